Background: an optimization exercise with open tools, aiming at small area. Do not read the settings as production practice.
Only simulation tests tie the RTL to the original design; equivalence was not proved.
Runs are listed by start time; runs that overlapped did not see each other's results, and the first one shown may already differ from the original design.
Some runs may be left out. An edit can pass the tests and still lose a function that they never use.
Power is estimated from default activity; no workload was simulated.

$ cat constraint.sdc
create_clock -name core_clock -period 10.0 [get_ports {clk}]
set_input_delay 2.0000 -clock core_clock [delete_from_list [all_inputs] [get_ports {clk}]]
set_output_delay 2.0000 -clock core_clock [all_outputs]
set_load 0.01 [all_outputs]
$ cat run.sh
#!/bin/bash
# synth_recipe.tcl (not shown) runs the flow's synth.tcl, then flattens the netlist and writes it again
# the make line also repeats each setting of config.mk as NAME=value (left out here)
make -C /OpenROAD-flow-scripts/flow DESIGN_CONFIG=/design/flow/config.mk WORK_HOME=/design/flow/orfs CLKGATE_MAP_FILE= SYNTH_SCRIPT=/design/flow/synth_recipe.tcl finish
$ cat config.mk
export PLATFORM = sky130hd
export DESIGN_NAME = MacArray
export DESIGN_NICKNAME = MacArray
export VERILOG_FILES = /design/flow/design.v
export SDC_FILE = /design/flow/constraint.sdc
export NUM_CORES = 4
export LEC_CHECK = 0
export CAP_MARGIN = 20
export CORE_MARGIN = 2
export CORE_UTILIZATION = 40
export SLEW_MARGIN = 20
$ cat design.v
`timescale 1 ns / 1 ps
module mac #(
  parameter IFMAP_BITWIDTH   = 16,
  parameter W_BITWIDTH   = 8,
  parameter OFMAP_BITWIDTH   = 32
)
(
  input  logic                                             clk,
  input  logic                                             rstn,
  input  logic                                             I_en,
  output logic                                             I_ready,
  input  logic [IFMAP_BITWIDTH-1:0]                        I_in,
  output logic [IFMAP_BITWIDTH-1:0]                        I_out,
  input  logic                                             W_en,
  output logic                                             W_ready,
  input  logic [W_BITWIDTH-1:0]                            W_in,
  output logic [W_BITWIDTH-1:0]                            W_out,
  input  logic [OFMAP_BITWIDTH-1:0]                        P_in,
  output logic [OFMAP_BITWIDTH-1:0]                        P_out
);
  always_ff @( posedge clk) begin
    if (!rstn) begin
      I_out       <= 0;
      I_ready     <= 0;
      W_out       <= 0;
      W_ready     <= 0;
      P_out       <= 0;
    end else begin
      if (W_en) begin
        W_out     <= W_in;
        W_ready   <= 1;
      end else begin
        W_ready   <= 0;
      end
      if (I_en) begin
        I_out     <= I_in;
        I_ready   <= 1;
        P_out     <= P_in + {{24{W_out[W_BITWIDTH-1]}}, W_out[W_BITWIDTH-1:0]} * {{16{I_in[IFMAP_BITWIDTH-1]}}, I_in[IFMAP_BITWIDTH-1:0]};
      end else begin
        I_ready   <= 0;
      end
    end
  end
endmodule
`timescale 1 ns / 1 ps
module MacArray
#(
    parameter MAC_ROW                                                   = 4,
    parameter MAC_COL                                                   = 4,
    parameter IFMAP_BITWIDTH                                            = 16,
    parameter W_BITWIDTH                                                = 8,
    parameter OFMAP_BITWIDTH                                            = 32
)
(
    input  logic                                                        clk,
    input  logic                                                        rstn,
    input  logic                                                        w_prefetch_in,
    input  logic                                                        w_enable_in,
    input  logic [MAC_COL-1:0][W_BITWIDTH-1:0]                          w_data_in,
    input  logic                                                        ifmap_start_in,
    input  logic [MAC_ROW-1:0]                                          ifmap_enable_in,
    input  logic [MAC_ROW-1:0][IFMAP_BITWIDTH-1:0]                      ifmap_data_in,
    output logic [MAC_COL-1:0]                                          ofmap_valid_out,
    output logic [MAC_COL-1:0][OFMAP_BITWIDTH-1:0]                      ofmap_data_out
);
    logic [MAC_COL-1:0][MAC_ROW-1:0]                                    mac_I_en;
    logic [MAC_COL-1:0][MAC_ROW-1:0]                                    mac_I_ready;
    logic [MAC_COL-1:0][MAC_ROW-1:0][IFMAP_BITWIDTH-1:0]                mac_I_in;
    logic [MAC_COL-1:0][MAC_ROW-1:0][IFMAP_BITWIDTH-1:0]                mac_I_out;
    logic [MAC_COL-1:0][MAC_ROW-1:0]                                    mac_W_en;
    logic [MAC_COL-1:0][MAC_ROW-1:0]                                    mac_W_ready;
    logic [MAC_COL-1:0][MAC_ROW-1:0][W_BITWIDTH-1:0]                    mac_W_in;
    logic [MAC_COL-1:0][MAC_ROW-1:0][W_BITWIDTH-1:0]                    mac_W_out;
    logic [MAC_COL-1:0][MAC_ROW-1:0][OFMAP_BITWIDTH-1:0]                mac_P_in;
    logic [MAC_COL-1:0][MAC_ROW-1:0][OFMAP_BITWIDTH-1:0]                mac_P_out;
    logic                                                               bias;  
    assign bias = 1'b0;
    genvar i, j;
    generate
        for (i = 0; i< MAC_COL; i = i+1) begin
            for (j=0; j< MAC_ROW; j = j+1) begin
                mac #(.IFMAP_BITWIDTH(IFMAP_BITWIDTH), .W_BITWIDTH(W_BITWIDTH), .OFMAP_BITWIDTH(OFMAP_BITWIDTH))
                mac_i_j ( .clk(clk), .rstn(rstn), .I_en(mac_I_en[i][j]),
                    .I_ready(mac_I_ready[i][j]), .I_in(mac_I_in[i][j]), .I_out(mac_I_out[i][j]),
                    .W_en(mac_W_en[i][j]), .W_ready(mac_W_ready[i][j]), .W_in(mac_W_in[i][j]),
                    .W_out(mac_W_out[i][j]), .P_in(mac_P_in[i][j]), .P_out(mac_P_out[i][j]));
            end
        end
    endgenerate
    integer r, c;
    always_comb begin
        for (r = 0; r < MAC_ROW; r = r+1) begin
            for (c = 0; c < MAC_COL; c = c+1) begin
                if (c == 0) begin
                    mac_I_en[c][r] = ifmap_enable_in[r];
                    mac_I_in[c][r] = ifmap_data_in[r];
                end else begin
                    mac_I_en[c][r] = mac_I_ready[c-1][r];
                    mac_I_in[c][r] = mac_I_out[c-1][r];
                end
                if (r == 0) begin
                    mac_W_en[c][r] = w_enable_in;
                    mac_W_in[c][r] = w_data_in[c];
                    mac_P_in[c][r] = bias;
                end else begin
                    mac_W_en[c][r] = w_enable_in & mac_W_ready[c][r-1];
                    mac_W_in[c][r] = mac_W_out[c][r-1];
                    mac_P_in[c][r] = mac_P_out[c][r-1];
                end
            end
        end
        for (c = 0; c < MAC_COL; c = c+1) begin
            ofmap_valid_out[c] = mac_I_ready[c][MAC_ROW-1];
            ofmap_data_out[c] = mac_P_out[c][MAC_ROW-1];
        end
    end
endmodule
==> results of run 1 <==
where the power goes:
group          internal (mW)  total (mW)  switching, mW  leakage (nW)
Sequential              3.36        3.56          0.204          6.62
Combinational          0.578        1.42          0.841          53.1
Clock                   2.59        4.27           1.68          1.88
synth_stat cells (10+ instances only):
cell / count
mux2i_1: 529
nand4_1: 32
o21ai_1: 13
and3_1: 54
dfxtp_1: 816
o21bai_1: 84
o31ai_1: 28
xor2_1: 133
a41o_1: 10
nand2b_1: 155
nor2b_1: 83
nand2_1: 891
a31oi_1: 57
o41ai_1: 15
and2_1: 1394
a21oi_1: 569
or3_1: 50
a211o_1: 10
xnor2_1: 488
o2111ai_1: 10
fa_1: 1660
nor2_1: 1144
a2111oi_0: 12
a21boi_0: 31
or2_2: 23
and4_1: 12
o21ai_0: 299
o211ai_1: 33
o21a_1: 79
nand4b_1: 10
o22ai_1: 10
a211oi_1: 89
clkbuf_1: 395
nor3_1: 118
inv_1: 2251
ha_1: 1080
buf_1: 58
a21o_1: 199
nand3_1: 128
nand3b_1: 31
o311ai_0: 11
metrics by stage:
stage	power [mW]	instances	instance area (µm²)
2_1_floorplan	4.528	13250	115500
3_3_place_gp	5.032	16890	121500
3_5_place_dp	5.045	16890	121500
4_1_cts	9.380	17090	125300
5_1_grt	9.688	17090	125400
6_report	9.250	17100	125400
kinds of logic after synthesis:
logic type / count (synthesis) / synth area share (%)
AO/OA/AOI/OAI: 1667 / 9.207
XOR/XNOR: 625 / 4.791
flip-flops: 816 / 14.14
buffers and inverters: 2712 / 8.829
adder cells (fa/ha/maj): 2740 / 40.47
multiplexers: 530 / 4.595
AND/OR/NAND/NOR: 4156 / 17.96
cell type report:
type                            instances  area, µm²  share of cell area, %
Multi-Input combinational cell       9718      88970                  70.97
Sequential cell                       816      16350                  13.04
Inverter                             2253       8464                  6.752
Tap cell                             3781       4731                  3.774
Clock buffer                          141       3083                  2.459
Timing Repair Buffer                  319       2957                  2.358
Clock inverter                         57      784.5                 0.6258
Antenna cell                           10      25.02                0.01996
path summary, 6_finish.rpt:
check                                                                         start                                                    to  slack, ps  depth (start not counted)
worst max-delay path                                              ifmap_data_in[35]  genblk1[0].genblk1[2].mac_i_j.P_out[31]$_SDFFE_PN0P_        900                         31
worst min-delay path            genblk1[2].genblk1[1].mac_i_j.W_out[2]$_SDFFE_PN0P_   genblk1[2].genblk1[1].mac_i_j.W_out[2]$_SDFFE_PN0P_        450                          2
worst max register to register  genblk1[3].genblk1[3].mac_i_j.W_out[3]$_SDFFE_PN0P_  genblk1[3].genblk1[3].mac_i_j.P_out[31]$_SDFFE_PN0P_       1790                         26
worst min register to register  genblk1[2].genblk1[1].mac_i_j.W_out[2]$_SDFFE_PN0P_   genblk1[2].genblk1[1].mac_i_j.W_out[2]$_SDFFE_PN0P_        450                          2
placed cells by master (no fill, tap or decap), types with 50 or more instances in the layout:
cell type and instances:
dfxtp_1 805, a31oi_1 57, nor3_1 118, and3_1 54
nor2_1 1144, clkbuf_16 113, nand2_1 891, ha_1 1080
nand2b_1 155, mux2i_1 529, o21bai_1 84, o21a_1 79
a21oi_1 569, fa_1 1660, and2_1 1393, a211oi_1 89
inv_1 2250, or3_1 50, clkdlybuf4s50_1 228, nor2b_1 83
xor2_1 133, buf_4 85, nand3_1 128, a21o_1 199
xnor2_1 487, o21ai_0 299
routing by layer:
metal | track usage (%) | vias up | part of all wire, %
li1 | - | 41800 | -
met1 | 28.78 | 42290 | 49
met2 | 31.19 | 1305 | 44
met3 | 2.700 | 298 | 4.8
met4 | 4.010 | 32 | 1.8
met5 | 0 | - | 0.073
flip-flops by register name (all words and copies together), names as in the netlist:
| register | flops |
|---|---|
| genblk1.genblk1.mac_i_j.W_out | 128 |
| genblk1.genblk1.mac_i_j.P_out | 480 |
| genblk1.genblk1.mac_i_j.W_ready | 3 |
| genblk1.genblk1.mac_i_j.I_ready | 13 |
| genblk1.genblk1.mac_i_j.I_out | 192 |
worst min-delay path: stages, from the launching register on:
cell,delay (ps)
dfxtp_1,310
nand2_1,50
a21oi_1,50
==> results by group, run 1 <==
Run status
  – Status: timing/DRC/antenna clean

Detailed routing
  – DR pass1 iterations: 5
  – Remaining DRCs: 0
  – Routed length per placed instance: 16.85 µm
  – Final WL: 288100 µm
  – Vias/cell: 5.014
  – Detailed Route Iter0 Violations: 4748
  – Final ANT Viol Nets: 0
  – Routed vias: 85720

Placed design
  – Dpl hpwl: 232800 µm
  – RePlAce Congestion: 0.8643
  – PortBufs: 234
  – Place WS: 203.2 ps

Synthesis
  – Synth Area per Inst: 8.719 µm²
  – Synth Cell Area: 115500 µm²
  – Async S/R FF share, synth: 0%
  – Mapped Cells: 13250
  – Sequential area share after synthesis: 14.14%
  – Ys Warns: 2
  – Area contributors post-synth: fa_1 (29%), dfxtp_1 (14%), ha_1 (12%), and2_1 (7.6%), inv_1 (7.3%)
  – Yosys cell types: 89
  – Top_reg_cell synth: dfxtp_1
  – #FFs+latches synth: 816
  – Post-synth EDFFs: 0
  – Synth top area share: 28.77%
  – Largest area contributor in the netlist: fa_1

Clock network
  – Clock transition at the registers of the reported paths: 60 ps
  – Clk latency of the worst-skew pair: 880 ps
  – Post-CTS setup buffer count: 0
  – TritonCTS clock tree: done
  – Sinks on Clock Net: 816
  – Clk Tree Root Cell: clkbuf_16
  – TritonCTS Buffers: 110
  – H-tree depth: 3
  – Clk buf depth: 4
  – Post-cts hold buffer count: 0
  – Cts repair resizes: 0

Worst setup path
  – Crit. End Element: flip-flop
  – Worst path required time: 10690 ps
  – Worst Setup Start Kind: input pin
  – WS Path Type: input pin to flip-flop
  – CP bufs+invs: 5
  – Max stage delay on crit path: 810 ps
  – Worst-path maximum fanout: 9
  – Crit-path leading delay family: compound AO/OA/AOI/OAI gates
  – Worst EP arrival: 9790 ps
  – CP max stage cell: clkdlybuf4s50_1

Global routing
  – GR Util All Layers: 19.78%
  – First-pass GRT wire length: 469400 µm
  – Initial antenna violation count: 30
  – Largest net degree at the start of global routing: 84
  – Vias in the first global route: 85600
  – Gr ovfl total: 0

Floorplan
  – DIE AREA: 293000 µm²
  – # IOs: 237
  – Rows: 197
  – Die height: 541.3 µm
  – Die width: 541.3 µm
  – Initial core utilization: 40.15%
  – Core area: 287700 µm²

Timing
  – Final setup viols: 0
  – Least-Margin Pin Slew: 1160 ps
  – Min setup slack post-route: 895.1 ps
  – Skew final: 83.25 ps
  – Relative slew margins: 22.09%
  – WHS: 454.2 ps
  – Hold Vio Cnt, Final: 0
  – Tmin final: 9105 ps
  – Final Max Slew Viols: 0
  – Tcrit/Tclk final: 91.05%
  – RSZ-0062 raised after global routing: false
  – Fmax achieved: 0.1098 GHz
  – Total negative slack: 0 ps

Layout
  – Final Util: 43.58%
  – Fill count: 28530
  – Layout cells sized above 1: 2.586%
  – Area Growth Syn to Fin: 8.547%
  – Final-stage net count: 16060

Pwr
  – Maximum vdd drop: 0.1689 mV
  – PwrDens: 73.78 nW/µm²
  – LEAKAGE: 61.58 nW

Hold path
  – Min-delay worst type: flip-flop to flip-flop

Job
  – Max-cap viol count: 0
## Run 2: large edit since run 1, in outline
design.v: 117 -> 3654 lines; modules unchanged: 0
  MacArray: edited, 72 -> 423 lines, not shown
  macc_c0_r0: new, 317 lines
  macc_c0_r1: new, 430 lines, shown in part
  macc_c0_r2: new, 403 lines, not shown
  macc_c0_r3: new, 403 lines, not shown
  fin_c0: new, 66 lines
  macc_cn_r0: new, 362 lines, not shown
  macc_cn_r1: new, 394 lines, not shown
  macc_cn_r2: new, 394 lines, not shown
  macc_cn_r3: new, 394 lines, not shown
  fin_cn: new, 46 lines
  fa: new, 4 lines
  ha: new, 4 lines
  fa1: new, 4 lines
  bsel: new, 3 lines
  bsel0: new, 3 lines
  bseln: new, 3 lines
  removed: mac
  code outside the modules changed too, not shown
==> module macc_c0_r0 as of run 2 <==
module macc_c0_r0 (
    input  logic [7:0]  w,
    input  logic [15:0] x,
    output logic [1:0] dout,
    output logic [25:0] sum
);
    wire s1;
    wire c1;
    wire s2;
    wire c2;
    wire s3;
    wire c3;
    wire s4;
    wire c4;
    wire s5;
    wire c5;
    wire s6;
    wire c6;
    wire s7;
    wire c7;
    wire s8;
    wire c8;
    wire s9;
    wire c9;
    wire s10;
    wire c10;
    wire s11;
    wire c11;
    wire s12;
    wire c12;
    wire s13;
    wire c13;
    wire s14;
    wire c14;
    wire s15;
    wire c15;
    wire s16;
    wire c16;
    wire s17;
    wire c17;
    wire s18;
    wire c18;
    wire s19;
    wire c19;
    wire s20;
    wire c20;
    wire s21;
    wire c21;
    wire s22;
    wire c22;
    wire s23;
    wire c23;
    wire s24;
    wire c24;
    wire s25;
    wire c25;
    wire s26;
    wire c26;
    wire s27;
    wire c27;
    wire s28;
    wire c28;
    wire s29;
    wire c29;
    wire s30;
    wire c30;
    wire s31;
    wire c31;
    wire s32;
    wire c32;
    wire s33;
    wire c33;
    wire s34;
    wire c34;
    wire s35;
    wire c35;
    wire s36;
    wire c36;
    wire s37;
    wire c37;
    wire s38;
    wire c38;
    wire s39;
    wire c39;
    wire s40;
    wire c40;
    wire s41;
    wire c41;
    wire s42;
    wire c42;
    wire s43;
    wire c43;
    wire s44;
    wire c44;
    wire s45;
    wire c45;
    wire s46;
    wire c46;
    wire s47;
    wire c47;
    wire s48;
    wire c48;
    wire s49;
    wire c49;
    wire s50;
    wire c50;
    wire s51;
    wire c51;
    wire s52;
    wire c52;
    wire one0 = w[0] ^ 1'b0;
    wire two0 = (w[1] & ~w[0] & ~1'b0) | (~w[1] & w[0] & 1'b0);
    wire neg0 = w[1];
    wire nz0  = one0 | two0;
    wire pp0_0;
    bsel0 upp0_0 (.one(one0), .neg(neg0), .xa(x[0]), .pp(pp0_0));
    wire pp0_1;
    bsel upp0_1 (.one(one0), .two(two0), .neg(neg0), .xa(x[1]), .xb(x[0]), .pp(pp0_1));
    wire pp0_2;
    bsel upp0_2 (.one(one0), .two(two0), .neg(neg0), .xa(x[2]), .xb(x[1]), .pp(pp0_2));
    wire pp0_3;
    bsel upp0_3 (.one(one0), .two(two0), .neg(neg0), .xa(x[3]), .xb(x[2]), .pp(pp0_3));
    wire pp0_4;
    bsel upp0_4 (.one(one0), .two(two0), .neg(neg0), .xa(x[4]), .xb(x[3]), .pp(pp0_4));
    wire pp0_5;
    bsel upp0_5 (.one(one0), .two(two0), .neg(neg0), .xa(x[5]), .xb(x[4]), .pp(pp0_5));
    wire pp0_6;
    bsel upp0_6 (.one(one0), .two(two0), .neg(neg0), .xa(x[6]), .xb(x[5]), .pp(pp0_6));
    wire pp0_7;
    bsel upp0_7 (.one(one0), .two(two0), .neg(neg0), .xa(x[7]), .xb(x[6]), .pp(pp0_7));
    wire pp0_8;
    bsel upp0_8 (.one(one0), .two(two0), .neg(neg0), .xa(x[8]), .xb(x[7]), .pp(pp0_8));
    wire pp0_9;
    bsel upp0_9 (.one(one0), .two(two0), .neg(neg0), .xa(x[9]), .xb(x[8]), .pp(pp0_9));
    wire pp0_10;
    bsel upp0_10 (.one(one0), .two(two0), .neg(neg0), .xa(x[10]), .xb(x[9]), .pp(pp0_10));
    wire pp0_11;
    bsel upp0_11 (.one(one0), .two(two0), .neg(neg0), .xa(x[11]), .xb(x[10]), .pp(pp0_11));
    wire pp0_12;
    bsel upp0_12 (.one(one0), .two(two0), .neg(neg0), .xa(x[12]), .xb(x[11]), .pp(pp0_12));
    wire pp0_13;
    bsel upp0_13 (.one(one0), .two(two0), .neg(neg0), .xa(x[13]), .xb(x[12]), .pp(pp0_13));
    wire pp0_14;
    bsel upp0_14 (.one(one0), .two(two0), .neg(neg0), .xa(x[14]), .xb(x[13]), .pp(pp0_14));
    wire pp0_15;
    bsel upp0_15 (.one(one0), .two(two0), .neg(neg0), .xa(x[15]), .xb(x[14]), .pp(pp0_15));
    wire pp0_16;
    bseln upp0_16 (.nz(nz0), .neg(neg0), .xs(x[15]), .ppn(pp0_16));
    wire one1 = w[2] ^ w[1];
    wire two1 = (w[3] & ~w[2] & ~w[1]) | (~w[3] & w[2] & w[1]);
    wire neg1 = w[3];
    wire nz1  = one1 | two1;
    wire pp1_0;
    bsel0 upp1_0 (.one(one1), .neg(neg1), .xa(x[0]), .pp(pp1_0));
    wire pp1_1;
    bsel upp1_1 (.one(one1), .two(two1), .neg(neg1), .xa(x[1]), .xb(x[0]), .pp(pp1_1));
    wire pp1_2;
    bsel upp1_2 (.one(one1), .two(two1), .neg(neg1), .xa(x[2]), .xb(x[1]), .pp(pp1_2));
    wire pp1_3;
    bsel upp1_3 (.one(one1), .two(two1), .neg(neg1), .xa(x[3]), .xb(x[2]), .pp(pp1_3));
    wire pp1_4;
    bsel upp1_4 (.one(one1), .two(two1), .neg(neg1), .xa(x[4]), .xb(x[3]), .pp(pp1_4));
    wire pp1_5;
    bsel upp1_5 (.one(one1), .two(two1), .neg(neg1), .xa(x[5]), .xb(x[4]), .pp(pp1_5));
    wire pp1_6;
    bsel upp1_6 (.one(one1), .two(two1), .neg(neg1), .xa(x[6]), .xb(x[5]), .pp(pp1_6));
    wire pp1_7;
    bsel upp1_7 (.one(one1), .two(two1), .neg(neg1), .xa(x[7]), .xb(x[6]), .pp(pp1_7));
    wire pp1_8;
    bsel upp1_8 (.one(one1), .two(two1), .neg(neg1), .xa(x[8]), .xb(x[7]), .pp(pp1_8));
    wire pp1_9;
    bsel upp1_9 (.one(one1), .two(two1), .neg(neg1), .xa(x[9]), .xb(x[8]), .pp(pp1_9));
    wire pp1_10;
    bsel upp1_10 (.one(one1), .two(two1), .neg(neg1), .xa(x[10]), .xb(x[9]), .pp(pp1_10));
    wire pp1_11;
    bsel upp1_11 (.one(one1), .two(two1), .neg(neg1), .xa(x[11]), .xb(x[10]), .pp(pp1_11));
    wire pp1_12;
    bsel upp1_12 (.one(one1), .two(two1), .neg(neg1), .xa(x[12]), .xb(x[11]), .pp(pp1_12));
    wire pp1_13;
    bsel upp1_13 (.one(one1), .two(two1), .neg(neg1), .xa(x[13]), .xb(x[12]), .pp(pp1_13));
    wire pp1_14;
    bsel upp1_14 (.one(one1), .two(two1), .neg(neg1), .xa(x[14]), .xb(x[13]), .pp(pp1_14));
    wire pp1_15;
    bsel upp1_15 (.one(one1), .two(two1), .neg(neg1), .xa(x[15]), .xb(x[14]), .pp(pp1_15));
    wire pp1_16;
    bseln upp1_16 (.nz(nz1), .neg(neg1), .xs(x[15]), .ppn(pp1_16));
    wire one2 = w[4] ^ w[3];
    wire two2 = (w[5] & ~w[4] & ~w[3]) | (~w[5] & w[4] & w[3]);
    wire neg2 = w[5];
    wire nz2  = one2 | two2;
    wire pp2_0;
    bsel0 upp2_0 (.one(one2), .neg(neg2), .xa(x[0]), .pp(pp2_0));
    wire pp2_1;
    bsel upp2_1 (.one(one2), .two(two2), .neg(neg2), .xa(x[1]), .xb(x[0]), .pp(pp2_1));
    wire pp2_2;
    bsel upp2_2 (.one(one2), .two(two2), .neg(neg2), .xa(x[2]), .xb(x[1]), .pp(pp2_2));
    wire pp2_3;
    bsel upp2_3 (.one(one2), .two(two2), .neg(neg2), .xa(x[3]), .xb(x[2]), .pp(pp2_3));
    wire pp2_4;
    bsel upp2_4 (.one(one2), .two(two2), .neg(neg2), .xa(x[4]), .xb(x[3]), .pp(pp2_4));
    wire pp2_5;
    bsel upp2_5 (.one(one2), .two(two2), .neg(neg2), .xa(x[5]), .xb(x[4]), .pp(pp2_5));
    wire pp2_6;
    bsel upp2_6 (.one(one2), .two(two2), .neg(neg2), .xa(x[6]), .xb(x[5]), .pp(pp2_6));
    wire pp2_7;
    bsel upp2_7 (.one(one2), .two(two2), .neg(neg2), .xa(x[7]), .xb(x[6]), .pp(pp2_7));
    wire pp2_8;
    bsel upp2_8 (.one(one2), .two(two2), .neg(neg2), .xa(x[8]), .xb(x[7]), .pp(pp2_8));
    wire pp2_9;
    bsel upp2_9 (.one(one2), .two(two2), .neg(neg2), .xa(x[9]), .xb(x[8]), .pp(pp2_9));
    wire pp2_10;
    bsel upp2_10 (.one(one2), .two(two2), .neg(neg2), .xa(x[10]), .xb(x[9]), .pp(pp2_10));
    wire pp2_11;
    bsel upp2_11 (.one(one2), .two(two2), .neg(neg2), .xa(x[11]), .xb(x[10]), .pp(pp2_11));
    wire pp2_12;
    bsel upp2_12 (.one(one2), .two(two2), .neg(neg2), .xa(x[12]), .xb(x[11]), .pp(pp2_12));
    wire pp2_13;
    bsel upp2_13 (.one(one2), .two(two2), .neg(neg2), .xa(x[13]), .xb(x[12]), .pp(pp2_13));
    wire pp2_14;
    bsel upp2_14 (.one(one2), .two(two2), .neg(neg2), .xa(x[14]), .xb(x[13]), .pp(pp2_14));
    wire pp2_15;
    bsel upp2_15 (.one(one2), .two(two2), .neg(neg2), .xa(x[15]), .xb(x[14]), .pp(pp2_15));
    wire pp2_16;
    bseln upp2_16 (.nz(nz2), .neg(neg2), .xs(x[15]), .ppn(pp2_16));
    wire one3 = w[6] ^ w[5];
    wire two3 = (w[7] & ~w[6] & ~w[5]) | (~w[7] & w[6] & w[5]);
    wire neg3 = w[7];
    wire nz3  = one3 | two3;
    wire pp3_0;
    bsel0 upp3_0 (.one(one3), .neg(neg3), .xa(x[0]), .pp(pp3_0));
    wire pp3_1;
    bsel upp3_1 (.one(one3), .two(two3), .neg(neg3), .xa(x[1]), .xb(x[0]), .pp(pp3_1));
    wire pp3_2;
    bsel upp3_2 (.one(one3), .two(two3), .neg(neg3), .xa(x[2]), .xb(x[1]), .pp(pp3_2));
    wire pp3_3;
    bsel upp3_3 (.one(one3), .two(two3), .neg(neg3), .xa(x[3]), .xb(x[2]), .pp(pp3_3));
    wire pp3_4;
    bsel upp3_4 (.one(one3), .two(two3), .neg(neg3), .xa(x[4]), .xb(x[3]), .pp(pp3_4));
    wire pp3_5;
    bsel upp3_5 (.one(one3), .two(two3), .neg(neg3), .xa(x[5]), .xb(x[4]), .pp(pp3_5));
    wire pp3_6;
    bsel upp3_6 (.one(one3), .two(two3), .neg(neg3), .xa(x[6]), .xb(x[5]), .pp(pp3_6));
    wire pp3_7;
    bsel upp3_7 (.one(one3), .two(two3), .neg(neg3), .xa(x[7]), .xb(x[6]), .pp(pp3_7));
    wire pp3_8;
    bsel upp3_8 (.one(one3), .two(two3), .neg(neg3), .xa(x[8]), .xb(x[7]), .pp(pp3_8));
    wire pp3_9;
    bsel upp3_9 (.one(one3), .two(two3), .neg(neg3), .xa(x[9]), .xb(x[8]), .pp(pp3_9));
    wire pp3_10;
    bsel upp3_10 (.one(one3), .two(two3), .neg(neg3), .xa(x[10]), .xb(x[9]), .pp(pp3_10));
    wire pp3_11;
    bsel upp3_11 (.one(one3), .two(two3), .neg(neg3), .xa(x[11]), .xb(x[10]), .pp(pp3_11));
    wire pp3_12;
    bsel upp3_12 (.one(one3), .two(two3), .neg(neg3), .xa(x[12]), .xb(x[11]), .pp(pp3_12));
    wire pp3_13;
    bsel upp3_13 (.one(one3), .two(two3), .neg(neg3), .xa(x[13]), .xb(x[12]), .pp(pp3_13));
    wire pp3_14;
    bsel upp3_14 (.one(one3), .two(two3), .neg(neg3), .xa(x[14]), .xb(x[13]), .pp(pp3_14));
    wire pp3_15;
    bsel upp3_15 (.one(one3), .two(two3), .neg(neg3), .xa(x[15]), .xb(x[14]), .pp(pp3_15));
    wire pp3_16;
    bseln upp3_16 (.nz(nz3), .neg(neg3), .xs(x[15]), .ppn(pp3_16));
    ha us1 (.a(neg0), .b(pp0_0), .s(s1), .co(c1));
    fa us2 (.a(neg1), .b(pp0_2), .ci(pp1_0), .s(s2), .co(c2));
    fa us3 (.a(pp0_3), .b(pp1_1), .ci(c2), .s(s3), .co(c3));
    fa us4 (.a(neg2), .b(pp0_4), .ci(pp1_2), .s(s4), .co(c4));
    fa us5 (.a(pp2_0), .b(s4), .ci(c3), .s(s5), .co(c5));
    fa us6 (.a(pp0_5), .b(pp1_3), .ci(pp2_1), .s(s6), .co(c6));
    fa us7 (.a(c4), .b(s6), .ci(c5), .s(s7), .co(c7));
    fa us8 (.a(neg3), .b(pp0_6), .ci(pp1_4), .s(s8), .co(c8));
    fa us9 (.a(pp2_2), .b(pp3_0), .ci(c6), .s(s9), .co(c9));
    fa us10 (.a(s8), .b(s9), .ci(c7), .s(s10), .co(c10));
    fa us11 (.a(pp0_7), .b(pp1_5), .ci(pp2_3), .s(s11), .co(c11));
    fa us12 (.a(pp3_1), .b(c8), .ci(s11), .s(s12), .co(c12));
    fa us13 (.a(c9), .b(s12), .ci(c10), .s(s13), .co(c13));
    fa us14 (.a(pp0_8), .b(pp1_6), .ci(pp2_4), .s(s14), .co(c14));
    fa us15 (.a(pp3_2), .b(c11), .ci(s14), .s(s15), .co(c15));
    fa us16 (.a(c12), .b(s15), .ci(c13), .s(s16), .co(c16));
    fa us17 (.a(pp0_9), .b(pp1_7), .ci(pp2_5), .s(s17), .co(c17));
    fa us18 (.a(pp3_3), .b(c14), .ci(s17), .s(s18), .co(c18));
    fa us19 (.a(c15), .b(s18), .ci(c16), .s(s19), .co(c19));
    fa us20 (.a(pp0_10), .b(pp1_8), .ci(pp2_6), .s(s20), .co(c20));
    fa us21 (.a(pp3_4), .b(c17), .ci(s20), .s(s21), .co(c21));
    fa us22 (.a(c18), .b(s21), .ci(c19), .s(s22), .co(c22));
    fa us23 (.a(pp0_11), .b(pp1_9), .ci(pp2_7), .s(s23), .co(c23));
    fa us24 (.a(pp3_5), .b(c20), .ci(s23), .s(s24), .co(c24));
    fa us25 (.a(c21), .b(s24), .ci(c22), .s(s25), .co(c25));
    fa us26 (.a(pp0_12), .b(pp1_10), .ci(pp2_8), .s(s26), .co(c26));
    fa us27 (.a(pp3_6), .b(c23), .ci(s26), .s(s27), .co(c27));
    ha us28 (.a(c24), .b(s27), .s(s28), .co(c28));
    fa us29 (.a(pp0_13), .b(pp1_11), .ci(pp2_9), .s(s29), .co(c29));
    fa us30 (.a(pp3_7), .b(c26), .ci(s29), .s(s30), .co(c30));
    fa us31 (.a(c27), .b(s30), .ci(c28), .s(s31), .co(c31));
    fa us32 (.a(pp0_14), .b(pp1_12), .ci(pp2_10), .s(s32), .co(c32));
    fa us33 (.a(pp3_8), .b(c29), .ci(s32), .s(s33), .co(c33));
    fa us34 (.a(c30), .b(s33), .ci(c31), .s(s34), .co(c34));
    fa us35 (.a(pp0_15), .b(pp1_13), .ci(pp2_11), .s(s35), .co(c35));
    fa us36 (.a(pp3_9), .b(c32), .ci(s35), .s(s36), .co(c36));
    fa us37 (.a(c33), .b(s36), .ci(c34), .s(s37), .co(c37));
    fa us38 (.a(pp0_16), .b(pp1_14), .ci(pp2_12), .s(s38), .co(c38));
    fa us39 (.a(pp3_10), .b(c35), .ci(s38), .s(s39), .co(c39));
    fa us40 (.a(c36), .b(s39), .ci(c37), .s(s40), .co(c40));
    fa us41 (.a(pp1_15), .b(pp2_13), .ci(pp3_11), .s(s41), .co(c41));
    fa us42 (.a(c38), .b(s41), .ci(c39), .s(s42), .co(c42));
    ha us43 (.a(s42), .b(c40), .s(s43), .co(c43));
    fa us44 (.a(pp1_16), .b(pp2_14), .ci(pp3_12), .s(s44), .co(c44));
    fa us45 (.a(c41), .b(s44), .ci(c42), .s(s45), .co(c45));
    ha us46 (.a(s45), .b(c43), .s(s46), .co(c46));
    fa us47 (.a(pp2_15), .b(pp3_13), .ci(c44), .s(s47), .co(c47));
    fa us48 (.a(s47), .b(c45), .ci(c46), .s(s48), .co(c48));
    fa us49 (.a(pp2_16), .b(pp3_14), .ci(c47), .s(s49), .co(c49));
    ha us50 (.a(s49), .b(c48), .s(s50), .co(c50));
    fa us51 (.a(pp3_15), .b(c49), .ci(c50), .s(s51), .co(c51));
    ha us52 (.a(pp3_16), .b(c51), .s(s52), .co(c52));
    assign sum = {1'b0, 1'b0, c52, s52, s51, s50, s48, s46, s43, s40, s37, s34, s31, s28, s25, s22, s19, s16, s13, s10, s7, s5, s3, s2, pp0_1, s1};
    assign dout = {c25, c1};
endmodule
==> module macc_c0_r1 as of run 2, first 124 of 430 lines <==
module macc_c0_r1 (
    input  logic [7:0]  w,
    input  logic [15:0] x,
    input  logic [25:0] pin,
    input  logic [1:0] din,
    output logic [1:0] dout,
    output logic [25:0] sum
);
    wire s1;
    wire c1;
    wire s2;
    wire c2;
    wire s3;
    wire c3;
    wire s4;
    wire c4;
    wire s5;
    wire c5;
    wire s6;
    wire c6;
    wire s7;
    wire c7;
    wire s8;
    wire c8;
    wire s9;
    wire c9;
    wire s10;
    wire c10;
    wire s11;
    wire c11;
    wire s12;
    wire c12;
    wire s13;
    wire c13;
    wire s14;
    wire c14;
    wire s15;
    wire c15;
    wire s16;
    wire c16;
    wire s17;
    wire c17;
    wire s18;
    wire c18;
    wire s19;
    wire c19;
    wire s20;
    wire c20;
    wire s21;
    wire c21;
    wire s22;
    wire c22;
    wire s23;
    wire c23;
    wire s24;
    wire c24;
    wire s25;
    wire c25;
    wire s26;
    wire c26;
    wire s27;
    wire c27;
    wire s28;
    wire c28;
    wire s29;
    wire c29;
    wire s30;
    wire c30;
    wire s31;
    wire c31;
    wire s32;
    wire c32;
    wire s33;
    wire c33;
    wire s34;
    wire c34;
    wire s35;
    wire c35;
    wire s36;
    wire c36;
    wire s37;
    wire c37;
    wire s38;
    wire c38;
    wire s39;
    wire c39;
    wire s40;
    wire c40;
    wire s41;
    wire c41;
    wire s42;
    wire c42;
    wire s43;
    wire c43;
    wire s44;
    wire c44;
    wire s45;
    wire c45;
    wire s46;
    wire c46;
    wire s47;
    wire c47;
    wire s48;
    wire c48;
    wire s49;
    wire c49;
    wire s50;
    wire c50;
    wire s51;
    wire c51;
    wire s52;
    wire c52;
    wire s53;
    wire c53;
    wire s54;
    wire c54;
    wire s55;
    wire c55;
    wire s56;
    wire c56;
    wire s57;
    wire c57;
    wire s58;
    wire c58;
==> module fin_c0 as of run 2 <==
module fin_c0 (
    input  logic [25:0] s,
    input  logic [1:0] d,
    output logic [25:0] y
);
    wire s1;
    wire c1;
    wire s2;
    wire c2;
    wire s3;
    wire c3;
    wire s4;
    wire c4;
    wire s5;
    wire c5;
    wire s6;
    wire c6;
    wire s7;
    wire c7;
    wire s8;
    wire c8;
    wire s9;
    wire c9;
    wire s10;
    wire c10;
    wire s11;
    wire c11;
    wire s12;
    wire c12;
    wire s13;
    wire c13;
    wire s14;
    wire c14;
    wire s15;
    wire c15;
    wire s16;
    wire c16;
    wire s17;
    wire c17;
    wire s18;
    wire c18;
    wire s19;
    wire c19;
    ha us1 (.a(s[9]), .b(d[0]), .s(s1), .co(c1));
    ha us2 (.a(s[10]), .b(c1), .s(s2), .co(c2));
    ha us3 (.a(s[11]), .b(c2), .s(s3), .co(c3));
    ha us4 (.a(s[12]), .b(c3), .s(s4), .co(c4));
    ha us5 (.a(s[13]), .b(c4), .s(s5), .co(c5));
    ha us6 (.a(s[14]), .b(c5), .s(s6), .co(c6));
    ha us7 (.a(s[15]), .b(c6), .s(s7), .co(c7));
    ha us8 (.a(s[16]), .b(c7), .s(s8), .co(c8));
    ha us9 (.a(s[17]), .b(c8), .s(s9), .co(c9));
    fa us10 (.a(s[18]), .b(d[1]), .ci(c9), .s(s10), .co(c10));
    assign s11 = ~s10;
    assign c11 = s10;
    fa us12 (.a(s[19]), .b(c10), .ci(c11), .s(s12), .co(c12));
    assign s13 = ~s12;
    assign c13 = s12;
    fa us14 (.a(s[20]), .b(c12), .ci(c13), .s(s14), .co(c14));
    fa1 us15 (.a(s[21]), .b(c14), .s(s15), .co(c15));
    ha us16 (.a(s[22]), .b(c15), .s(s16), .co(c16));
    fa1 us17 (.a(s[23]), .b(c16), .s(s17), .co(c17));
    ha us18 (.a(s[24]), .b(c17), .s(s18), .co(c18));
    assign s19 = s[25] ~^ c18;
    assign y = {s19, s18, s17, s16, s15, s14, s13, s11, s9, s8, s7, s6, s5, s4, s3, s2, s1, s[8], s[7], s[6], s[5], s[4], s[3], s[2], s[1], s[0]};
endmodule
==> module fin_cn as of run 2 <==
module fin_cn (
    input  logic [25:0] s,
    input  logic [0:0] d,
    output logic [25:0] y
);
    wire s1;
    wire c1;
    wire s2;
    wire c2;
    wire s3;
    wire c3;
    wire s4;
    wire c4;
    wire s5;
    wire c5;
    wire s6;
    wire c6;
    wire s7;
    wire c7;
    wire s8;
    wire c8;
    wire s9;
    wire c9;
    wire s10;
    wire c10;
    wire s11;
    wire c11;
    wire s12;
    wire c12;
    wire s13;
    wire c13;
    ha us1 (.a(s[13]), .b(d[0]), .s(s1), .co(c1));
    ha us2 (.a(s[14]), .b(c1), .s(s2), .co(c2));
    ha us3 (.a(s[15]), .b(c2), .s(s3), .co(c3));
    ha us4 (.a(s[16]), .b(c3), .s(s4), .co(c4));
    ha us5 (.a(s[17]), .b(c4), .s(s5), .co(c5));
    fa1 us6 (.a(s[18]), .b(c5), .s(s6), .co(c6));
    fa1 us7 (.a(s[19]), .b(c6), .s(s7), .co(c7));
    ha us8 (.a(s[20]), .b(c7), .s(s8), .co(c8));
    fa1 us9 (.a(s[21]), .b(c8), .s(s9), .co(c9));
    ha us10 (.a(s[22]), .b(c9), .s(s10), .co(c10));
    fa1 us11 (.a(s[23]), .b(c10), .s(s11), .co(c11));
    ha us12 (.a(s[24]), .b(c11), .s(s12), .co(c12));
    assign s13 = s[25] ~^ c12;
    assign y = {s13, s12, s11, s10, s9, s8, s7, s6, s5, s4, s3, s2, s1, s[12], s[11], s[10], s[9], s[8], s[7], s[6], s[5], s[4], s[3], s[2], s[1], s[0]};
endmodule
==> module fa as of run 2 <==
module fa (input logic a, input logic b, input logic ci, output logic s, output logic co);
    assign s  = a ^ b ^ ci;
    assign co = (a & b) | (a & ci) | (b & ci);
endmodule
==> module ha as of run 2 <==
module ha (input logic a, input logic b, output logic s, output logic co);
    assign s  = a ^ b;
    assign co = a & b;
endmodule
==> module fa1 as of run 2 <==
module fa1 (input logic a, input logic b, output logic s, output logic co);
    assign s  = ~(a ^ b);
    assign co = a | b;
endmodule
==> module bsel as of run 2 <==
module bsel (input logic one, input logic two, input logic neg, input logic xa, input logic xb, output logic pp);
    assign pp = ((one & xa) | (two & xb)) ^ neg;
endmodule
==> module bsel0 as of run 2 <==
module bsel0 (input logic one, input logic neg, input logic xa, output logic pp);
    assign pp = (one & xa) ^ neg;
endmodule
==> module bseln as of run 2 <==
module bseln (input logic nz, input logic neg, input logic xs, output logic ppn);
    assign ppn = ~((nz & xs) ^ neg);
endmodule
--- a/config.mk
+++ b/config.mk
@@ -5,7 +5,9 @@
 export SDC_FILE = /design/flow/constraint.sdc
 export NUM_CORES = 4
 export LEC_CHECK = 0
+export ABC_CLOCK_PERIOD_IN_PS = 10000
 export CAP_MARGIN = 20
 export CORE_MARGIN = 2
 export CORE_UTILIZATION = 40
 export SLEW_MARGIN = 20
+export SYNTH_HIERARCHICAL = 1
==> results by group, run 2 <==
Run status
  – Status: timing/DRC/antenna clean

Synthesis
  – Synth Area per Inst: 11.88 µm²
  – Async S/R FF share, synth: 0%
  – Sequential area share after synthesis: 19.90%
  – Synth Cell Area: 77560 µm²
  – #FFs+latches synth: 771
  – Area contributors post-synth: fa_1 (27%), dfxtp_1 (20%), a22oi_2 (15%), xnor2_1 (12%), mux2i_1 (6.9%)
  – Mapped Cells: 6530
  – Post-synth EDFFs: 0
  – Top_reg_cell synth: dfxtp_1
  – Synth cell count leaders: fa_1 (1042), xnor2_1 (1028), a22oi_2 (960)
  – Yosys cell types: 30
  – Largest area contributor in the netlist: fa_1
  – Synth top area share: 26.89%
  – Cell with the most instances after synthesis: fa_1
  – Ys Warns: 7

Clock network
  – Sinks on Clock Net: 771
  – Post-cts hold buffer count: 0
  – Clock transition at the registers of the reported paths: 60 ps
  – Clk buf depth: 3
  – TritonCTS clock tree: done
  – H-tree depth: 3
  – Cts repair resizes: 0
  – Post-CTS setup buffer count: 0
  – Clk latency of the worst-skew pair: 730 ps
  – Clk Tree Root Cell: clkbuf_16
  – TritonCTS Buffers: 92

Worst setup path
  – Critical-path cell list: buf_4 > xor2_1 > buf_4 > nand2_1 > xnor2_1 > fa_1 > fa_1 > fa_1 > fa_1 > fa_1 > fa_1 > fa_1 > fa_1 > fa_1 > fa_1 > fa_1 > fa_1 > fa_1 > fa_1 > fa_1 > ha_1 > fa_1 > mux2i_1 > nor2b_1
  – Max stage delay on crit path: 480 ps
  – Worst EP arrival: 9120 ps
  – WS Path Type: flip-flop to flip-flop
  – Worst path required time: 10640 ps
  – Crit. End Element: flip-flop
  – Worst Setup Start Kind: flip-flop
  – Crit-path leading delay family: adder cells
  – Most frequent CP cell: fa_1
  – CP max stage cell: fa_1
  – CP bufs+invs: 2
  – Worst-path maximum fanout: 23

Detailed routing
  – Remaining DRCs: 0
  – Routed length per placed instance: 20.75 µm
  – Detailed Route Iter0 Violations: 2676
  – Vias/cell: 5.218
  – Routed vias: 46630
  – Final WL: 185400 µm
  – Final ANT Viol Nets: 0
  – DR pass1 iterations: 5

Global routing
  – Initial antenna violation count: 0
  – First-pass GRT wire length: 293000 µm
  – Vias in the first global route: 49540
  – Gr ovfl total: 0
  – Largest net degree at the start of global routing: 254
  – GR Util All Layers: 18.67%

Layout
  – Area Growth Syn to Fin: 6.488%
  – Design Area, Final: 82600 µm²
  – Layout cells sized above 1: 20.91%
  – Final-stage net count: 7673
  – Commonest non-fill, non-tap cells in the layout: fa_1 (1042), xnor2_1 (1028), a22oi_2 (960), dfxtp_1 (767), mux2i_1 (531)
  – Commonest non-fill, non-tap cell in the layout: fa_1

Floorplan
  – Rows: 161
  – Die height: 444.4 µm
  – # IOs: 237
  – Core area: 192600 µm²
  – Initial core utilization: 40.28%
  – Die width: 444.4 µm
  – DIE AREA: 197500 µm²

Placed design
  – Dpl hpwl: 142000 µm
  – RePlAce Congestion: 0.8381
  – PortBufs: 234
  – Post-DP Area: 79320 µm²

Timing
  – Final Max Slew Viols: 0
  – Total negative slack: 0 ps
  – Relative slew margins: 27.91%
  – Fmax achieved: 0.1179 GHz
  – Final setup viols: 0
  – Skew final: 24.25 ps
  – Least-Margin Pin Slew: 1074 ps
  – Hold Vio Cnt, Final: 0
  – RSZ-0062 raised after global routing: false
  – Tcrit/Tclk final: 84.79%
  – Tmin final: 8479 ps

Job
  – Max-cap viol count: 0

Pwr
  – Maximum vdd drop: 0.2008 mV
  – PwrDens: 132.6 nW/µm²
  – LEAKAGE: 30.68 nW

Hold path
  – Min-delay worst type: flip-flop to flip-flop
==> run 2: changes by cell type in the layout (fill, tap and decap cells not counted), moves of 320 or more <==
cell,before,now
ha_1,1080,193
nor2_1,1144,48
and2_1,1393,14
nor2b_1,83,403
a22oi_2,0,960
a21oi_1,569,0
fa_1,1660,1042
nand2_1,891,304
xnor2_1,487,1028
inv_1,2250,58
==> run 2: kinds of logic (layout without fill, tap and decap cells) <==
group           count (synthesis)  after routing  share of synthesized area [%]
compound gates               1040           1040                          16.00
xor+xnor                     1152           1152                          13.01
fa+ha+maj                    1235           1235                          30.01
buf+inv                       783            658                          7.156
flops                         771            771                          19.90
mux                           531            531                          6.853
other cells                     4             10                        0.01935
simple gates                 1014           1014                          7.056
==> run 2: layout make-up <==
type	count	area, µm²
Timing Repair Buffer	430	3821
Fill cell	18040	110000
Tap cell	2526	3161
Antenna cell	2	5.005
Clock buffer	121	2592
Sequential cell	771	15440
Clock inverter	49	651.9
Multi-Input combinational cell	4980	56710
Inverter	58	217.7
==> run 2: per-stage QoR <==
stage                     power (mW)  utilization, %  hold slack, ps  cells  worst slack, ps
after global routing           11.70           42.89           503.0   8935             1121
after CTS                      11.21           42.87           469.4   8935             1547
after detailed placement       7.539           41.19           457.2   8765             1260
final                          10.96           42.89           459.8   8937             1521
after floorplan                7.306               -           441.2   6534            802.7
after global placement         7.478           41.19           448.2   8765             1274
==> run 2: layer usage <==
metal  up-vias  track usage [%]  wire (µm)
met1     24170            25.04      82120
met3       163            2.023       5598
met4         0            3.914       3529
met5         -                0          0
met2       762            32.42      94160
li1      21540                -          -
==> run 2: worst paths after layout <==
kind / start / slack [ps] / cells after the start / to
max: w_c2r0[1]$_SDFFE_PN0P_ / 1520 / 24 / p_c2r0[17]$_SDFFE_PN0P_
min: w_c3r3[7]$_SDFFE_PN0P_ / 460 / 2 / w_c3r3[7]$_SDFFE_PN0P_
max reg2reg: w_c2r0[1]$_SDFFE_PN0P_ / 1520 / 24 / p_c2r0[17]$_SDFFE_PN0P_
min reg2reg: w_c3r3[7]$_SDFFE_PN0P_ / 460 / 2 / w_c3r3[7]$_SDFFE_PN0P_
==> run 2: where the power goes <==
group	internal (mW)	switching (mW)	total, mW
sequential	3.30	0.393	3.70
combinational	1.79	1.86	3.65
clock	2.13	1.48	3.61
==> run 2: per-module statistics from Yosys (local to each module, per instance), excerpt <==
module,area (µm²),cells inside,copies in the design
bseln,12.51,2,64
macc_c0_r3,381.6,54,1
macc_cn_r0,361.6,52,3
fa1,27.53,5,14
fa,20.02,1,1042
MacArray,25340,2115,1
bsel,21.27,2,960
macc_cn_r3,366.6,52,3
macc_c0_r2,366.6,52,1
fin_cn,203.9,27,3
fin_c0,211.5,29,1
ha,12.51,1,179
macc_c0_r1,386.6,54,1
bsel0,12.51,2,64
==> run 2: worst reg2reg max path: cells and delay by family (launching register included) <==
family,cells,cell delay [ps]
flip-flops,1,380
multiplexers,1,60
XOR/XNOR,2,340
AND/OR/NAND/NOR,2,250
buffers and inverters,2,640
adder cells (fa/ha/maj),17,6750
==> inputs of run 3 (changes only) <==
==> flow/run.sh (new file) <==
#!/bin/bash
# Standard layout; keep a copy of the helper scripts for reference.
set -e
ls -la > ls.txt
bash standard.sh > standard.log 2>&1
==> standard.sh (new file) <==
#!/bin/bash
# synth_recipe.tcl (not shown) runs the flow's synth.tcl, then flattens the netlist and writes it again
# the make line also repeats each setting of config.mk as NAME=value (left out here)
make -C /OpenROAD-flow-scripts/flow DESIGN_CONFIG=/design/flow/config.mk WORK_HOME=/design/flow/orfs CLKGATE_MAP_FILE= SYNTH_SCRIPT=/design/flow/synth_recipe.tcl "${@:-finish}"
--- a/config.mk
+++ b/config.mk
@@ -8,6 +8,7 @@
 export ABC_CLOCK_PERIOD_IN_PS = 10000
 export CAP_MARGIN = 20
 export CORE_MARGIN = 2
-export CORE_UTILIZATION = 40
+export CORE_UTILIZATION = 65
+export PLACE_DENSITY = 0.75
 export SLEW_MARGIN = 20
 export SYNTH_HIERARCHICAL = 1
removed: run.sh
==> results by group, run 3 <==
Worst setup path
  – Max stage delay on crit path: 710 ps
  – Critical-path cell list: nor2b_1 > a22oi_2 > xnor2_1 > fa_1 > fa_1 > fa_1 > fa_1 > fa_1 > fa_1 > fa_1 > fa_1 > fa_1 > fa_1 > fa_1 > fa_1 > fa_1 > fa_1 > fa_1 > ha_1 > fa_1 > mux2i_1 > nor2b_1
  – Worst EP arrival: 9100 ps
  – Worst Setup Start Kind: flip-flop
  – Crit. End Element: flip-flop
  – Worst-path maximum fanout: 13
  – WS Path Type: flip-flop to flip-flop
  – CP max stage cell: dfxtp_1
  – Worst path required time: 10560 ps
  – Most frequent CP cell: fa_1

Floorplan
  – DIE AREA: 122100 µm²
  – Rows: 126
  – Die height: 349.4 µm
  – Die width: 349.4 µm
  – Core area: 118200 µm²
  – Initial core utilization: 65.60%
  – # IOs: 237

Clock network
  – Clk buf depth: 3
  – TritonCTS Buffers: 89
  – Clk Tree Root Cell: clkbuf_16
  – TritonCTS clock tree: done
  – H-tree depth: 3
  – Cts repair resizes: 0
  – Post-CTS setup buffer count: 0
  – Clock transition at the registers of the reported paths: 60 ps
  – Clk latency of the worst-skew pair: 680 ps
  – Post-cts hold buffer count: 0
  – Sinks on Clock Net: 771

Timing
  – Final Max Slew Viols: 0
  – RSZ-0062 raised after global routing: false
  – Least-Margin Pin Slew: 1120 ps
  – Skew final: 23.45 ps
  – Total negative slack: 0 ps
  – Fmax achieved: 0.1172 GHz
  – Hold Vio Cnt, Final: 0
  – Tcrit/Tclk final: 85.33%
  – Relative slew margins: 24.87%
  – Final setup viols: 0
  – Tmin final: 8533 ps

Pwr
  – Switching pwr: 3.704 mW
  – Power Internal: 7.222 mW
  – Comb pwr share: 34.1%
  – Sequential power share: 33.8%
  – Maximum vdd drop: 0.2769 mV
  – LEAKAGE: 30.64 nW
  – PwrDens: 134.5 nW/µm²
  – Clock Power Share: 32.1%
  – Switching part of the total: 33.90%

Synthesis
  – Ys Warns: 7
  – Synth cell count leaders: fa_1 (1042), xnor2_1 (1028), a22oi_2 (960)
  – #FFs+latches synth: 771
  – Post-synth EDFFs: 0
  – Cell with the most instances after synthesis: fa_1
  – Sequential area share after synthesis: 19.90%
  – Top_reg_cell synth: dfxtp_1
  – Area contributors post-synth: fa_1 (27%), dfxtp_1 (20%), a22oi_2 (15%), xnor2_1 (12%), mux2i_1 (6.9%)
  – Yosys cell types: 30
  – Largest area contributor in the netlist: fa_1
  – Synth Cell Area: 77560 µm²
  – Async S/R FF share, synth: 0%
  – Synth top area share: 26.89%
  – Mapped Cells: 6530
  – Synth Area per Inst: 11.88 µm²

Detailed routing
  – Final WL: 171900 µm
  – Routed vias: 47410
  – Remaining DRCs: 0
  – Length of routed wiring on met1: 71060 µm
  – DR pass1 iterations: 5
  – Detailed Route Iter0 Violations: 3047
  – DR WL met3: 6389 µm
  – Routed length per placed instance: 21.64 µm
  – Top sig layer: met4
  – Final ANT Viol Nets: 0
  – Met2 routed WL: 87700 µm
  – Vias/cell: 5.967

Layout
  – Commonest non-fill, non-tap cell in the layout: fa_1
  – ANT cells: 0
  – Fill count: 8828
  – Layout cells sized above 1: 20.83%
  – Final-stage net count: 7675
  – Commonest non-fill, non-tap cells in the layout: fa_1 (1042), xnor2_1 (1028), a22oi_2 (960), dfxtp_1 (767), mux2i_1 (531)
  – Final Util: 68.71%
  – Area Growth Syn to Fin: 4.741%

Global routing
  – Vias in the first global route: 50090
  – Largest net degree at the start of global routing: 193
  – Gr ovfl total: 0
  – First-pass GRT wire length: 279300 µm
  – Initial antenna violation count: 0
  – GR Util All Layers: 28.72%

Run status
  – Status: timing/DRC/antenna clean

Job
  – Max-cap viol count: 0

Placed design
  – RePlAce Congestion: 0.8842
  – Dpl hpwl: 129300 µm
  – PortBufs: 234

Hold path
  – Min-delay worst type: flip-flop to flip-flop
## run 3: cell counts after synthesis
Identical to the previous run, type by type.
## run 3: area by class of cell
cell class	count	area (µm²)	share of cell area, %
Multi-Input combinational cell	4980	56670	69.76
Sequential cell	771	15440	19.00
Timing Repair Buffer	435	3846	4.734
Clock buffer	120	2546	3.134
Tap cell	1536	1922	2.366
Clock inverter	45	596.8	0.7346
Inverter	58	217.7	0.2680
## run 3: final timing paths
| kind | depth (start not counted) | start | end | slack, ps |
|---|---|---|---|---|
| max reg2reg | 22 | w_c3r0[1]$_SDFFE_PN0P_ | p_c3r0[17]$_SDFFE_PN0P_ | 1470 |
| min | 2 | p_c1r3[18]$_SDFFE_PN1P_ | p_c1r3[18]$_SDFFE_PN1P_ | 480 |
| min reg2reg | 2 | p_c1r3[18]$_SDFFE_PN1P_ | p_c1r3[18]$_SDFFE_PN1P_ | 480 |
| max | 22 | w_c3r0[1]$_SDFFE_PN0P_ | p_c3r0[17]$_SDFFE_PN0P_ | 1470 |
## run 3: logic make-up after synthesis
kind of cell / count (synthesis) / synth area share, %
flops: 771 / 19.90
compound gates: 1040 / 16.00
other cells: 4 / 0.01935
mux: 531 / 6.853
fa+ha+maj: 1235 / 30.01
xor+xnor: 1152 / 13.01
simple gates: 1014 / 7.056
buf+inv: 783 / 7.156
## run 3: power groups by stage
stage	clock [mW]	sequential (mW)	combinational (mW)
global route	3.70	3.73	4.17
detailed placement	0	3.76	3.78
global placement	0	3.75	3.69
finish	3.51	3.69	3.73
floorplan	0	3.65	3.66
CTS	3.58	3.69	3.81
## run 3: metrics by stage
step	cells	worst slack, ps	power, mW	instance area, µm²	hold slack (ps)
after global placement	7780	1500	7.445	78070	455.4
after floorplan	6534	802.7	7.306	77580	441.2
after CTS	7945	1430	11.08	81230	483.8
final	7945	1467	10.93	81240	478.0
after global routing	7945	1136	11.59	81240	499.9
after detailed placement	7780	1373	7.542	78080	467.4
## run 3: Yosys stat by module, one instance, submodules excluded, a selection
module	area, µm²	copies in the design	cells inside
bsel	21.27	960	2
fa1	27.53	14	5
fin_c0	211.5	1	29
MacArray	25340	1	2115
macc_cn_r3	366.6	3	52
ha	12.51	179	1
macc_c0_r2	366.6	1	52
bsel0	12.51	64	2
macc_c0_r3	381.6	1	54
bseln	12.51	64	2
macc_cn_r0	361.6	3	52
macc_cn_r2	366.6	3	52
macc_c0_r0	376.6	1	54
fa	20.02	1042	1
## run 3: worst max-delay path, delay by kind of cell (launching register included)
kind / cells / cell delay, ps
DFF: 1 / 710
xor gates and xnor gates: 1 / 170
AOI/OAI and AO/OA: 1 / 120
and+or+nand+nor: 2 / 640
muxes: 1 / 140
adders and majority gates: 17 / 6630
## run 3: layer usage
layer  up-vias  GRT usage (%)
li1      21560              -
met1     24400          38.00
met2      1149          49.26
met3       304          2.573
met4         0          10.58
met5         -              0
==> inputs of run 4 (changes only) <==
==> flow/run.sh (replaced) <==
#!/bin/bash
# Layout flow: the standard synthesis, then an area-oriented re-mapping of the
# combinational logic (every cell except the registers, full adders, half
# adders and tie cells is turned back into logic and mapped again by ABC for
# area), then the standard flow from floorplan to finish.
# Each tool's output goes to a log file of its own in this folder.
set -euo pipefail
R=orfs/results/${FLOW_PLATFORM:-sky130hd}/MacArray/base
LIB=${FLOW_HOME}/platforms/sky130hd/lib/sky130_fd_sc_hd__tt_025C_1v80.lib
YOSYS=$(command -v yosys || echo /OpenROAD-flow-scripts/tools/install/yosys/bin/yosys)

bash standard.sh synth > 1_synth_standard.log 2>&1
cp $R/1_2_yosys.v 1_2_yosys_standard.v

DONT_USE=""
for c in $(sed -n 's/^export DONT_USE_CELLS += //p; /^ *sky130_fd_sc_hd__/p' ${FLOW_HOME}/platforms/sky130hd/config.mk | tr -d '\\'); do
  DONT_USE="$DONT_USE -dont_use $c"
done
cat > remap.abc <<EOF
strash
dch
map -a
topo
EOF
cat > remap.ys <<EOF
read_liberty -ignore_miss_func $LIB
read_verilog 1_2_yosys_standard.v
hierarchy -top MacArray
setattr -mod -set keep_hierarchy 1 sky130_fd_sc_hd__fa_1 sky130_fd_sc_hd__ha_1 sky130_fd_sc_hd__dfxtp_1 sky130_fd_sc_hd__conb_1
flatten
opt_clean
abc -liberty $LIB -script remap.abc $DONT_USE
opt_clean -purge
tee -o remap_stat.txt stat -liberty $LIB
select MacArray
write_verilog -noattr -noexpr -nohex -nodec -selected 1_2_yosys_remapped.v
EOF
$YOSYS -s remap.ys > 1_remap_yosys.log 2>&1
cp 1_2_yosys_remapped.v $R/1_2_yosys.v
touch $R/1_2_yosys.v

bash standard.sh finish > 2_layout_standard.log 2>&1
--- a/config.mk
+++ b/config.mk
@@ -8,7 +8,7 @@
 export ABC_CLOCK_PERIOD_IN_PS = 10000
 export CAP_MARGIN = 20
 export CORE_MARGIN = 2
-export CORE_UTILIZATION = 65
-export PLACE_DENSITY = 0.75
+export CORE_UTILIZATION = 60
+export PLACE_DENSITY = 0.7
 export SLEW_MARGIN = 20
 export SYNTH_HIERARCHICAL = 1
==> results by group, run 4 <==
Run status
  – Status: timing/DRC/antenna clean

Placed design
  – PortBufs: 234
  – Dpl hpwl: 137600 µm
  – RePlAce Congestion: 0.9508
  – Place WS: 1358 ps

Timing
  – Skew final: 42.62 ps
  – Final setup viols: 0
  – Hold Vio Cnt, Final: 0
  – Tcrit/Tclk final: 87.40%
  – Fmax achieved: 0.1144 GHz
  – Min setup slack post-route: 1260 ps
  – Tmin final: 8740 ps
  – Final Max Slew Viols: 0
  – Least-Margin Pin Slew: 1071 ps
  – RSZ-0062 raised after global routing: false
  – Total negative slack: 0 ps
  – Relative slew margins: 28.53%

Job
  – Max-cap viol count: 0

Worst setup path
  – CP bufs+invs: 1
  – Critical-path cell list: clkinv_1 > nand2_1 > nand2_1 > nor2_1 > xor2_1 > fa_1 > fa_1 > fa_1 > fa_1 > fa_1 > fa_1 > fa_1 > fa_1 > fa_1 > fa_1 > fa_1 > fa_1 > fa_1 > fa_1 > fa_1 > ha_1 > fa_1 > nor2_1 > nor2_1
  – FF-to-FF setup slack: 1260 ps
  – Worst R2R End: p_c2r0[17]$_SDFFE_PN0P_
  – CP Launch Point: w_c2r0[1]$_SDFFE_PN0P_
  – Crit path depth: 24
  – R2r startpoint: w_c2r0[1]$_SDFFE_PN0P_
  – CP max stage cell: dfxtp_1
  – Worst EP arrival: 9280 ps
  – Crit. End Element: flip-flop
  – Worst path required time: 10550 ps
  – Max stage delay on crit path: 660 ps
  – Worst-path maximum fanout: 16
  – WS Path Type: flip-flop to flip-flop
  – Worst R2R Path Depth: 24
  – Most frequent CP cell: fa_1
  – Worst Setup Start Kind: flip-flop
  – Crit-path leading delay family: adder cells
  – CP endpoint: p_c2r0[17]$_SDFFE_PN0P_

Detailed routing
  – Final ANT Viol Nets: 0
  – Vias/cell: 6.114
  – Final WL: 181400 µm
  – Routed length per placed instance: 21.36 µm
  – Routed vias: 51930
  – Detailed Route Iter0 Violations: 4777
  – DR pass1 iterations: 6
  – Remaining DRCs: 0

Clock network
  – Post-cts hold buffer count: 0
  – TritonCTS clock tree: done
  – TritonCTS Buffers: 87
  – Clock transition at the registers of the reported paths: 60 ps
  – Post-CTS setup buffer count: 0
  – Clk latency of the worst-skew pair: 680 ps
  – H-tree depth: 3
  – Clk Tree Root Cell: clkbuf_16
  – Cts repair resizes: 0
  – Clk buf depth: 3
  – Sinks on Clock Net: 771

Floorplan
  – # IOs: 237
  – Rows: 120
  – Initial core utilization: 60.32%
  – Die height: 331.6 µm
  – DIE AREA: 110000 µm²
  – Core area: 106800 µm²
  – Die width: 331.6 µm

Synthesis
  – Ys Warns: 7
  – Mapped Cells: 6596
  – Synth Area per Inst: 9.762 µm²
  – Synth Cell Area: 64390 µm²

Layout
  – Fill count: 8683
  – Commonest non-fill, non-tap cells in the layout: fa_1 (1042), o22ai_1 (990), xor2_1 (890), nor2_1 (851), dfxtp_1 (771)
  – Commonest non-fill, non-tap cell in the layout: fa_1
  – Area Growth Syn to Fin: 12.39%
  – Final-stage net count: 8357
  – Layout cells sized above 1: 4.374%

Global routing
  – First-pass GRT wire length: 289900 µm
  – Largest net degree at the start of global routing: 206
  – GR Util All Layers: 33.18%
  – Initial antenna violation count: 6
  – Gr ovfl total: 0
  – Vias in the first global route: 52550

Pwr
  – Overall power: 11.86 mW
  – LEAKAGE: 35.13 nW
  – Maximum vdd drop: 0.1758 mV
  – PwrDens: 163.9 nW/µm²

Hold path
  – Min-delay worst type: flip-flop to flip-flop
  – Hold Startpoint: x_c1r0[13]$_DFF_P_
==> run 4: cell types whose count changed in the layout (fill, tap and decap cells not counted), moves of 58 or more <==
cell and change:
nor2_1 +803, nand3_1 +119, a21oi_1 +298, inv_1 -58, xnor2_1 -1008, clkinv_1 +405
xor2_1 +775, buf_4 -104, a22oi_2 -960, nor2b_1 -403, o21ai_0 +452, nand2_1 +161
o22ai_1 +990, mux2i_1 -531
==> run 4: worst min path at each step <==
stage,end,slack [ps],depth (start not counted)
6_report,x_c2r0[13]$_DFF_P_,350,0
5_1_grt,x_c2r0[13]$_DFF_P_,350,0
4_1_cts,x_c2r0[13]$_DFF_P_,350,0
3_5_place_dp,x_c1r3[3]$_DFF_P_,340,0
3_3_place_gp,x_c1r3[2]$_DFF_P_,350,0
2_1_floorplan,x_c1r0[10]$_DFF_P_,340,0
==> run 4: report_power, final <==
group | internal, mW | switching (mW)
logic | 2.15 | 2.69
clock network | 2.02 | 1.39
registers | 3.33 | 0.277
total | 7.51 | 4.35
==> run 4: layout make-up <==
cell class                      instances  area [µm²]  area share [%]
Sequential cell                       771       15430           21.33
Antenna cell                            3       7.507         0.01037
Tap cell                             1403        1755           2.426
Multi-Input combinational cell       5415       47420           65.53
Inverter                              407        1528           2.111
Clock inverter                         39       476.7          0.6587
Timing Repair Buffer                  335        3166           4.374
Clock buffer                          121        2579           3.563
==> run 4: stage by stage <==
stage	util [%]	area, µm²	instances	hold slack (ps)
finish	67.79	72370	8494	351.5
global route	67.78	72360	8492	353.5
CTS	67.77	72340	8490	348.8
detailed placement	64.91	69290	8330	344.3
global placement	64.85	69230	8328	345.8
floorplan	-	64390	6596	338.0
==> run 4: layer usage <==
| layer | vias to the layer above | track usage (%) | part of all wire (%) |
|---|---|---|---|
| met2 | 2126 | 56.77 | 49 |
| met4 | 4 | 13.50 | 4.5 |
| met5 | - | 0 | 0.016 |
| li1 | 23670 | - | - |
| met3 | 422 | 4.543 | 6.6 |
| met1 | 25710 | 42.58 | 40 |
==> inputs of run 5 (changes only) <==
--- a/config.mk
+++ b/config.mk
@@ -9,6 +9,8 @@
 export CAP_MARGIN = 20
 export CORE_MARGIN = 2
 export CORE_UTILIZATION = 60
+export CTS_BUF_LIST = sky130_fd_sc_hd__clkbuf_4
+export CTS_CLUSTER_SIZE = 20
 export PLACE_DENSITY = 0.7
 export SLEW_MARGIN = 20
 export SYNTH_HIERARCHICAL = 1
==> results by group, run 5 <==
Floorplan
  – # IOs: 237
  – Rows: 120
  – Die height: 331.6 µm
  – Core area: 106800 µm²
  – Die width: 331.6 µm
  – Initial core utilization: 60.32%
  – DIE AREA: 110000 µm²

Pwr
  – Switching pwr: 4.341 mW
  – PwrDens: 156.4 nW/µm²
  – Maximum vdd drop: 0.1589 mV
  – LEAKAGE: 35.16 nW
  – Switching part of the total: 38.60%
  – Clock Power Share: 25.0%
  – Overall power: 11.25 mW
  – Comb pwr share: 43.0%
  – Sequential power share: 32.1%
  – Power Internal: 6.905 mW

Clock network
  – TritonCTS Buffers: 205
  – Clock transition at the registers of the reported paths: 80 ps
  – TritonCTS clock tree: done
  – Post-CTS setup buffer count: 0
  – Sinks on Clock Net: 771
  – H-tree depth: 4
  – Post-cts hold buffer count: 0
  – Cts repair resizes: 0
  – Clk Tree Root Cell: clkbuf_4
  – Clk latency of the worst-skew pair: 1130 ps
  – Clk buf depth: 3

Synthesis
  – Mapped Cells: 6596
  – Synth Cell Area: 64390 µm²
  – Ys Warns: 7
  – Synth Area per Inst: 9.762 µm²

Worst setup path
  – Worst path required time: 10980 ps
  – R2r startpoint: w_c2r0[1]$_SDFFE_PN0P_
  – Worst R2R End: p_c2r0[17]$_SDFFE_PN0P_
  – Worst EP arrival: 9730 ps
  – WS Path Type: flip-flop to flip-flop
  – Crit path depth: 24
  – Worst R2R Path Depth: 24
  – Worst-path maximum fanout: 16
  – Critical-path cell list: clkinv_1 > nand2_1 > nand2_1 > nor2_1 > xor2_1 > fa_1 > fa_1 > fa_1 > fa_1 > fa_1 > fa_1 > fa_1 > fa_1 > fa_1 > fa_1 > fa_1 > fa_1 > fa_1 > fa_1 > fa_1 > ha_1 > fa_1 > nor2_1 > nor2_1
  – Most frequent CP cell: fa_1
  – Crit-path leading delay family: adder cells
  – FF-to-FF setup slack: 1260 ps
  – CP bufs+invs: 1
  – Max stage delay on crit path: 660 ps
  – Worst Setup Start Kind: flip-flop
  – Crit. End Element: flip-flop
  – CP max stage cell: dfxtp_1

Hold path
  – Min-delay worst type: flip-flop to flip-flop
  – Hold-critical path depth: 0
  – Hold Path End: x_c2r2[13]$_DFF_P_
  – Hold Startpoint: x_c1r2[13]$_DFF_P_

Global routing
  – Gr ovfl total: 0
  – First-pass GRT wire length: 290300 µm
  – GR Util All Layers: 33.30%
  – Largest net degree at the start of global routing: 206
  – Vias in the first global route: 53620
  – Initial antenna violation count: 7

Timing
  – Skew final: 99.24 ps
  – Final Max Slew Viols: 0
  – Final setup viols: 0
  – Tcrit/Tclk final: 87.45%
  – Hold Vio Cnt, Final: 0
  – Tmin final: 8745 ps
  – Total negative slack: 0 ps
  – Least-Margin Pin Slew: 1165 ps
  – Fmax achieved: 0.1144 GHz
  – Relative slew margins: 22.25%
  – RSZ-0062 raised after global routing: false

Layout
  – Area Growth Syn to Fin: 11.65%
  – Commonest non-fill, non-tap cells in the layout: fa_1 (1042), o22ai_1 (990), xor2_1 (890), nor2_1 (851), dfxtp_1 (771)
  – Final cell count without fillers: 8702
  – Commonest non-fill, non-tap cell in the layout: fa_1
  – Final-stage net count: 8474
  – Layout cells sized above 1: 6.501%

Detailed routing
  – DR pass1 iterations: 7
  – Remaining DRCs: 0
  – Final ANT Viol Nets: 0
  – Detailed Route Iter0 Violations: 4881
  – Routed vias: 52650
  – Final WL: 181600 µm
  – Routed length per placed instance: 20.87 µm
  – Vias/cell: 6.050

Placed design
  – RePlAce Congestion: 0.9508
  – Dpl hpwl: 137600 µm
  – PortBufs: 234
  – Post-Place Cells: 8330

Run status
  – Status: timing/DRC/antenna clean

Job
  – Max-cap viol count: 0
## run 5: through the flow
| step | area [µm²] | utilization, % | setup slack, ps | hold slack, ps |
|---|---|---|---|---|
| finish | 71890 | 67.34 | 1255 | 328.0 |
| global route | 71890 | 67.34 | 899.8 | 346.1 |
| CTS | 71870 | 67.32 | 1327 | 326.2 |
| detailed placement | 69290 | 64.91 | 1358 | 344.3 |
| global placement | 69230 | 64.85 | 1397 | 345.8 |
| floorplan | 64390 | - | 1615 | 338.0 |
## run 5: power groups by stage
stage | clock network, mW | logic, mW | registers, mW
after floorplan | 0 | 3.18 | 3.60
after global placement | 0 | 4.77 | 3.68
after detailed placement | 0 | 4.85 | 3.68
after CTS | 2.88 | 4.89 | 3.61
after global routing | 3.04 | 5.49 | 3.63
final | 2.81 | 4.83 | 3.61
## run 5: layer usage
metal	vias up	wire length (µm)	track usage, %
met5	-	29	0
li1	24030	-	-
met2	2286	89990	56.77
met4	4	7873	14.60
met1	25870	71220	42.08
met3	461	12540	5.191
## run 5: worst max path at each step
stage	slack, ps	to	startpoint
after floorplan	1610	p_c3r0[17]$_SDFFE_PN0P_	w_c3r0[1]$_SDFFE_PN0P_
after global placement	1400	p_c2r0[17]$_SDFFE_PN0P_	w_c2r0[1]$_SDFFE_PN0P_
after detailed placement	1360	p_c2r0[17]$_SDFFE_PN0P_	w_c2r0[1]$_SDFFE_PN0P_
after CTS	1330	ofmap_data_out[29]	p_c0r3[9]$_SDFFE_PN0P_
after global routing	900	p_c2r0[17]$_SDFFE_PN0P_	w_c2r0[1]$_SDFFE_PN0P_
final	1260	p_c2r0[17]$_SDFFE_PN0P_	w_c2r0[1]$_SDFFE_PN0P_
## run 5: area by class of cell
type                       count  area, µm²
fill                        8860      34860
multi-input combinational   5415      47420
timing repair buffer         334       3151
inverter                     407       1528
tap                         1403       1755
clock buffer                 286       2147
sequential                   771      15430
clock inverter                78      434.2
antenna                        8      20.02
## run 5: worst register-to-register path, delay by kind of cell (launching register included)
| kind | cells | cell delay, ps |
|---|---|---|
| adder cells (fa/ha/maj) | 17 | 6600 |
| AND/OR/NAND/NOR | 5 | 960 |
| flip-flops | 1 | 660 |
| buffers and inverters | 1 | 310 |
| XOR/XNOR | 1 | 100 |
==> inputs of run 6 (changes only) <==
--- a/flow/run.sh
+++ b/flow/run.sh
@@ -39,4 +39,9 @@
 cp 1_2_yosys_remapped.v $R/1_2_yosys.v
 touch $R/1_2_yosys.v
 
-bash standard.sh finish > 2_layout_standard.log 2>&1
+# Clock tree: mid-size clock buffers in larger sink clusters, no dummy loads.
+# Ports: buffered as in the standard flow, with the smallest buffer.
+bash standard.sh finish \
+  "CTS_ARGS=-sink_clustering_enable -repair_clock_nets -buf_list sky130_fd_sc_hd__clkbuf_8 -dont_use_dummy_load -sink_clustering_size 15 -sink_clustering_max_diameter 80" \
+  "BUFFER_PORTS_ARGS=-buffer_cell sky130_fd_sc_hd__buf_1" \
+  > 2_layout_standard.log 2>&1
--- a/config.mk
+++ b/config.mk
@@ -9,8 +9,6 @@
 export CAP_MARGIN = 20
 export CORE_MARGIN = 2
 export CORE_UTILIZATION = 60
-export CTS_BUF_LIST = sky130_fd_sc_hd__clkbuf_4
-export CTS_CLUSTER_SIZE = 20
 export PLACE_DENSITY = 0.7
 export SLEW_MARGIN = 20
 export SYNTH_HIERARCHICAL = 1
==> results by group, run 6 <==
Timing
  – Final setup viols: 0
  – Fmax achieved: 0.1172 GHz
  – Skew final: 85.91 ps
  – Final Max Slew Viols: 0
  – Least-Margin Pin Slew: 1103 ps
  – Relative slew margins: 26.38%
  – Tmin final: 8533 ps
  – Total negative slack: 0 ps
  – RSZ-0062 raised after global routing: false
  – Tcrit/Tclk final: 85.33%
  – Hold Vio Cnt, Final: 0

Worst setup path
  – Critical-path cell list: clkinv_1 > nand2_1 > nand2_1 > nor2_1 > xor2_1 > fa_1 > fa_1 > fa_1 > fa_1 > fa_1 > fa_1 > fa_1 > fa_1 > fa_1 > fa_1 > fa_1 > fa_1 > fa_1 > fa_1 > fa_1 > ha_1 > fa_1 > nor2_1 > nor2_1
  – Worst R2R End: p_c1r0[17]$_SDFFE_PN0P_
  – Worst EP arrival: 9140 ps
  – Crit path depth: 24
  – Worst path required time: 10610 ps
  – R2r startpoint: w_c1r0[1]$_SDFFE_PN0P_
  – Worst Setup Start Kind: flip-flop
  – Worst R2R Path Depth: 24
  – Crit. End Element: flip-flop
  – Max stage delay on crit path: 610 ps
  – Worst-path maximum fanout: 16
  – Most frequent CP cell: fa_1
  – Crit-path leading delay family: adder cells
  – CP bufs+invs: 1
  – FF-to-FF setup slack: 1470 ps
  – CP max stage cell: dfxtp_1
  – CP Launch Point: w_c1r0[1]$_SDFFE_PN0P_
  – CP endpoint: p_c1r0[17]$_SDFFE_PN0P_
  – WS Path Type: flip-flop to flip-flop

Global routing
  – GR Util All Layers: 32.59%
  – Initial antenna violation count: 9
  – GR Util met1: 42.45%
  – Met3 Use GR: 4.426%
  – Gr ovfl total: 0
  – Largest net degree at the start of global routing: 192
  – Met2 usage in global routing: 55.23%
  – First-pass GRT wire length: 285000 µm
  – Layer carrying the most global-route usage: met2
  – Vias in the first global route: 51740

Hold path
  – Hold Startpoint: x_c1r2[3]$_DFF_P_
  – Min-delay worst type: flip-flop to flip-flop

Floorplan
  – Initial core utilization: 60.32%
  – Die height: 331.6 µm
  – # IOs: 237
  – Core area: 106800 µm²
  – DIE AREA: 110000 µm²
  – Rows: 120
  – Die width: 331.6 µm

Clock network
  – Post-CTS setup buffer count: 0
  – Clock transition at the registers of the reported paths: 90 ps
  – TritonCTS Buffers: 68
  – Sinks on Clock Net: 771
  – Cts repair resizes: 0
  – H-tree depth: 3
  – Clk buf depth: 3
  – Clk Tree Root Cell: clkbuf_8
  – TritonCTS clock tree: done
  – Post-cts hold buffer count: 0
  – Clk latency of the worst-skew pair: 730 ps

Detailed routing
  – Remaining DRCs: 0
  – Vias/cell: 6.133
  – Final ANT Viol Nets: 0
  – Final WL: 178200 µm
  – Routed length per placed instance: 21.22 µm
  – Routed vias: 51510
  – DR pass1 iterations: 5
  – Detailed Route Iter0 Violations: 4845

Synthesis
  – Synth Cell Area: 64390 µm²
  – Ys Warns: 7
  – Synth Area per Inst: 9.762 µm²
  – Mapped Cells: 6596

Pwr
  – Maximum vdd drop: 0.1836 mV
  – Overall power: 10.01 mW
  – LEAKAGE: 33.50 nW
  – PwrDens: 145.7 nW/µm²

Layout
  – Fill count: 9233
  – Commonest non-fill, non-tap cell in the layout: fa_1
  – Final-stage net count: 8334
  – Area Growth Syn to Fin: 6.768%
  – Commonest non-fill, non-tap cells in the layout: fa_1 (1042), o22ai_1 (990), xor2_1 (890), nor2_1 (851), dfxtp_1 (771)
  – Layout cells sized above 1: 3.232%

Run status
  – Status: timing/DRC/antenna clean

Placed design
  – Dpl hpwl: 136500 µm
  – PortBufs: 234
  – RePlAce Congestion: 0.9591

Job
  – Max-cap viol count: 0
-- run 6: worst min-delay path by stage --
stage | end | slack, ps | cells after the start
final | x_c2r2[3]$_DFF_P_ | 360 | 0
after global routing | x_c1r0[9]$_DFF_P_ | 350 | 0
after CTS | x_c1r0[9]$_DFF_P_ | 350 | 0
after global placement | x_c2r0[11]$_DFF_P_ | 350 | 0
after floorplan | x_c1r0[10]$_DFF_P_ | 340 | 0
after detailed placement | x_c2r2[3]$_DFF_P_ | 350 | 0
-- run 6: report_power, final --
| group | switching, mW | total, mW | leakage, nW | internal, mW |
|---|---|---|---|---|
| logic | 2.70 | 4.74 | 26.6 | 2.04 |
| registers | 0.279 | 3.61 | 6.37 | 3.33 |
| clock network | 1.06 | 1.67 | 0.489 | 0.609 |
| total | 4.04 | 10.0 | 33.5 | 5.98 |
-- run 6: through the flow --
step                area [µm²]  setup slack, ps  hold WS (ps)  instances  util (%)
global placement         67750             1675         345.1       8325     63.46
finish                   68750             1467         359.4       8398     64.40
CTS                      68740             1512         354.9       8395     64.39
detailed placement       67810             1527         345.1       8327     63.52
floorplan                64390             1615         338.0       6596         -
global route             68740             1042         350.5       8396     64.40
-- run 6: cell type report --
type / count / area, µm² / area share [%]
multi-input cells: 5415 / 47420 / 68.98
flip-flops and latches: 771 / 15430 / 22.45
well taps: 1403 / 1755 / 2.553
repair buffers: 331 / 1664 / 2.421
inverters: 407 / 1528 / 2.222
clock buffers: 68 / 935.9 / 1.361
diodes: 3 / 7.507 / 0.01092
-- run 6: routing by layer --
metal  share of wire (%)  up-vias
met5               0.033        -
met4                 4.2       10
met3                 6.9      400
met2                  49     2100
met1                  40    25480
li1                    -    23510
==> inputs of run 7 (changes only) <==
--- a/design.v
+++ b/design.v
@@ -43,12 +43,12 @@
     logic ir_c0r2;
     logic [25:0] p_c0r2, sum_c0r2;
     logic [15:0] x_c0r2;
-    logic [0:0] d_c0r2, dsum_c0r2;
+    logic [1:0] d_c0r2, dsum_c0r2;
     logic [7:0] w_c0r3;
     logic ir_c0r3;
     logic [25:0] p_c0r3, sum_c0r3;
     logic [15:0] x_c0r3;
-    logic [1:0] d_c0r3, dsum_c0r3;
+    logic [0:0] d_c0r3, dsum_c0r3;
     macc_c0_r0 u_c0r0 (.w(w_c0r0), .x(ifmap_data_in[0]), .dout(dsum_c0r0), .sum(sum_c0r0));
     always_ff @(posedge clk) begin
         if (!rstn)       w_c0r0 <= 8'd0;
@@ -118,7 +118,7 @@
     always_ff @(posedge clk) x_c0r3 <= ifmap_data_in[3];
     always_ff @(posedge clk) begin
         if (!rstn) begin
-            p_c0r3 <= 26'h1540000;
+            p_c0r3 <= 26'h0000000;
             d_c0r3 <= '0;
         end else if (ifmap_enable_in[3]) begin
             p_c0r3 <= sum_c0r3;
@@ -133,17 +133,17 @@
     logic ir_c1r0;
     logic [25:0] p_c1r0, sum_c1r0;
     logic [15:0] x_c1r0;
-    logic [0:0] d_c1r0, dsum_c1r0;
+    logic [1:0] d_c1r0, dsum_c1r0;
     logic [7:0] w_c1r1;
     logic ir_c1r1;
     logic [25:0] p_c1r1, sum_c1r1;
     logic [15:0] x_c1r1;
-    logic [0:0] d_c1r1, dsum_c1r1;
+    logic [1:0] d_c1r1, dsum_c1r1;
     logic [7:0] w_c1r2;
     logic ir_c1r2;
     logic [25:0] p_c1r2, sum_c1r2;
     logic [15:0] x_c1r2;
-    logic [0:0] d_c1r2, dsum_c1r2;
+    logic [1:0] d_c1r2, dsum_c1r2;
     logic [7:0] w_c1r3;
     logic ir_c1r3;
     logic [25:0] p_c1r3, sum_c1r3;
@@ -218,7 +218,7 @@
     always_ff @(posedge clk) x_c1r3 <= x_c0r3;
     always_ff @(posedge clk) begin
         if (!rstn) begin
-            p_c1r3 <= 26'h1540000;
+            p_c1r3 <= 26'h0000000;
             d_c1r3 <= '0;
         end else if (ir_c0r3) begin
             p_c1r3 <= sum_c1r3;
@@ -233,17 +233,17 @@
     logic ir_c2r0;
     logic [25:0] p_c2r0, sum_c2r0;
     logic [15:0] x_c2r0;
-    logic [0:0] d_c2r0, dsum_c2r0;
+    logic [1:0] d_c2r0, dsum_c2r0;
     logic [7:0] w_c2r1;
     logic ir_c2r1;
     logic [25:0] p_c2r1, sum_c2r1;
     logic [15:0] x_c2r1;
-    logic [0:0] d_c2r1, dsum_c2r1;
+    logic [1:0] d_c2r1, dsum_c2r1;
     logic [7:0] w_c2r2;
     logic ir_c2r2;
     logic [25:0] p_c2r2, sum_c2r2;
     logic [15:0] x_c2r2;
-    logic [0:0] d_c2r2, dsum_c2r2;
+    logic [1:0] d_c2r2, dsum_c2r2;
     logic [7:0] w_c2r3;
     logic ir_c2r3;
     logic [25:0] p_c2r3, sum_c2r3;
@@ -318,7 +318,7 @@
     always_ff @(posedge clk) x_c2r3 <= x_c1r3;
     always_ff @(posedge clk) begin
         if (!rstn) begin
-            p_c2r3 <= 26'h1540000;
+            p_c2r3 <= 26'h0000000;
             d_c2r3 <= '0;
         end else if (ir_c1r3) begin
             p_c2r3 <= sum_c2r3;
@@ -332,15 +332,15 @@
     logic [7:0] w_c3r0;
     logic ir_c3r0;
     logic [25:0] p_c3r0, sum_c3r0;
-    logic [0:0] d_c3r0, dsum_c3r0;
+    logic [1:0] d_c3r0, dsum_c3r0;
     logic [7:0] w_c3r1;
     logic ir_c3r1;
     logic [25:0] p_c3r1, sum_c3r1;
-    logic [0:0] d_c3r1, dsum_c3r1;
+    logic [1:0] d_c3r1, dsum_c3r1;
     logic [7:0] w_c3r2;
     logic ir_c3r2;
     logic [25:0] p_c3r2, sum_c3r2;
-    logic [0:0] d_c3r2, dsum_c3r2;
+    logic [1:0] d_c3r2, dsum_c3r2;
     logic [7:0] w_c3r3;
     logic ir_c3r3;
     logic [25:0] p_c3r3, sum_c3r3;
@@ -410,7 +410,7 @@
     end
     always_ff @(posedge clk) begin
         if (!rstn) begin
-            p_c3r3 <= 26'h1540000;
+            p_c3r3 <= 26'h0000000;
             d_c3r3 <= '0;
         end else if (ir_c2r3) begin
             p_c3r3 <= sum_c3r3;
@@ -528,10 +528,6 @@
     wire c49;
     wire s50;
     wire c50;
-    wire s51;
-    wire c51;
-    wire s52;
-    wire c52;
     wire one0 = w[0] ^ 1'b0;
     wire two0 = (w[1] & ~w[0] & ~1'b0) | (~w[1] & w[0] & 1'b0);
     wire neg0 = w[1];
@@ -711,7 +707,7 @@
     fa us25 (.a(c21), .b(s24), .ci(c22), .s(s25), .co(c25));
     fa us26 (.a(pp0_12), .b(pp1_10), .ci(pp2_8), .s(s26), .co(c26));
     fa us27 (.a(pp3_6), .b(c23), .ci(s26), .s(s27), .co(c27));
-    ha us28 (.a(c24), .b(s27), .s(s28), .co(c28));
+    fa us28 (.a(c24), .b(s27), .ci(c25), .s(s28), .co(c28));
     fa us29 (.a(pp0_13), .b(pp1_11), .ci(pp2_9), .s(s29), .co(c29));
     fa us30 (.a(pp3_7), .b(c26), .ci(s29), .s(s30), .co(c30));
     fa us31 (.a(c27), .b(s30), .ci(c28), .s(s31), .co(c31));
@@ -726,18 +722,16 @@
     fa us40 (.a(c36), .b(s39), .ci(c37), .s(s40), .co(c40));
     fa us41 (.a(pp1_15), .b(pp2_13), .ci(pp3_11), .s(s41), .co(c41));
     fa us42 (.a(c38), .b(s41), .ci(c39), .s(s42), .co(c42));
-    ha us43 (.a(s42), .b(c40), .s(s43), .co(c43));
-    fa us44 (.a(pp1_16), .b(pp2_14), .ci(pp3_12), .s(s44), .co(c44));
-    fa us45 (.a(c41), .b(s44), .ci(c42), .s(s45), .co(c45));
-    ha us46 (.a(s45), .b(c43), .s(s46), .co(c46));
-    fa us47 (.a(pp2_15), .b(pp3_13), .ci(c44), .s(s47), .co(c47));
-    fa us48 (.a(s47), .b(c45), .ci(c46), .s(s48), .co(c48));
-    fa us49 (.a(pp2_16), .b(pp3_14), .ci(c47), .s(s49), .co(c49));
-    ha us50 (.a(s49), .b(c48), .s(s50), .co(c50));
-    fa us51 (.a(pp3_15), .b(c49), .ci(c50), .s(s51), .co(c51));
-    ha us52 (.a(pp3_16), .b(c51), .s(s52), .co(c52));
-    assign sum = {1'b0, 1'b0, c52, s52, s51, s50, s48, s46, s43, s40, s37, s34, s31, s28, s25, s22, s19, s16, s13, s10, s7, s5, s3, s2, pp0_1, s1};
-    assign dout = {c25, c1};
+    fa us43 (.a(pp1_16), .b(pp2_14), .ci(pp3_12), .s(s43), .co(c43));
+    fa us44 (.a(c41), .b(s43), .ci(c42), .s(s44), .co(c44));
+    fa us45 (.a(pp2_15), .b(pp3_13), .ci(c43), .s(s45), .co(c45));
+    ha us46 (.a(s45), .b(c44), .s(s46), .co(c46));
+    fa us47 (.a(pp2_16), .b(pp3_14), .ci(c45), .s(s47), .co(c47));
+    ha us48 (.a(s47), .b(c46), .s(s48), .co(c48));
+    fa us49 (.a(pp3_15), .b(c47), .ci(c48), .s(s49), .co(c49));
+    ha us50 (.a(pp3_16), .b(c49), .s(s50), .co(c50));
+    assign sum = {1'b0, 1'b0, c50, s50, s49, s48, s46, s44, s42, s40, s37, s34, s31, s28, s25, s22, s19, s16, s13, s10, s7, s5, s3, s2, pp0_1, s1};
+    assign dout = {c40, c1};
 endmodule
 module macc_c0_r1 (
     input  logic [7:0]  w,
@@ -901,30 +895,6 @@
     wire c76;
     wire s77;
     wire c77;
-    wire s78;
-    wire c78;
-    wire s79;
-    wire c79;
-    wire s80;
-    wire c80;
-    wire s81;
-    wire c81;
-    wire s82;
-    wire c82;
-    wire s83;
-    wire c83;
-    wire s84;
-    wire c84;
-    wire s85;
-    wire c85;
-    wire s86;
-    wire c86;
-    wire s87;
-    wire c87;
-    wire s88;
-    wire c88;
-    wire s89;
-    wire c89;
     wire one0 = w[0] ^ 1'b0;
     wire two0 = (w[1] & ~w[0] & ~1'b0) | (~w[1] & w[0] & 1'b0);
     wire neg0 = w[1];
@@ -1079,102 +1049,90 @@
     bseln upp3_16 (.nz(nz3), .neg(neg3), .xs(x[15]), .ppn(pp3_16));
     fa us1 (.a(pin[0]), .b(neg0), .ci(pp0_0), .s(s1), .co(c1));
     fa us2 (.a(pin[1]), .b(din[0]), .ci(pp0_1), .s(s2), .co(c2));
-    ha us3 (.a(c1), .b(s2), .s(s3), .co(c3));
-    fa us4 (.a(pin[2]), .b(neg1), .ci(pp0_2), .s(s4), .co(c4));
-    fa us5 (.a(pp1_0), .b(c2), .ci(s4), .s(s5), .co(c5));
-    ha us6 (.a(c3), .b(s5), .s(s6), .co(c6));
-    fa us7 (.a(pin[3]), .b(pp0_3), .ci(pp1_1), .s(s7), .co(c7));
-    fa us8 (.a(c4), .b(s7), .ci(c5), .s(s8), .co(c8));
-    ha us9 (.a(c6), .b(s8), .s(s9), .co(c9));
-    fa us10 (.a(pin[4]), .b(neg2), .ci(pp0_4), .s(s10), .co(c10));
-    fa us11 (.a(pp1_2), .b(pp2_0), .ci(s10), .s(s11), .co(c11));
-    fa us12 (.a(c7), .b(s11), .ci(c8), .s(s12), .co(c12));
-    ha us13 (.a(c9), .b(s12), .s(s13), .co(c13));
-    fa us14 (.a(pin[5]), .b(pp0_5), .ci(pp1_3), .s(s14), .co(c14));
-    fa us15 (.a(pp2_1), .b(c10), .ci(s14), .s(s15), .co(c15));
+    fa us3 (.a(pin[2]), .b(neg1), .ci(pp0_2), .s(s3), .co(c3));
+    fa us4 (.a(pp1_0), .b(c2), .ci(s3), .s(s4), .co(c4));
+    fa us5 (.a(pin[3]), .b(pp0_3), .ci(pp1_1), .s(s5), .co(c5));
+    fa us6 (.a(c3), .b(s5), .ci(c4), .s(s6), .co(c6));
+    fa us7 (.a(pin[4]), .b(neg2), .ci(pp0_4), .s(s7), .co(c7));
+    fa us8 (.a(pp1_2), .b(pp2_0), .ci(c5), .s(s8), .co(c8));
+    fa us9 (.a(s7), .b(s8), .ci(c6), .s(s9), .co(c9));
+    fa us10 (.a(pin[5]), .b(pp0_5), .ci(pp1_3), .s(s10), .co(c10));
+    fa us11 (.a(pp2_1), .b(c7), .ci(s10), .s(s11), .co(c11));
+    fa us12 (.a(c8), .b(s11), .ci(c9), .s(s12), .co(c12));
+    fa us13 (.a(pin[6]), .b(neg3), .ci(pp0_6), .s(s13), .co(c13));
+    fa us14 (.a(pp1_4), .b(pp2_2), .ci(pp3_0), .s(s14), .co(c14));
+    fa us15 (.a(c10), .b(s13), .ci(s14), .s(s15), .co(c15));
     fa us16 (.a(c11), .b(s15), .ci(c12), .s(s16), .co(c16));
-    ha us17 (.a(c13), .b(s16), .s(s17), .co(c17));
-    fa us18 (.a(pin[6]), .b(neg3), .ci(pp0_6), .s(s18), .co(c18));
-    fa us19 (.a(pp1_4), .b(pp2_2), .ci(pp3_0), .s(s19), .co(c19));
-    fa us20 (.a(s18), .b(c14), .ci(s19), .s(s20), .co(c20));
-    fa us21 (.a(c15), .b(s20), .ci(c16), .s(s21), .co(c21));
-    ha us22 (.a(c17), .b(s21), .s(s22), .co(c22));
-    fa us23 (.a(pin[7]), .b(pp0_7), .ci(pp1_5), .s(s23), .co(c23));
-    fa us24 (.a(pp2_3), .b(pp3_1), .ci(c18), .s(s24), .co(c24));
-    fa us25 (.a(c19), .b(s23), .ci(s24), .s(s25), .co(c25));
-    fa us26 (.a(c20), .b(s25), .ci(c21), .s(s26), .co(c26));
-    ha us27 (.a(c22), .b(s26), .s(s27), .co(c27));
-    fa us28 (.a(pin[8]), .b(pp0_8), .ci(pp1_6), .s(s28), .co(c28));
-    fa us29 (.a(pp2_4), .b(pp3_2), .ci(c23), .s(s29), .co(c29));
-    fa us30 (.a(s28), .b(c24), .ci(s29), .s(s30), .co(c30));
-    fa us31 (.a(c25), .b(s30), .ci(c26), .s(s31), .co(c31));
-    ha us32 (.a(c27), .b(s31), .s(s32), .co(c32));
-    fa us33 (.a(pin[9]), .b(pp0_9), .ci(pp1_7), .s(s33), .co(c33));
-    fa us34 (.a(pp2_5), .b(pp3_3), .ci(c28), .s(s34), .co(c34));
-    fa us35 (.a(s33), .b(c29), .ci(s34), .s(s35), .co(c35));
-    fa us36 (.a(c30), .b(s35), .ci(c31), .s(s36), .co(c36));
-    ha us37 (.a(c32), .b(s36), .s(s37), .co(c37));
-    fa us38 (.a(pin[10]), .b(pp0_10), .ci(pp1_8), .s(s38), .co(c38));
-    fa us39 (.a(pp2_6), .b(pp3_4), .ci(c33), .s(s39), .co(c39));
-    fa us40 (.a(s38), .b(c34), .ci(s39), .s(s40), .co(c40));
-    fa us41 (.a(c35), .b(s40), .ci(c36), .s(s41), .co(c41));
-    ha us42 (.a(c37), .b(s41), .s(s42), .co(c42));
-    fa us43 (.a(pin[11]), .b(pp0_11), .ci(pp1_9), .s(s43), .co(c43));
-    fa us44 (.a(pp2_7), .b(pp3_5), .ci(c38), .s(s44), .co(c44));
-    fa us45 (.a(s43), .b(c39), .ci(s44), .s(s45), .co(c45));
-    fa us46 (.a(c40), .b(s45), .ci(c41), .s(s46), .co(c46));
-    ha us47 (.a(c42), .b(s46), .s(s47), .co(c47));
-    fa us48 (.a(pin[12]), .b(din[1]), .ci(pp0_12), .s(s48), .co(c48));
-    fa us49 (.a(pp1_10), .b(pp2_8), .ci(pp3_6), .s(s49), .co(c49));
-    fa us50 (.a(s48), .b(c43), .ci(s49), .s(s50), .co(c50));
-    fa us51 (.a(c44), .b(s50), .ci(c45), .s(s51), .co(c51));
-    fa us52 (.a(s51), .b(c46), .ci(c47), .s(s52), .co(c52));
-    fa us53 (.a(pin[13]), .b(pp0_13), .ci(pp1_11), .s(s53), .co(c53));
-    fa us54 (.a(pp2_9), .b(pp3_7), .ci(c48), .s(s54), .co(c54));
-    fa us55 (.a(c49), .b(s53), .ci(s54), .s(s55), .co(c55));
-    fa us56 (.a(c50), .b(s55), .ci(c51), .s(s56), .co(c56));
-    fa us57 (.a(pin[14]), .b(pp0_14), .ci(pp1_12), .s(s57), .co(c57));
-    fa us58 (.a(pp2_10), .b(pp3_8), .ci(c53), .s(s58), .co(c58));
+    fa us17 (.a(pin[7]), .b(pp0_7), .ci(pp1_5), .s(s17), .co(c17));
+    fa us18 (.a(pp2_3), .b(pp3_1), .ci(c13), .s(s18), .co(c18));
+    fa us19 (.a(c14), .b(s17), .ci(s18), .s(s19), .co(c19));
+    fa us20 (.a(c15), .b(s19), .ci(c16), .s(s20), .co(c20));
+    fa us21 (.a(pin[8]), .b(pp0_8), .ci(pp1_6), .s(s21), .co(c21));
+    fa us22 (.a(pp2_4), .b(pp3_2), .ci(c17), .s(s22), .co(c22));
+    fa us23 (.a(s21), .b(c18), .ci(s22), .s(s23), .co(c23));
+    fa us24 (.a(c19), .b(s23), .ci(c20), .s(s24), .co(c24));
+    fa us25 (.a(pin[9]), .b(pp0_9), .ci(pp1_7), .s(s25), .co(c25));
+    fa us26 (.a(pp2_5), .b(pp3_3), .ci(c21), .s(s26), .co(c26));
+    fa us27 (.a(s25), .b(c22), .ci(s26), .s(s27), .co(c27));
+    fa us28 (.a(c23), .b(s27), .ci(c24), .s(s28), .co(c28));
+    fa us29 (.a(pin[10]), .b(pp0_10), .ci(pp1_8), .s(s29), .co(c29));
+    fa us30 (.a(pp2_6), .b(pp3_4), .ci(c25), .s(s30), .co(c30));
+    fa us31 (.a(s29), .b(c26), .ci(s30), .s(s31), .co(c31));
+    fa us32 (.a(c27), .b(s31), .ci(c28), .s(s32), .co(c32));
+    fa us33 (.a(pin[11]), .b(pp0_11), .ci(pp1_9), .s(s33), .co(c33));
+    fa us34 (.a(pp2_7), .b(pp3_5), .ci(c29), .s(s34), .co(c34));
+    fa us35 (.a(s33), .b(c30), .ci(s34), .s(s35), .co(c35));
+    ha us36 (.a(c31), .b(s35), .s(s36), .co(c36));
+    fa us37 (.a(pin[12]), .b(pp0_12), .ci(pp1_10), .s(s37), .co(c37));
+    fa us38 (.a(pp2_8), .b(pp3_6), .ci(c33), .s(s38), .co(c38));
+    fa us39 (.a(s37), .b(c34), .ci(s38), .s(s39), .co(c39));
+    fa us40 (.a(c35), .b(s39), .ci(c36), .s(s40), .co(c40));
+    fa us41 (.a(pin[13]), .b(pp0_13), .ci(pp1_11), .s(s41), .co(c41));
+    fa us42 (.a(pp2_9), .b(pp3_7), .ci(c37), .s(s42), .co(c42));
+    fa us43 (.a(s41), .b(c38), .ci(s42), .s(s43), .co(c43));
+    fa us44 (.a(c39), .b(s43), .ci(c40), .s(s44), .co(c44));
+    fa us45 (.a(pin[14]), .b(pp0_14), .ci(pp1_12), .s(s45), .co(c45));
+    fa us46 (.a(pp2_10), .b(pp3_8), .ci(c41), .s(s46), .co(c46));
+    fa us47 (.a(s45), .b(c42), .ci(s46), .s(s47), .co(c47));
+    fa us48 (.a(c43), .b(s47), .ci(c44), .s(s48), .co(c48));
+    fa us49 (.a(pin[15]), .b(pp0_15), .ci(pp1_13), .s(s49), .co(c49));
+    fa us50 (.a(pp2_11), .b(pp3_9), .ci(c45), .s(s50), .co(c50));
+    fa us51 (.a(s49), .b(c46), .ci(s50), .s(s51), .co(c51));
+    fa us52 (.a(c47), .b(s51), .ci(c48), .s(s52), .co(c52));
+    fa us53 (.a(pin[16]), .b(pp0_16), .ci(pp1_14), .s(s53), .co(c53));
+    fa us54 (.a(pp2_12), .b(pp3_10), .ci(c49), .s(s54), .co(c54));
+    fa us55 (.a(s53), .b(c50), .ci(s54), .s(s55), .co(c55));
+    fa us56 (.a(c51), .b(s55), .ci(c52), .s(s56), .co(c56));
+    fa us57 (.a(pin[17]), .b(din[1]), .ci(pp1_15), .s(s57), .co(c57));
+    fa us58 (.a(pp2_13), .b(pp3_11), .ci(c53), .s(s58), .co(c58));
     fa us59 (.a(s57), .b(c54), .ci(s58), .s(s59), .co(c59));
-    ha us60 (.a(c55), .b(s59), .s(s60), .co(c60));
-    fa us61 (.a(pin[15]), .b(pp0_15), .ci(pp1_13), .s(s61), .co(c61));
-    fa us62 (.a(pp2_11), .b(pp3_9), .ci(c57), .s(s62), .co(c62));
-    fa us63 (.a(s61), .b(c58), .ci(s62), .s(s63), .co(c63));
-    fa us64 (.a(c59), .b(s63), .ci(c60), .s(s64), .co(c64));
-    fa us65 (.a(pin[16]), .b(pp0_16), .ci(pp1_14), .s(s65), .co(c65));
-    fa us66 (.a(pp2_12), .b(pp3_10), .ci(c61), .s(s66), .co(c66));
-    fa us67 (.a(s65), .b(c62), .ci(s66), .s(s67), .co(c67));
-    fa us68 (.a(c63), .b(s67), .ci(c64), .s(s68), .co(c68));
-    fa us69 (.a(pin[17]), .b(pp1_15), .ci(pp2_13), .s(s69), .co(c69));
-    fa us70 (.a(pp3_11), .b(c65), .ci(s69), .s(s70), .co(c70));
-    fa us71 (.a(c66), .b(s70), .ci(c67), .s(s71), .co(c71));
-    ha us72 (.a(s71), .b(c68), .s(s72), .co(c72));
-    fa us73 (.a(pin[18]), .b(pp1_16), .ci(pp2_14), .s(s73), .co(c73));
-    fa us74 (.a(pp3_12), .b(c69), .ci(s73), .s(s74), .co(c74));
-    fa us75 (.a(c70), .b(s74), .ci(c71), .s(s75), .co(c75));
-    ha us76 (.a(s75), .b(c72), .s(s76), .co(c76));
-    fa us77 (.a(pin[19]), .b(pp2_15), .ci(pp3_13), .s(s77), .co(c77));
-    fa us78 (.a(c73), .b(s77), .ci(c74), .s(s78), .co(c78));
-    fa us79 (.a(s78), .b(c75), .ci(c76), .s(s79), .co(c79));
-    fa us80 (.a(pin[20]), .b(pp2_16), .ci(pp3_14), .s(s80), .co(c80));
-    fa us81 (.a(c77), .b(s80), .ci(c78), .s(s81), .co(c81));
-    ha us82 (.a(s81), .b(c79), .s(s82), .co(c82));
-    fa us83 (.a(pin[21]), .b(pp3_15), .ci(c80), .s(s83), .co(c83));
-    fa us84 (.a(s83), .b(c81), .ci(c82), .s(s84), .co(c84));
-    fa us85 (.a(pin[22]), .b(pp3_16), .ci(c83), .s(s85), .co(c85));
-    ha us86 (.a(s85), .b(c84), .s(s86), .co(c86));
-    fa us87 (.a(pin[23]), .b(c85), .ci(c86), .s(s87), .co(c87));
-    ha us88 (.a(pin[24]), .b(c87), .s(s88), .co(c88));
-    assign s89 = pin[25] ^ c88;
-    assign sum = {s89, s88, s87, s86, s84, s82, s79, s76, s72, s68, s64, s60, s56, s52, s47, s42, s37, s32, s27, s22, s17, s13, s9, s6, s3, s1};
-    assign dout = {c56, c52};
+    fa us60 (.a(c55), .b(s59), .ci(c56), .s(s60), .co(c60));
+    fa us61 (.a(pin[18]), .b(pp1_16), .ci(pp2_14), .s(s61), .co(c61));
+    fa us62 (.a(pp3_12), .b(c57), .ci(s61), .s(s62), .co(c62));
+    fa us63 (.a(c58), .b(s62), .ci(c59), .s(s63), .co(c63));
+    ha us64 (.a(s63), .b(c60), .s(s64), .co(c64));
+    fa us65 (.a(pin[19]), .b(pp2_15), .ci(pp3_13), .s(s65), .co(c65));
+    fa us66 (.a(c61), .b(s65), .ci(c62), .s(s66), .co(c66));
+    fa us67 (.a(s66), .b(c63), .ci(c64), .s(s67), .co(c67));
+    fa us68 (.a(pin[20]), .b(pp2_16), .ci(pp3_14), .s(s68), .co(c68));
+    fa us69 (.a(c65), .b(s68), .ci(c66), .s(s69), .co(c69));
+    ha us70 (.a(s69), .b(c67), .s(s70), .co(c70));
+    fa us71 (.a(pin[21]), .b(pp3_15), .ci(c68), .s(s71), .co(c71));
+    fa us72 (.a(s71), .b(c69), .ci(c70), .s(s72), .co(c72));
+    fa us73 (.a(pin[22]), .b(pp3_16), .ci(c71), .s(s73), .co(c73));
+    ha us74 (.a(s73), .b(c72), .s(s74), .co(c74));
+    fa us75 (.a(pin[23]), .b(c73), .ci(c74), .s(s75), .co(c75));
+    ha us76 (.a(pin[24]), .b(c75), .s(s76), .co(c76));
+    assign s77 = pin[25] ^ c76;
+    assign sum = {s77, s76, s75, s74, s72, s70, s67, s64, s60, s56, s52, s48, s44, s40, s36, s32, s28, s24, s20, s16, s12, s9, s6, s4, s2, s1};
+    assign dout = {c32, c1};
 endmodule
 module macc_c0_r2 (
     input  logic [7:0]  w,
     input  logic [15:0] x,
     input  logic [25:0] pin,
     input  logic [1:0] din,
-    output logic [0:0] dout,
+    output logic [1:0] dout,
     output logic [25:0] sum
 );
     wire s1;
@@ -1331,12 +1289,6 @@
     wire c76;
     wire s77;
     wire c77;
-    wire s78;
-    wire c78;
-    wire s79;
-    wire c79;
-    wire s80;
-    wire c80;
     wire one0 = w[0] ^ 1'b0;
     wire two0 = (w[1] & ~w[0] & ~1'b0) | (~w[1] & w[0] & 1'b0);
     wire neg0 = w[1];
@@ -1490,20 +1442,20 @@
     wire pp3_16;
     bseln upp3_16 (.nz(nz3), .neg(neg3), .xs(x[15]), .ppn(pp3_16));
     fa us1 (.a(pin[0]), .b(neg0), .ci(pp0_0), .s(s1), .co(c1));
-    fa us2 (.a(pin[1]), .b(pp0_1), .ci(c1), .s(s2), .co(c2));
+    fa us2 (.a(pin[1]), .b(din[0]), .ci(pp0_1), .s(s2), .co(c2));
     fa us3 (.a(pin[2]), .b(neg1), .ci(pp0_2), .s(s3), .co(c3));
-    fa us4 (.a(pp1_0), .b(s3), .ci(c2), .s(s4), .co(c4));
+    fa us4 (.a(pp1_0), .b(c2), .ci(s3), .s(s4), .co(c4));
     fa us5 (.a(pin[3]), .b(pp0_3), .ci(pp1_1), .s(s5), .co(c5));
     fa us6 (.a(c3), .b(s5), .ci(c4), .s(s6), .co(c6));
     fa us7 (.a(pin[4]), .b(neg2), .ci(pp0_4), .s(s7), .co(c7));
-    fa us8 (.a(pp1_2), .b(pp2_0), .ci(s7), .s(s8), .co(c8));
-    fa us9 (.a(c5), .b(s8), .ci(c6), .s(s9), .co(c9));
+    fa us8 (.a(pp1_2), .b(pp2_0), .ci(c5), .s(s8), .co(c8));
+    fa us9 (.a(s7), .b(s8), .ci(c6), .s(s9), .co(c9));
     fa us10 (.a(pin[5]), .b(pp0_5), .ci(pp1_3), .s(s10), .co(c10));
     fa us11 (.a(pp2_1), .b(c7), .ci(s10), .s(s11), .co(c11));
     fa us12 (.a(c8), .b(s11), .ci(c9), .s(s12), .co(c12));
     fa us13 (.a(pin[6]), .b(neg3), .ci(pp0_6), .s(s13), .co(c13));
     fa us14 (.a(pp1_4), .b(pp2_2), .ci(pp3_0), .s(s14), .co(c14));
-    fa us15 (.a(s13), .b(c10), .ci(s14), .s(s15), .co(c15));
+    fa us15 (.a(c10), .b(s13), .ci(s14), .s(s15), .co(c15));
     fa us16 (.a(c11), .b(s15), .ci(c12), .s(s16), .co(c16));
     fa us17 (.a(pin[7]), .b(pp0_7), .ci(pp1_5), .s(s17), .co(c17));
     fa us18 (.a(pp2_3), .b(pp3_1), .ci(c13), .s(s18), .co(c18));
@@ -1521,63 +1473,60 @@
     fa us30 (.a(pp2_6), .b(pp3_4), .ci(c25), .s(s30), .co(c30));
     fa us31 (.a(s29), .b(c26), .ci(s30), .s(s31), .co(c31));
     fa us32 (.a(c27), .b(s31), .ci(c28), .s(s32), .co(c32));
-    fa us33 (.a(pin[11]), .b(pp0_11), .ci(pp1_9), .s(s33), .co(c33));
-    fa us34 (.a(pp2_7), .b(pp3_5), .ci(c29), .s(s34), .co(c34));
-    fa us35 (.a(s33), .b(c30), .ci(s34), .s(s35), .co(c35));
-    fa us36 (.a(c31), .b(s35), .ci(c32), .s(s36), .co(c36));
+    fa us33 (.a(pin[11]), .b(din[1]), .ci(pp0_11), .s(s33), .co(c33));
+    fa us34 (.a(pp1_9), .b(pp2_7), .ci(pp3_5), .s(s34), .co(c34));
+    fa us35 (.a(c29), .b(s33), .ci(s34), .s(s35), .co(c35));
+    fa us36 (.a(c30), .b(s35), .ci(c31), .s(s36), .co(c36));
     fa us37 (.a(pin[12]), .b(pp0_12), .ci(pp1_10), .s(s37), .co(c37));
     fa us38 (.a(pp2_8), .b(pp3_6), .ci(c33), .s(s38), .co(c38));
-    fa us39 (.a(s37), .b(c34), .ci(s38), .s(s39), .co(c39));
+    fa us39 (.a(c34), .b(s37), .ci(s38), .s(s39), .co(c39));
     fa us40 (.a(c35), .b(s39), .ci(c36), .s(s40), .co(c40));
-    fa us41 (.a(pin[13]), .b(din[0]), .ci(pp0_13), .s(s41), .co(c41));
-    fa us42 (.a(pp1_11), .b(pp2_9), .ci(pp3_7), .s(s42), .co(c42));
-    fa us43 (.a(s41), .b(c37), .ci(s42), .s(s43), .co(c43));
-    fa us44 (.a(c38), .b(s43), .ci(c39), .s(s44), .co(c44));
-    fa us45 (.a(pin[14]), .b(din[1]), .ci(pp0_14), .s(s45), .co(c45));
-    fa us46 (.a(pp1_12), .b(pp2_10), .ci(pp3_8), .s(s46), .co(c46));
-    fa us47 (.a(c41), .b(s45), .ci(c42), .s(s47), .co(c47));
-    fa us48 (.a(s46), .b(s47), .ci(c43), .s(s48), .co(c48));
-    ha us49 (.a(s48), .b(c44), .s(s49), .co(c49));
-    fa us50 (.a(pin[15]), .b(pp0_15), .ci(pp1_13), .s(s50), .co(c50));
-    fa us51 (.a(pp2_11), .b(pp3_9), .ci(c45), .s(s51), .co(c51));
-    fa us52 (.a(c46), .b(s50), .ci(s51), .s(s52), .co(c52));
-    fa us53 (.a(c47), .b(s52), .ci(c48), .s(s53), .co(c53));
-    ha us54 (.a(s53), .b(c49), .s(s54), .co(c54));
-    fa us55 (.a(pin[16]), .b(pp0_16), .ci(pp1_14), .s(s55), .co(c55));
-    fa us56 (.a(pp2_12), .b(pp3_10), .ci(c50), .s(s56), .co(c56));
-    fa us57 (.a(s55), .b(c51), .ci(s56), .s(s57), .co(c57));
-    fa us58 (.a(c52), .b(s57), .ci(c53), .s(s58), .co(c58));
-    ha us59 (.a(c54), .b(s58), .s(s59), .co(c59));
-    fa us60 (.a(pin[17]), .b(pp1_15), .ci(pp2_13), .s(s60), .co(c60));
-    fa us61 (.a(pp3_11), .b(c55), .ci(s60), .s(s61), .co(c61));
-    fa us62 (.a(c56), .b(s61), .ci(c57), .s(s62), .co(c62));
-    fa us63 (.a(s62), .b(c58), .ci(c59), .s(s63), .co(c63));
-    fa us64 (.a(pin[18]), .b(pp1_16), .ci(pp2_14), .s(s64), .co(c64));
-    fa us65 (.a(pp3_12), .b(c60), .ci(s64), .s(s65), .co(c65));
+    fa us41 (.a(pin[13]), .b(pp0_13), .ci(pp1_11), .s(s41), .co(c41));
+    fa us42 (.a(pp2_9), .b(pp3_7), .ci(c37), .s(s42), .co(c42));
+    fa us43 (.a(s41), .b(c38), .ci(s42), .s(s43), .co(c43));
+    fa us44 (.a(c39), .b(s43), .ci(c40), .s(s44), .co(c44));
+    fa us45 (.a(pin[14]), .b(pp0_14), .ci(pp1_12), .s(s45), .co(c45));
+    fa us46 (.a(pp2_10), .b(pp3_8), .ci(c41), .s(s46), .co(c46));
+    fa us47 (.a(s45), .b(c42), .ci(s46), .s(s47), .co(c47));
+    fa us48 (.a(c43), .b(s47), .ci(c44), .s(s48), .co(c48));
+    fa us49 (.a(pin[15]), .b(pp0_15), .ci(pp1_13), .s(s49), .co(c49));
+    fa us50 (.a(pp2_11), .b(pp3_9), .ci(c45), .s(s50), .co(c50));
+    fa us51 (.a(s49), .b(c46), .ci(s50), .s(s51), .co(c51));
+    fa us52 (.a(c47), .b(s51), .ci(c48), .s(s52), .co(c52));
+    fa us53 (.a(pin[16]), .b(pp0_16), .ci(pp1_14), .s(s53), .co(c53));
+    fa us54 (.a(pp2_12), .b(pp3_10), .ci(c49), .s(s54), .co(c54));
+    fa us55 (.a(s53), .b(c50), .ci(s54), .s(s55), .co(c55));
+    fa us56 (.a(c51), .b(s55), .ci(c52), .s(s56), .co(c56));
+    fa us57 (.a(pin[17]), .b(pp1_15), .ci(pp2_13), .s(s57), .co(c57));
+    fa us58 (.a(pp3_11), .b(c53), .ci(s57), .s(s58), .co(c58));
+    fa us59 (.a(c54), .b(s58), .ci(c55), .s(s59), .co(c59));
+    ha us60 (.a(s59), .b(c56), .s(s60), .co(c60));
+    fa us61 (.a(pin[18]), .b(pp1_16), .ci(pp2_14), .s(s61), .co(c61));
+    fa us62 (.a(pp3_12), .b(c57), .ci(s61), .s(s62), .co(c62));
+    fa us63 (.a(c58), .b(s62), .ci(c59), .s(s63), .co(c63));
+    ha us64 (.a(s63), .b(c60), .s(s64), .co(c64));
+    fa us65 (.a(pin[19]), .b(pp2_15), .ci(pp3_13), .s(s65), .co(c65));
     fa us66 (.a(c61), .b(s65), .ci(c62), .s(s66), .co(c66));
-    ha us67 (.a(s66), .b(c63), .s(s67), .co(c67));
-    fa us68 (.a(pin[19]), .b(pp2_15), .ci(pp3_13), .s(s68), .co(c68));
-    fa us69 (.a(c64), .b(s68), .ci(c65), .s(s69), .co(c69));
-    fa us70 (.a(s69), .b(c66), .ci(c67), .s(s70), .co(c70));
-    fa us71 (.a(pin[20]), .b(pp2_16), .ci(pp3_14), .s(s71), .co(c71));
-    fa us72 (.a(c68), .b(s71), .ci(c69), .s(s72), .co(c72));
-    ha us73 (.a(s72), .b(c70), .s(s73), .co(c73));
-    fa us74 (.a(pin[21]), .b(pp3_15), .ci(c71), .s(s74), .co(c74));
-    fa us75 (.a(s74), .b(c72), .ci(c73), .s(s75), .co(c75));
-    fa us76 (.a(pin[22]), .b(pp3_16), .ci(c74), .s(s76), .co(c76));
-    ha us77 (.a(s76), .b(c75), .s(s77), .co(c77));
-    fa us78 (.a(pin[23]), .b(c76), .ci(c77), .s(s78), .co(c78));
-    ha us79 (.a(pin[24]), .b(c78), .s(s79), .co(c79));
-    assign s80 = pin[25] ^ c79;
-    assign sum = {s80, s79, s78, s77, s75, s73, s70, s67, s63, s59, s54, s49, s44, s40, s36, s32, s28, s24, s20, s16, s12, s9, s6, s4, s2, s1};
-    assign dout = {c40};
+    fa us67 (.a(s66), .b(c63), .ci(c64), .s(s67), .co(c67));
+    fa us68 (.a(pin[20]), .b(pp2_16), .ci(pp3_14), .s(s68), .co(c68));
+    fa us69 (.a(c65), .b(s68), .ci(c66), .s(s69), .co(c69));
+    ha us70 (.a(s69), .b(c67), .s(s70), .co(c70));
+    fa us71 (.a(pin[21]), .b(pp3_15), .ci(c68), .s(s71), .co(c71));
+    fa us72 (.a(s71), .b(c69), .ci(c70), .s(s72), .co(c72));
+    fa us73 (.a(pin[22]), .b(pp3_16), .ci(c71), .s(s73), .co(c73));
+    ha us74 (.a(s73), .b(c72), .s(s74), .co(c74));
+    fa us75 (.a(pin[23]), .b(c73), .ci(c74), .s(s75), .co(c75));
+    ha us76 (.a(pin[24]), .b(c75), .s(s76), .co(c76));
+    assign s77 = pin[25] ^ c76;
+    assign sum = {s77, s76, s75, s74, s72, s70, s67, s64, s60, s56, s52, s48, s44, s40, s36, s32, s28, s24, s20, s16, s12, s9, s6, s4, s2, s1};
+    assign dout = {c32, c1};
 endmodule
 module macc_c0_r3 (
     input  logic [7:0]  w,
     input  logic [15:0] x,
     input  logic [25:0] pin,
-    input  logic [0:0] din,
-    output logic [1:0] dout,
+    input  logic [1:0] din,
+    output logic [0:0] dout,
     output logic [25:0] sum
 );
     wire s1;
@@ -1740,6 +1689,38 @@
     wire c79;
     wire s80;
     wire c80;
+    wire s81;
+    wire c81;
+    wire s82;
+    wire c82;
+    wire s83;
+    wire c83;
+    wire s84;
+    wire c84;
+    wire s85;
+    wire c85;
+    wire s86;
+    wire c86;
+    wire s87;
+    wire c87;
+    wire s88;
+    wire c88;
+    wire s89;
+    wire c89;
+    wire s90;
+    wire c90;
+    wire s91;
+    wire c91;
+    wire s92;
+    wire c92;
+    wire s93;
+    wire c93;
+    wire s94;
+    wire c94;
+    wire s95;
+    wire c95;
+    wire s96;
+    wire c96;
     wire one0 = w[0] ^ 1'b0;
     wire two0 = (w[1] & ~w[0] & ~1'b0) | (~w[1] & w[0] & 1'b0);
     wire neg0 = w[1];
@@ -1893,91 +1874,111 @@
     wire pp3_16;
     bseln upp3_16 (.nz(nz3), .neg(neg3), .xs(x[15]), .ppn(pp3_16));
     fa us1 (.a(pin[0]), .b(neg0), .ci(pp0_0), .s(s1), .co(c1));
-    fa us2 (.a(pin[1]), .b(pp0_1), .ci(c1), .s(s2), .co(c2));
-    fa us3 (.a(pin[2]), .b(neg1), .ci(pp0_2), .s(s3), .co(c3));
-    fa us4 (.a(pp1_0), .b(s3), .ci(c2), .s(s4), .co(c4));
-    fa us5 (.a(pin[3]), .b(pp0_3), .ci(pp1_1), .s(s5), .co(c5));
-    fa us6 (.a(c3), .b(s5), .ci(c4), .s(s6), .co(c6));
-    fa us7 (.a(pin[4]), .b(neg2), .ci(pp0_4), .s(s7), .co(c7));
-    fa us8 (.a(pp1_2), .b(pp2_0), .ci(s7), .s(s8), .co(c8));
-    fa us9 (.a(c5), .b(s8), .ci(c6), .s(s9), .co(c9));
-    fa us10 (.a(pin[5]), .b(pp0_5), .ci(pp1_3), .s(s10), .co(c10));
-    fa us11 (.a(pp2_1), .b(c7), .ci(s10), .s(s11), .co(c11));
-    fa us12 (.a(c8), .b(s11), .ci(c9), .s(s12), .co(c12));
-    fa us13 (.a(pin[6]), .b(neg3), .ci(pp0_6), .s(s13), .co(c13));
-    fa us14 (.a(pp1_4), .b(pp2_2), .ci(pp3_0), .s(s14), .co(c14));
-    fa us15 (.a(s13), .b(c10), .ci(s14), .s(s15), .co(c15));
+    fa us2 (.a(pin[1]), .b(din[0]), .ci(pp0_1), .s(s2), .co(c2));
+    ha us3 (.a(c1), .b(s2), .s(s3), .co(c3));
+    fa us4 (.a(pin[2]), .b(neg1), .ci(pp0_2), .s(s4), .co(c4));
+    fa us5 (.a(pp1_0), .b(c2), .ci(s4), .s(s5), .co(c5));
+    ha us6 (.a(c3), .b(s5), .s(s6), .co(c6));
+    fa us7 (.a(pin[3]), .b(pp0_3), .ci(pp1_1), .s(s7), .co(c7));
+    fa us8 (.a(c4), .b(s7), .ci(c5), .s(s8), .co(c8));
+    ha us9 (.a(c6), .b(s8), .s(s9), .co(c9));
+    fa us10 (.a(pin[4]), .b(neg2), .ci(pp0_4), .s(s10), .co(c10));
+    fa us11 (.a(pp1_2), .b(pp2_0), .ci(c7), .s(s11), .co(c11));
+    fa us12 (.a(s10), .b(s11), .ci(c8), .s(s12), .co(c12));
+    ha us13 (.a(c9), .b(s12), .s(s13), .co(c13));
+    fa us14 (.a(pin[5]), .b(pp0_5), .ci(pp1_3), .s(s14), .co(c14));
+    fa us15 (.a(pp2_1), .b(c10), .ci(s14), .s(s15), .co(c15));
     fa us16 (.a(c11), .b(s15), .ci(c12), .s(s16), .co(c16));
-    fa us17 (.a(pin[7]), .b(pp0_7), .ci(pp1_5), .s(s17), .co(c17));
-    fa us18 (.a(pp2_3), .b(pp3_1), .ci(c13), .s(s18), .co(c18));
-    fa us19 (.a(c14), .b(s17), .ci(s18), .s(s19), .co(c19));
-    fa us20 (.a(c15), .b(s19), .ci(c16), .s(s20), .co(c20));
-    fa us21 (.a(pin[8]), .b(pp0_8), .ci(pp1_6), .s(s21), .co(c21));
-    fa us22 (.a(pp2_4), .b(pp3_2), .ci(c17), .s(s22), .co(c22));
-    fa us23 (.a(s21), .b(c18), .ci(s22), .s(s23), .co(c23));
-    fa us24 (.a(c19), .b(s23), .ci(c20), .s(s24), .co(c24));
-    fa us25 (.a(pin[9]), .b(pp0_9), .ci(pp1_7), .s(s25), .co(c25));
-    fa us26 (.a(pp2_5), .b(pp3_3), .ci(c21), .s(s26), .co(c26));
-    fa us27 (.a(s25), .b(c22), .ci(s26), .s(s27), .co(c27));
-    ha us28 (.a(c23), .b(s27), .s(s28), .co(c28));
-    fa us29 (.a(pin[10]), .b(pp0_10), .ci(pp1_8), .s(s29), .co(c29));
-    fa us30 (.a(pp2_6), .b(pp3_4), .ci(c25), .s(s30), .co(c30));
-    fa us31 (.a(s29), .b(c26), .ci(s30), .s(s31), .co(c31));
-    fa us32 (.a(c27), .b(s31), .ci(c28), .s(s32), .co(c32));
-    fa us33 (.a(pin[11]), .b(pp0_11), .ci(pp1_9), .s(s33), .co(c33));
-    fa us34 (.a(pp2_7), .b(pp3_5), .ci(c29), .s(s34), .co(c34));
-    fa us35 (.a(s33), .b(c30), .ci(s34), .s(s35), .co(c35));
-    fa us36 (.a(c31), .b(s35), .ci(c32), .s(s36), .co(c36));
-    fa us37 (.a(pin[12]), .b(pp0_12), .ci(pp1_10), .s(s37), .co(c37));
-    fa us38 (.a(pp2_8), .b(pp3_6), .ci(c33), .s(s38), .co(c38));
-    fa us39 (.a(s37), .b(c34), .ci(s38), .s(s39), .co(c39));
-    fa us40 (.a(c35), .b(s39), .ci(c36), .s(s40), .co(c40));
-    fa us41 (.a(pin[13]), .b(din[0]), .ci(pp0_13), .s(s41), .co(c41));
-    fa us42 (.a(pp1_11), .b(pp2_9), .ci(pp3_7), .s(s42), .co(c42));
-    fa us43 (.a(s41), .b(c37), .ci(s42), .s(s43), .co(c43));
-    fa us44 (.a(c38), .b(s43), .ci(c39), .s(s44), .co(c44));
-    ha us45 (.a(s44), .b(c40), .s(s45), .co(c45));
-    fa us46 (.a(pin[14]), .b(pp0_14), .ci(pp1_12), .s(s46), .co(c46));
-    fa us47 (.a(pp2_10), .b(pp3_8), .ci(c41), .s(s47), .co(c47));
-    fa us48 (.a(c42), .b(s46), .ci(s47), .s(s48), .co(c48));
-    fa us49 (.a(c43), .b(s48), .ci(c44), .s(s49), .co(c49));
-    ha us50 (.a(s49), .b(c45), .s(s50), .co(c50));
-    fa us51 (.a(pin[15]), .b(pp0_15), .ci(pp1_13), .s(s51), .co(c51));
-    fa us52 (.a(pp2_11), .b(pp3_9), .ci(c46), .s(s52), .co(c52));
-    fa us53 (.a(s51), .b(c47), .ci(s52), .s(s53), .co(c53));
-    fa us54 (.a(c48), .b(s53), .ci(c49), .s(s54), .co(c54));
-    ha us55 (.a(s54), .b(c50), .s(s55), .co(c55));
-    fa us56 (.a(pin[16]), .b(pp0_16), .ci(pp1_14), .s(s56), .co(c56));
-    fa us57 (.a(pp2_12), .b(pp3_10), .ci(c51), .s(s57), .co(c57));
-    fa us58 (.a(s56), .b(c52), .ci(s57), .s(s58), .co(c58));
-    fa us59 (.a(c53), .b(s58), .ci(c54), .s(s59), .co(c59));
-    ha us60 (.a(s59), .b(c55), .s(s60), .co(c60));
-    fa us61 (.a(pin[17]), .b(pp1_15), .ci(pp2_13), .s(s61), .co(c61));
-    fa us62 (.a(pp3_11), .b(c56), .ci(s61), .s(s62), .co(c62));
-    fa us63 (.a(c57), .b(s62), .ci(c58), .s(s63), .co(c63));
-    fa us64 (.a(s63), .b(c59), .ci(c60), .s(s64), .co(c64));
-    fa us65 (.a(pin[18]), .b(pp1_16), .ci(pp2_14), .s(s65), .co(c65));
-    fa us66 (.a(pp3_12), .b(c61), .ci(s65), .s(s66), .co(c66));
-    fa us67 (.a(c62), .b(s66), .ci(c63), .s(s67), .co(c67));
-    fa us68 (.a(pin[19]), .b(pp2_15), .ci(pp3_13), .s(s68), .co(c68));
-    fa us69 (.a(c65), .b(s68), .ci(c66), .s(s69), .co(c69));
-    ha us70 (.a(s69), .b(c67), .s(s70), .co(c70));
-    fa us71 (.a(pin[20]), .b(pp2_16), .ci(pp3_14), .s(s71), .co(c71));
-    fa us72 (.a(c68), .b(s71), .ci(c69), .s(s72), .co(c72));
-    ha us73 (.a(s72), .b(c70), .s(s73), .co(c73));
-    fa us74 (.a(pin[21]), .b(pp3_15), .ci(c71), .s(s74), .co(c74));
-    fa us75 (.a(s74), .b(c72), .ci(c73), .s(s75), .co(c75));
-    fa us76 (.a(pin[22]), .b(pp3_16), .ci(c74), .s(s76), .co(c76));
-    ha us77 (.a(s76), .b(c75), .s(s77), .co(c77));
-    fa us78 (.a(pin[23]), .b(c76), .ci(c77), .s(s78), .co(c78));
-    ha us79 (.a(pin[24]), .b(c78), .s(s79), .co(c79));
-    assign s80 = pin[25] ^ c79;
-    assign sum = {s80, s79, s78, s77, s75, s73, s70, s67, s64, s60, s55, s50, s45, s40, s36, s32, s28, s24, s20, s16, s12, s9, s6, s4, s2, s1};
-    assign dout = {c64, c24};
+    ha us17 (.a(c13), .b(s16), .s(s17), .co(c17));
+    fa us18 (.a(pin[6]), .b(neg3), .ci(pp0_6), .s(s18), .co(c18));
+    fa us19 (.a(pp1_4), .b(pp2_2), .ci(pp3_0), .s(s19), .co(c19));
+    fa us20 (.a(c14), .b(s18), .ci(s19), .s(s20), .co(c20));
+    fa us21 (.a(c15), .b(s20), .ci(c16), .s(s21), .co(c21));
+    ha us22 (.a(c17), .b(s21), .s(s22), .co(c22));
+    fa us23 (.a(pin[7]), .b(pp0_7), .ci(pp1_5), .s(s23), .co(c23));
+    fa us24 (.a(pp2_3), .b(pp3_1), .ci(c18), .s(s24), .co(c24));
+    fa us25 (.a(c19), .b(s23), .ci(s24), .s(s25), .co(c25));
+    fa us26 (.a(c20), .b(s25), .ci(c21), .s(s26), .co(c26));
+    ha us27 (.a(c22), .b(s26), .s(s27), .co(c27));
+    fa us28 (.a(pin[8]), .b(pp0_8), .ci(pp1_6), .s(s28), .co(c28));
+    fa us29 (.a(pp2_4), .b(pp3_2), .ci(c23), .s(s29), .co(c29));
+    fa us30 (.a(s28), .b(c24), .ci(s29), .s(s30), .co(c30));
+    fa us31 (.a(c25), .b(s30), .ci(c26), .s(s31), .co(c31));
+    ha us32 (.a(c27), .b(s31), .s(s32), .co(c32));
+    fa us33 (.a(pin[9]), .b(pp0_9), .ci(pp1_7), .s(s33), .co(c33));
+    fa us34 (.a(pp2_5), .b(pp3_3), .ci(c28), .s(s34), .co(c34));
+    fa us35 (.a(s33), .b(c29), .ci(s34), .s(s35), .co(c35));
+    fa us36 (.a(c30), .b(s35), .ci(c31), .s(s36), .co(c36));
+    ha us37 (.a(c32), .b(s36), .s(s37), .co(c37));
+    fa us38 (.a(pin[10]), .b(pp0_10), .ci(pp1_8), .s(s38), .co(c38));
+    fa us39 (.a(pp2_6), .b(pp3_4), .ci(c33), .s(s39), .co(c39));
+    fa us40 (.a(s38), .b(c34), .ci(s39), .s(s40), .co(c40));
+    fa us41 (.a(c35), .b(s40), .ci(c36), .s(s41), .co(c41));
+    ha us42 (.a(c37), .b(s41), .s(s42), .co(c42));
+    fa us43 (.a(pin[11]), .b(din[1]), .ci(pp0_11), .s(s43), .co(c43));
+    fa us44 (.a(pp1_9), .b(pp2_7), .ci(pp3_5), .s(s44), .co(c44));
+    fa us45 (.a(c38), .b(s43), .ci(s44), .s(s45), .co(c45));
+    fa us46 (.a(c39), .b(s45), .ci(c40), .s(s46), .co(c46));
+    fa us47 (.a(s46), .b(c41), .ci(c42), .s(s47), .co(c47));
+    fa us48 (.a(pin[12]), .b(pp0_12), .ci(pp1_10), .s(s48), .co(c48));
+    fa us49 (.a(pp2_8), .b(pp3_6), .ci(c43), .s(s49), .co(c49));
+    fa us50 (.a(c44), .b(s48), .ci(s49), .s(s50), .co(c50));
+    fa us51 (.a(c45), .b(s50), .ci(c46), .s(s51), .co(c51));
+    ha us52 (.a(s51), .b(c47), .s(s52), .co(c52));
+    fa us53 (.a(pin[13]), .b(pp0_13), .ci(pp1_11), .s(s53), .co(c53));
+    fa us54 (.a(pp2_9), .b(pp3_7), .ci(c48), .s(s54), .co(c54));
+    fa us55 (.a(s53), .b(c49), .ci(s54), .s(s55), .co(c55));
+    fa us56 (.a(c50), .b(s55), .ci(c51), .s(s56), .co(c56));
+    ha us57 (.a(s56), .b(c52), .s(s57), .co(c57));
+    fa us58 (.a(pin[14]), .b(pp0_14), .ci(pp1_12), .s(s58), .co(c58));
+    fa us59 (.a(pp2_10), .b(pp3_8), .ci(c53), .s(s59), .co(c59));
+    fa us60 (.a(s58), .b(c54), .ci(s59), .s(s60), .co(c60));
+    fa us61 (.a(c55), .b(s60), .ci(c56), .s(s61), .co(c61));
+    ha us62 (.a(s61), .b(c57), .s(s62), .co(c62));
+    fa us63 (.a(pin[15]), .b(pp0_15), .ci(pp1_13), .s(s63), .co(c63));
+    fa us64 (.a(pp2_11), .b(pp3_9), .ci(c58), .s(s64), .co(c64));
+    fa us65 (.a(s63), .b(c59), .ci(s64), .s(s65), .co(c65));
+    fa us66 (.a(c60), .b(s65), .ci(c61), .s(s66), .co(c66));
+    ha us67 (.a(s66), .b(c62), .s(s67), .co(c67));
+    fa us68 (.a(pin[16]), .b(pp0_16), .ci(pp1_14), .s(s68), .co(c68));
+    fa us69 (.a(pp2_12), .b(pp3_10), .ci(c63), .s(s69), .co(c69));
+    fa us70 (.a(s68), .b(c64), .ci(s69), .s(s70), .co(c70));
+    fa us71 (.a(c65), .b(s70), .ci(c66), .s(s71), .co(c71));
+    ha us72 (.a(s71), .b(c67), .s(s72), .co(c72));
+    fa us73 (.a(pin[17]), .b(pp1_15), .ci(pp2_13), .s(s73), .co(c73));
+    fa us74 (.a(pp3_11), .b(c68), .ci(s73), .s(s74), .co(c74));
+    fa us75 (.a(c69), .b(s74), .ci(c70), .s(s75), .co(c75));
+    fa us76 (.a(s75), .b(c71), .ci(c72), .s(s76), .co(c76));
+    fa us77 (.a(pin[18]), .b(pp1_16), .ci(pp2_14), .s(s77), .co(c77));
+    fa us78 (.a(pp3_12), .b(c73), .ci(s77), .s(s78), .co(c78));
+    fa us79 (.a(c74), .b(s78), .ci(c75), .s(s79), .co(c79));
+    assign s80 = ~s79;
+    assign c80 = s79;
+    fa us81 (.a(pin[19]), .b(pp2_15), .ci(pp3_13), .s(s81), .co(c81));
+    fa us82 (.a(c77), .b(s81), .ci(c78), .s(s82), .co(c82));
+    fa us83 (.a(s82), .b(c79), .ci(c80), .s(s83), .co(c83));
+    assign s84 = ~s83;
+    assign c84 = s83;
+    fa us85 (.a(pin[20]), .b(pp2_16), .ci(pp3_14), .s(s85), .co(c85));
+    fa us86 (.a(c81), .b(s85), .ci(c82), .s(s86), .co(c86));
+    fa us87 (.a(s86), .b(c83), .ci(c84), .s(s87), .co(c87));
+    fa us88 (.a(pin[21]), .b(pp3_15), .ci(c85), .s(s88), .co(c88));
+    fa us89 (.a(s88), .b(c86), .ci(c87), .s(s89), .co(c89));
+    assign s90 = ~s89;
+    assign c90 = s89;
+    fa us91 (.a(pin[22]), .b(pp3_16), .ci(c88), .s(s91), .co(c91));
+    fa us92 (.a(s91), .b(c89), .ci(c90), .s(s92), .co(c92));
+    fa us93 (.a(pin[23]), .b(c91), .ci(c92), .s(s93), .co(c93));
+    assign s94 = ~s93;
+    assign c94 = s93;
+    fa us95 (.a(pin[24]), .b(c93), .ci(c94), .s(s95), .co(c95));
+    assign s96 = pin[25] ~^ c95;
+    assign sum = {s96, s95, s94, s92, s90, s87, s84, s80, s76, s72, s67, s62, s57, s52, s47, s42, s37, s32, s27, s22, s17, s13, s9, s6, s3, s1};
+    assign dout = {c76};
 endmodule
 module fin_c0 (
     input  logic [25:0] s,
-    input  logic [1:0] d,
+    input  logic [0:0] d,
     output logic [25:0] y
 );
     wire s1;
@@ -1996,55 +1997,20 @@
     wire c7;
     wire s8;
     wire c8;
-    wire s9;
-    wire c9;
-    wire s10;
-    wire c10;
-    wire s11;
-    wire c11;
-    wire s12;
-    wire c12;
-    wire s13;
-    wire c13;
-    wire s14;
-    wire c14;
-    wire s15;
-    wire c15;
-    wire s16;
-    wire c16;
-    wire s17;
-    wire c17;
-    wire s18;
-    wire c18;
-    wire s19;
-    wire c19;
-    ha us1 (.a(s[9]), .b(d[0]), .s(s1), .co(c1));
-    ha us2 (.a(s[10]), .b(c1), .s(s2), .co(c2));
-    ha us3 (.a(s[11]), .b(c2), .s(s3), .co(c3));
-    ha us4 (.a(s[12]), .b(c3), .s(s4), .co(c4));
-    ha us5 (.a(s[13]), .b(c4), .s(s5), .co(c5));
-    ha us6 (.a(s[14]), .b(c5), .s(s6), .co(c6));
-    ha us7 (.a(s[15]), .b(c6), .s(s7), .co(c7));
-    ha us8 (.a(s[16]), .b(c7), .s(s8), .co(c8));
-    ha us9 (.a(s[17]), .b(c8), .s(s9), .co(c9));
-    fa us10 (.a(s[18]), .b(d[1]), .ci(c9), .s(s10), .co(c10));
-    assign s11 = ~s10;
-    assign c11 = s10;
-    fa us12 (.a(s[19]), .b(c10), .ci(c11), .s(s12), .co(c12));
-    assign s13 = ~s12;
-    assign c13 = s12;
-    fa us14 (.a(s[20]), .b(c12), .ci(c13), .s(s14), .co(c14));
-    fa1 us15 (.a(s[21]), .b(c14), .s(s15), .co(c15));
-    ha us16 (.a(s[22]), .b(c15), .s(s16), .co(c16));
-    fa1 us17 (.a(s[23]), .b(c16), .s(s17), .co(c17));
-    ha us18 (.a(s[24]), .b(c17), .s(s18), .co(c18));
-    assign s19 = s[25] ~^ c18;
-    assign y = {s19, s18, s17, s16, s15, s14, s13, s11, s9, s8, s7, s6, s5, s4, s3, s2, s1, s[8], s[7], s[6], s[5], s[4], s[3], s[2], s[1], s[0]};
+    ha us1 (.a(s[18]), .b(d[0]), .s(s1), .co(c1));
+    ha us2 (.a(s[19]), .b(c1), .s(s2), .co(c2));
+    ha us3 (.a(s[20]), .b(c2), .s(s3), .co(c3));
+    ha us4 (.a(s[21]), .b(c3), .s(s4), .co(c4));
+    ha us5 (.a(s[22]), .b(c4), .s(s5), .co(c5));
+    ha us6 (.a(s[23]), .b(c5), .s(s6), .co(c6));
+    ha us7 (.a(s[24]), .b(c6), .s(s7), .co(c7));
+    assign s8 = s[25] ^ c7;
+    assign y = {s8, s7, s6, s5, s4, s3, s2, s1, s[17], s[16], s[15], s[14], s[13], s[12], s[11], s[10], s[9], s[8], s[7], s[6], s[5], s[4], s[3], s[2], s[1], s[0]};
 endmodule
 module macc_cn_r0 (
     input  logic [7:0]  w,
     input  logic [15:0] x,
-    output logic [0:0] dout,
+    output logic [1:0] dout,
     output logic [25:0] sum
 );
     wire s1;
@@ -2147,40 +2113,6 @@
     wire c49;
     wire s50;
     wire c50;
-    wire s51;
-    wire c51;
-    wire s52;
-    wire c52;
-    wire s53;
-    wire c53;
-    wire s54;
-    wire c54;
-    wire s55;
-    wire c55;
-    wire s56;
-    wire c56;
-    wire s57;
-    wire c57;
-    wire s58;
-    wire c58;
-    wire s59;
-    wire c59;
-    wire s60;
-    wire c60;
-    wire s61;
-    wire c61;
-    wire s62;
-    wire c62;
-    wire s63;
-    wire c63;
-    wire s64;
-    wire c64;
-    wire s65;
-    wire c65;
-    wire s66;
-    wire c66;
-    wire s67;
-    wire c67;
     wire one0 = w[0] ^ 1'b0;
     wire two0 = (w[1] & ~w[0] & ~1'b0) | (~w[1] & w[0] & 1'b0);
     wire neg0 = w[1];
@@ -2334,81 +2266,64 @@
     wire pp3_16;
     bseln upp3_16 (.nz(nz3), .neg(neg3), .xs(x[15]), .ppn(pp3_16));
     ha us1 (.a(neg0), .b(pp0_0), .s(s1), .co(c1));
-    ha us2 (.a(pp0_1), .b(c1), .s(s2), .co(c2));
-    fa us3 (.a(neg1), .b(pp0_2), .ci(pp1_0), .s(s3), .co(c3));
-    ha us4 (.a(c2), .b(s3), .s(s4), .co(c4));
-    fa us5 (.a(pp0_3), .b(pp1_1), .ci(c3), .s(s5), .co(c5));
-    ha us6 (.a(c4), .b(s5), .s(s6), .co(c6));
-    fa us7 (.a(neg2), .b(pp0_4), .ci(pp1_2), .s(s7), .co(c7));
-    fa us8 (.a(pp2_0), .b(s7), .ci(c5), .s(s8), .co(c8));
-    ha us9 (.a(c6), .b(s8), .s(s9), .co(c9));
-    fa us10 (.a(pp0_5), .b(pp1_3), .ci(pp2_1), .s(s10), .co(c10));
-    fa us11 (.a(c7), .b(s10), .ci(c8), .s(s11), .co(c11));
-    ha us12 (.a(c9), .b(s11), .s(s12), .co(c12));
-    fa us13 (.a(neg3), .b(pp0_6), .ci(pp1_4), .s(s13), .co(c13));
-    fa us14 (.a(pp2_2), .b(pp3_0), .ci(c10), .s(s14), .co(c14));
-    fa us15 (.a(s13), .b(s14), .ci(c11), .s(s15), .co(c15));
-    ha us16 (.a(c12), .b(s15), .s(s16), .co(c16));
-    fa us17 (.a(pp0_7), .b(pp1_5), .ci(pp2_3), .s(s17), .co(c17));
-    fa us18 (.a(pp3_1), .b(c13), .ci(s17), .s(s18), .co(c18));
-    fa us19 (.a(c14), .b(s18), .ci(c15), .s(s19), .co(c19));
-    ha us20 (.a(c16), .b(s19), .s(s20), .co(c20));
-    fa us21 (.a(pp0_8), .b(pp1_6), .ci(pp2_4), .s(s21), .co(c21));
-    fa us22 (.a(pp3_2), .b(c17), .ci(s21), .s(s22), .co(c22));
-    fa us23 (.a(c18), .b(s22), .ci(c19), .s(s23), .co(c23));
-    ha us24 (.a(c20), .b(s23), .s(s24), .co(c24));
-    fa us25 (.a(pp0_9), .b(pp1_7), .ci(pp2_5), .s(s25), .co(c25));
-    fa us26 (.a(pp3_3), .b(c21), .ci(s25), .s(s26), .co(c26));
-    fa us27 (.a(c22), .b(s26), .ci(c23), .s(s27), .co(c27));
-    ha us28 (.a(c24), .b(s27), .s(s28), .co(c28));
-    fa us29 (.a(pp0_10), .b(pp1_8), .ci(pp2_6), .s(s29), .co(c29));
-    fa us30 (.a(pp3_4), .b(c25), .ci(s29), .s(s30), .co(c30));
-    fa us31 (.a(c26), .b(s30), .ci(c27), .s(s31), .co(c31));
-    ha us32 (.a(c28), .b(s31), .s(s32), .co(c32));
-    fa us33 (.a(pp0_11), .b(pp1_9), .ci(pp2_7), .s(s33), .co(c33));
-    fa us34 (.a(pp3_5), .b(c29), .ci(s33), .s(s34), .co(c34));
-    fa us35 (.a(c30), .b(s34), .ci(c31), .s(s35), .co(c35));
-    ha us36 (.a(c32), .b(s35), .s(s36), .co(c36));
-    fa us37 (.a(pp0_12), .b(pp1_10), .ci(pp2_8), .s(s37), .co(c37));
-    fa us38 (.a(pp3_6), .b(c33), .ci(s37), .s(s38), .co(c38));
-    fa us39 (.a(c34), .b(s38), .ci(c35), .s(s39), .co(c39));
-    ha us40 (.a(c36), .b(s39), .s(s40), .co(c40));
-    fa us41 (.a(pp0_13), .b(pp1_11), .ci(pp2_9), .s(s41), .co(c41));
-    fa us42 (.a(pp3_7), .b(c37), .ci(s41), .s(s42), .co(c42));
-    fa us43 (.a(c38), .b(s42), .ci(c39), .s(s43), .co(c43));
-    ha us44 (.a(c40), .b(s43), .s(s44), .co(c44));
-    fa us45 (.a(pp0_14), .b(pp1_12), .ci(pp2_10), .s(s45), .co(c45));
-    fa us46 (.a(pp3_8), .b(c41), .ci(s45), .s(s46), .co(c46));
-    fa us47 (.a(c42), .b(s46), .ci(c43), .s(s47), .co(c47));
-    ha us48 (.a(c44), .b(s47), .s(s48), .co(c48));
-    fa us49 (.a(pp0_15), .b(pp1_13), .ci(pp2_11), .s(s49), .co(c49));
-    fa us50 (.a(pp3_9), .b(c45), .ci(s49), .s(s50), .co(c50));
-    fa us51 (.a(c46), .b(s50), .ci(c47), .s(s51), .co(c51));
-    ha us52 (.a(c48), .b(s51), .s(s52), .co(c52));
-    fa us53 (.a(pp0_16), .b(pp1_14), .ci(pp2_12), .s(s53), .co(c53));
-    fa us54 (.a(pp3_10), .b(c49), .ci(s53), .s(s54), .co(c54));
-    fa us55 (.a(c50), .b(s54), .ci(c51), .s(s55), .co(c55));
-    ha us56 (.a(c52), .b(s55), .s(s56), .co(c56));
-    fa us57 (.a(pp1_15), .b(pp2_13), .ci(pp3_11), .s(s57), .co(c57));
-    fa us58 (.a(c53), .b(s57), .ci(c54), .s(s58), .co(c58));
-    fa us59 (.a(s58), .b(c55), .ci(c56), .s(s59), .co(c59));
-    fa us60 (.a(pp1_16), .b(pp2_14), .ci(pp3_12), .s(s60), .co(c60));
-    fa us61 (.a(c57), .b(s60), .ci(c58), .s(s61), .co(c61));
-    fa us62 (.a(pp2_15), .b(pp3_13), .ci(c60), .s(s62), .co(c62));
-    ha us63 (.a(s62), .b(c61), .s(s63), .co(c63));
-    fa us64 (.a(pp2_16), .b(pp3_14), .ci(c62), .s(s64), .co(c64));
-    ha us65 (.a(s64), .b(c63), .s(s65), .co(c65));
-    fa us66 (.a(pp3_15), .b(c64), .ci(c65), .s(s66), .co(c66));
-    ha us67 (.a(pp3_16), .b(c66), .s(s67), .co(c67));
-    assign sum = {1'b0, 1'b0, c67, s67, s66, s65, s63, s61, s59, s56, s52, s48, s44, s40, s36, s32, s28, s24, s20, s16, s12, s9, s6, s4, s2, s1};
-    assign dout = {c59};
+    fa us2 (.a(neg1), .b(pp0_2), .ci(pp1_0), .s(s2), .co(c2));
+    fa us3 (.a(pp0_3), .b(pp1_1), .ci(c2), .s(s3), .co(c3));
+    fa us4 (.a(neg2), .b(pp0_4), .ci(pp1_2), .s(s4), .co(c4));
+    fa us5 (.a(pp2_0), .b(s4), .ci(c3), .s(s5), .co(c5));
+    fa us6 (.a(pp0_5), .b(pp1_3), .ci(pp2_1), .s(s6), .co(c6));
+    fa us7 (.a(c4), .b(s6), .ci(c5), .s(s7), .co(c7));
+    fa us8 (.a(neg3), .b(pp0_6), .ci(pp1_4), .s(s8), .co(c8));
+    fa us9 (.a(pp2_2), .b(pp3_0), .ci(c6), .s(s9), .co(c9));
+    fa us10 (.a(s8), .b(s9), .ci(c7), .s(s10), .co(c10));
+    fa us11 (.a(pp0_7), .b(pp1_5), .ci(pp2_3), .s(s11), .co(c11));
+    fa us12 (.a(pp3_1), .b(c8), .ci(s11), .s(s12), .co(c12));
+    fa us13 (.a(c9), .b(s12), .ci(c10), .s(s13), .co(c13));
+    fa us14 (.a(pp0_8), .b(pp1_6), .ci(pp2_4), .s(s14), .co(c14));
+    fa us15 (.a(pp3_2), .b(c11), .ci(s14), .s(s15), .co(c15));
+    fa us16 (.a(c12), .b(s15), .ci(c13), .s(s16), .co(c16));
+    fa us17 (.a(pp0_9), .b(pp1_7), .ci(pp2_5), .s(s17), .co(c17));
+    fa us18 (.a(pp3_3), .b(c14), .ci(s17), .s(s18), .co(c18));
+    fa us19 (.a(c15), .b(s18), .ci(c16), .s(s19), .co(c19));
+    fa us20 (.a(pp0_10), .b(pp1_8), .ci(pp2_6), .s(s20), .co(c20));
+    fa us21 (.a(pp3_4), .b(c17), .ci(s20), .s(s21), .co(c21));
+    fa us22 (.a(c18), .b(s21), .ci(c19), .s(s22), .co(c22));
+    fa us23 (.a(pp0_11), .b(pp1_9), .ci(pp2_7), .s(s23), .co(c23));
+    fa us24 (.a(pp3_5), .b(c20), .ci(s23), .s(s24), .co(c24));
+    fa us25 (.a(c21), .b(s24), .ci(c22), .s(s25), .co(c25));
+    fa us26 (.a(pp0_12), .b(pp1_10), .ci(pp2_8), .s(s26), .co(c26));
+    fa us27 (.a(pp3_6), .b(c23), .ci(s26), .s(s27), .co(c27));
+    fa us28 (.a(c24), .b(s27), .ci(c25), .s(s28), .co(c28));
+    fa us29 (.a(pp0_13), .b(pp1_11), .ci(pp2_9), .s(s29), .co(c29));
+    fa us30 (.a(pp3_7), .b(c26), .ci(s29), .s(s30), .co(c30));
+    fa us31 (.a(c27), .b(s30), .ci(c28), .s(s31), .co(c31));
+    fa us32 (.a(pp0_14), .b(pp1_12), .ci(pp2_10), .s(s32), .co(c32));
+    fa us33 (.a(pp3_8), .b(c29), .ci(s32), .s(s33), .co(c33));
+    fa us34 (.a(c30), .b(s33), .ci(c31), .s(s34), .co(c34));
+    fa us35 (.a(pp0_15), .b(pp1_13), .ci(pp2_11), .s(s35), .co(c35));
+    fa us36 (.a(pp3_9), .b(c32), .ci(s35), .s(s36), .co(c36));
+    fa us37 (.a(c33), .b(s36), .ci(c34), .s(s37), .co(c37));
+    fa us38 (.a(pp0_16), .b(pp1_14), .ci(pp2_12), .s(s38), .co(c38));
+    fa us39 (.a(pp3_10), .b(c35), .ci(s38), .s(s39), .co(c39));
+    fa us40 (.a(c36), .b(s39), .ci(c37), .s(s40), .co(c40));
+    fa us41 (.a(pp1_15), .b(pp2_13), .ci(pp3_11), .s(s41), .co(c41));
+    fa us42 (.a(c38), .b(s41), .ci(c39), .s(s42), .co(c42));
+    fa us43 (.a(pp1_16), .b(pp2_14), .ci(pp3_12), .s(s43), .co(c43));
+    fa us44 (.a(c41), .b(s43), .ci(c42), .s(s44), .co(c44));
+    fa us45 (.a(pp2_15), .b(pp3_13), .ci(c43), .s(s45), .co(c45));
+    ha us46 (.a(s45), .b(c44), .s(s46), .co(c46));
+    fa us47 (.a(pp2_16), .b(pp3_14), .ci(c45), .s(s47), .co(c47));
+    ha us48 (.a(s47), .b(c46), .s(s48), .co(c48));
+    fa us49 (.a(pp3_15), .b(c47), .ci(c48), .s(s49), .co(c49));
+    ha us50 (.a(pp3_16), .b(c49), .s(s50), .co(c50));
+    assign sum = {1'b0, 1'b0, c50, s50, s49, s48, s46, s44, s42, s40, s37, s34, s31, s28, s25, s22, s19, s16, s13, s10, s7, s5, s3, s2, pp0_1, s1};
+    assign dout = {c40, c1};
 endmodule
 module macc_cn_r1 (
     input  logic [7:0]  w,
     input  logic [15:0] x,
     input  logic [25:0] pin,
-    input  logic [0:0] din,
-    output logic [0:0] dout,
+    input  logic [1:0] din,
+    output logic [1:0] dout,
     output logic [25:0] sum
 );
     wire s1;
@@ -2718,20 +2633,20 @@
     wire pp3_16;
     bseln upp3_16 (.nz(nz3), .neg(neg3), .xs(x[15]), .ppn(pp3_16));
     fa us1 (.a(pin[0]), .b(neg0), .ci(pp0_0), .s(s1), .co(c1));
-    fa us2 (.a(pin[1]), .b(pp0_1), .ci(c1), .s(s2), .co(c2));
+    fa us2 (.a(pin[1]), .b(din[0]), .ci(pp0_1), .s(s2), .co(c2));
     fa us3 (.a(pin[2]), .b(neg1), .ci(pp0_2), .s(s3), .co(c3));
-    fa us4 (.a(pp1_0), .b(s3), .ci(c2), .s(s4), .co(c4));
+    fa us4 (.a(pp1_0), .b(c2), .ci(s3), .s(s4), .co(c4));
     fa us5 (.a(pin[3]), .b(pp0_3), .ci(pp1_1), .s(s5), .co(c5));
     fa us6 (.a(c3), .b(s5), .ci(c4), .s(s6), .co(c6));
     fa us7 (.a(pin[4]), .b(neg2), .ci(pp0_4), .s(s7), .co(c7));
-    fa us8 (.a(pp1_2), .b(pp2_0), .ci(s7), .s(s8), .co(c8));
-    fa us9 (.a(c5), .b(s8), .ci(c6), .s(s9), .co(c9));
+    fa us8 (.a(pp1_2), .b(pp2_0), .ci(c5), .s(s8), .co(c8));
+    fa us9 (.a(s7), .b(s8), .ci(c6), .s(s9), .co(c9));
     fa us10 (.a(pin[5]), .b(pp0_5), .ci(pp1_3), .s(s10), .co(c10));
     fa us11 (.a(pp2_1), .b(c7), .ci(s10), .s(s11), .co(c11));
     fa us12 (.a(c8), .b(s11), .ci(c9), .s(s12), .co(c12));
     fa us13 (.a(pin[6]), .b(neg3), .ci(pp0_6), .s(s13), .co(c13));
     fa us14 (.a(pp1_4), .b(pp2_2), .ci(pp3_0), .s(s14), .co(c14));
-    fa us15 (.a(s13), .b(c10), .ci(s14), .s(s15), .co(c15));
+    fa us15 (.a(c10), .b(s13), .ci(s14), .s(s15), .co(c15));
     fa us16 (.a(c11), .b(s15), .ci(c12), .s(s16), .co(c16));
     fa us17 (.a(pin[7]), .b(pp0_7), .ci(pp1_5), .s(s17), .co(c17));
     fa us18 (.a(pp2_3), .b(pp3_1), .ci(c13), .s(s18), .co(c18));
@@ -2748,7 +2663,7 @@
     fa us29 (.a(pin[10]), .b(pp0_10), .ci(pp1_8), .s(s29), .co(c29));
     fa us30 (.a(pp2_6), .b(pp3_4), .ci(c25), .s(s30), .co(c30));
     fa us31 (.a(s29), .b(c26), .ci(s30), .s(s31), .co(c31));
-    fa us32 (.a(c27), .b(s31), .ci(c28), .s(s32), .co(c32));
+    ha us32 (.a(c27), .b(s31), .s(s32), .co(c32));
     fa us33 (.a(pin[11]), .b(pp0_11), .ci(pp1_9), .s(s33), .co(c33));
     fa us34 (.a(pp2_7), .b(pp3_5), .ci(c29), .s(s34), .co(c34));
     fa us35 (.a(s33), .b(c30), .ci(s34), .s(s35), .co(c35));
@@ -2760,7 +2675,7 @@
     fa us41 (.a(pin[13]), .b(pp0_13), .ci(pp1_11), .s(s41), .co(c41));
     fa us42 (.a(pp2_9), .b(pp3_7), .ci(c37), .s(s42), .co(c42));
     fa us43 (.a(s41), .b(c38), .ci(s42), .s(s43), .co(c43));
-    ha us44 (.a(c39), .b(s43), .s(s44), .co(c44));
+    fa us44 (.a(c39), .b(s43), .ci(c40), .s(s44), .co(c44));
     fa us45 (.a(pin[14]), .b(pp0_14), .ci(pp1_12), .s(s45), .co(c45));
     fa us46 (.a(pp2_10), .b(pp3_8), .ci(c41), .s(s46), .co(c46));
     fa us47 (.a(s45), .b(c42), .ci(s46), .s(s47), .co(c47));
@@ -2773,14 +2688,14 @@
     fa us54 (.a(pp2_12), .b(pp3_10), .ci(c49), .s(s54), .co(c54));
     fa us55 (.a(s53), .b(c50), .ci(s54), .s(s55), .co(c55));
     fa us56 (.a(c51), .b(s55), .ci(c52), .s(s56), .co(c56));
-    fa us57 (.a(pin[17]), .b(pp1_15), .ci(pp2_13), .s(s57), .co(c57));
-    fa us58 (.a(pp3_11), .b(c53), .ci(s57), .s(s58), .co(c58));
-    fa us59 (.a(c54), .b(s58), .ci(c55), .s(s59), .co(c59));
-    ha us60 (.a(s59), .b(c56), .s(s60), .co(c60));
-    fa us61 (.a(pin[18]), .b(din[0]), .ci(pp1_16), .s(s61), .co(c61));
-    fa us62 (.a(pp2_14), .b(pp3_12), .ci(s61), .s(s62), .co(c62));
-    fa us63 (.a(c57), .b(s62), .ci(c58), .s(s63), .co(c63));
-    fa us64 (.a(s63), .b(c59), .ci(c60), .s(s64), .co(c64));
+    fa us57 (.a(pin[17]), .b(din[1]), .ci(pp1_15), .s(s57), .co(c57));
+    fa us58 (.a(pp2_13), .b(pp3_11), .ci(c53), .s(s58), .co(c58));
+    fa us59 (.a(s57), .b(c54), .ci(s58), .s(s59), .co(c59));
+    fa us60 (.a(c55), .b(s59), .ci(c56), .s(s60), .co(c60));
+    fa us61 (.a(pin[18]), .b(pp1_16), .ci(pp2_14), .s(s61), .co(c61));
+    fa us62 (.a(pp3_12), .b(c57), .ci(s61), .s(s62), .co(c62));
+    fa us63 (.a(c58), .b(s62), .ci(c59), .s(s63), .co(c63));
+    ha us64 (.a(s63), .b(c60), .s(s64), .co(c64));
     fa us65 (.a(pin[19]), .b(pp2_15), .ci(pp3_13), .s(s65), .co(c65));
     fa us66 (.a(c61), .b(s65), .ci(c62), .s(s66), .co(c66));
     fa us67 (.a(s66), .b(c63), .ci(c64), .s(s67), .co(c67));
@@ -2795,14 +2710,14 @@
     ha us76 (.a(pin[24]), .b(c75), .s(s76), .co(c76));
     assign s77 = pin[25] ^ c76;
     assign sum = {s77, s76, s75, s74, s72, s70, s67, s64, s60, s56, s52, s48, s44, s40, s36, s32, s28, s24, s20, s16, s12, s9, s6, s4, s2, s1};
-    assign dout = {c40};
+    assign dout = {c28, c1};
 endmodule
 module macc_cn_r2 (
     input  logic [7:0]  w,
     input  logic [15:0] x,
     input  logic [25:0] pin,
-    input  logic [0:0] din,
-    output logic [0:0] dout,
+    input  logic [1:0] din,
+    output logic [1:0] dout,
     output logic [25:0] sum
 );
     wire s1;
@@ -3112,20 +3027,20 @@
     wire pp3_16;
     bseln upp3_16 (.nz(nz3), .neg(neg3), .xs(x[15]), .ppn(pp3_16));
     fa us1 (.a(pin[0]), .b(neg0), .ci(pp0_0), .s(s1), .co(c1));
-    fa us2 (.a(pin[1]), .b(pp0_1), .ci(c1), .s(s2), .co(c2));
+    fa us2 (.a(pin[1]), .b(din[0]), .ci(pp0_1), .s(s2), .co(c2));
     fa us3 (.a(pin[2]), .b(neg1), .ci(pp0_2), .s(s3), .co(c3));
-    fa us4 (.a(pp1_0), .b(s3), .ci(c2), .s(s4), .co(c4));
+    fa us4 (.a(pp1_0), .b(c2), .ci(s3), .s(s4), .co(c4));
     fa us5 (.a(pin[3]), .b(pp0_3), .ci(pp1_1), .s(s5), .co(c5));
     fa us6 (.a(c3), .b(s5), .ci(c4), .s(s6), .co(c6));
     fa us7 (.a(pin[4]), .b(neg2), .ci(pp0_4), .s(s7), .co(c7));
-    fa us8 (.a(pp1_2), .b(pp2_0), .ci(s7), .s(s8), .co(c8));
-    fa us9 (.a(c5), .b(s8), .ci(c6), .s(s9), .co(c9));
+    fa us8 (.a(pp1_2), .b(pp2_0), .ci(c5), .s(s8), .co(c8));
+    fa us9 (.a(s7), .b(s8), .ci(c6), .s(s9), .co(c9));
     fa us10 (.a(pin[5]), .b(pp0_5), .ci(pp1_3), .s(s10), .co(c10));
     fa us11 (.a(pp2_1), .b(c7), .ci(s10), .s(s11), .co(c11));
     fa us12 (.a(c8), .b(s11), .ci(c9), .s(s12), .co(c12));
     fa us13 (.a(pin[6]), .b(neg3), .ci(pp0_6), .s(s13), .co(c13));
     fa us14 (.a(pp1_4), .b(pp2_2), .ci(pp3_0), .s(s14), .co(c14));
-    fa us15 (.a(s13), .b(c10), .ci(s14), .s(s15), .co(c15));
+    fa us15 (.a(c10), .b(s13), .ci(s14), .s(s15), .co(c15));
     fa us16 (.a(c11), .b(s15), .ci(c12), .s(s16), .co(c16));
     fa us17 (.a(pin[7]), .b(pp0_7), .ci(pp1_5), .s(s17), .co(c17));
     fa us18 (.a(pp2_3), .b(pp3_1), .ci(c13), .s(s18), .co(c18));
@@ -3139,25 +3054,25 @@
     fa us26 (.a(pp2_5), .b(pp3_3), .ci(c21), .s(s26), .co(c26));
     fa us27 (.a(s25), .b(c22), .ci(s26), .s(s27), .co(c27));
     fa us28 (.a(c23), .b(s27), .ci(c24), .s(s28), .co(c28));
-    fa us29 (.a(pin[10]), .b(pp0_10), .ci(pp1_8), .s(s29), .co(c29));
-    fa us30 (.a(pp2_6), .b(pp3_4), .ci(c25), .s(s30), .co(c30));
-    fa us31 (.a(s29), .b(c26), .ci(s30), .s(s31), .co(c31));
-    fa us32 (.a(c27), .b(s31), .ci(c28), .s(s32), .co(c32));
+    fa us29 (.a(pin[10]), .b(din[1]), .ci(pp0_10), .s(s29), .co(c29));
+    fa us30 (.a(pp1_8), .b(pp2_6), .ci(pp3_4), .s(s30), .co(c30));
+    fa us31 (.a(c25), .b(s29), .ci(s30), .s(s31), .co(c31));
+    fa us32 (.a(c26), .b(s31), .ci(c27), .s(s32), .co(c32));
     fa us33 (.a(pin[11]), .b(pp0_11), .ci(pp1_9), .s(s33), .co(c33));
     fa us34 (.a(pp2_7), .b(pp3_5), .ci(c29), .s(s34), .co(c34));
-    fa us35 (.a(s33), .b(c30), .ci(s34), .s(s35), .co(c35));
+    fa us35 (.a(c30), .b(s33), .ci(s34), .s(s35), .co(c35));
     fa us36 (.a(c31), .b(s35), .ci(c32), .s(s36), .co(c36));
     fa us37 (.a(pin[12]), .b(pp0_12), .ci(pp1_10), .s(s37), .co(c37));
     fa us38 (.a(pp2_8), .b(pp3_6), .ci(c33), .s(s38), .co(c38));
     fa us39 (.a(s37), .b(c34), .ci(s38), .s(s39), .co(c39));
     fa us40 (.a(c35), .b(s39), .ci(c36), .s(s40), .co(c40));
-    fa us41 (.a(pin[13]), .b(din[0]), .ci(pp0_13), .s(s41), .co(c41));
-    fa us42 (.a(pp1_11), .b(pp2_9), .ci(pp3_7), .s(s42), .co(c42));
-    fa us43 (.a(s41), .b(c37), .ci(s42), .s(s43), .co(c43));
-    fa us44 (.a(c38), .b(s43), .ci(c39), .s(s44), .co(c44));
+    fa us41 (.a(pin[13]), .b(pp0_13), .ci(pp1_11), .s(s41), .co(c41));
+    fa us42 (.a(pp2_9), .b(pp3_7), .ci(c37), .s(s42), .co(c42));
+    fa us43 (.a(s41), .b(c38), .ci(s42), .s(s43), .co(c43));
+    fa us44 (.a(c39), .b(s43), .ci(c40), .s(s44), .co(c44));
     fa us45 (.a(pin[14]), .b(pp0_14), .ci(pp1_12), .s(s45), .co(c45));
     fa us46 (.a(pp2_10), .b(pp3_8), .ci(c41), .s(s46), .co(c46));
-    fa us47 (.a(c42), .b(s45), .ci(s46), .s(s47), .co(c47));
+    fa us47 (.a(s45), .b(c42), .ci(s46), .s(s47), .co(c47));
     fa us48 (.a(c43), .b(s47), .ci(c44), .s(s48), .co(c48));
     fa us49 (.a(pin[15]), .b(pp0_15), .ci(pp1_13), .s(s49), .co(c49));
     fa us50 (.a(pp2_11), .b(pp3_9), .ci(c45), .s(s50), .co(c50));
@@ -3189,13 +3104,13 @@
     ha us76 (.a(pin[24]), .b(c75), .s(s76), .co(c76));
     assign s77 = pin[25] ^ c76;
     assign sum = {s77, s76, s75, s74, s72, s70, s67, s64, s60, s56, s52, s48, s44, s40, s36, s32, s28, s24, s20, s16, s12, s9, s6, s4, s2, s1};
-    assign dout = {c40};
+    assign dout = {c28, c1};
 endmodule
 module macc_cn_r3 (
     input  logic [7:0]  w,
     input  logic [15:0] x,
     input  logic [25:0] pin,
-    input  logic [0:0] din,
+    input  logic [1:0] din,
     output logic [0:0] dout,
     output logic [25:0] sum
 );
@@ -3353,6 +3268,44 @@
     wire c76;
     wire s77;
     wire c77;
+    wire s78;
+    wire c78;
+    wire s79;
+    wire c79;
+    wire s80;
+    wire c80;
+    wire s81;
+    wire c81;
+    wire s82;
+    wire c82;
+    wire s83;
+    wire c83;
+    wire s84;
+    wire c84;
+    wire s85;
+    wire c85;
+    wire s86;
+    wire c86;
+    wire s87;
+    wire c87;
+    wire s88;
+    wire c88;
+    wire s89;
+    wire c89;
+    wire s90;
+    wire c90;
+    wire s91;
+    wire c91;
+    wire s92;
+    wire c92;
+    wire s93;
+    wire c93;
+    wire s94;
+    wire c94;
+    wire s95;
+    wire c95;
+    wire s96;
+    wire c96;
     wire one0 = w[0] ^ 1'b0;
     wire two0 = (w[1] & ~w[0] & ~1'b0) | (~w[1] & w[0] & 1'b0);
     wire neg0 = w[1];
@@ -3506,84 +3459,107 @@
     wire pp3_16;
     bseln upp3_16 (.nz(nz3), .neg(neg3), .xs(x[15]), .ppn(pp3_16));
     fa us1 (.a(pin[0]), .b(neg0), .ci(pp0_0), .s(s1), .co(c1));
-    fa us2 (.a(pin[1]), .b(pp0_1), .ci(c1), .s(s2), .co(c2));
-    fa us3 (.a(pin[2]), .b(neg1), .ci(pp0_2), .s(s3), .co(c3));
-    fa us4 (.a(pp1_0), .b(s3), .ci(c2), .s(s4), .co(c4));
-    fa us5 (.a(pin[3]), .b(pp0_3), .ci(pp1_1), .s(s5), .co(c5));
-    fa us6 (.a(c3), .b(s5), .ci(c4), .s(s6), .co(c6));
-    fa us7 (.a(pin[4]), .b(neg2), .ci(pp0_4), .s(s7), .co(c7));
-    fa us8 (.a(pp1_2), .b(pp2_0), .ci(s7), .s(s8), .co(c8));
-    fa us9 (.a(c5), .b(s8), .ci(c6), .s(s9), .co(c9));
-    fa us10 (.a(pin[5]), .b(pp0_5), .ci(pp1_3), .s(s10), .co(c10));
-    fa us11 (.a(pp2_1), .b(c7), .ci(s10), .s(s11), .co(c11));
-    fa us12 (.a(c8), .b(s11), .ci(c9), .s(s12), .co(c12));
-    fa us13 (.a(pin[6]), .b(neg3), .ci(pp0_6), .s(s13), .co(c13));
-    fa us14 (.a(pp1_4), .b(pp2_2), .ci(pp3_0), .s(s14), .co(c14));
-    fa us15 (.a(s13), .b(c10), .ci(s14), .s(s15), .co(c15));
+    fa us2 (.a(pin[1]), .b(din[0]), .ci(pp0_1), .s(s2), .co(c2));
+    ha us3 (.a(c1), .b(s2), .s(s3), .co(c3));
+    fa us4 (.a(pin[2]), .b(neg1), .ci(pp0_2), .s(s4), .co(c4));
+    fa us5 (.a(pp1_0), .b(c2), .ci(s4), .s(s5), .co(c5));
+    ha us6 (.a(c3), .b(s5), .s(s6), .co(c6));
+    fa us7 (.a(pin[3]), .b(pp0_3), .ci(pp1_1), .s(s7), .co(c7));
+    fa us8 (.a(c4), .b(s7), .ci(c5), .s(s8), .co(c8));
+    ha us9 (.a(c6), .b(s8), .s(s9), .co(c9));
+    fa us10 (.a(pin[4]), .b(neg2), .ci(pp0_4), .s(s10), .co(c10));
+    fa us11 (.a(pp1_2), .b(pp2_0), .ci(c7), .s(s11), .co(c11));
+    fa us12 (.a(s10), .b(s11), .ci(c8), .s(s12), .co(c12));
+    ha us13 (.a(c9), .b(s12), .s(s13), .co(c13));
+    fa us14 (.a(pin[5]), .b(pp0_5), .ci(pp1_3), .s(s14), .co(c14));
+    fa us15 (.a(pp2_1), .b(c10), .ci(s14), .s(s15), .co(c15));
     fa us16 (.a(c11), .b(s15), .ci(c12), .s(s16), .co(c16));
-    fa us17 (.a(pin[7]), .b(pp0_7), .ci(pp1_5), .s(s17), .co(c17));
-    fa us18 (.a(pp2_3), .b(pp3_1), .ci(c13), .s(s18), .co(c18));
-    fa us19 (.a(c14), .b(s17), .ci(s18), .s(s19), .co(c19));
-    fa us20 (.a(c15), .b(s19), .ci(c16), .s(s20), .co(c20));
-    fa us21 (.a(pin[8]), .b(pp0_8), .ci(pp1_6), .s(s21), .co(c21));
-    fa us22 (.a(pp2_4), .b(pp3_2), .ci(c17), .s(s22), .co(c22));
-    fa us23 (.a(s21), .b(c18), .ci(s22), .s(s23), .co(c23));
-    fa us24 (.a(c19), .b(s23), .ci(c20), .s(s24), .co(c24));
-    fa us25 (.a(pin[9]), .b(pp0_9), .ci(pp1_7), .s(s25), .co(c25));
-    fa us26 (.a(pp2_5), .b(pp3_3), .ci(c21), .s(s26), .co(c26));
-    fa us27 (.a(s25), .b(c22), .ci(s26), .s(s27), .co(c27));
-    fa us28 (.a(c23), .b(s27), .ci(c24), .s(s28), .co(c28));
-    fa us29 (.a(pin[10]), .b(pp0_10), .ci(pp1_8), .s(s29), .co(c29));
-    fa us30 (.a(pp2_6), .b(pp3_4), .ci(c25), .s(s30), .co(c30));
-    fa us31 (.a(s29), .b(c26), .ci(s30), .s(s31), .co(c31));
-    fa us32 (.a(c27), .b(s31), .ci(c28), .s(s32), .co(c32));
-    fa us33 (.a(pin[11]), .b(pp0_11), .ci(pp1_9), .s(s33), .co(c33));
-    fa us34 (.a(pp2_7), .b(pp3_5), .ci(c29), .s(s34), .co(c34));
-    fa us35 (.a(s33), .b(c30), .ci(s34), .s(s35), .co(c35));
-    fa us36 (.a(c31), .b(s35), .ci(c32), .s(s36), .co(c36));
-    fa us37 (.a(pin[12]), .b(pp0_12), .ci(pp1_10), .s(s37), .co(c37));
-    fa us38 (.a(pp2_8), .b(pp3_6), .ci(c33), .s(s38), .co(c38));
-    fa us39 (.a(s37), .b(c34), .ci(s38), .s(s39), .co(c39));
-    fa us40 (.a(c35), .b(s39), .ci(c36), .s(s40), .co(c40));
-    fa us41 (.a(pin[13]), .b(din[0]), .ci(pp0_13), .s(s41), .co(c41));
-    fa us42 (.a(pp1_11), .b(pp2_9), .ci(pp3_7), .s(s42), .co(c42));
-    fa us43 (.a(s41), .b(c37), .ci(s42), .s(s43), .co(c43));
-    fa us44 (.a(c38), .b(s43), .ci(c39), .s(s44), .co(c44));
-    fa us45 (.a(pin[14]), .b(pp0_14), .ci(pp1_12), .s(s45), .co(c45));
-    fa us46 (.a(pp2_10), .b(pp3_8), .ci(c41), .s(s46), .co(c46));
-    fa us47 (.a(c42), .b(s45), .ci(s46), .s(s47), .co(c47));
-    fa us48 (.a(c43), .b(s47), .ci(c44), .s(s48), .co(c48));
-    fa us49 (.a(pin[15]), .b(pp0_15), .ci(pp1_13), .s(s49), .co(c49));
-    fa us50 (.a(pp2_11), .b(pp3_9), .ci(c45), .s(s50), .co(c50));
-    fa us51 (.a(s49), .b(c46), .ci(s50), .s(s51), .co(c51));
-    fa us52 (.a(c47), .b(s51), .ci(c48), .s(s52), .co(c52));
-    fa us53 (.a(pin[16]), .b(pp0_16), .ci(pp1_14), .s(s53), .co(c53));
-    fa us54 (.a(pp2_12), .b(pp3_10), .ci(c49), .s(s54), .co(c54));
-    fa us55 (.a(s53), .b(c50), .ci(s54), .s(s55), .co(c55));
-    fa us56 (.a(c51), .b(s55), .ci(c52), .s(s56), .co(c56));
-    fa us57 (.a(pin[17]), .b(pp1_15), .ci(pp2_13), .s(s57), .co(c57));
-    fa us58 (.a(pp3_11), .b(c53), .ci(s57), .s(s58), .co(c58));
-    fa us59 (.a(c54), .b(s58), .ci(c55), .s(s59), .co(c59));
-    ha us60 (.a(s59), .b(c56), .s(s60), .co(c60));
-    fa us61 (.a(pin[18]), .b(pp1_16), .ci(pp2_14), .s(s61), .co(c61));
-    fa us62 (.a(pp3_12), .b(c57), .ci(s61), .s(s62), .co(c62));
-    fa us63 (.a(c58), .b(s62), .ci(c59), .s(s63), .co(c63));
-    ha us64 (.a(s63), .b(c60), .s(s64), .co(c64));
-    fa us65 (.a(pin[19]), .b(pp2_15), .ci(pp3_13), .s(s65), .co(c65));
-    fa us66 (.a(c61), .b(s65), .ci(c62), .s(s66), .co(c66));
-    fa us67 (.a(s66), .b(c63), .ci(c64), .s(s67), .co(c67));
-    fa us68 (.a(pin[20]), .b(pp2_16), .ci(pp3_14), .s(s68), .co(c68));
-    fa us69 (.a(c65), .b(s68), .ci(c66), .s(s69), .co(c69));
-    ha us70 (.a(s69), .b(c67), .s(s70), .co(c70));
-    fa us71 (.a(pin[21]), .b(pp3_15), .ci(c68), .s(s71), .co(c71));
-    fa us72 (.a(s71), .b(c69), .ci(c70), .s(s72), .co(c72));
-    fa us73 (.a(pin[22]), .b(pp3_16), .ci(c71), .s(s73), .co(c73));
-    ha us74 (.a(s73), .b(c72), .s(s74), .co(c74));
-    fa us75 (.a(pin[23]), .b(c73), .ci(c74), .s(s75), .co(c75));
-    ha us76 (.a(pin[24]), .b(c75), .s(s76), .co(c76));
-    assign s77 = pin[25] ^ c76;
-    assign sum = {s77, s76, s75, s74, s72, s70, s67, s64, s60, s56, s52, s48, s44, s40, s36, s32, s28, s24, s20, s16, s12, s9, s6, s4, s2, s1};
-    assign dout = {c40};
+    ha us17 (.a(c13), .b(s16), .s(s17), .co(c17));
+    fa us18 (.a(pin[6]), .b(neg3), .ci(pp0_6), .s(s18), .co(c18));
+    fa us19 (.a(pp1_4), .b(pp2_2), .ci(pp3_0), .s(s19), .co(c19));
+    fa us20 (.a(c14), .b(s18), .ci(s19), .s(s20), .co(c20));
+    fa us21 (.a(c15), .b(s20), .ci(c16), .s(s21), .co(c21));
+    ha us22 (.a(c17), .b(s21), .s(s22), .co(c22));
+    fa us23 (.a(pin[7]), .b(pp0_7), .ci(pp1_5), .s(s23), .co(c23));
+    fa us24 (.a(pp2_3), .b(pp3_1), .ci(c18), .s(s24), .co(c24));
+    fa us25 (.a(c19), .b(s23), .ci(s24), .s(s25), .co(c25));
+    fa us26 (.a(c20), .b(s25), .ci(c21), .s(s26), .co(c26));
+    ha us27 (.a(c22), .b(s26), .s(s27), .co(c27));
+    fa us28 (.a(pin[8]), .b(pp0_8), .ci(pp1_6), .s(s28), .co(c28));
+    fa us29 (.a(pp2_4), .b(pp3_2), .ci(c23), .s(s29), .co(c29));
+    fa us30 (.a(s28), .b(c24), .ci(s29), .s(s30), .co(c30));
+    fa us31 (.a(c25), .b(s30), .ci(c26), .s(s31), .co(c31));
+    ha us32 (.a(c27), .b(s31), .s(s32), .co(c32));
+    fa us33 (.a(pin[9]), .b(pp0_9), .ci(pp1_7), .s(s33), .co(c33));
+    fa us34 (.a(pp2_5), .b(pp3_3), .ci(c28), .s(s34), .co(c34));
+    fa us35 (.a(s33), .b(c29), .ci(s34), .s(s35), .co(c35));
+    fa us36 (.a(c30), .b(s35), .ci(c31), .s(s36), .co(c36));
+    ha us37 (.a(c32), .b(s36), .s(s37), .co(c37));
+    fa us38 (.a(pin[10]), .b(din[1]), .ci(pp0_10), .s(s38), .co(c38));
+    fa us39 (.a(pp1_8), .b(pp2_6), .ci(pp3_4), .s(s39), .co(c39));
+    fa us40 (.a(c33), .b(s38), .ci(s39), .s(s40), .co(c40));
+    fa us41 (.a(c34), .b(s40), .ci(c35), .s(s41), .co(c41));
+    fa us42 (.a(s41), .b(c36), .ci(c37), .s(s42), .co(c42));
+    fa us43 (.a(pin[11]), .b(pp0_11), .ci(pp1_9), .s(s43), .co(c43));
+    fa us44 (.a(pp2_7), .b(pp3_5), .ci(c38), .s(s44), .co(c44));
+    fa us45 (.a(c39), .b(s43), .ci(s44), .s(s45), .co(c45));
+    fa us46 (.a(c40), .b(s45), .ci(c41), .s(s46), .co(c46));
+    ha us47 (.a(s46), .b(c42), .s(s47), .co(c47));
+    fa us48 (.a(pin[12]), .b(pp0_12), .ci(pp1_10), .s(s48), .co(c48));
+    fa us49 (.a(pp2_8), .b(pp3_6), .ci(c43), .s(s49), .co(c49));
+    fa us50 (.a(s48), .b(c44), .ci(s49), .s(s50), .co(c50));
+    fa us51 (.a(c45), .b(s50), .ci(c46), .s(s51), .co(c51));
+    ha us52 (.a(s51), .b(c47), .s(s52), .co(c52));
+    fa us53 (.a(pin[13]), .b(pp0_13), .ci(pp1_11), .s(s53), .co(c53));
+    fa us54 (.a(pp2_9), .b(pp3_7), .ci(c48), .s(s54), .co(c54));
+    fa us55 (.a(s53), .b(c49), .ci(s54), .s(s55), .co(c55));
+    fa us56 (.a(c50), .b(s55), .ci(c51), .s(s56), .co(c56));
+    ha us57 (.a(s56), .b(c52), .s(s57), .co(c57));
+    fa us58 (.a(pin[14]), .b(pp0_14), .ci(pp1_12), .s(s58), .co(c58));
+    fa us59 (.a(pp2_10), .b(pp3_8), .ci(c53), .s(s59), .co(c59));
+    fa us60 (.a(s58), .b(c54), .ci(s59), .s(s60), .co(c60));
+    fa us61 (.a(c55), .b(s60), .ci(c56), .s(s61), .co(c61));
+    ha us62 (.a(s61), .b(c57), .s(s62), .co(c62));
+    fa us63 (.a(pin[15]), .b(pp0_15), .ci(pp1_13), .s(s63), .co(c63));
+    fa us64 (.a(pp2_11), .b(pp3_9), .ci(c58), .s(s64), .co(c64));
+    fa us65 (.a(s63), .b(c59), .ci(s64), .s(s65), .co(c65));
+    fa us66 (.a(c60), .b(s65), .ci(c61), .s(s66), .co(c66));
+    ha us67 (.a(s66), .b(c62), .s(s67), .co(c67));
+    fa us68 (.a(pin[16]), .b(pp0_16), .ci(pp1_14), .s(s68), .co(c68));
+    fa us69 (.a(pp2_12), .b(pp3_10), .ci(c63), .s(s69), .co(c69));
+    fa us70 (.a(s68), .b(c64), .ci(s69), .s(s70), .co(c70));
+    fa us71 (.a(c65), .b(s70), .ci(c66), .s(s71), .co(c71));
+    ha us72 (.a(s71), .b(c67), .s(s72), .co(c72));
+    fa us73 (.a(pin[17]), .b(pp1_15), .ci(pp2_13), .s(s73), .co(c73));
+    fa us74 (.a(pp3_11), .b(c68), .ci(s73), .s(s74), .co(c74));
+    fa us75 (.a(c69), .b(s74), .ci(c70), .s(s75), .co(c75));
+    fa us76 (.a(s75), .b(c71), .ci(c72), .s(s76), .co(c76));
+    fa us77 (.a(pin[18]), .b(pp1_16), .ci(pp2_14), .s(s77), .co(c77));
+    fa us78 (.a(pp3_12), .b(c73), .ci(s77), .s(s78), .co(c78));
+    fa us79 (.a(c74), .b(s78), .ci(c75), .s(s79), .co(c79));
+    assign s80 = ~s79;
+    assign c80 = s79;
+    fa us81 (.a(pin[19]), .b(pp2_15), .ci(pp3_13), .s(s81), .co(c81));
+    fa us82 (.a(c77), .b(s81), .ci(c78), .s(s82), .co(c82));
+    fa us83 (.a(s82), .b(c79), .ci(c80), .s(s83), .co(c83));
+    assign s84 = ~s83;
+    assign c84 = s83;
+    fa us85 (.a(pin[20]), .b(pp2_16), .ci(pp3_14), .s(s85), .co(c85));
+    fa us86 (.a(c81), .b(s85), .ci(c82), .s(s86), .co(c86));
+    fa us87 (.a(s86), .b(c83), .ci(c84), .s(s87), .co(c87));
+    fa us88 (.a(pin[21]), .b(pp3_15), .ci(c85), .s(s88), .co(c88));
+    fa us89 (.a(s88), .b(c86), .ci(c87), .s(s89), .co(c89));
+    assign s90 = ~s89;
+    assign c90 = s89;
+    fa us91 (.a(pin[22]), .b(pp3_16), .ci(c88), .s(s91), .co(c91));
+    fa us92 (.a(s91), .b(c89), .ci(c90), .s(s92), .co(c92));
+    fa us93 (.a(pin[23]), .b(c91), .ci(c92), .s(s93), .co(c93));
+    assign s94 = ~s93;
+    assign c94 = s93;
+    fa us95 (.a(pin[24]), .b(c93), .ci(c94), .s(s95), .co(c95));
+    assign s96 = pin[25] ~^ c95;
+    assign sum = {s96, s95, s94, s92, s90, s87, s84, s80, s76, s72, s67, s62, s57, s52, s47, s42, s37, s32, s27, s22, s17, s13, s9, s6, s3, s1};
+    assign dout = {c76};
 endmodule
 module fin_cn (
     input  logic [25:0] s,
@@ -3606,30 +3582,15 @@
     wire c7;
     wire s8;
     wire c8;
-    wire s9;
-    wire c9;
-    wire s10;
-    wire c10;
-    wire s11;
-    wire c11;
-    wire s12;
-    wire c12;
-    wire s13;
-    wire c13;
-    ha us1 (.a(s[13]), .b(d[0]), .s(s1), .co(c1));
-    ha us2 (.a(s[14]), .b(c1), .s(s2), .co(c2));
-    ha us3 (.a(s[15]), .b(c2), .s(s3), .co(c3));
-    ha us4 (.a(s[16]), .b(c3), .s(s4), .co(c4));
-    ha us5 (.a(s[17]), .b(c4), .s(s5), .co(c5));
-    fa1 us6 (.a(s[18]), .b(c5), .s(s6), .co(c6));
-    fa1 us7 (.a(s[19]), .b(c6), .s(s7), .co(c7));
-    ha us8 (.a(s[20]), .b(c7), .s(s8), .co(c8));
-    fa1 us9 (.a(s[21]), .b(c8), .s(s9), .co(c9));
-    ha us10 (.a(s[22]), .b(c9), .s(s10), .co(c10));
-    fa1 us11 (.a(s[23]), .b(c10), .s(s11), .co(c11));
-    ha us12 (.a(s[24]), .b(c11), .s(s12), .co(c12));
-    assign s13 = s[25] ~^ c12;
-    assign y = {s13, s12, s11, s10, s9, s8, s7, s6, s5, s4, s3, s2, s1, s[12], s[11], s[10], s[9], s[8], s[7], s[6], s[5], s[4], s[3], s[2], s[1], s[0]};
+    ha us1 (.a(s[18]), .b(d[0]), .s(s1), .co(c1));
+    ha us2 (.a(s[19]), .b(c1), .s(s2), .co(c2));
+    ha us3 (.a(s[20]), .b(c2), .s(s3), .co(c3));
+    ha us4 (.a(s[21]), .b(c3), .s(s4), .co(c4));
+    ha us5 (.a(s[22]), .b(c4), .s(s5), .co(c5));
+    ha us6 (.a(s[23]), .b(c5), .s(s6), .co(c6));
+    ha us7 (.a(s[24]), .b(c6), .s(s7), .co(c7));
+    assign s8 = s[25] ^ c7;
+    assign y = {s8, s7, s6, s5, s4, s3, s2, s1, s[17], s[16], s[15], s[14], s[13], s[12], s[11], s[10], s[9], s[8], s[7], s[6], s[5], s[4], s[3], s[2], s[1], s[0]};
 endmodule
 module fa (input logic a, input logic b, input logic ci, output logic s, output logic co);
     assign s  = a ^ b ^ ci;
==> results by group, run 7 <==
Synthesis
  – Synth Area per Inst: 9.812 µm²
  – Mapped Cells: 6538
  – Synth Cell Area: 64150 µm²
  – Ys Warns: 7

Global routing
  – Largest net degree at the start of global routing: 190
  – Initial antenna violation count: 6
  – Vias in the first global route: 51380
  – First-pass GRT wire length: 286000 µm
  – GR Util All Layers: 33.34%
  – Gr ovfl total: 0

Clock network
  – Post-cts hold buffer count: 0
  – Sinks on Clock Net: 780
  – Clock transition at the registers of the reported paths: 100 ps
  – Cts repair resizes: 0
  – H-tree depth: 3
  – Clk latency of the worst-skew pair: 760 ps
  – TritonCTS clock tree: done
  – Clk buf depth: 3
  – TritonCTS Buffers: 66
  – Post-CTS setup buffer count: 0
  – Clk Tree Root Cell: clkbuf_8

Timing
  – Final setup viols: 0
  – Total negative slack: 0 ps
  – Skew final: 60.25 ps
  – Relative slew margins: 23.39%
  – WHS: 360.4 ps
  – Final Max Slew Viols: 0
  – Hold Vio Cnt, Final: 0
  – Fmax achieved: 0.1148 GHz
  – RSZ-0062 raised after global routing: false
  – Tcrit/Tclk final: 87.14%
  – Tmin final: 8714 ps
  – Least-Margin Pin Slew: 1142 ps

Detailed routing
  – Final WL: 181800 µm
  – Routed length per placed instance: 21.82 µm
  – Routed vias: 51540
  – Final ANT Viol Nets: 0
  – Detailed Route Iter0 Violations: 4989
  – Vias/cell: 6.186
  – DR pass1 iterations: 6
  – Remaining DRCs: 0

Floorplan
  – DIE AREA: 109600 µm²
  – Die height: 331.0 µm
  – Initial core utilization: 60.69%
  – Die width: 331.0 µm
  – Core area: 105700 µm²
  – # IOs: 237
  – Rows: 119

Placed design
  – PortBufs: 234
  – Dpl hpwl: 138200 µm
  – RePlAce Congestion: 0.9279

Worst setup path
  – Crit. End Element: flip-flop
  – Worst EP arrival: 9350 ps
  – WS Path Type: flip-flop to flip-flop
  – Worst-path maximum fanout: 15
  – Worst Setup Start Kind: flip-flop
  – Worst path required time: 10640 ps

Pwr
  – Maximum vdd drop: 0.2359 mV
  – Comb pwr share: 45.4%
  – Sequential power share: 37.5%
  – LEAKAGE: 33.35 nW
  – Switching part of the total: 39.87%
  – PwrDens: 142.3 nW/µm²
  – Switching pwr: 3.883 mW
  – Clock Power Share: 17.2%
  – Power Internal: 5.857 mW

Layout
  – Layout cells sized above 1: 3.216%
  – Commonest non-fill, non-tap cell in the layout: fa_1
  – Commonest non-fill, non-tap cells in the layout: fa_1 (1056), o22ai_1 (987), nor2_1 (902), xor2_1 (895), dfxtp_1 (780)
  – Area of the multi-input gates: 47220 µm²
  – Area Growth Syn to Fin: 6.715%
  – Fill count: 9105
  – FF/Latch Area: 15620 µm²
  – Final-stage net count: 8242

Hold path
  – Min-delay worst type: flip-flop to flip-flop

Run status
  – Status: timing/DRC/antenna clean

Job
  – Max-cap viol count: 0
==> run 7: path summary, 6_finish.rpt <==
kind	from	end	slack, ps	cells past startpoint
hold / removal	x_c1r3[9]$_DFF_P_	x_c2r3[9]$_DFF_P_	360	0
hold reg to reg	x_c1r3[9]$_DFF_P_	x_c2r3[9]$_DFF_P_	360	0
setup / recovery	w_c2r1[1]$_SDFFE_PN0P_	p_c2r1[25]$_SDFFE_PN0P_	1290	27
setup reg to reg	w_c2r1[1]$_SDFFE_PN0P_	p_c2r1[25]$_SDFFE_PN0P_	1290	27
==> run 7: power by group through the flow <==
stage	sequential [mW]	clock, mW	combinational [mW]
3_3_place_gp	3.72	0	4.33
2_1_floorplan	3.65	0	2.97
5_1_grt	3.68	1.80	4.99
6_report	3.65	1.67	4.42
3_5_place_dp	3.73	0	4.41
4_1_cts	3.65	1.71	4.44
==> run 7: cell type report <==
type                            count  area share, %
Clock buffer                       66          1.327
Sequential cell                   780          22.81
Inverter                          353          1.935
Tap cell                         1391          2.542
Multi-Input combinational cell   5405          68.97
Timing Repair Buffer              331          2.401
Antenna cell                        5        0.01828
==> run 7: metal layers <==
metal | track usage [%] | wire length (µm) | vias to the layer above
met1 | 44.23 | 74410 | 25740
met5 | 0 | 27 | -
li1 | - | - | 23360
met4 | 12.91 | 7554 | 4
met3 | 4.437 | 12170 | 353
met2 | 55.86 | 87630 | 2081
==> run 7: critical path, stage by stage, from the launching register on <==
cell,delay (ps)
dfxtp_1,700
clkinv_1,300
nand2_1,170
nand2_1,60
nand2_1,470
o22ai_1,160
xor2_1,190
fa_1,410
fa_1,520
fa_1,420
ha_1,200
fa_1,380
fa_1,390
fa_1,390
fa_1,380
fa_1,390
fa_1,400
fa_1,380
ha_1,200
fa_1,370
ha_1,200
fa_1,370
ha_1,200
fa_1,400
ha_1,210
o21ai_0,150
a21oi_1,60
a211oi_1,150
==> run 7: metrics by stage <==
| stage | util [%] | power [mW] | worst slack [ps] | instances | instance area (µm²) |
|---|---|---|---|---|---|
| after floorplan | - | 6.618 | 1428 | 6538 | 64150 |
| after global placement | 63.87 | 8.055 | 676.7 | 8259 | 67520 |
| after global routing | 64.76 | 10.47 | 879.0 | 8329 | 68460 |
| after detailed placement | 63.89 | 8.141 | 688.4 | 8260 | 67540 |
| final | 64.76 | 9.740 | 1286 | 8331 | 68460 |
| after CTS | 64.75 | 9.799 | 1347 | 8326 | 68450 |
==> inputs of run 8 (changes only) <==
--- a/config.mk
+++ b/config.mk
@@ -6,9 +6,9 @@
 export NUM_CORES = 4
 export LEC_CHECK = 0
 export ABC_CLOCK_PERIOD_IN_PS = 10000
-export CAP_MARGIN = 20
+export CAP_MARGIN = 5
 export CORE_MARGIN = 2
-export CORE_UTILIZATION = 60
-export PLACE_DENSITY = 0.7
-export SLEW_MARGIN = 20
+export CORE_UTILIZATION = 70
+export PLACE_DENSITY = 0.8
+export SLEW_MARGIN = 5
 export SYNTH_HIERARCHICAL = 1
==> results by group, run 8 <==
Run status
  – Status: timing/DRC/antenna clean

Worst setup path
  – Worst-path maximum fanout: 17
  – Worst Setup Start Kind: flip-flop
  – FF-to-FF setup slack: 1210 ps
  – Worst path required time: 10680 ps
  – Most frequent CP cell: fa_1
  – Worst R2R Path Depth: 23
  – WS Path Type: flip-flop to flip-flop
  – Critical-path cell list: clkinv_1 > nor2_1 > a21oi_1 > fa_1 > fa_1 > fa_1 > ha_1 > fa_1 > fa_1 > fa_1 > fa_1 > fa_1 > fa_1 > fa_1 > ha_1 > fa_1 > ha_1 > fa_1 > ha_1 > fa_1 > ha_1 > or2_2 > a31oi_1
  – Worst EP arrival: 9470 ps
  – R2r startpoint: w_c3r1[0]$_SDFFE_PN0P_
  – Max stage delay on crit path: 750 ps
  – CP max stage cell: dfxtp_1
  – Crit. End Element: flip-flop
  – CP Launch Point: w_c3r1[0]$_SDFFE_PN0P_

Placed design
  – Place WS: 762.4 ps
  – RePlAce Congestion: 0.9707
  – PortBufs: 234
  – Dpl hpwl: 135300 µm

Layout
  – Fill count: 6905
  – Commonest non-fill, non-tap cell in the layout: fa_1
  – Final-stage net count: 8242
  – Final Util: 74.74%
  – FF/Latch Area: 15620 µm²
  – Area of the multi-input gates: 47220 µm²
  – Area Growth Syn to Fin: 6.300%
  – Layout cells sized above 1: 3.201%
  – Commonest non-fill, non-tap cells in the layout: fa_1 (1056), o22ai_1 (987), nor2_1 (902), xor2_1 (895), dfxtp_1 (780)

Global routing
  – Gr ovfl total: 0
  – First-pass GRT wire length: 284300 µm
  – Largest net degree at the start of global routing: 232
  – GR Util All Layers: 38.34%
  – Vias in the first global route: 52140
  – Initial antenna violation count: 12

Detailed routing
  – Final ANT Viol Nets: 0
  – Routed vias: 52510
  – Routed length per placed instance: 22.02 µm
  – DR pass1 iterations: 8
  – Remaining DRCs: 0
  – Final WL: 179000 µm
  – Vias/cell: 6.461
  – Detailed Route Iter0 Violations: 6045

Pwr
  – LEAKAGE: 33.35 nW
  – Overall power: 9.647 mW
  – PwrDens: 141.5 nW/µm²
  – Maximum vdd drop: 0.1985 mV

Clock network
  – Post-cts hold buffer count: 0
  – Clk latency of the worst-skew pair: 800 ps
  – Sinks on Clock Net: 780
  – Clk buf depth: 3
  – H-tree depth: 3
  – TritonCTS clock tree: done
  – Cts repair resizes: 0
  – Post-CTS setup buffer count: 0
  – TritonCTS Buffers: 67
  – Clock transition at the registers of the reported paths: 120 ps
  – Clk Tree Root Cell: clkbuf_8

Floorplan
  – DIE AREA: 94080 µm²
  – Initial core utilization: 70.31%
  – # IOs: 237
  – Die height: 306.7 µm
  – Core area: 91250 µm²
  – Die width: 306.7 µm
  – Rows: 111

Timing
  – Min setup slack post-route: 1214 ps
  – Skew final: 102.3 ps
  – Total negative slack: 0 ps
  – Tmin final: 8786 ps
  – Relative slew margins: 21.13%
  – Final setup viols: 0
  – RSZ-0062 raised after global routing: false
  – Tcrit/Tclk final: 87.86%
  – WHS: 327.5 ps
  – Least-Margin Pin Slew: 1176 ps
  – Fmax achieved: 0.1138 GHz
  – Final Max Slew Viols: 0
  – Hold Vio Cnt, Final: 0

Synthesis
  – Ys Warns: 7
  – Mapped Cells: 6538
  – Synth Cell Area: 64150 µm²
  – Synth Area per Inst: 9.812 µm²

Hold path
  – Hold-critical path depth: 0
  – Min-delay worst type: flip-flop to flip-flop
  – Hold Startpoint: x_c0r0[8]$_DFF_P_

Job
  – Max-cap viol count: 0
==> run 8: power breakdown <==
group / switching [mW] / leakage (nW) / internal (mW)
Sequential: 0.280 / 6.44 / 3.37
Clock: 1.06 / 0.482 / 0.601
Combinational: 2.47 / 26.4 / 1.87
==> run 8: final cells by class <==
cell class	instances	area share [%]
Antenna cell	5	0.01835
Timing Repair Buffer	330	2.369
Clock buffer	67	1.352
Tap cell	1186	2.176
Multi-Input combinational cell	5405	69.24
Sequential cell	780	22.90
Inverter	353	1.943
==> run 8: worst max-delay path: cells and delay by family, from the launching register on <==
kind / cells / cell delay [ps]
and+or+nand+nor: 2 / 610
DFF: 1 / 750
buffers and inverters: 1 / 680
adders and majority gates: 18 / 6430
AOI/OAI and AO/OA: 2 / 260
==> run 8: metrics by stage <==
stage          cells  cell area, µm²
4_1_cts         8121           68180
6_report        8126           68190
3_3_place_gp    8054           67260
5_1_grt         8125           68190
3_5_place_dp    8054           67260
2_1_floorplan   6538           64150
==> run 8: final timing paths <==
check                                               end
worst max register to register  p_c3r1[25]$_SDFFE_PN0P_
worst min-delay path                  x_c1r0[8]$_DFF_P_
worst max-delay path            p_c3r1[25]$_SDFFE_PN0P_
worst min register to register        x_c1r0[8]$_DFF_P_
==> run 8: metal layers <==
layer | wire length, µm | vias to the layer above | global-route usage (%)
met5 | 185 | - | 0
met4 | 10370 | 8 | 19.85
met3 | 16090 | 532 | 7.161
met2 | 84210 | 2874 | 61.76
met1 | 68130 | 25700 | 49.81
li1 | - | 23390 | -
==> inputs of run 9 (changes only) <==
--- a/design.v
+++ b/design.v
@@ -31,17 +31,17 @@
     end
     logic [7:0] w_c0r0;
     logic ir_c0r0;
-    logic [25:0] p_c0r0, sum_c0r0;
+    logic [23:0] p_c0r0, sum_c0r0;
     logic [15:0] x_c0r0;
     logic [1:0] d_c0r0, dsum_c0r0;
     logic [7:0] w_c0r1;
     logic ir_c0r1;
-    logic [25:0] p_c0r1, sum_c0r1;
+    logic [24:0] p_c0r1, sum_c0r1;
     logic [15:0] x_c0r1;
     logic [1:0] d_c0r1, dsum_c0r1;
     logic [7:0] w_c0r2;
     logic ir_c0r2;
-    logic [25:0] p_c0r2, sum_c0r2;
+    logic [24:0] p_c0r2, sum_c0r2;
     logic [15:0] x_c0r2;
     logic [1:0] d_c0r2, dsum_c0r2;
     logic [7:0] w_c0r3;
@@ -61,7 +61,7 @@
     always_ff @(posedge clk) x_c0r0 <= ifmap_data_in[0];
     always_ff @(posedge clk) begin
         if (!rstn) begin
-            p_c0r0 <= 26'h0550000;
+            p_c0r0 <= 24'h0550000;
             d_c0r0 <= '0;
         end else if (ifmap_enable_in[0]) begin
             p_c0r0 <= sum_c0r0;
@@ -80,7 +80,7 @@
     always_ff @(posedge clk) x_c0r1 <= ifmap_data_in[1];
     always_ff @(posedge clk) begin
         if (!rstn) begin
-            p_c0r1 <= 26'h0aa0000;
+            p_c0r1 <= 25'h0aa0000;
             d_c0r1 <= '0;
         end else if (ifmap_enable_in[1]) begin
             p_c0r1 <= sum_c0r1;
@@ -99,7 +99,7 @@
     always_ff @(posedge clk) x_c0r2 <= ifmap_data_in[2];
     always_ff @(posedge clk) begin
         if (!rstn) begin
-            p_c0r2 <= 26'h0ff0000;
+            p_c0r2 <= 25'h0ff0000;
             d_c0r2 <= '0;
         end else if (ifmap_enable_in[2]) begin
             p_c0r2 <= sum_c0r2;
@@ -131,17 +131,17 @@
     assign ofmap_data_out[0]  = {{6{y_c0[25]}}, y_c0};
     logic [7:0] w_c1r0;
     logic ir_c1r0;
-    logic [25:0] p_c1r0, sum_c1r0;
+    logic [23:0] p_c1r0, sum_c1r0;
     logic [15:0] x_c1r0;
     logic [1:0] d_c1r0, dsum_c1r0;
     logic [7:0] w_c1r1;
     logic ir_c1r1;
-    logic [25:0] p_c1r1, sum_c1r1;
+    logic [24:0] p_c1r1, sum_c1r1;
     logic [15:0] x_c1r1;
     logic [1:0] d_c1r1, dsum_c1r1;
     logic [7:0] w_c1r2;
     logic ir_c1r2;
-    logic [25:0] p_c1r2, sum_c1r2;
+    logic [24:0] p_c1r2, sum_c1r2;
     logic [15:0] x_c1r2;
     logic [1:0] d_c1r2, dsum_c1r2;
     logic [7:0] w_c1r3;
@@ -161,7 +161,7 @@
     always_ff @(posedge clk) x_c1r0 <= x_c0r0;
     always_ff @(posedge clk) begin
         if (!rstn) begin
-            p_c1r0 <= 26'h0550000;
+            p_c1r0 <= 24'h0550000;
             d_c1r0 <= '0;
         end else if (ir_c0r0) begin
             p_c1r0 <= sum_c1r0;
@@ -180,7 +180,7 @@
     always_ff @(posedge clk) x_c1r1 <= x_c0r1;
     always_ff @(posedge clk) begin
         if (!rstn) begin
-            p_c1r1 <= 26'h0aa0000;
+            p_c1r1 <= 25'h0aa0000;
             d_c1r1 <= '0;
         end else if (ir_c0r1) begin
             p_c1r1 <= sum_c1r1;
@@ -199,7 +199,7 @@
     always_ff @(posedge clk) x_c1r2 <= x_c0r2;
     always_ff @(posedge clk) begin
         if (!rstn) begin
-            p_c1r2 <= 26'h0ff0000;
+            p_c1r2 <= 25'h0ff0000;
             d_c1r2 <= '0;
         end else if (ir_c0r2) begin
             p_c1r2 <= sum_c1r2;
@@ -231,17 +231,17 @@
     assign ofmap_data_out[1]  = {{6{y_c1[25]}}, y_c1};
     logic [7:0] w_c2r0;
     logic ir_c2r0;
-    logic [25:0] p_c2r0, sum_c2r0;
+    logic [23:0] p_c2r0, sum_c2r0;
     logic [15:0] x_c2r0;
     logic [1:0] d_c2r0, dsum_c2r0;
     logic [7:0] w_c2r1;
     logic ir_c2r1;
-    logic [25:0] p_c2r1, sum_c2r1;
+    logic [24:0] p_c2r1, sum_c2r1;
     logic [15:0] x_c2r1;
     logic [1:0] d_c2r1, dsum_c2r1;
     logic [7:0] w_c2r2;
     logic ir_c2r2;
-    logic [25:0] p_c2r2, sum_c2r2;
+    logic [24:0] p_c2r2, sum_c2r2;
     logic [15:0] x_c2r2;
     logic [1:0] d_c2r2, dsum_c2r2;
     logic [7:0] w_c2r3;
@@ -261,7 +261,7 @@
     always_ff @(posedge clk) x_c2r0 <= x_c1r0;
     always_ff @(posedge clk) begin
         if (!rstn) begin
-            p_c2r0 <= 26'h0550000;
+            p_c2r0 <= 24'h0550000;
             d_c2r0 <= '0;
         end else if (ir_c1r0) begin
             p_c2r0 <= sum_c2r0;
@@ -280,7 +280,7 @@
     always_ff @(posedge clk) x_c2r1 <= x_c1r1;
     always_ff @(posedge clk) begin
         if (!rstn) begin
-            p_c2r1 <= 26'h0aa0000;
+            p_c2r1 <= 25'h0aa0000;
             d_c2r1 <= '0;
         end else if (ir_c1r1) begin
             p_c2r1 <= sum_c2r1;
@@ -299,7 +299,7 @@
     always_ff @(posedge clk) x_c2r2 <= x_c1r2;
     always_ff @(posedge clk) begin
         if (!rstn) begin
-            p_c2r2 <= 26'h0ff0000;
+            p_c2r2 <= 25'h0ff0000;
             d_c2r2 <= '0;
         end else if (ir_c1r2) begin
             p_c2r2 <= sum_c2r2;
@@ -331,15 +331,15 @@
     assign ofmap_data_out[2]  = {{6{y_c2[25]}}, y_c2};
     logic [7:0] w_c3r0;
     logic ir_c3r0;
-    logic [25:0] p_c3r0, sum_c3r0;
+    logic [23:0] p_c3r0, sum_c3r0;
     logic [1:0] d_c3r0, dsum_c3r0;
     logic [7:0] w_c3r1;
     logic ir_c3r1;
-    logic [25:0] p_c3r1, sum_c3r1;
+    logic [24:0] p_c3r1, sum_c3r1;
     logic [1:0] d_c3r1, dsum_c3r1;
     logic [7:0] w_c3r2;
     logic ir_c3r2;
-    logic [25:0] p_c3r2, sum_c3r2;
+    logic [24:0] p_c3r2, sum_c3r2;
     logic [1:0] d_c3r2, dsum_c3r2;
     logic [7:0] w_c3r3;
     logic ir_c3r3;
@@ -356,7 +356,7 @@
     end
     always_ff @(posedge clk) begin
         if (!rstn) begin
-            p_c3r0 <= 26'h0550000;
+            p_c3r0 <= 24'h0550000;
             d_c3r0 <= '0;
         end else if (ir_c2r0) begin
             p_c3r0 <= sum_c3r0;
@@ -374,7 +374,7 @@
     end
     always_ff @(posedge clk) begin
         if (!rstn) begin
-            p_c3r1 <= 26'h0aa0000;
+            p_c3r1 <= 25'h0aa0000;
             d_c3r1 <= '0;
         end else if (ir_c2r1) begin
             p_c3r1 <= sum_c3r1;
@@ -392,7 +392,7 @@
     end
     always_ff @(posedge clk) begin
         if (!rstn) begin
-            p_c3r2 <= 26'h0ff0000;
+            p_c3r2 <= 25'h0ff0000;
             d_c3r2 <= '0;
         end else if (ir_c2r2) begin
             p_c3r2 <= sum_c3r2;
@@ -426,7 +426,7 @@
     input  logic [7:0]  w,
     input  logic [15:0] x,
     output logic [1:0] dout,
-    output logic [25:0] sum
+    output logic [23:0] sum
 );
     wire s1;
     wire c1;
@@ -730,16 +730,16 @@
     ha us48 (.a(s47), .b(c46), .s(s48), .co(c48));
     fa us49 (.a(pp3_15), .b(c47), .ci(c48), .s(s49), .co(c49));
     ha us50 (.a(pp3_16), .b(c49), .s(s50), .co(c50));
-    assign sum = {1'b0, 1'b0, c50, s50, s49, s48, s46, s44, s42, s40, s37, s34, s31, s28, s25, s22, s19, s16, s13, s10, s7, s5, s3, s2, pp0_1, s1};
+    assign sum = {c50, s50, s49, s48, s46, s44, s42, s40, s37, s34, s31, s28, s25, s22, s19, s16, s13, s10, s7, s5, s3, s2, pp0_1, s1};
     assign dout = {c40, c1};
 endmodule
 module macc_c0_r1 (
     input  logic [7:0]  w,
     input  logic [15:0] x,
-    input  logic [25:0] pin,
+    input  logic [23:0] pin,
     input  logic [1:0] din,
     output logic [1:0] dout,
-    output logic [25:0] sum
+    output logic [24:0] sum
 );
     wire s1;
     wire c1;
@@ -891,10 +891,6 @@
     wire c74;
     wire s75;
     wire c75;
-    wire s76;
-    wire c76;
-    wire s77;
-    wire c77;
     wire one0 = w[0] ^ 1'b0;
     wire two0 = (w[1] & ~w[0] & ~1'b0) | (~w[1] & w[0] & 1'b0);
     wire neg0 = w[1];
@@ -1122,18 +1118,16 @@
     fa us73 (.a(pin[22]), .b(pp3_16), .ci(c71), .s(s73), .co(c73));
     ha us74 (.a(s73), .b(c72), .s(s74), .co(c74));
     fa us75 (.a(pin[23]), .b(c73), .ci(c74), .s(s75), .co(c75));
-    ha us76 (.a(pin[24]), .b(c75), .s(s76), .co(c76));
-    assign s77 = pin[25] ^ c76;
-    assign sum = {s77, s76, s75, s74, s72, s70, s67, s64, s60, s56, s52, s48, s44, s40, s36, s32, s28, s24, s20, s16, s12, s9, s6, s4, s2, s1};
+    assign sum = {c75, s75, s74, s72, s70, s67, s64, s60, s56, s52, s48, s44, s40, s36, s32, s28, s24, s20, s16, s12, s9, s6, s4, s2, s1};
     assign dout = {c32, c1};
 endmodule
 module macc_c0_r2 (
     input  logic [7:0]  w,
     input  logic [15:0] x,
-    input  logic [25:0] pin,
+    input  logic [24:0] pin,
     input  logic [1:0] din,
     output logic [1:0] dout,
-    output logic [25:0] sum
+    output logic [24:0] sum
 );
     wire s1;
     wire c1;
@@ -1287,8 +1281,6 @@
     wire c75;
     wire s76;
     wire c76;
-    wire s77;
-    wire c77;
     wire one0 = w[0] ^ 1'b0;
     wire two0 = (w[1] & ~w[0] & ~1'b0) | (~w[1] & w[0] & 1'b0);
     wire neg0 = w[1];
@@ -1516,15 +1508,14 @@
     fa us73 (.a(pin[22]), .b(pp3_16), .ci(c71), .s(s73), .co(c73));
     ha us74 (.a(s73), .b(c72), .s(s74), .co(c74));
     fa us75 (.a(pin[23]), .b(c73), .ci(c74), .s(s75), .co(c75));
-    ha us76 (.a(pin[24]), .b(c75), .s(s76), .co(c76));
-    assign s77 = pin[25] ^ c76;
-    assign sum = {s77, s76, s75, s74, s72, s70, s67, s64, s60, s56, s52, s48, s44, s40, s36, s32, s28, s24, s20, s16, s12, s9, s6, s4, s2, s1};
+    assign s76 = pin[24] ^ c75;
+    assign sum = {s76, s75, s74, s72, s70, s67, s64, s60, s56, s52, s48, s44, s40, s36, s32, s28, s24, s20, s16, s12, s9, s6, s4, s2, s1};
     assign dout = {c32, c1};
 endmodule
 module macc_c0_r3 (
     input  logic [7:0]  w,
     input  logic [15:0] x,
-    input  logic [25:0] pin,
+    input  logic [24:0] pin,
     input  logic [1:0] din,
     output logic [0:0] dout,
     output logic [25:0] sum
@@ -1972,7 +1963,7 @@
     assign s94 = ~s93;
     assign c94 = s93;
     fa us95 (.a(pin[24]), .b(c93), .ci(c94), .s(s95), .co(c95));
-    assign s96 = pin[25] ~^ c95;
+    assign s96 = ~c95;
     assign sum = {s96, s95, s94, s92, s90, s87, s84, s80, s76, s72, s67, s62, s57, s52, s47, s42, s37, s32, s27, s22, s17, s13, s9, s6, s3, s1};
     assign dout = {c76};
 endmodule
@@ -2011,7 +2002,7 @@
     input  logic [7:0]  w,
     input  logic [15:0] x,
     output logic [1:0] dout,
-    output logic [25:0] sum
+    output logic [23:0] sum
 );
     wire s1;
     wire c1;
@@ -2315,16 +2306,16 @@
     ha us48 (.a(s47), .b(c46), .s(s48), .co(c48));
     fa us49 (.a(pp3_15), .b(c47), .ci(c48), .s(s49), .co(c49));
     ha us50 (.a(pp3_16), .b(c49), .s(s50), .co(c50));
-    assign sum = {1'b0, 1'b0, c50, s50, s49, s48, s46, s44, s42, s40, s37, s34, s31, s28, s25, s22, s19, s16, s13, s10, s7, s5, s3, s2, pp0_1, s1};
+    assign sum = {c50, s50, s49, s48, s46, s44, s42, s40, s37, s34, s31, s28, s25, s22, s19, s16, s13, s10, s7, s5, s3, s2, pp0_1, s1};
     assign dout = {c40, c1};
 endmodule
 module macc_cn_r1 (
     input  logic [7:0]  w,
     input  logic [15:0] x,
-    input  logic [25:0] pin,
+    input  logic [23:0] pin,
     input  logic [1:0] din,
     output logic [1:0] dout,
-    output logic [25:0] sum
+    output logic [24:0] sum
 );
     wire s1;
     wire c1;
@@ -2476,10 +2467,6 @@
     wire c74;
     wire s75;
     wire c75;
-    wire s76;
-    wire c76;
-    wire s77;
-    wire c77;
     wire one0 = w[0] ^ 1'b0;
     wire two0 = (w[1] & ~w[0] & ~1'b0) | (~w[1] & w[0] & 1'b0);
     wire neg0 = w[1];
@@ -2707,18 +2694,16 @@
     fa us73 (.a(pin[22]), .b(pp3_16), .ci(c71), .s(s73), .co(c73));
     ha us74 (.a(s73), .b(c72), .s(s74), .co(c74));
     fa us75 (.a(pin[23]), .b(c73), .ci(c74), .s(s75), .co(c75));
-    ha us76 (.a(pin[24]), .b(c75), .s(s76), .co(c76));
-    assign s77 = pin[25] ^ c76;
-    assign sum = {s77, s76, s75, s74, s72, s70, s67, s64, s60, s56, s52, s48, s44, s40, s36, s32, s28, s24, s20, s16, s12, s9, s6, s4, s2, s1};
+    assign sum = {c75, s75, s74, s72, s70, s67, s64, s60, s56, s52, s48, s44, s40, s36, s32, s28, s24, s20, s16, s12, s9, s6, s4, s2, s1};
     assign dout = {c28, c1};
 endmodule
 module macc_cn_r2 (
     input  logic [7:0]  w,
     input  logic [15:0] x,
-    input  logic [25:0] pin,
+    input  logic [24:0] pin,
     input  logic [1:0] din,
     output logic [1:0] dout,
-    output logic [25:0] sum
+    output logic [24:0] sum
 );
     wire s1;
     wire c1;
@@ -2872,8 +2857,6 @@
     wire c75;
     wire s76;
     wire c76;
-    wire s77;
-    wire c77;
     wire one0 = w[0] ^ 1'b0;
     wire two0 = (w[1] & ~w[0] & ~1'b0) | (~w[1] & w[0] & 1'b0);
     wire neg0 = w[1];
@@ -3101,15 +3084,14 @@
     fa us73 (.a(pin[22]), .b(pp3_16), .ci(c71), .s(s73), .co(c73));
     ha us74 (.a(s73), .b(c72), .s(s74), .co(c74));
     fa us75 (.a(pin[23]), .b(c73), .ci(c74), .s(s75), .co(c75));
-    ha us76 (.a(pin[24]), .b(c75), .s(s76), .co(c76));
-    assign s77 = pin[25] ^ c76;
-    assign sum = {s77, s76, s75, s74, s72, s70, s67, s64, s60, s56, s52, s48, s44, s40, s36, s32, s28, s24, s20, s16, s12, s9, s6, s4, s2, s1};
+    assign s76 = pin[24] ^ c75;
+    assign sum = {s76, s75, s74, s72, s70, s67, s64, s60, s56, s52, s48, s44, s40, s36, s32, s28, s24, s20, s16, s12, s9, s6, s4, s2, s1};
     assign dout = {c28, c1};
 endmodule
 module macc_cn_r3 (
     input  logic [7:0]  w,
     input  logic [15:0] x,
-    input  logic [25:0] pin,
+    input  logic [24:0] pin,
     input  logic [1:0] din,
     output logic [0:0] dout,
     output logic [25:0] sum
@@ -3557,7 +3539,7 @@
     assign s94 = ~s93;
     assign c94 = s93;
     fa us95 (.a(pin[24]), .b(c93), .ci(c94), .s(s95), .co(c95));
-    assign s96 = pin[25] ~^ c95;
+    assign s96 = ~c95;
     assign sum = {s96, s95, s94, s92, s90, s87, s84, s80, s76, s72, s67, s62, s57, s52, s47, s42, s37, s32, s27, s22, s17, s13, s9, s6, s3, s1};
     assign dout = {c76};
 endmodule
--- a/config.mk
+++ b/config.mk
@@ -6,9 +6,9 @@
 export NUM_CORES = 4
 export LEC_CHECK = 0
 export ABC_CLOCK_PERIOD_IN_PS = 10000
-export CAP_MARGIN = 5
+export CAP_MARGIN = 20
 export CORE_MARGIN = 2
-export CORE_UTILIZATION = 70
-export PLACE_DENSITY = 0.8
-export SLEW_MARGIN = 5
+export CORE_UTILIZATION = 60
+export PLACE_DENSITY = 0.7
+export SLEW_MARGIN = 20
 export SYNTH_HIERARCHICAL = 1
==> results by group, run 9 <==
Run status
  – Status: timing/DRC/antenna clean

Floorplan
  – Die height: 329.2 µm
  – Die width: 329.2 µm
  – # IOs: 237
  – DIE AREA: 108400 µm²
  – Rows: 119
  – Initial core utilization: 60.37%
  – Core area: 105100 µm²

Timing
  – Skew final: 98.07 ps
  – Final setup viols: 0
  – Least-Margin Pin Slew: 1125 ps
  – Total negative slack: 0 ps
  – Relative slew margins: 24.56%
  – RSZ-0062 raised after global routing: false
  – Fmax achieved: 0.1169 GHz
  – Final Max Slew Viols: 0
  – Tmin final: 8555 ps
  – Tcrit/Tclk final: 85.55%
  – Hold Vio Cnt, Final: 0

Pwr
  – PwrDens: 140.8 nW/µm²
  – Maximum vdd drop: 0.2204 mV
  – Overall power: 9.529 mW
  – LEAKAGE: 32.98 nW

Worst setup path
  – CP endpoint: p_c0r3[17]$_SDFFE_PN0P_
  – Crit. End Element: flip-flop
  – Worst Setup Start Kind: input pin
  – Worst-path maximum fanout: 8
  – R2r startpoint: w_c3r2[0]$_SDFFE_PN0P_
  – Worst R2R Path Depth: 23
  – WS Path Type: input pin to flip-flop
  – Worst R2R End: p_c3r2[24]$_SDFFE_PN0P_
  – Worst path required time: 10690 ps
  – CP Launch Point: ifmap_data_in[49]
  – Worst EP arrival: 9240 ps
  – FF-to-FF setup slack: 1570 ps

Hold path
  – Hold Startpoint: x_c1r0[13]$_DFF_P_
  – Min-delay worst type: flip-flop to flip-flop

Clock network
  – Clk buf depth: 3
  – TritonCTS Buffers: 61
  – TritonCTS clock tree: done
  – Sinks on Clock Net: 764
  – Clk latency of the worst-skew pair: 850 ps
  – Post-cts hold buffer count: 0
  – Clk Tree Root Cell: clkbuf_8
  – H-tree depth: 2
  – Cts repair resizes: 0
  – Clock transition at the registers of the reported paths: 100 ps
  – Post-CTS setup buffer count: 0

Layout
  – Final Util: 64.40%
  – Commonest non-fill, non-tap cell in the layout: fa_1
  – Area Growth Syn to Fin: 6.668%
  – Layout cells sized above 1: 3.168%
  – Final cell count without fillers: 8243
  – Fill count: 9061
  – Final-stage net count: 8148
  – Commonest non-fill, non-tap cells in the layout: fa_1 (1056), o22ai_1 (987), xor2_1 (891), nor2_1 (883), dfxtp_1 (764)

Global routing
  – First-pass GRT wire length: 281700 µm
  – Gr ovfl total: 0
  – Vias in the first global route: 50480
  – GR Util All Layers: 32.98%
  – Initial antenna violation count: 5
  – Largest net degree at the start of global routing: 201

Detailed routing
  – Detailed Route Iter0 Violations: 5191
  – Final ANT Viol Nets: 0
  – DR pass1 iterations: 6
  – Remaining DRCs: 0
  – Routed length per placed instance: 21.64 µm
  – Final WL: 178400 µm
  – Routed vias: 51150
  – Vias/cell: 6.205

Job
  – Max-cap viol count: 0

Synthesis
  – Synth Cell Area: 63460 µm²
  – Synth Area per Inst: 9.829 µm²
  – Ys Warns: 7
  – Mapped Cells: 6457

Placed design
  – PortBufs: 234
  – Dpl hpwl: 136400 µm
  – RePlAce Congestion: 0.9656
  – Post-Place Cells: 8178
run 9: cell types whose count changed in the layout (fill, tap and decap cells not counted), sizes merged, moves of 2 or more:
| cell | before | now |
|---|---|---|
| a21oi | 289 | 281 |
| clkbuf | 68 | 64 |
| clkinv | 351 | 346 |
| conb | 4 | 0 |
| dfxtp | 780 | 764 |
| diode | 5 | 3 |
| ha | 144 | 136 |
| nor2 | 902 | 883 |
| o21ai | 484 | 470 |
| xor2 | 895 | 891 |
run 9: layout make-up:
type / count / area, µm² / share of cell area, %
multi-input combinational: 5345 / 46870 / 69.23
sequential: 764 / 15290 / 22.59
tap: 1391 / 1740 / 2.571
timing repair buffer: 331 / 1642 / 2.425
inverter: 348 / 1306 / 1.930
clock buffer: 61 / 839.6 / 1.240
antenna: 3 / 7.507 / 0.01109
run 9: power by group:
part / internal, mW / switching [mW] / total, mW / leakage, nW
Sequential: 3.30 / 0.287 / 3.59 / 6.31
Clock: 0.541 / 1.04 / 1.58 / 0.439
Combinational: 1.87 / 2.48 / 4.36 / 26.2
run 9: how the worst min path moves through the flow:
| stage | end | slack, ps | cells after the start |
|---|---|---|---|
| after floorplan | x_c1r0[10]$_DFF_P_ | 340 | 0 |
| after global placement | x_c2r2[9]$_DFF_P_ | 350 | 0 |
| after detailed placement | x_c2r2[9]$_DFF_P_ | 350 | 0 |
| after CTS | x_c2r0[13]$_DFF_P_ | 350 | 0 |
| after global routing | x_c2r0[13]$_DFF_P_ | 350 | 0 |
| final | x_c2r0[13]$_DFF_P_ | 350 | 0 |
run 9: worst max-delay path: stages:
cell	delay, ps
buf_1	300
clkinv_1	350
o22ai_1	280
xor2_1	130
fa_1	420
fa_1	430
fa_1	410
fa_1	400
fa_1	390
fa_1	380
fa_1	380
fa_1	390
fa_1	410
fa_1	450
ha_1	200
fa_1	360
ha_1	200
ha_1	190
ha_1	180
ha_1	190
ha_1	190
fa_1	420
nor2_1	120
nor2_1	50
run 9: per-layer routing:
layer	GRT usage, %	up-vias	wire length, µm
met1	44.16	25450	72070
met5	0	-	11
met3	4.763	371	12930
met2	53.96	2220	85150
li1	-	23110	-
met4	14.00	2	8255
run 9: per-stage QoR:
step	area (µm²)	hold WS (ps)	worst slack (ps)
2_1_floorplan	63460	338.0	1428
3_3_place_gp	66820	345.9	799.0
3_5_place_dp	66820	352.1	717.8
4_1_cts	67660	347.9	1581
5_1_grt	67700	347.1	1220
6_report	67700	348.7	1445
==> inputs of run 10 (changes only) <==
--- a/design.v
+++ b/design.v
@@ -61,7 +61,7 @@
     always_ff @(posedge clk) x_c0r0 <= ifmap_data_in[0];
     always_ff @(posedge clk) begin
         if (!rstn) begin
-            p_c0r0 <= 24'h0550000;
+            p_c0r0 <= 24'h550000;
             d_c0r0 <= '0;
         end else if (ifmap_enable_in[0]) begin
             p_c0r0 <= sum_c0r0;
@@ -161,7 +161,7 @@
     always_ff @(posedge clk) x_c1r0 <= x_c0r0;
     always_ff @(posedge clk) begin
         if (!rstn) begin
-            p_c1r0 <= 24'h0550000;
+            p_c1r0 <= 24'h550000;
             d_c1r0 <= '0;
         end else if (ir_c0r0) begin
             p_c1r0 <= sum_c1r0;
@@ -261,7 +261,7 @@
     always_ff @(posedge clk) x_c2r0 <= x_c1r0;
     always_ff @(posedge clk) begin
         if (!rstn) begin
-            p_c2r0 <= 24'h0550000;
+            p_c2r0 <= 24'h550000;
             d_c2r0 <= '0;
         end else if (ir_c1r0) begin
             p_c2r0 <= sum_c2r0;
@@ -356,7 +356,7 @@
     end
     always_ff @(posedge clk) begin
         if (!rstn) begin
-            p_c3r0 <= 24'h0550000;
+            p_c3r0 <= 24'h550000;
             d_c3r0 <= '0;
         end else if (ir_c2r0) begin
             p_c3r0 <= sum_c3r0;
--- a/flow/run.sh
+++ b/flow/run.sh
@@ -17,6 +17,9 @@
   DONT_USE="$DONT_USE -dont_use $c"
 done
 cat > remap.abc <<EOF
+strash
+dch
+map -a
 strash
 dch
 map -a
==> results by group, run 10 <==
Pwr
  – Switching part of the total: 40.23%
  – Power Internal: 5.880 mW
  – Overall power: 9.838 mW
  – LEAKAGE: 32.93 nW
  – Maximum vdd drop: 0.2229 mV
  – Clock Power Share: 17.3%
  – Switching pwr: 3.958 mW
  – Sequential power share: 36.6%
  – Comb pwr share: 46.1%
  – PwrDens: 144.5 nW/µm²

Placed design
  – Place WS: 681.4 ps
  – Dpl hpwl: 139100 µm
  – PortBufs: 234
  – RePlAce Congestion: 0.9778
  – Post-DP Area: 67110 µm²

Synthesis
  – Synth Area per Inst: 9.783 µm²
  – Ys Warns: 7
  – Mapped Cells: 6480
  – Synth Cell Area: 63390 µm²

Floorplan
  – Die width: 329.1 µm
  – DIE AREA: 108300 µm²
  – Die height: 329.1 µm
  – Rows: 119
  – Initial core utilization: 60.39%
  – Core area: 105000 µm²
  – # IOs: 237

Detailed routing
  – Final WL: 180300 µm
  – DR pass1 iterations: 7
  – Routed length per placed instance: 21.67 µm
  – Final ANT Viol Nets: 0
  – Routed vias: 51160
  – Remaining DRCs: 0
  – Vias/cell: 6.148
  – Detailed Route Iter0 Violations: 4810

Timing
  – Final setup viols: 0
  – Fmax achieved: 0.1157 GHz
  – WHS: 356.2 ps
  – Relative slew margins: 27.74%
  – Final Max Slew Viols: 0
  – Tcrit/Tclk final: 86.43%
  – Least-Margin Pin Slew: 1084 ps
  – RSZ-0062 raised after global routing: false
  – Min setup slack post-route: 1357 ps
  – Skew final: 78.15 ps
  – Tmin final: 8643 ps
  – Hold Vio Cnt, Final: 0
  – Total negative slack: 0 ps

Global routing
  – First-pass GRT wire length: 284400 µm
  – Initial antenna violation count: 7
  – Vias in the first global route: 50550
  – GR Util All Layers: 33.39%
  – Largest net degree at the start of global routing: 193
  – Gr ovfl total: 0

Layout
  – Design Area, Final: 68080 µm²
  – Commonest non-fill, non-tap cells in the layout: fa_1 (1056), nor2_1 (983), o22ai_1 (960), xor2_1 (873), dfxtp_1 (762)
  – Commonest non-fill, non-tap cell in the layout: fa_1
  – Layout cells sized above 1: 3.190%
  – Area Growth Syn to Fin: 7.384%
  – Final-stage net count: 8226

Worst setup path
  – Max stage delay on crit path: 440 ps
  – Crit. End Element: flip-flop
  – CP endpoint: p_c0r3[17]$_SDFFE_PN0P_
  – CP max stage cell: fa_1
  – Worst R2R End: p_c3r1[23]$_SDFFE_PN1P_
  – CP Launch Point: ifmap_data_in[50]
  – R2r startpoint: w_c3r1[3]$_SDFFE_PN0P_
  – WS Path Type: input pin to flip-flop
  – Worst-path maximum fanout: 8
  – Worst R2R Path Depth: 24
  – Most frequent CP cell: fa_1
  – FF-to-FF setup slack: 1660 ps
  – Worst EP arrival: 9250 ps
  – Worst path required time: 10610 ps
  – Worst Setup Start Kind: input pin

Hold path
  – Min-delay worst type: flip-flop to flip-flop
  – Hold-critical path depth: 0

Job
  – Max-cap viol count: 0

Clock network
  – Clk Tree Root Cell: clkbuf_8
  – H-tree depth: 3
  – Clock transition at the registers of the reported paths: 100 ps
  – Cts repair resizes: 0
  – Clk latency of the worst-skew pair: 760 ps
  – TritonCTS Buffers: 69
  – Post-cts hold buffer count: 0
  – Sinks on Clock Net: 764
  – TritonCTS clock tree: done
  – Post-CTS setup buffer count: 0
  – Clk buf depth: 3

Run status
  – Status: timing/DRC/antenna clean
[run 10: cell count changes in the layout (fill, tap and decap cells not counted), moves of 39 or more]
cell and delta:
a211oi_1 +48, a21oi_1 -39, buf_4 +47, clkinv_1 +39, nand2_1 -102, nor2_1 +100
o21ai_0 +59
[run 10: cell type report]
class,count,area [µm²]
flip-flops and latches,764,15300
well taps,1391,1740
multi-input cells,5329,46650
repair buffers,378,1974
inverters,387,1453
clock buffers,69,949.7
diodes,3,7.507
fillers,9002,36890
[run 10: power by group through the flow]
stage          Sequential (mW)  Combinational [mW]  Clock, mW
2_1_floorplan             3.59                3.06          0
3_3_place_gp              3.67                4.41          0
3_5_place_dp              3.68                4.49          0
4_1_cts                   3.61                4.51       1.74
5_1_grt                   3.63                5.09       1.85
6_report                  3.60                4.53       1.70
[run 10: how the worst min path moves through the flow]
stage / slack, ps / to / from
floorplan: 340 / x_c1r0[10]$_DFF_P_ / x_c0r0[10]$_DFF_P_
global placement: 350 / x_c1r0[11]$_DFF_P_ / x_c0r0[11]$_DFF_P_
global route: 370 / x_c1r1[13]$_DFF_P_ / x_c0r1[13]$_DFF_P_
finish: 360 / x_c1r1[13]$_DFF_P_ / x_c0r1[13]$_DFF_P_
CTS: 350 / x_c1r1[13]$_DFF_P_ / x_c0r1[13]$_DFF_P_
detailed placement: 350 / x_c1r0[13]$_DFF_P_ / x_c0r0[13]$_DFF_P_
[run 10: per-layer routing]
layer / up-vias / GRT usage [%] / share of wire (%)
met5: - / 0 / 0.0067
met4: 2 / 14.57 / 4.8
met3: 393 / 4.661 / 7.2
met2: 2167 / 54.11 / 47
met1: 25300 / 45.10 / 41
li1: 23300 / - / -
[run 10: per-stage QoR]
step / std cells / utilization (%)
finish: 8321 / 64.85
global route: 8320 / 64.85
CTS: 8317 / 64.83
detailed placement: 8248 / 63.93
global placement: 8248 / 63.93
floorplan: 6480 / -
[run 10: critical path, delay by kind of cell]
family / cells / cell delay [ps]
AND/OR/NAND/NOR: 3 / 390
buffers and inverters: 2 / 640
AO/OA/AOI/OAI: 2 / 250
adder cells (fa/ha/maj): 18 / 5940

## what the ideal ports hide
The flow's constraints put no driver on any port. The routed layouts listed below were extracted and timed again, unchanged, in two steps.
Step 1 sets driving cells, clkbuf_16 on the clock port and buf_2 on the other inputs (assumed; they add their load-dependent delay and slew).
Step 2, shift: input delay + t, output delay - t, t = (earliest + latest rising clock arrival at the registers) / 2. This alone moves slack from input paths to output paths.
Slacks: ideal ports / drivers / drivers and shift; pairs: ideal ports / drivers.
run	shift t [ns]	setup WS [ns]	latest minus earliest clock arrival (ns)
run 1	0.946	0.895 / 0.977 / 0.031	0.086 / 0.086
run 2	0.798	1.521 / 1.521 / 1.247	0.034 / 0.034
run 3	0.755	1.467 / 1.467 / 1.320	0.026 / 0.026
run 4	0.736	1.260 / 1.260 / 1.260	0.042 / 0.043
run 5	1.152	1.255 / 1.255 / 1.255	0.107 / 0.107
run 6	0.764	1.467 / 1.467 / 1.467	0.103 / 0.103
run 7	0.799	1.286 / 1.286 / 0.692	0.061 / 0.061
run 8	0.816	1.214 / 1.214 / 0.737	0.112 / 0.113
run 9	0.875	1.445 / 1.489 / 0.614	0.105 / 0.105
run 10	0.790	1.357 / 1.404 / 0.614	0.086 / 0.086
After both steps setup and hold are still met in every run listed. The setup slack of run 1, which loses most, moves by +0.082 ns with the drivers and by -0.864 ns with both steps.
